This is an optimization exercise on Yosys and OpenROAD, whose aim is small area, not a production implementation. Where RTL was checked, it was by simulation tests only, not by an equivalence proof against the original. Runs are listed by start time; runs that overlapped did not see each other's results, and the first one shown may already differ from the original design. The series may have gaps, and a smaller design here may also do less where the tests do not look. Only the layout flow was run in runs 4 and 5; the RTL was not checked for function there.

**design/flow/design.v**
```verilog
`timescale 1ns / 1ps
module PWMA(
    input clk,
    input reset,
    input [7:0] SW,
    output reg pwm_a,
    output reg pwm_b
    );
    reg [10:0] counter;
    reg pa, pb;
    wire [10:0] cnext = counter + 11'd1;
    function below;
        input [2:0] sel;
        input [10:0] c;
        begin
            case (sel)
                3'd1: below = c < 11'd650;
                3'd2: below = c < 11'd750;
                3'd3: below = c < 11'd850;
                3'd4: below = c < 11'd950;
                default: below = 1'b0;
            endcase
        end
    endfunction
    wire [10:0] cnext2 = counter + 11'd2;
    always @(posedge clk) begin
        if (reset) begin
            counter <= 11'd0;
            pa <= 1'b0;
            pb <= 1'b0;
            pwm_a <= 1'b0;
            pwm_b <= 1'b0;
        end
        else begin
            counter <= cnext;
            pa <= below(SW[6:4], cnext2);
            pb <= below(SW[3:1], cnext2);
            pwm_a <= pa;
            pwm_b <= pb;
        end
    end
endmodule
`timescale 1ns / 1ps
module distance(
    input clk,
    input reset,
    input disF,
    input disB,
    output reg detF,
    output reg detB
    );
    always @ (posedge clk) begin
        if (reset) begin
            detF <= 0;
            detB <= 0;
        end
        else begin
            if (disF == 0) begin
                detF <= 1;
            end
            else begin
                detF <= 0;
            end
            if (disB == 0) begin
                detB <= 1;
            end
            else begin
                detB <= 0;
            end
        end
    end
endmodule
`timescale 1ns / 1ps
module Overcurrent(
    input clk,
    input reset,
    input sens,
    output reg oc_flag
);
    reg [16:0] oc_timer;
    reg [13:0] debounce;
    localparam [16:0] TIM_END = 17'd43223;    
    localparam [13:0] DEB_END = 14'd6219;     
    wire [16:0] tim_next = {oc_timer[15:0], ~(oc_timer[16] ^ oc_timer[13])};
    wire [13:0] deb_next = {debounce[12:0], ~(debounce[13] ^ debounce[12])};
    wire tim_end = (oc_timer == TIM_END);
    wire deb_end = (debounce == DEB_END);
    always @(posedge clk) begin
        if (reset) begin
            oc_flag <= 1'b0;
            oc_timer <= 17'd0;
            debounce <= 14'd0;
        end
        else if (oc_flag) begin
            if (deb_end) begin
                oc_flag <= 1'b0;
                debounce <= 14'd0;
            end
            else
                debounce <= deb_next;
        end
        else if (tim_end) begin
            if (sens) begin
                if (deb_end) begin
                    debounce <= 14'd0;
                    oc_flag <= 1'b1;
                end
                else
                    debounce <= deb_next;
            end
            else
                oc_timer <= 17'd0;
        end
        else
            oc_timer <= tim_next;
    end
endmodule
`timescale 1ns / 1ps
module IPS_Line(
    input clk,
    input reset,
    input IPS_F,
    input IPS_L,
    input IPS_R,
    input IPS_TR,
    input IPS_TL,
    input EFOR,
    input EREV,
    input EL,
    input ER,
    input EAL,
    input EAR,
    input EFLIP,
    output reg ETL,
    output reg ETR,
    output reg FORA,
    output reg BCKA,
    output reg FORB
);
    localparam IDLE = 3'b000;
    localparam FORWARD = 3'b001;
    localparam ARIGHT = 3'b010;
    localparam ALEFT = 3'b011;
    localparam RIGHT = 3'b100;
    localparam LEFT = 3'b101;
    localparam SPIN = 3'b110;
    localparam REVERSE = 3'b111;
    reg [2:0] state;
    always @(posedge clk) begin
        ETR <= (state == RIGHT) || (state == SPIN);
        ETL <= (state == LEFT);
    end
    always @(posedge clk) begin
        if (reset) begin
            state <= IDLE;
            {FORA, BCKA, FORB} <= 3'b000;
        end
        else begin
            case (state)
                IDLE: begin
                    {FORA, BCKA, FORB} <= 3'b000;
                    if (IPS_F && EFOR && !EREV)
                        state <= FORWARD;
                    else if (IPS_F && !EFOR && !EREV)
                        state <= IDLE;
                    else if (EFLIP)
                        state <= SPIN;
                    else if (EREV)
                        state <= REVERSE;
                end
                FORWARD: begin
                    {FORA, BCKA, FORB} <= 3'b101;
                    if (!IPS_F)
                        state <= IDLE;
                    else if (IPS_TR && ER)
                        state <= RIGHT;
                    else if (IPS_TL && EL)
                        state <= LEFT;
                    else if (IPS_R && EAR)
                        state <= ARIGHT;
                    else if (IPS_L && EAL)
                        state <= ALEFT;
                end
                ARIGHT: begin
                    {FORA, BCKA, FORB} <= 3'b100;
                    if (IPS_F && !IPS_R)
                        state <= IDLE;
                end
                ALEFT: begin
                    {FORA, BCKA, FORB} <= 3'b011;
                    if (IPS_F && !IPS_L)
                        state <= IDLE;
                end
                RIGHT: begin
                    {FORA, BCKA, FORB} <= IPS_TL ? 3'b101 : 3'b100;
                    if (IPS_F && !IPS_L && !IPS_TL && !IPS_TR)
                        state <= IDLE;
                end
                LEFT: begin
                    {FORA, BCKA, FORB} <= IPS_TR ? 3'b101 : 3'b011;
                    if (IPS_F && !IPS_R && !IPS_TR && !IPS_TL)
                        state <= IDLE;
                end
                SPIN: begin
                    {FORA, BCKA, FORB} <= 3'b100;
                    if (IPS_F)
                        state <= IDLE;
                end
                REVERSE: begin
                    {FORA, BCKA, FORB} <= 3'b010;
                    if (!EREV)
                        state <= IDLE;
                end
            endcase
        end
    end
endmodule
`timescale 1ns / 1ps
module c_store(
    input clk,
    input reset,
    input [1:0] code,
    output reg [1:0] pos1, pos2, pos3
    );
    reg [1:0] state;             
    wire in_use = (pos1 == code) || (pos2 == code) || (pos3 == code);
    wire bgr = (pos1 == 2'b11) && (pos2 == 2'b10) && (pos3 == 2'b01);
    wire bg0 = (pos1 == 2'b11) && (pos2 == 2'b10) && (pos3 == 2'b00);
    reg [1:0] st;
    reg [1:0] n1, n2, n3;
    always @(*) begin
        st = state;
        n1 = pos1;
        n2 = pos2;
        n3 = pos3;
        if (code != 2'b00 && !in_use)
            st = code;
        else if (code == 2'b10 && bgr) begin
            n2 = 2'b01;
            n3 = 2'b10;
        end
        else if (code == 2'b11 && bgr) begin
            n1 = 2'b10;
            n2 = 2'b01;
            n3 = 2'b11;
        end
        else if (code == 2'b11 && bg0) begin
            n1 = 2'b10;
            n2 = 2'b11;
        end
        else
            st = 2'b00;
        if (st != 2'b00) begin
            if (pos1 == 2'b00)
                n1 = st;
            else if (pos2 == 2'b00)
                n2 = st;
            else if (pos3 == 2'b00)
                n3 = st;
        end
    end
    always @(posedge clk) begin
        if (reset) begin
            state <= 2'b00;
            pos1 <= 2'b00;
            pos2 <= 2'b00;
            pos3 <= 2'b00;
        end
        else begin
            state <= st;
            pos1 <= n1;
            pos2 <= n2;
            pos3 <= n3;
        end
    end
endmodule
`timescale 1ns / 1ps
module Color(
    input clk,
    input reset,
    input signal,
    output s2, s3,
    output wrap,                 
    output reg done,             
    output reg [1:0] state,
    output [5:0] led
    );
    reg [14:0] win;              
    localparam [14:0] WIN_LAST = 15'd25566;      
    assign wrap = (win == WIN_LAST);
    wire [14:0] win_next = {win[13:0], ~(win[14] ^ win[13])};
    reg pre_signal;
    wire edge_now = signal ^ pre_signal;
    reg [13:0] cnt;
    reg [13:0] x;
    reg [1:0] k;
    reg [1:0] code;              
    reg done2;
    wire gt = cnt > x;
    wire lt = cnt < x;
    wire f5 = cnt > 14'd5000;
    assign s2 = state[1];
    assign s3 = state[0];
    always @(posedge clk) begin
        if (reset) begin
            win <= 15'd0;
            pre_signal <= 1'b0;
            cnt <= 14'd0;
            done <= 1'b0;
            state <= 2'd0;
            k <= 2'd0;
            code <= 2'd0;
        end
        else begin
            pre_signal <= signal;
            done <= wrap;
            if (done)
                state <= state + 2'd1;
            if (done2 && state == 2'd3)
                code <= k;
            if (wrap) begin
                win <= 15'd0;
                cnt <= {13'd0, edge_now};
                case (state)
                    2'd3: begin
                        x <= cnt;
                        k <= {1'b1, f5};
                    end
                    2'd0: begin
                        if (gt || !k[1])
                            x <= cnt;
                        k <= {lt & k[0], (gt | ~k[1]) & f5};
                    end
                    2'd1: begin
                        if (gt && f5)
                            k <= 2'b11;
                        else if (lt && k[0])
                            k <= 2'b01;
                        else if (lt && k[1])
                            k <= 2'b10;
                        else
                            k <= 2'b00;
                    end
                    default: ;
                endcase
            end
            else begin
                win <= win_next;
                cnt <= cnt + {13'd0, edge_now};
            end
        end
    end
    always @(posedge clk)
        done2 <= done;
    c_store cstore(
        .clk(clk),
        .reset(reset),
        .code(code),
        .pos1(led[1:0]),
        .pos2(led[3:2]),
        .pos3(led[5:4])
    );
endmodule
`timescale 1ns / 1ps
module detect(
input clk,
input reset,
input isig,
input col_wrap,              
input col_done,              
input [1:0] col_state,
output reg IRED,
output reg IGREEN,
output reg IBLUE,
output reg IWHITE
    );
    reg pre_signal;
    reg [11:0] cnt;                  
    reg [1:0] statee;
    reg rok, bok, gok;
    wire detected = IRED | IGREEN | IBLUE;
    wire edge_now = isig ^ pre_signal;
    wire [11:0] f = cnt + {11'd0, edge_now & ~(&cnt)};
    wire ir_wrap = col_wrap && col_state == 2'd3;
    wire ir_done = col_done && col_state == 2'd3;
    always @(posedge clk) begin
        if (reset) begin
            pre_signal <= 1'b0;
            cnt <= 12'd0;
            statee <= 2'd0;
            gok <= 1'b0;
            IRED <= 1'b0;
            IGREEN <= 1'b0;
            IBLUE <= 1'b0;
            IWHITE <= 1'b0;
        end
        else begin
            pre_signal <= isig;
            cnt <= ir_wrap ? 12'd0 : f;
            if (ir_wrap && !detected) begin
                case (statee)
                    2'd0: rok <= f > 12'd800 && f < 12'd1200;
                    2'd1: bok <= f > 12'd2800 && f < 12'd3200;
                    2'd3: gok <= f > 12'd1800 && f < 12'd2300;
                    default: ;
                endcase
            end
            if (ir_done) begin
                statee <= statee + 2'd1;
                if (!detected && statee == 2'd2) begin
                    IRED <= rok;
                    IBLUE <= !rok && bok;
                    IGREEN <= !rok && !bok && gok;
                    IWHITE <= !rok && !bok && !gok;
                end
            end
        end
    end
endmodule
`timescale 1ns / 1ps
module Top(
    input clk,
    input [7:0] SW,
    input reset,
    input sens,
    input disF,
    input disB,
    input BOX,
    input signal,
    input IPS_F,
    input IPS_L,
    input IPS_R,
    input IPS_TR,
    input IPS_TL,
    input isig,
    output reg FORA,
    output reg BCKA,
    output reg FORB,
    output BCKB,
    output ENA,
    output ENB,
    output s2, s3,
    output [7:0] led,
    output [1:0] spot,
    output IWHITE,
    output IRED,
    output IGREEN,
    output IBLUE,
    output drop
);
    wire pwm_a, pwm_b;
    wire oc_flag;
    wire detF, detB;
    wire FORA_IPS, BCKA_IPS, FORB_IPS;
    wire TL, TR;
    reg L, R, AL, AR, FLIP, FOR, REV;
    wire col_wrap, col_done;
    wire [1:0] col_state;
    PWMA pwm (.clk(clk), .reset(reset), .SW(SW), .pwm_a(pwm_a), .pwm_b(pwm_b));
    distance distance (
    .clk(clk),
    .reset(reset),
    .disF(disF),
    .disB(disB),
    .detF(detF),
    .detB(detB)
    );
    Overcurrent oc_protection (
    .clk(clk),
    .reset(reset),
    .sens(sens),
    .oc_flag(oc_flag)
    );
    IPS_Line ips_line (
        .clk(clk),
        .reset(reset),
        .IPS_F(IPS_F),
        .IPS_L(IPS_L),
        .IPS_R(IPS_R),
        .IPS_TR(IPS_TR),
        .IPS_TL(IPS_TL),
        .FORA(FORA_IPS),
        .BCKA(BCKA_IPS),
        .FORB(FORB_IPS),
        .EFOR(FOR),
        .EREV(REV),
        .EL(L),
        .ER(R),
        .EAL(AL),
        .EAR(AR),
        .ETL(TL),
        .ETR(TR),
        .EFLIP(FLIP)
    );
    Color color (
        .clk(clk),
        .reset(reset),
        .signal(signal),
        .s2(s2),
        .s3(s3),
        .wrap(col_wrap),
        .done(col_done),
        .state(col_state),
        .led(led[5:0])
    );
    assign led[7:6] = 2'b00;
    assign drop = 1'b0;
    detect IR (
        .clk(clk),
        .reset(reset),
        .isig(isig),
        .col_wrap(col_wrap),
        .col_done(col_done),
        .col_state(col_state),
        .IWHITE(IWHITE),
        .IRED(IRED),
        .IGREEN(IGREEN),
        .IBLUE(IBLUE)
    );
    localparam START   = 4'd0;
    localparam PCOL    = 4'd1;
    localparam ASSIGN  = 4'd2;
    localparam POS1    = 4'd3;
    localparam POS2    = 4'd4;
    localparam SKIP    = 4'd5;
    localparam POS3    = 4'd6;
    localparam DASSIGN = 4'd7;
    localparam DPOS1   = 4'd8;
    localparam DPOS2   = 4'd9;
    localparam SPIN    = 4'd10;
    localparam PICKUP  = 4'd11;
    localparam DROPD   = 4'd12;
    reg [3:0] state;
    reg [1:0] pos;
    assign spot = {pos[1] | (pos[0] & IGREEN), pos[0] & ~IGREEN};
    reg [17:0] cnt;
    reg deb_done;
    localparam [17:0] CNT_SPIN = 18'd0;          
    localparam [17:0] CNT_SKIP = 18'd70086;      
    localparam [17:0] CNT_END  = 18'd56963;
    wire cnt_end = (cnt == CNT_END);
    wire [17:0] cnt_next = {cnt[16:0], ~(cnt[17] ^ cnt[10])};
    wire deb_end = deb_done | cnt_end;
    wire [1:0] ir_code = IRED ? 2'b01 : IGREEN ? 2'b10 : 2'b11;
    always @(posedge clk) begin
    if (reset) begin
        state <= START;
        L <= 0;
        R <= 0;
        AL <= 1;
        AR <= 1;
        pos <= 2'd0;
        FLIP <= 0;
        FOR <= 0;
        REV <= 0;
        deb_done <= 0;
        FORA <= 0;
        BCKA <= 0;
        FORB <= 0;
    end
    else begin
    if (SW[0]) begin
        case(state)
            START: begin
                FOR <= IRED | IGREEN | IBLUE;
                REV <= 0;
                if (IRED | IGREEN | IBLUE)
                    state <= PCOL;
            end
            PCOL: begin
                FOR <= 1;
                REV <= 0;
                if (led[1:0] == ir_code) begin
                    pos <= 2'd1;
                    state <= ASSIGN;
                end
                else if (led[3:2] == ir_code) begin
                    pos <= 2'd2;
                    state <= ASSIGN;
                end
                else if (led[5:4] == ir_code) begin
                    pos <= 2'd3;
                    state <= ASSIGN;
                end
            end
            ASSIGN: begin
                state <= (pos == 2'd1) ? POS1 : POS2;
            end
            POS1: begin
                L <= 0;
                R <= 0;
                AL <= 1;
                AR <= 1;
                if (IPS_TR) begin
                    AR <= 0;
                    cnt <= CNT_SKIP;
                    state <= SKIP;
                end
                else if (detF) begin
                    cnt <= CNT_SPIN;
                    state <= SPIN;
                end
            end
            POS2: begin
                if (pos == 2'd2) begin
                    L <= 1;
                    R <= 1;
                    AL <= 1;
                    AR <= 1;
                    if (detF) begin
                        cnt <= CNT_SPIN;
                        state <= SPIN;
                    end
                end
                else begin
                    if (IPS_TL && !L && !TL && !TR) begin
                        AL <= 0;
                        cnt <= CNT_SKIP;
                        state <= SKIP;
                    end
                    else begin
                        L <= 0;
                        R <= 1;
                        AR <= 1;
                        AL <= 1;
                    end
                end
            end
            SKIP: begin
                if (deb_end) begin
                    deb_done <= 1;
                    if (pos == 2'd3) begin
                        if (IPS_TL)
                            state <= POS3;
                    end
                    else if (pos == 2'd1)
                        state <= POS1;
                end
                else begin
                    cnt <= cnt_next;
                    L <= 0;
                    R <= 0;
                end
            end
            POS3: begin
                R <= 0;
                L <= 1;
                AL <= 1;
                AR <= 1;
                if (detF) begin
                    cnt <= CNT_SPIN;
                    state <= SPIN;
                end
            end
            DASSIGN: begin
                state <= (pos == 2'd1) ? DPOS1 : DPOS2;
            end
            DPOS1: begin
                FOR <= 1;
                REV <= 0;
                L <= 0;
                R <= 0;
                AL <= 1;
                AR <= 1;
                if (IPS_TL) begin
                    AL <= 0;
                    cnt <= CNT_SKIP;
                    state <= SKIP;
                end
                if (detF)
                    state <= DROPD;
            end
            SPIN: begin
                FOR <= 0;
                REV <= 1;
                if (cnt_end) begin
                    FLIP <= 1;
                    FOR <= 1;
                    REV <= 0;
                    if (IPS_F) begin
                        FLIP <= 0;
                        REV <= 1;
                        state <= PICKUP;
                    end
                end
                else
                    cnt <= cnt_next;
            end
            PICKUP: begin
                if (detB) begin
                    REV <= 1;
                    FOR <= 0;
                end
                else if (BOX) begin
                    REV <= 0;
                    FOR <= 1;
                    state <= DASSIGN;
                end
            end
            DROPD: begin
                if (detF)
                    FOR <= 0;
                if (!BOX) begin
                    cnt <= CNT_END;
                    state <= SPIN;
                end
            end
            default: ;
        endcase
    end
        FORA <= FORA_IPS;
        BCKA <= BCKA_IPS;
        FORB <= FORB_IPS;
    end
end
    assign BCKB = (FORA | BCKA) & ~FORB;
    assign ENA = pwm_a && ~oc_flag;
    assign ENB = pwm_b && ~oc_flag;
endmodule
```
**design/flow/run.sh**
```bash
#!/bin/bash
# synth_recipe.tcl (not shown) runs the flow's synth.tcl, then flattens the netlist and writes it again
# the make line also repeats each setting of config.mk as NAME=value (left out here)
make -C /OpenROAD-flow-scripts/flow DESIGN_CONFIG=/design/flow/config.mk WORK_HOME=/design/flow/orfs CLKGATE_MAP_FILE= SYNTH_SCRIPT=/design/flow/synth_recipe.tcl finish
```
**design/flow/config.mk**
```make
export PLATFORM = sky130hd
export DESIGN_NAME = Top
export DESIGN_NICKNAME = Top
export VERILOG_FILES = /design/flow/design.v
export SDC_FILE = /design/flow/constraint.sdc
export NUM_CORES = 4
export LEC_CHECK = 0
export CAP_MARGIN = 20
export CORE_MARGIN = 2
export CORE_UTILIZATION = 40
export SLEW_MARGIN = 20
```
**design/flow/constraint.sdc**
```tcl
create_clock -name core_clock -period 10.0 [get_ports {clk}]
set_input_delay 2.0000 -clock core_clock [delete_from_list [all_inputs] [get_ports {clk}]]
set_output_delay 2.0000 -clock core_clock [all_outputs]
set_load 0.01 [all_outputs]
```
==> summary.txt, run 1 <==
Fraction of the yosys area taken by sequential cells -> 42.46%
Number of hold-repair buffers added at the cts stage -> 0
Number of buffers between clock root and the deepest sink -> 2
Total inserted antenna cells -> 0
Total of flip-flops plus latches after synthesis -> 174
Number of enable flip-flop cells after synthesis -> 34
Pin count of the biggest net entering global routing -> 68
Via density per instance -> 5.530
Fraction of synthesized cell area in xor and xnor cells -> 4.377%
Final HPWL DP -> 13.70 mm
Ratio of cells with drive above 1 in the final layout -> 5.385%
Footprint of the flip-flops and latches -> 3824 um2
Congestion Overflow GR -> 0
Required time at the worst-slack endpoint -> 10.22 ns
Largest area contributor in the synthesized netlist -> dfxtp_1
Final cycle utilization of the critical path -> 46.83%
Total cell area at the placement stage -> 9545 um2
Critical register-to-register path startpoint -> IR.cnt[2]
Worst hold path stage count -> 1
Result of the run -> no timing/DRC/antenna violations
Fin worst setup slack -> 5.317 ns
Average wire per standard cell -> 15.15 um
MaxCap Viol Count -> 0
Vias in the first global route -> 6541
Final Hold Viols -> 0
Most used flip-flop cell after synthesis -> dfxtp_1
Ys Warns -> 8
Number of placed instances with taps included -> 1288
Starting Density -> 41.01%
Worst Setup Start Kind -> input pin
Average cell area after synthesis -> 8.820 um2
Post-synthesis mux area share -> 2.168%
Length in cells of the worst reg-to-reg path -> 11
Critical path type -> input pin to register
Layout area overhead -> 12.95%
Starting DRC count in detailed routing -> 586
Count of H-tree levels built during CTS -> 4
Worst hold start -> pwm.pa
Post-route cell area -> 10170 um2
Synthesized area -> 9005 um2
Number of core rows -> 54
Worst slew margin relative to its limit -> 36.98%
Overall routed net length -> 19.99 mm
Via count -> 7300
Clock transition at path regs -> 0.07 ns
Clock tree skew after final layout -> 0.01193 ns
Count of buffers added by post-CTS timing repair for setup -> 0
Main combinational cell family by area after synthesis -> simple AND/OR/NAND/NOR gates
Achievable Freq -> 213.5 MHz
Nature of the critical path endpoint -> register
Crit path DAT -> 4.91 ns
Complex-gate fraction of the synthesized area -> 19.20%
RSZ-0062 raised after global routing -> no
Final sum of negative setup slack -> 0 ns
Commonest cells in the netlist -> dfxtp_1, nor2_1, nand2_1
Final #Nets -> 1076
Core Box Area -> 21960 um2
Number of antenna violations at the first check in global routing -> 0
Area of the die -> 23730 um2
Transition at the pin with the smallest max-transition slack -> 0.9453 ns
Most used standard cell by instance count after synthesis -> dfxtp_1
Instance count of the mapped netlist -> 1021
Total Routing Usage GR -> 17.01%
Share of flip-flops with an asynchronous set or reset -> 0%
Count of input and output buffers -> 39
Multi-input combinational cell area -> 4798 um2
Arithmetic-cell share of the synthesized area counting full adders, half adders and majority gates -> 3.891%
Most area-consuming cells after synthesis -> dfxtp_1, edfxtp_1, nor2_1, ha_1, a21oi_1
Simple-gate portion of the synthesized area -> 23.52%
Global-route wire length before repair -> 33.02 mm
Final cell count without fillers -> 1320
Minimum clock period after layout -> 4.683 ns
Chip Width -> 154.0 um
Iteration count of the initial detailed-routing pass -> 7
Final ANT Viol Nets -> 0
Io pins -> 44
Remaining design rule violation count -> 0
Classification of the worst-slack hold path -> register to register
CTS tree -> done
Chip Height -> 154.0 um
Worst Setup SP -> isig
Slew Viols, Final -> 0
Count of final setup violators -> 0
Count of unique library cells instantiated by Yosys -> 77
Clock network latency to the later pin of the worst-skew pair -> 0.44 ns
Crit path max fanout -> 17
Fillers -> 2081
Root buf cell -> clkbuf_16
TritonCTS buffer count -> 17
Minimum setup slack after placement -> 4.965 ns
Hold path endpoint -> pwm.pwm_a
Total number of clock tree sinks -> 174
Final GP Congestion -> 0.8379
Capturing point of the worst reg2reg path -> IR.rok
Register-to-register setup slack -> 6.40 ns
Resize count post-CTS -> 0
Yosys top cell area share -> 31.12%
[worst max-delay path, stage by stage]
cell             delay [ns]
clkdlybuf4s50_1        0.43
xnor2_1                0.16
a21oi_1                0.14
ha_1                   0.20
ha_1                   0.55
nand3_1                0.17
or2_1                  0.29
mux2_2                 0.28
o21ai_0                0.28
nand2b_1               0.12
o31ai_1                0.29
[worst max path at each step]
| stage | end | slack (ns) | cells after the start |
|---|---|---|---|
| floorplan | cnt[0] | 5.83 | 5 |
| global placement | IR.rok | 4.99 | 11 |
| detailed placement | IR.rok | 4.96 | 11 |
| CTS | IR.rok | 5.37 | 11 |
| global route | IR.rok | 5.15 | 11 |
| finish | IR.rok | 5.32 | 11 |
[placed cells by master (no fill, tap or decap), drive strengths merged, types with 7 or more instances in the layout]
cell,synthesis,routed
a31oi,11,11
and2,24,24
inv,38,43
a22oi,13,13
nand2b,14,14
o21a,8,8
mux2i,15,15
a21o,8,8
nor2,106,106
or2,7,7
buf,20,7
nand4,15,15
edfxtp,34,34
xor2,25,25
ha,28,28
dfxtp,140,140
nor2b,33,33
nor4b,7,7
a21oi,62,62
and3,13,13
clkdlybuf4s50,0,38
clkbuf,40,17
or3,7,7
nor3,23,23
a22o,27,27
xnor2,20,20
a211oi,8,8
o211ai,13,13
nand2,80,80
nand4b,12,12
nand3,29,29
o21ai,49,49
clkinv,0,9
[cell type report]
cell class | instances | share of cell area [%]
clock inverters | 15 | 1.968
repair buffers | 45 | 4.232
inverters | 38 | 1.402
flip-flops and latches | 174 | 37.59
multi-input cells | 751 | 47.18
well taps | 280 | 3.444
clock buffers | 17 | 4.183
[sequential cells by signal, summed over array words and instances (netlist names), 3 cells and up]
name and count:
cnt 18, oc_protection.oc_timer 17, color.win 15, color.cnt 14, color.x 14, oc_protection.debounce 14, IR.cnt 12, pwm.counter 11
state 4, ips_line.state 3
[per-stage QoR]
stage,util [%],hold WS (ns)
2_1_floorplan,-,0.4066
3_3_place_gp,43.47,0.4174
3_5_place_dp,43.47,0.4270
4_1_cts,46.32,0.4445
5_1_grt,46.32,0.4609
6_report,46.32,0.4385
[cells by family after synthesis]
kind of cell | count (synthesis)
xor gates and xnor gates | 45
adders and majority gates | 28
AOI/OAI and AO/OA | 254
and+or+nand+nor | 402
DFF | 174
buffers and inverters | 98
muxes | 19
other | 1
[metal layers]
layer | vias to the layer above | global-route usage [%] | wire, um | share of wire, %
li1 | 3705 | - | - | -
met1 | 3424 | 23.59 | 9918 | 50
met2 | 150 | 25.90 | 8803 | 44
met3 | 21 | 3.861 | 985 | 4.9
met4 | 0 | 6.231 | 286 | 1.4
met5 | - | 0 | 0 | 0
Power of run 1 is not shown: the default activity estimate is doubtful for this run.
==> run 2, diff against run 1 <==
--- a/design/flow/config.mk
+++ b/design/flow/config.mk
@@ -5,6 +5,7 @@
 export SDC_FILE = /design/flow/constraint.sdc
 export NUM_CORES = 4
 export LEC_CHECK = 0
+export ABC_AREA = 1
 export CAP_MARGIN = 20
 export CORE_MARGIN = 2
 export CORE_UTILIZATION = 40
==> run 2 against run 1 <==
Still clean. Via count grew 12%. Worst hold slack got worse by 0.037 ns. Clock skew rose by 0.0042 ns.
==> summary.txt, run 2 <==
Register with the most flip-flops -> cnt
Required time at the worst-slack endpoint -> 10.18 ns (-0.04 ns)
Final ANT Viol Nets -> 0 (unchanged)
Nature of the critical path endpoint -> register
Ratio of cells with drive above 1 in the final layout -> 5.949% (+0.56 points)
CTS tree -> done
Starting DRC count in detailed routing -> 489 (-17%)
Complex-gate fraction of the synthesized area -> 12.29% (-6.9 points)
Layout area overhead -> 13.31%
Post-synthesis mux area share -> 0% (-2.2 points)
Root buf cell -> clkbuf_16
Arithmetic-cell share of the synthesized area counting full adders, half adders and majority gates -> 3.841% (-0.050 points)
Number of buffers between clock root and the deepest sink -> 2 (unchanged)
Slew Viols, Final -> 0 (unchanged)
Crit path DAT -> 4.71 ns (-0.20 ns)
Simple-gate portion of the synthesized area -> 30.80% (+7.3 points)
Final GP Congestion -> 0.9029 (+7.8%)
Average cell area after synthesis -> 7.120 um2 (-19%)
Worst slew margin relative to its limit -> 46.09% (+9.1 points)
Resize count post-CTS -> 0 (unchanged)
Register-to-register setup slack -> 7.00 ns (+0.60 ns)
Length in cells of the worst reg-to-reg path -> 16 (+5)
Yosys top cell area share -> 30.73% (-0.40 points)
Capturing point of the worst reg2reg path -> IR.bok
MaxCap Viol Count -> 0 (unchanged)
Core Box Area -> 22500 um2 (+2.5%)
Clock tree skew after final layout -> 0.01609 ns (+0.004163 ns)
Total number of clock tree sinks -> 174 (unchanged)
Most frequent cells in the layout -> nand2_1, inv_1, nor2_1
Via count -> 8155 (+12%)
Count of H-tree levels built during CTS -> 4 (unchanged)
Worst hold start -> color.done
Crit path max fanout -> 6 (-11)
Ys Warns -> 8 (unchanged)
Classification of the worst-slack hold path -> register to register
Share of flip-flops with an asynchronous set or reset -> 0% (unchanged)
Number of enable flip-flop cells after synthesis -> 34 (unchanged)
Count of input and output buffers -> 39 (unchanged)
Final sum of negative setup slack -> 0 ns (unchanged)
Via density per instance -> 5.056 (-8.6%)
Chip Width -> 155.0 um (+0.63%)
Congestion Overflow GR -> 0 (unchanged)
Fraction of synthesized cell area in xor and xnor cells -> 1.248% (-3.1 points)
Most common cell after layout, fill and taps aside -> nand2_1
Number of hold-repair buffers added at the cts stage -> 0 (unchanged)
Final cell count without fillers -> 1613 (+22%)
Largest area contributor in the synthesized netlist -> dfxtp_1
Flip-flop count of the largest register after layout -> 18 (unchanged)
Total of flip-flops plus latches after synthesis -> 174 (unchanged)
Fraction of the yosys area taken by sequential cells -> 41.92% (-0.54 points)
Final #Nets -> 1364 (+27%)
Average wire per standard cell -> 12.80 um (-16%)
Most area-consuming cells after synthesis -> dfxtp_1, nand2_1, edfxtp_1, inv_1, nor2_1
TritonCTS buffer count -> 17 (unchanged)
Critical path type -> input pin to register
Worst Setup Start Kind -> input pin
Most used standard cell by instance count after synthesis -> nand2_1
Final Hold Viols -> 0 (unchanged)
Global-route wire length before repair -> 35.02 mm (+6.1%)
Most used flip-flop cell after synthesis -> dfxtp_1
Count of final setup violators -> 0 (unchanged)
Worst hold path stage count -> 0 (-1)
Number of core rows -> 55 (+1.9%)
Io pins -> 44 (unchanged)
Starting Density -> 40.53% (-0.47 points)
Overall routed net length -> 20.65 mm (+3.3%)
Number of antenna violations at the first check in global routing -> 0 (unchanged)
Count of unique library cells instantiated by Yosys -> 51 (-34%)
Clock transition at path regs -> 0.07 ns (about the same)
Result of the run -> no timing/DRC/antenna violations
Final HPWL DP -> 14.70 mm (+7.3%)
Iteration count of the initial detailed-routing pass -> 5 (-2)
Registers with the most flip-flops -> cnt x18, oc_protection.oc_timer x17, color.win x15
Synthesized area -> 9121 um2 (+1.3%)
Main combinational cell family by area after synthesis -> simple AND/OR/NAND/NOR gates
RSZ-0062 raised after global routing -> no
Total inserted antenna cells -> 0 (unchanged)
Hold path endpoint -> color.done2
Minimum clock period after layout -> 4.525 ns (-0.1582 ns)
Area of the die -> 24030 um2 (+1.3%)
Chip Height -> 155.0 um (+0.63%)
Clock network latency to the later pin of the worst-skew pair -> 0.43 ns (about the same)
Transition at the pin with the smallest max-transition slack -> 0.8057 ns (-0.1395 ns)
Instance count of the mapped netlist -> 1281 (+25%)
Achievable Freq -> 221.0 MHz (+3.5%)
Critical register-to-register path startpoint -> IR.cnt[7]
Remaining design rule violation count -> 0 (unchanged)
Vias in the first global route -> 7489 (+14%)
Count of buffers added by post-CTS timing repair for setup -> 0 (unchanged)
Final cycle utilization of the critical path -> 45.25% (-1.6 points)
Number of placed instances with taps included -> 1581 (+23%)
Commonest cells in the netlist -> nand2_1, inv_1, nor2_1
Total Routing Usage GR -> 17.58% (+0.57 points)
Pin count of the biggest net entering global routing -> 48 (-29%)
[run 2: changes by cell type in the layout (fill, tap and decap cells not counted), sizes merged, moves of 18 or more]
cell / delta
a22o: -27
and2: -23
inv: +162
nand2: +201
nand3: +68
nor2: +79
nor2b: -33
o21ai: +18
[run 2: kinds of logic (layout without fill, tap and decap cells)]
| logic type | Yosys count | count (layout) |
|---|---|---|
| flip-flops | 174 | 174 |
| XOR/XNOR | 13 | 13 |
| AO/OA/AOI/OAI | 196 | 196 |
| adder cells (fa/ha/maj) | 28 | 28 |
| buffers and inverters | 230 | 275 |
| other | 1 | 3 |
| AND/OR/NAND/NOR | 639 | 639 |
[run 2: stage by stage]
step	instance area, um2	setup slack [ns]	util [%]	hold WS [ns]
after detailed placement	9758	5.028	43.36	0.3851
after global routing	10330	5.082	45.93	0.4051
after global placement	9758	5.041	43.36	0.3911
after CTS	10330	5.473	45.93	0.4008
after floorplan	9129	5.353	-	0.3646
final	10330	5.475	45.93	0.4018
[run 2: area by class of cell]
class	instances	area, um2
fill	2294	12170
multi-input combinational	879	4412
sequential	174	3824
inverter	200	750.7
clock buffer	19	454.2
timing repair buffer	43	415.4
tap	285	356.6
clock inverter	13	122.6
[run 2: worst max-delay path by stage]
stage / from / to / slack, ns / cells past startpoint
detailed placement: isig / IR.bok / 5.03 / 16
floorplan: IPS_TL / cnt[0] / 5.35 / 6
global placement: isig / IR.bok / 5.04 / 16
CTS: isig / IR.bok / 5.47 / 16
global route: isig / IR.bok / 5.08 / 16
finish: isig / IR.bok / 5.47 / 16
[run 2: critical path: stages]
cell and delay, ns:
clkdlybuf4s50_1 0.43, xnor2_1 0.14, a21oi_1 0.12, ha_1 0.28, ha_1 0.23, nand3_1 0.14
nor2_1 0.29, nand2_1 0.10, xor2_1 0.36, inv_1 0.10, nor2_1 0.14, nand3_1 0.08
nor2_1 0.13, nand2_1 0.07, nand2_1 0.06, nor2_1 0.03
[run 2: per-layer routing]
| metal | track usage, % | share of wire (%) | vias up |
|---|---|---|---|
| met3 | 3.510 | 4.7 | 21 |
| met5 | 0 | 0 | - |
| met4 | 4.586 | 0.98 | 0 |
| met2 | 28.68 | 45 | 154 |
| met1 | 23.88 | 50 | 3728 |
| li1 | - | - | 4252 |
Power of run 2 is not shown: the default activity estimate is doubtful for this run.
==> run 3, diff against run 2 <==
==> design/flow/flow/run.sh (new file) <==
#!/bin/bash
# Own flow: the standard layout (standard.sh) with two changes:
#  - clock tree: no dummy balancing loads, smaller clock buffers;
#  - port buffers: the smallest buffer, buf_1.
# Each tool's output goes to ORFS's own logs under orfs/logs; make's output
# goes to flow_make.log here.
set -euo pipefail
export CTS_ARGS="-sink_clustering_enable -repair_clock_nets -dont_use_dummy_load -root_buf sky130_fd_sc_hd__clkbuf_16 -buf_list sky130_fd_sc_hd__clkbuf_8 -sink_clustering_size 30 -sink_clustering_max_diameter 100"
export BUFFER_PORTS_ARGS="-buffer_cell sky130_fd_sc_hd__buf_1"
bash standard.sh finish > flow_make.log 2>&1
==> design/flow/standard.sh (new file) <==
#!/bin/bash
# synth_recipe.tcl (not shown) runs the flow's synth.tcl, then flattens the netlist and writes it again
# the make line also repeats each setting of config.mk as NAME=value (left out here)
make -C /OpenROAD-flow-scripts/flow DESIGN_CONFIG=/design/flow/config.mk WORK_HOME=/design/flow/orfs CLKGATE_MAP_FILE= SYNTH_SCRIPT=/design/flow/synth_recipe.tcl "${@:-finish}"
--- a/design/flow/config.mk
+++ b/design/flow/config.mk
@@ -5,7 +5,6 @@
 export SDC_FILE = /design/flow/constraint.sdc
 export NUM_CORES = 4
 export LEC_CHECK = 0
-export ABC_AREA = 1
 export CAP_MARGIN = 20
 export CORE_MARGIN = 2
 export CORE_UTILIZATION = 40
removed: design/flow/run.sh
==> run 3 against run 2 <==
Flip-flop and latch count is the same. Highest routed layer unchanged. Critical path depth shrank 5. Still clean. Die area shrank 1.2%. Non-clock buffer count grew 2. Sequential share of layout area grew 3.0 points. Utilization shrank 2.4 points. Register-to-register slack lost 0.49 ns. Cell area shrank 7.6%. Via count shrank 11%. Routed wire length shrank 5.8%. Count of clock-buffer cells in the layout shrank 2.
==> summary.txt, run 3 <==
Cell with the most instances on the worst path -> ha_1
RSZ-0062 raised after global routing -> no
Final #Nets -> 1076 (-21%)
Remaining design rule violation count -> 0 (unchanged)
Most common cell after layout, fill and taps aside -> dfxtp_1
Share of flip-flops with an asynchronous set or reset -> 0% (unchanged)
Critical path type -> input pin to register
Synthesized area -> 9005 um2 (-1.3%)
Via density per instance -> 5.544 (+9.7%)
Via count -> 7235 (-11%)
Classification of the worst-slack hold path -> register to register
Io pins -> 44 (unchanged)
Achievable Freq -> 234.1 MHz (+6.0%)
Registers with the most flip-flops -> cnt x18, oc_protection.oc_timer x17, color.win x15
Nature of the critical path endpoint -> register
Final GP Congestion -> 0.8444 (-6.5%)
Total Routing Usage GR -> 17.17% (-0.40 points)
Congestion Overflow GR -> 0 (unchanged)
Pin count of the biggest net entering global routing -> 63 (+31%)
Overall routed net length -> 19.44 mm (-5.8%)
Iteration count of the initial detailed-routing pass -> 5 (unchanged)
Worst Setup Start Kind -> input pin
Largest area contributor in the synthesized netlist -> dfxtp_1
Resize count post-CTS -> 0 (unchanged)
Yosys top cell area share -> 31.12% (+0.40 points)
Cell chain of the critical path -> buf_1 > xnor2_1 > a21oi_1 > ha_1 > ha_1 > nand3_1 > or2_1 > mux2_2 > o21ai_0 > nand2b_1 > o31ai_1
Result of the run -> no timing/DRC/antenna violations
Count of final setup violators -> 0 (unchanged)
Count of buffers added by post-CTS timing repair for setup -> 0 (unchanged)
Ys Warns -> 8 (unchanged)
Fillers -> 2188 (-4.6%)
Total inserted antenna cells -> 0 (unchanged)
Most used flip-flop cell after synthesis -> dfxtp_1
Minimum clock period after layout -> 4.271 ns (-0.2542 ns)
Global-route wire length before repair -> 33.84 mm (-3.4%)
Starting Density -> 41.01% (+0.47 points)
Layout area overhead -> 6.086%
Average wire per standard cell -> 14.90 um (+16%)
Transition at the pin with the smallest max-transition slack -> 0.8987 ns (+0.09295 ns)
Most used standard cell by instance count after synthesis -> dfxtp_1
Tightest hold margin -> 0.4416 ns (+0.03985 ns)
Starting DRC count in detailed routing -> 620 (+27%)
Clock tree skew after final layout -> 0.04661 ns (+0.03053 ns)
Area of the die -> 23730 um2 (-1.2%)
Most area-consuming cells after synthesis -> dfxtp_1, edfxtp_1, nor2_1, ha_1, a21oi_1
Clock transition at path regs -> 0.07 ns (about the same)
Total number of clock tree sinks -> 174 (unchanged)
Register-to-register setup slack -> 6.51 ns (-0.49 ns)
Chip Height -> 154.0 um (-0.62%)
Final HPWL DP -> 13.67 mm (-7.0%)
Final ANT Viol Nets -> 0 (unchanged)
Final sum of negative setup slack -> 0 ns (unchanged)
Count of input and output buffers -> 39 (unchanged)
Required time at the worst-slack endpoint -> 10.17 ns (about the same)
Vias in the first global route -> 6722 (-10%)
Slew Viols, Final -> 0 (unchanged)
Number of buffers between clock root and the deepest sink -> 2 (unchanged)
Final cycle utilization of the critical path -> 42.71% (-2.5 points)
Core Box Area -> 21960 um2 (-2.4%)
Minimum setup slack after placement -> 5.360 ns (+0.3324 ns)
Number of core rows -> 54 (-1.8%)
Register with the most flip-flops -> cnt
Ratio of cells with drive above 1 in the final layout -> 4.098% (-1.9 points)
Final Hold Viols -> 0 (unchanged)
MaxCap Viol Count -> 0 (unchanged)
Count of H-tree levels built during CTS -> 4 (unchanged)
Crit path max fanout -> 17 (+11)
Number of hold-repair buffers added at the cts stage -> 0 (unchanged)
Root buf cell -> clkbuf_16
Average cell area after synthesis -> 8.820 um2 (+24%)
Fraction of the yosys area taken by sequential cells -> 42.46% (+0.54 points)
Total of flip-flops plus latches after synthesis -> 174 (unchanged)
Number of enable flip-flop cells after synthesis -> 34 (unchanged)
Delay of the slowest cell on the worst path -> 0.55 ns (+0.12 ns)
Number of antenna violations at the first check in global routing -> 0 (unchanged)
Commonest cells in the netlist -> dfxtp_1, nor2_1, nand2_1
Most frequent cells in the layout -> dfxtp_1, nor2_1, nand2_1
Count of unique library cells instantiated by Yosys -> 77 (+51%)
Fin worst setup slack -> 5.729 ns (+0.2542 ns)
Cell with the biggest individual delay on the critical path -> ha_1
Chip Width -> 154.0 um (-0.62%)
Worst slew margin relative to its limit -> 40.01% (-6.1 points)
CTS tree -> done
Clock network latency to the later pin of the worst-skew pair -> 0.40 ns (-0.03 ns)
Finished Core Util -> 43.50% (-2.4 points)
TritonCTS buffer count -> 17 (unchanged)
Instance count of the mapped netlist -> 1021 (-20%)
Crit path DAT -> 4.44 ns (-0.27 ns)
Flip-flop count of the largest register after layout -> 18 (unchanged)
==> run 3: cell count changes after synthesis, sizes merged, moves of 23 or more <==
cell,change
a22o,+27
and2,+23
clkbuf,+29
inv,-158
nand2,-201
nand3,-68
nor2,-79
nor2b,+33
==> run 3: worst max-delay path, delay by kind of cell <==
family	cells	cell delay, ns
XOR/XNOR	1	0.14
AO/OA/AOI/OAI	3	0.62
buffers and inverters	1	0.10
adder cells (fa/ha/maj)	2	0.74
multiplexers	1	0.28
AND/OR/NAND/NOR	3	0.55
==> run 3: path summary, 6_finish.rpt <==
kind | start | end | depth (start not counted)
worst max-delay path | isig | IR.rok | 11
worst min-delay path | ips_line.BCKA | BCKA | 1
worst max register to register | IR.cnt[2] | IR.rok | 11
worst min register to register | ips_line.BCKA | BCKA | 1
==> run 3: through the flow <==
step,cells,instance area (um2)
floorplan,1023,9012
global placement,1288,9308
detailed placement,1288,9308
CTS,1305,9553
global route,1305,9553
finish,1305,9553
==> run 3: routing by layer <==
layer  track usage, %  vias up  routed length [um]
li1                 -     3705                   -
met1            23.76     3368                9520
met2            26.80      146                8607
met3            4.791       16                1130
met4            3.738        0                 182
met5                0        -                   0
==> run 3: kinds of logic (layout without fill, tap and decap cells) <==
group / after synthesis / count (layout) / synth area share (%)
simple gates: 402 / 402 / 23.52
compound gates: 254 / 254 / 19.20
flops: 174 / 174 / 42.46
buf+inv: 98 / 100 / 4.335
xor+xnor: 45 / 45 / 4.377
fa+ha+maj: 28 / 28 / 3.891
mux: 19 / 19 / 2.167
other cells: 1 / 3 / 0.04164
==> run 3: final cells by class <==
type / instances / area [um2] / area share, %
well taps: 280 / 350.3 / 3.667
multi-input cells: 751 / 4798 / 50.23
inverters: 38 / 142.6 / 1.493
clock buffers: 17 / 245.2 / 2.567
repair buffers: 45 / 192.7 / 2.017
flip-flops and latches: 174 / 3824 / 40.03
Power of run 3 is not shown: the default activity estimate is doubtful for this run.
==> run 4, diff against run 3 <==
--- a/design/flow/design.v
+++ b/design/flow/design.v
@@ -14,15 +14,16 @@
         input [10:0] c;
         begin
             case (sel)
-                3'd1: below = c < 11'd650;
-                3'd2: below = c < 11'd750;
-                3'd3: below = c < 11'd850;
-                3'd4: below = c < 11'd950;
+                3'd1: below = c < 11'd648;
+                3'd2: below = c < 11'd748;
+                3'd3: below = c < 11'd848;
+                3'd4: below = c < 11'd948;
                 default: below = 1'b0;
             endcase
+            if (sel >= 3'd1 && sel <= 3'd4 && c[10:1] == 10'h3ff)
+                below = 1'b1;
         end
     endfunction
-    wire [10:0] cnext2 = counter + 11'd2;
     always @(posedge clk) begin
         if (reset) begin
             counter <= 11'd0;
@@ -33,8 +34,8 @@
         end
         else begin
             counter <= cnext;
-            pa <= below(SW[6:4], cnext2);
-            pb <= below(SW[3:1], cnext2);
+            pa <= below(SW[6:4], counter);
+            pb <= below(SW[3:1], counter);
             pwm_a <= pa;
             pwm_b <= pb;
         end
@@ -79,16 +80,27 @@
 );
     reg [16:0] oc_timer;
     reg [13:0] debounce;
+    reg tim_done;                
     localparam [16:0] TIM_END = 17'd43223;    
     localparam [13:0] DEB_END = 14'd6219;     
     wire [16:0] tim_next = {oc_timer[15:0], ~(oc_timer[16] ^ oc_timer[13])};
     wire [13:0] deb_next = {debounce[12:0], ~(debounce[13] ^ debounce[12])};
-    wire tim_end = (oc_timer == TIM_END);
+    wire tim_end = tim_done | (oc_timer == TIM_END);
     wire deb_end = (debounce == DEB_END);
+    wire tim_clear = !oc_flag && tim_end && !sens;
+    always @(posedge clk) begin
+        if (reset || tim_clear) begin
+            oc_timer <= 17'd0;
+            tim_done <= 1'b0;
+        end
+        else begin
+            oc_timer <= tim_next;
+            tim_done <= tim_end;
+        end
+    end
     always @(posedge clk) begin
         if (reset) begin
             oc_flag <= 1'b0;
-            oc_timer <= 17'd0;
             debounce <= 14'd0;
         end
         else if (oc_flag) begin
@@ -99,20 +111,14 @@
             else
                 debounce <= deb_next;
         end
-        else if (tim_end) begin
-            if (sens) begin
-                if (deb_end) begin
-                    debounce <= 14'd0;
-                    oc_flag <= 1'b1;
-                end
-                else
-                    debounce <= deb_next;
+        else if (tim_end && sens) begin
+            if (deb_end) begin
+                debounce <= 14'd0;
+                oc_flag <= 1'b1;
             end
             else
-                oc_timer <= 17'd0;
+                debounce <= deb_next;
         end
-        else
-            oc_timer <= tim_next;
     end
 endmodule
 `timescale 1ns / 1ps
@@ -146,19 +152,33 @@
     localparam SPIN = 3'b110;
     localparam REVERSE = 3'b111;
     reg [2:0] state;
-    always @(posedge clk) begin
-        ETR <= (state == RIGHT) || (state == SPIN);
-        ETL <= (state == LEFT);
+    reg [2:0] prev;
+    reg ovr;
+    always @(posedge clk)
+        ovr <= (state == RIGHT) ? IPS_TL : IPS_TR;
+    always @(*) begin
+        ETR = (prev == RIGHT) || (prev == SPIN);
+        ETL = (prev == LEFT);
+        case (prev)
+            IDLE:    {FORA, BCKA, FORB} = 3'b000;
+            FORWARD: {FORA, BCKA, FORB} = 3'b101;
+            ARIGHT:  {FORA, BCKA, FORB} = 3'b100;
+            ALEFT:   {FORA, BCKA, FORB} = 3'b011;
+            RIGHT:   {FORA, BCKA, FORB} = ovr ? 3'b101 : 3'b100;
+            LEFT:    {FORA, BCKA, FORB} = ovr ? 3'b101 : 3'b011;
+            SPIN:    {FORA, BCKA, FORB} = 3'b100;
+            default: {FORA, BCKA, FORB} = 3'b010;    
+        endcase
     end
     always @(posedge clk) begin
         if (reset) begin
             state <= IDLE;
-            {FORA, BCKA, FORB} <= 3'b000;
+            prev <= IDLE;
         end
         else begin
+            prev <= state;
             case (state)
                 IDLE: begin
-                    {FORA, BCKA, FORB} <= 3'b000;
                     if (IPS_F && EFOR && !EREV)
                         state <= FORWARD;
                     else if (IPS_F && !EFOR && !EREV)
@@ -169,7 +189,6 @@
                         state <= REVERSE;
                 end
                 FORWARD: begin
-                    {FORA, BCKA, FORB} <= 3'b101;
                     if (!IPS_F)
                         state <= IDLE;
                     else if (IPS_TR && ER)
@@ -181,36 +200,24 @@
                     else if (IPS_L && EAL)
                         state <= ALEFT;
                 end
-                ARIGHT: begin
-                    {FORA, BCKA, FORB} <= 3'b100;
+                ARIGHT:
                     if (IPS_F && !IPS_R)
                         state <= IDLE;
-                end
-                ALEFT: begin
-                    {FORA, BCKA, FORB} <= 3'b011;
+                ALEFT:
                     if (IPS_F && !IPS_L)
                         state <= IDLE;
-                end
-                RIGHT: begin
-                    {FORA, BCKA, FORB} <= IPS_TL ? 3'b101 : 3'b100;
+                RIGHT:
                     if (IPS_F && !IPS_L && !IPS_TL && !IPS_TR)
                         state <= IDLE;
-                end
-                LEFT: begin
-                    {FORA, BCKA, FORB} <= IPS_TR ? 3'b101 : 3'b011;
+                LEFT:
                     if (IPS_F && !IPS_R && !IPS_TR && !IPS_TL)
                         state <= IDLE;
-                end
-                SPIN: begin
-                    {FORA, BCKA, FORB} <= 3'b100;
+                SPIN:
                     if (IPS_F)
                         state <= IDLE;
-                end
-                REVERSE: begin
-                    {FORA, BCKA, FORB} <= 3'b010;
+                REVERSE:
                     if (!EREV)
                         state <= IDLE;
-                end
             endcase
         end
     end
@@ -280,14 +287,13 @@
     input reset,
     input signal,
     output s2, s3,
-    output wrap,                 
     output reg done,             
     output reg [1:0] state,
     output [5:0] led
     );
     reg [14:0] win;              
     localparam [14:0] WIN_LAST = 15'd25566;      
-    assign wrap = (win == WIN_LAST);
+    wire wrap = (win == WIN_LAST);
     wire [14:0] win_next = {win[13:0], ~(win[14] ^ win[13])};
     reg pre_signal;
     wire edge_now = signal ^ pre_signal;
@@ -366,7 +372,6 @@
 input clk,
 input reset,
 input isig,
-input col_wrap,              
 input col_done,              
 input [1:0] col_state,
 output reg IRED,
@@ -375,13 +380,12 @@
 output reg IWHITE
     );
     reg pre_signal;
-    reg [11:0] cnt;                  
+    reg [11:0] cnt;
     reg [1:0] statee;
     reg rok, bok, gok;
     wire detected = IRED | IGREEN | IBLUE;
     wire edge_now = isig ^ pre_signal;
-    wire [11:0] f = cnt + {11'd0, edge_now & ~(&cnt)};
-    wire ir_wrap = col_wrap && col_state == 2'd3;
+    wire sat = &cnt[11:9];
     wire ir_done = col_done && col_state == 2'd3;
     always @(posedge clk) begin
         if (reset) begin
@@ -396,22 +400,24 @@
         end
         else begin
             pre_signal <= isig;
-            cnt <= ir_wrap ? 12'd0 : f;
-            if (ir_wrap && !detected) begin
-                case (statee)
-                    2'd0: rok <= f > 12'd800 && f < 12'd1200;
-                    2'd1: bok <= f > 12'd2800 && f < 12'd3200;
-                    2'd3: gok <= f > 12'd1800 && f < 12'd2300;
-                    default: ;
-                endcase
-            end
+            if (ir_done)
+                cnt <= {11'd0, edge_now};
+            else if (!sat)
+                cnt <= cnt + {11'd0, edge_now};
             if (ir_done) begin
                 statee <= statee + 2'd1;
-                if (!detected && statee == 2'd2) begin
-                    IRED <= rok;
-                    IBLUE <= !rok && bok;
-                    IGREEN <= !rok && !bok && gok;
-                    IWHITE <= !rok && !bok && !gok;
+                if (!detected) begin
+                    case (statee)
+                        2'd0: rok <= cnt > 12'd800 && cnt < 12'd1200;
+                        2'd1: bok <= cnt > 12'd2800 && cnt < 12'd3200;
+                        2'd3: gok <= cnt > 12'd1800 && cnt < 12'd2300;
+                        2'd2: begin
+                            IRED <= rok;
+                            IBLUE <= !rok && bok;
+                            IGREEN <= !rok && !bok && gok;
+                            IWHITE <= !rok && !bok && !gok;
+                        end
+                    endcase
                 end
             end
         end
@@ -454,7 +460,7 @@
     wire FORA_IPS, BCKA_IPS, FORB_IPS;
     wire TL, TR;
     reg L, R, AL, AR, FLIP, FOR, REV;
-    wire col_wrap, col_done;
+    wire col_done;
     wire [1:0] col_state;
     PWMA pwm (.clk(clk), .reset(reset), .SW(SW), .pwm_a(pwm_a), .pwm_b(pwm_b));
     distance distance (
@@ -498,7 +504,6 @@
         .signal(signal),
         .s2(s2),
         .s3(s3),
-        .wrap(col_wrap),
         .done(col_done),
         .state(col_state),
         .led(led[5:0])
@@ -509,7 +514,6 @@
         .clk(clk),
         .reset(reset),
         .isig(isig),
-        .col_wrap(col_wrap),
         .col_done(col_done),
         .col_state(col_state),
         .IWHITE(IWHITE),
@@ -593,7 +597,7 @@
                 AR <= 1;
                 if (IPS_TR) begin
                     AR <= 0;
-                    cnt <= CNT_SKIP;
+                    if (!deb_done) cnt <= CNT_SKIP;
                     state <= SKIP;
                 end
                 else if (detF) begin
@@ -615,7 +619,7 @@
                 else begin
                     if (IPS_TL && !L && !TL && !TR) begin
                         AL <= 0;
-                        cnt <= CNT_SKIP;
+                        if (!deb_done) cnt <= CNT_SKIP;
                         state <= SKIP;
                     end
                     else begin
@@ -664,7 +668,7 @@
                 AR <= 1;
                 if (IPS_TL) begin
                     AL <= 0;
-                    cnt <= CNT_SKIP;
+                    if (!deb_done) cnt <= CNT_SKIP;
                     state <= SKIP;
                 end
                 if (detF)
@@ -700,10 +704,8 @@
             DROPD: begin
                 if (detF)
                     FOR <= 0;
-                if (!BOX) begin
-                    cnt <= CNT_END;
+                if (!BOX)
                     state <= SPIN;
-                end
             end
             default: ;
         endcase
--- a/design/flow/config.mk
+++ b/design/flow/config.mk
@@ -7,5 +7,5 @@
 export LEC_CHECK = 0
 export CAP_MARGIN = 20
 export CORE_MARGIN = 2
-export CORE_UTILIZATION = 40
+export CORE_UTILIZATION = 65
 export SLEW_MARGIN = 20
==> run 4 against run 3 <==
Register-to-register slack gained 0.73 ns. Cell count fell by 12%. Setup slack improved by 0.44 ns. Critical path type unchanged. Worst hold slack lost 0.013 ns. Flip-flop and latch count did not move. Sequential share of layout area grew 2.3 points. Critical endpoint is now cnt[0]. First-iteration DRC count shrank 25%. Count of clock-buffer cells in the layout is the same.
==> summary.txt, run 4 <==
Critical path type -> input pin to register
Layout area overhead -> 4.658%
Most common cell after layout, fill and taps aside -> dfxtp_1
Clock tree skew after final layout -> 0.01645 ns (-0.03016 ns)
Nature of the critical path endpoint -> register
Remaining design rule violation count -> 0 (unchanged)
Clock transition at path regs -> 0.08 ns (about the same)
Instance count of the mapped netlist -> 956 (-6.4%)
Slew Viols, Final -> 0 (unchanged)
Transition at the pin with the smallest max-transition slack -> 0.9998 ns (+0.1011 ns)
Starting DRC count in detailed routing -> 462 (-25%)
Number of core rows -> 42 (-22%)
Final sum of negative setup slack -> 0 ns (unchanged)
Final Hold Viols -> 0 (unchanged)
Worst Setup Start Kind -> input pin
Length in cells of the worst reg-to-reg path -> 6 (-5)
Yosys top cell area share -> 32.50% (+1.4 points)
Family with the most delay on the worst path -> simple AND/OR/NAND/NOR gates
CTS tree -> done
Count of final setup violators -> 0 (unchanged)
Congestion Overflow GR -> 0 (unchanged)
Most frequent cells in the layout -> dfxtp_1, nor2_1, a21oi_1
Final cycle utilization of the critical path -> 38.27% (-4.4 points)
Number of enable flip-flop cells after synthesis -> 34 (unchanged)
Via density per instance -> 6.053 (+9.2%)
Most area-consuming cells after synthesis -> dfxtp_1, edfxtp_1, nor2_1, ha_1, a21oi_1
Registers with the most flip-flops -> cnt x18, oc_protection.oc_timer x17, color.win x15
Total number of clock tree sinks -> 174 (unchanged)
Count of unique library cells instantiated by Yosys -> 85 (+10%)
TritonCTS buffer count -> 17 (unchanged)
Critical path depth -> 7 (-4)
Count of buffers added by post-CTS timing repair for setup -> 0 (unchanged)
Count of input and output buffers -> 39 (unchanged)
Global routing usage on met3 -> 5.460% (+0.67 points)
Fraction of synthesized cell area in xor and xnor cells -> 3.758% (-0.62 points)
Flip-flop count of the largest register after layout -> 18 (unchanged)
Commonest cells in the netlist -> dfxtp_1, nor2_1, a21oi_1
Count of H-tree levels built during CTS -> 4 (unchanged)
Minimum clock period after layout -> 3.827 ns (-0.4440 ns)
Simple-gate portion of the synthesized area -> 23.48% (-0.047 points)
Cell with the biggest individual delay on the critical path -> nor2b_1
Chip Height -> 119.2 um (-23%)
Cell chain of the critical path -> buf_1 > nor2b_1 > inv_1 > a21oi_2 > inv_1 > and2_1 > a22o_1
Number of antenna violations at the first check in global routing -> 0 (unchanged)
Main combinational cell family by area after synthesis -> simple AND/OR/NAND/NOR gates
GRT met2 Usage -> 39.83% (+13 points)
Delay of the slowest cell on the worst path -> 0.56 ns (about the same)
Arithmetic-cell share of the synthesized area counting full adders, half adders and majority gates -> 4.063% (+0.17 points)
Classification of the worst-slack hold path -> register to register
Vias in the first global route -> 6423 (-4.4%)
Number of buffers between clock root and the deepest sink -> 2 (unchanged)
Iteration count of the initial detailed-routing pass -> 6 (+1)
Ys Warns -> 8 (unchanged)
Crit path buffers/inverters -> 3 (+2)
Complex-gate fraction of the synthesized area -> 17.05% (-2.2 points)
Root buf cell -> clkbuf_16
Share of flip-flops with an asynchronous set or reset -> 0% (unchanged)
Total of flip-flops plus latches after synthesis -> 174 (unchanged)
Final GP Congestion -> 0.8692 (+2.9%)
MaxCap Viol Count -> 0 (unchanged)
Register with the most flip-flops -> cnt
Post-route cell area -> 9025 um2 (-5.5%)
Result of the run -> no timing/DRC/antenna violations
Average cell area after synthesis -> 9.020 um2 (+2.3%)
GR Layer Usage met1 -> 35.74% (+12 points)
Most used standard cell by instance count after synthesis -> dfxtp_1
Cell with the most instances on the worst path -> inv_1
Achievable Freq -> 261.3 MHz (+12%)
Worst slew margin relative to its limit -> 33.26% (-6.8 points)
Average wire per standard cell -> 15.30 um (+2.7%)
Core Box Area -> 13090 um2 (-40%)
Fraction of the yosys area taken by sequential cells -> 44.34% (+1.9 points)
Largest area contributor in the synthesized netlist -> dfxtp_1
Total Routing Usage GR -> 25.43% (+8.3 points)
Final #Nets -> 1017 (-5.5%)
RSZ-0062 raised after global routing -> no
Resize count post-CTS -> 0 (unchanged)
Crit path DAT -> 3.95 ns (-0.49 ns)
Ratio of cells with drive above 1 in the final layout -> 4.451% (+0.35 points)
Total cell area at the placement stage -> 8776 um2 (-5.7%)
Via count -> 6912 (-4.5%)
Worst hold path stage count -> 0 (-1)
Clock network latency to the later pin of the worst-skew pair -> 0.37 ns (-0.03 ns)
Total inserted antenna cells -> 0 (unchanged)
Final HPWL DP -> 12.42 mm (-9.2%)
Most used flip-flop cell after synthesis -> dfxtp_1
Area of the die -> 14200 um2 (-40%)
Global route hottest layer -> met2
Chip Width -> 119.2 um (-23%)
Global-route wire length before repair -> 29.79 mm (-12%)
Final ANT Viol Nets -> 0 (unchanged)
Number of hold-repair buffers added at the cts stage -> 0 (unchanged)
Required time at the worst-slack endpoint -> 10.12 ns (-0.05 ns)
Starting Density -> 65.90% (+25 points)
Crit path max fanout -> 10 (-7)
Synthesized area -> 8623 um2 (-4.2%)
Io pins -> 44 (unchanged)
Overall routed net length -> 17.47 mm (-10%)
Pin count of the biggest net entering global routing -> 65 (+3.2%)
Post-synthesis mux area share -> 2.351% (+0.18 points)
==> run 4: changes by cell type after synthesis, moves of 7 or more <==
cell,change
nand2_1,-20
a22o_1,-16
and2_1,+11
xnor2_1,-7
o21ai_0,-19
nor2_1,+12
clkbuf_1,-11
and3_1,-9
==> run 4: final cells by class <==
type                    instances  area, um2
clock buffers                  17      245.2
fillers                      1084       4060
inverters                      44      165.2
multi-input cells             688       4393
flip-flops and latches        174       3824
well taps                     176      220.2
repair buffers                 43      177.7
==> run 4: metal layers <==
metal | up-vias | wire length [um]
met5 | - | 0
met4 | 0 | 157
met3 | 12 | 962
met2 | 198 | 8140
met1 | 3285 | 8211
li1 | 3417 | -
==> run 4: worst paths after layout <==
path                            startpoint          end  slack [ns]
worst min register to register  color.done  color.done2        0.43
worst max register to register    state[0]       cnt[0]        7.24
worst min-delay path            color.done  color.done2        0.43
worst max-delay path                IPS_TR       cnt[0]        6.17
==> run 4: cells by family (layout without fill, tap and decap cells) <==
kind of cell / Yosys count / in the layout
compound gates: 219 / 219
xor+xnor: 37 / 37
fa+ha+maj: 28 / 28
buf+inv: 96 / 104
flops: 174 / 174
mux: 20 / 20
other cells: 1 / 3
simple gates: 381 / 381
==> run 4: worst reg2reg max path, cell delays in order (launching register included) <==
cell      delay [ns]
dfxtp_1         0.98
nand2b_1        0.32
o22ai_1         0.28
a21oi_2         0.46
inv_1           0.07
and2_1          0.19
a22o_1          0.23
==> run 4: per-stage QoR <==
stage	instances	setup WS, ns	hold slack (ns)	utilization, %
2_1_floorplan	958	5.305	0.3990	-
3_3_place_gp	1124	5.924	0.4165	67.01
3_5_place_dp	1125	5.822	0.4178	67.07
4_1_cts	1142	6.212	0.4308	68.94
5_1_grt	1142	6.061	0.4591	68.97
6_report	1142	6.173	0.4289	68.97
Power of run 4 is not shown: the default activity estimate is doubtful for this run.
==> run 5, diff against run 4 <==
--- a/design/flow/config.mk
+++ b/design/flow/config.mk
@@ -7,5 +7,5 @@
 export LEC_CHECK = 0
 export CAP_MARGIN = 20
 export CORE_MARGIN = 2
-export CORE_UTILIZATION = 65
+export CORE_UTILIZATION = 40
 export SLEW_MARGIN = 20
==> run 5 against run 4 <==
Worst hold slack better by 0.019 ns. Utilization down 25 points. Die area is 60% higher. Sequential share of layout area fell by 0.67 points. Clock skew is 0.013 ns higher. First-iteration DRC count up 14%. Critical path type unchanged. Critical path depth unchanged.
==> summary.txt, run 5 <==
Most used standard cell by instance count after synthesis -> dfxtp_1
Nature of the critical path endpoint -> register
Number of buffers between clock root and the deepest sink -> 2 (unchanged)
Crit path max fanout -> 10 (unchanged)
Root buf cell -> clkbuf_16
Cell chain of the critical path -> buf_1 > nor2b_1 > inv_1 > a21oi_2 > inv_1 > and2_1 > a22o_1
Total number of clock tree sinks -> 174 (unchanged)
Critical register-to-register path startpoint -> state[3]
Final cycle utilization of the critical path -> 37.75% (-0.51 points)
Global-route wire length before repair -> 30.50 mm (+2.4%)
CTS tree -> done
Io pins -> 44 (unchanged)
Via count -> 6642 (-3.9%)
Final sum of negative setup slack -> 0 ns (unchanged)
Total of flip-flops plus latches after synthesis -> 174 (unchanged)
Pin count of the biggest net entering global routing -> 61 (-6.2%)
Delay of the slowest cell on the worst path -> 0.53 ns (-0.03 ns)
Final #Nets -> 1020 (+0.29%)
Final HPWL DP -> 12.53 mm (+0.91%)
Family with the most delay on the worst path -> simple AND/OR/NAND/NOR gates
Clock tree skew after final layout -> 0.02931 ns (+0.01286 ns)
Transition at the pin with the smallest max-transition slack -> 0.9170 ns (-0.08281 ns)
Number of enable flip-flop cells after synthesis -> 34 (unchanged)
Share of flip-flops with an asynchronous set or reset -> 0% (unchanged)
Worst hold start -> pwm.counter[0]
Total inserted antenna cells -> 0 (unchanged)
Yosys top cell area share -> 32.50% (unchanged)
MaxCap Viol Count -> 0 (unchanged)
Area of the die -> 22750 um2 (+60%)
Required time at the worst-slack endpoint -> 10.12 ns (about the same)
Total Routing Usage GR -> 16.60% (-8.8 points)
Count of H-tree levels built during CTS -> 4 (unchanged)
Resize count post-CTS -> 0 (unchanged)
Length in cells of the worst reg-to-reg path -> 6 (unchanged)
Ys Warns -> 8 (unchanged)
Count of input and output buffers -> 39 (unchanged)
Number of core rows -> 53 (+26%)
Critical path depth -> 7 (unchanged)
Vias in the first global route -> 6080 (-5.3%)
Chip Width -> 150.8 um (+27%)
Via density per instance -> 5.339 (-12%)
Number of antenna violations at the first check in global routing -> 0 (unchanged)
Fraction of the yosys area taken by sequential cells -> 44.34% (unchanged)
Hold path endpoint -> pwm.counter[0]
Most frequent cells in the layout -> dfxtp_1, nor2_1, a21oi_1
Worst slew margin relative to its limit -> 38.87% (+5.6 points)
Chip Height -> 150.8 um (+27%)
Crit path buffers/inverters -> 3 (unchanged)
Final ANT Viol Nets -> 0 (unchanged)
Most area-consuming cells after synthesis -> dfxtp_1, edfxtp_1, nor2_1, ha_1, a21oi_1
Register with the most flip-flops -> cnt
Count of buffers added by post-CTS timing repair for setup -> 0 (unchanged)
RSZ-0062 raised after global routing -> no
Most used flip-flop cell after synthesis -> dfxtp_1
Registers with the most flip-flops -> cnt x18, oc_protection.oc_timer x17, color.win x15
Flip-flop count of the largest register after layout -> 18 (unchanged)
Starting DRC count in detailed routing -> 527 (+14%)
Instance count of the mapped netlist -> 956 (unchanged)
Achievable Freq -> 264.9 MHz (+1.4%)
Final GP Congestion -> 0.8468 (-2.6%)
Commonest cells in the netlist -> dfxtp_1, nor2_1, a21oi_1
TritonCTS buffer count -> 17 (unchanged)
Most common cell after layout, fill and taps aside -> dfxtp_1
Result of the run -> no timing/DRC/antenna violations
Average cell area after synthesis -> 9.020 um2 (unchanged)
Clock transition at path regs -> 0.08 ns (about the same)
Core Box Area -> 21090 um2 (+61%)
Cell with the biggest individual delay on the critical path -> nor2b_1
Layout area overhead -> 6.341%
Minimum clock period after layout -> 3.775 ns (-0.05148 ns)
Largest area contributor in the synthesized netlist -> dfxtp_1
Slew Viols, Final -> 0 (unchanged)
Synthesized area -> 8623 um2 (unchanged)
Count of unique library cells instantiated by Yosys -> 85 (unchanged)
Capturing point of the worst reg2reg path -> state[2]
Clock network latency to the later pin of the worst-skew pair -> 0.39 ns (+0.02 ns)
Ratio of cells with drive above 1 in the final layout -> 4.644% (+0.19 points)
Remaining design rule violation count -> 0 (unchanged)
Crit path DAT -> 3.89 ns (-0.06 ns)
Congestion Overflow GR -> 0 (unchanged)
Critical path type -> input pin to register
Starting Density -> 40.89% (-25 points)
Worst hold path stage count -> 1 (+1)
Average wire per standard cell -> 14.49 um (-5.3%)
Cell with the most instances on the worst path -> inv_1
Register-to-register setup slack -> 7.37 ns (+0.13 ns)
Iteration count of the initial detailed-routing pass -> 5 (-1)
Overall routed net length -> 18.03 mm (+3.2%)
Number of hold-repair buffers added at the cts stage -> 0 (unchanged)
Final Hold Viols -> 0 (unchanged)
Worst Setup Start Kind -> input pin
Count of final setup violators -> 0 (unchanged)
Classification of the worst-slack hold path -> register to register
[run 5: final cells by class]
| cell class | instances | area, um2 |
|---|---|---|
| Inverter | 44 | 165.2 |
| Sequential cell | 174 | 3824 |
| Clock buffer | 17 | 245.2 |
| Tap cell | 275 | 344.1 |
| Multi-Input combinational cell | 688 | 4389 |
| Timing Repair Buffer | 46 | 202.7 |
| Fill cell | 2125 | 11920 |
[run 5: worst max path at each step]
| stage | endpoint | start | slack, ns |
|---|---|---|---|
| after floorplan | cnt[0] | reset | 5.31 |
| after global routing | cnt[0] | IPS_TR | 6.03 |
| final | cnt[0] | IPS_TR | 6.22 |
| after detailed placement | cnt[0] | IPS_TR | 5.85 |
| after global placement | cnt[0] | IPS_TR | 5.83 |
| after CTS | cnt[0] | IPS_TR | 6.25 |
[run 5: kinds of logic (layout without fill, tap and decap cells)]
family	Yosys count	after routing	synth area share [%]
muxes	20	20	2.351
adders and majority gates	28	28	4.063
xor gates and xnor gates	37	37	3.758
and+or+nand+nor	381	381	23.48
other	1	3	0.04349
buffers and inverters	96	107	4.919
DFF	174	174	44.34
AOI/OAI and AO/OA	219	219	17.05
[run 5: per-layer routing]
metal	vias up	routed length, um	GRT usage [%]
li1	3431	-	-
met1	3062	9099	24.28
met2	139	7896	24.80
met3	10	883	3.705
met4	0	153	4.206
met5	-	0	0
[run 5: stage by stage]
| stage | cells | hold WS, ns | worst slack, ns | util, % | cell area (um2) |
|---|---|---|---|---|---|
| finish | 1244 | 0.4477 | 6.225 | 43.49 | 9170 |
| global route | 1244 | 0.4631 | 6.031 | 43.49 | 9170 |
| floorplan | 958 | 0.3990 | 5.305 | - | 8631 |
| CTS | 1244 | 0.4529 | 6.252 | 43.49 | 9170 |
| global placement | 1227 | 0.4277 | 5.827 | 42.32 | 8925 |
| detailed placement | 1227 | 0.4327 | 5.846 | 42.32 | 8925 |
Power of run 5 is not shown: the default activity estimate is doubtful for this run.
==> run 6, diff against run 5 <==
--- a/design/flow/design.v
+++ b/design/flow/design.v
@@ -539,12 +539,11 @@
     assign spot = {pos[1] | (pos[0] & IGREEN), pos[0] & ~IGREEN};
     reg [17:0] cnt;
     reg deb_done;
-    localparam [17:0] CNT_SPIN = 18'd0;          
-    localparam [17:0] CNT_SKIP = 18'd70086;      
-    localparam [17:0] CNT_END  = 18'd56963;
-    wire cnt_end = (cnt == CNT_END);
+    localparam [17:0] CNT_SKIP = 18'd212679;     
+    localparam [17:0] CNT_SPIN = 18'd56963;      
+    wire cnt_end = (cnt == CNT_SPIN);
     wire [17:0] cnt_next = {cnt[16:0], ~(cnt[17] ^ cnt[10])};
-    wire deb_end = deb_done | cnt_end;
+    wire deb_end = deb_done | (cnt == CNT_SKIP);
     wire [1:0] ir_code = IRED ? 2'b01 : IGREEN ? 2'b10 : 2'b11;
     always @(posedge clk) begin
     if (reset) begin
@@ -597,11 +596,11 @@
                 AR <= 1;
                 if (IPS_TR) begin
                     AR <= 0;
-                    if (!deb_done) cnt <= CNT_SKIP;
+                    cnt <= 18'd0;
                     state <= SKIP;
                 end
                 else if (detF) begin
-                    cnt <= CNT_SPIN;
+                    cnt <= 18'd0;
                     state <= SPIN;
                 end
             end
@@ -612,14 +611,14 @@
                     AL <= 1;
                     AR <= 1;
                     if (detF) begin
-                        cnt <= CNT_SPIN;
+                        cnt <= 18'd0;
                         state <= SPIN;
                     end
                 end
                 else begin
                     if (IPS_TL && !L && !TL && !TR) begin
                         AL <= 0;
-                        if (!deb_done) cnt <= CNT_SKIP;
+                        cnt <= 18'd0;
                         state <= SKIP;
                     end
                     else begin
@@ -652,7 +651,7 @@
                 AL <= 1;
                 AR <= 1;
                 if (detF) begin
-                    cnt <= CNT_SPIN;
+                    cnt <= 18'd0;
                     state <= SPIN;
                 end
             end
@@ -668,7 +667,7 @@
                 AR <= 1;
                 if (IPS_TL) begin
                     AL <= 0;
-                    if (!deb_done) cnt <= CNT_SKIP;
+                    cnt <= 18'd0;
                     state <= SKIP;
                 end
                 if (detF)
--- a/design/flow/config.mk
+++ b/design/flow/config.mk
@@ -7,5 +7,5 @@
 export LEC_CHECK = 0
 export CAP_MARGIN = 20
 export CORE_MARGIN = 2
-export CORE_UTILIZATION = 40
+export CORE_UTILIZATION = 65
 export SLEW_MARGIN = 20
==> run 6 against run 5 <==
First-iteration DRC count fell by 3.8%. Flip-flop and latch count did not move. Global-route usage increased by 7.8 points. Synthesized area is 1.9% lower. Sequential share of layout area up 1.2 points. Critical path depth did not move. Routed wire length is 7.6% lower. Critical path type unchanged. Critical endpoint is now state[2].
==> summary.txt, run 6 <==
Result of the run -> no timing/DRC/antenna violations
Overall routed net length -> 16.67 mm (-7.6%)
Clock network latency to the later pin of the worst-skew pair -> 0.38 ns (about the same)
Slew Viols, Final -> 0 (unchanged)
Global-route wire length before repair -> 28.46 mm (-6.7%)
Number of enable flip-flop cells after synthesis -> 34 (unchanged)
Crit path buffers/inverters -> 1 (-2)
Io pins -> 44 (unchanged)
Instance count of the mapped netlist -> 935 (-2.2%)
Delay of the slowest cell on the worst path -> 0.48 ns (-0.05 ns)
CTS tree -> done
Number of hold-repair buffers added at the cts stage -> 0 (unchanged)
Synthesized area -> 8463 um2 (-1.9%)
Critical path type -> input pin to register
Final cell count without fillers -> 1121 (-9.9%)
Cell with the biggest individual delay on the critical path -> a2111oi_4
Minimum clock period after layout -> 3.674 ns (-0.1019 ns)
Achievable Freq -> 272.2 MHz (+2.8%)
Chip Width -> 118.1 um (-22%)
Chip Height -> 118.1 um (-22%)
Ys Warns -> 8 (unchanged)
Fraction of the yosys area taken by sequential cells -> 45.18% (+0.84 points)
Layout area overhead -> 5.426%
Final ANT Viol Nets -> 0 (unchanged)
Worst Setup Start Kind -> input pin
Fillers -> 1038 (-51%)
Count of input and output buffers -> 39 (unchanged)
Vias in the first global route -> 6240 (+2.6%)
MaxCap Viol Count -> 0 (unchanged)
Required time at the worst-slack endpoint -> 10.26 ns (+0.14 ns)
Transition at the pin with the smallest max-transition slack -> 1.029 ns (+0.1118 ns)
Family with the most delay on the worst path -> compound AO/OA/AOI/OAI gates
Share of flip-flops with an asynchronous set or reset -> 0% (unchanged)
Count of unique library cells instantiated by Yosys -> 78 (-8.2%)
Starting Density -> 66.79% (+26 points)
Total inserted antenna cells -> 0 (unchanged)
Flip-flop count of the largest register after layout -> 18 (unchanged)
Clock tree skew after final layout -> 0.02411 ns (-0.005197 ns)
Total number of clock tree sinks -> 174 (unchanged)
Final Hold Viols -> 0 (unchanged)
Ratio of cells with drive above 1 in the final layout -> 5.163% (+0.52 points)
Area of the die -> 13950 um2 (-39%)
Registers with the most flip-flops -> cnt x18, oc_protection.oc_timer x17, color.win x15
Via count -> 6695 (+0.80%)
Commonest cells in the netlist -> dfxtp_1, nor2_1, nand2_1
Count of buffers added by post-CTS timing repair for setup -> 0 (unchanged)
Nature of the critical path endpoint -> register
TritonCTS buffer count -> 17 (unchanged)
Average cell area after synthesis -> 9.051 um2 (+0.35%)
Via density per instance -> 5.972 (+12%)
Iteration count of the initial detailed-routing pass -> 5 (unchanged)
Count of final setup violators -> 0 (unchanged)
Final HPWL DP -> 11.72 mm (-6.5%)
Total of flip-flops plus latches after synthesis -> 174 (unchanged)
Number of placed instances with taps included -> 1104 (-10%)
Count of H-tree levels built during CTS -> 4 (unchanged)
Remaining design rule violation count -> 0 (unchanged)
Yosys top cell area share -> 33.12% (+0.62 points)
Pin count of the biggest net entering global routing -> 66 (+8.2%)
Clock transition at path regs -> 0.09 ns (about the same)
Starting DRC count in detailed routing -> 507 (-3.8%)
Register with the most flip-flops -> cnt
Cell chain of the critical path -> buf_1 > nand2b_1 > nor2_1 > o21ai_0 > a2111oi_4 > and3_4 > mux2_4
Final GP Congestion -> 0.8895 (+5.0%)
RSZ-0062 raised after global routing -> no
Final sum of negative setup slack -> 0 ns (unchanged)
Final #Nets -> 1000 (-2.0%)
Most area-consuming cells after synthesis -> dfxtp_1, edfxtp_1, ha_1, nor2_1, nand2_1
Resize count post-CTS -> 0 (unchanged)
Most common cell after layout, fill and taps aside -> dfxtp_1
Largest area contributor in the synthesized netlist -> dfxtp_1
Most frequent cells in the layout -> dfxtp_1, nor2_1, nand2_1
Most used standard cell by instance count after synthesis -> dfxtp_1
Average wire per standard cell -> 14.87 um (+2.6%)
Most used flip-flop cell after synthesis -> dfxtp_1
Congestion Overflow GR -> 0 (unchanged)
Worst slew margin relative to its limit -> 31.41% (-7.5 points)
Classification of the worst-slack hold path -> register to register
Core Box Area -> 12670 um2 (-40%)
Final cycle utilization of the critical path -> 36.74% (-1.0 points)
Root buf cell -> clkbuf_16
Total Routing Usage GR -> 24.42% (+7.8 points)
Number of core rows -> 41 (-23%)
Crit path max fanout -> 8 (-2)
Number of antenna violations at the first check in global routing -> 0 (unchanged)
Number of buffers between clock root and the deepest sink -> 2 (unchanged)
Crit path DAT -> 3.93 ns (+0.04 ns)
-- run 6: cell types whose count changed after synthesis, moves of 7 or more --
cell and delta:
a22oi_1 -11, nand2_1 +22, o211ai_1 -8, o21ai_0 +9, a22o_1 +9, o221ai_1 -7
nand3_1 +10, nor2_1 -29, mux2i_1 -8
-- run 6: through the flow --
stage	area [um2]	util, %	setup slack [ns]	hold WS, ns
2_1_floorplan	8471	-	5.336	0.3990
3_3_place_gp	8666	68.39	6.043	0.4261
3_5_place_dp	8670	68.42	5.994	0.4366
4_1_cts	8915	70.36	6.373	0.4382
5_1_grt	8922	70.42	6.255	0.4601
6_report	8922	70.42	6.326	0.4343
-- run 6: worst paths after layout --
| kind | start | depth (start not counted) | slack (ns) | endpoint |
|---|---|---|---|---|
| worst min-delay path | oc_protection.oc_timer[0] | 1 | 0.43 | oc_protection.oc_timer[1] |
| worst min register to register | oc_protection.oc_timer[0] | 1 | 0.43 | oc_protection.oc_timer[1] |
| worst max-delay path | IPS_TL | 7 | 6.33 | state[2] |
| worst max register to register | color.cnt[3] | 8 | 7.10 | color.x[7] |
-- run 6: logic make-up after synthesis --
logic type | after synthesis | synth area share (%)
AOI/OAI and AO/OA | 217 | 17.61
DFF | 174 | 45.18
other | 1 | 0.04431
adders and majority gates | 28 | 4.140
and+or+nand+nor | 374 | 23.06
xor gates and xnor gates | 38 | 3.932
muxes | 14 | 1.759
buffers and inverters | 89 | 4.273
-- run 6: final cells by class --
type	instances	area [um2]	area share (%)
clock buffers	17	245.2	2.749
inverters	40	150.1	1.683
multi-input cells	674	4303	48.23
flip-flops and latches	174	3824	42.86
well taps	172	215.2	2.412
repair buffers	44	185.2	2.075
-- run 6: routing by layer --
metal,vias up,global-route usage [%],wire length (um)
met5,-,0,0
li1,3339,-,-
met4,0,7.756,295
met2,148,40.35,7780
met3,26,4.603,792
met1,3182,32.39,7799
Power of run 6 is not shown: the default activity estimate is doubtful for this run.
==> run 7, diff against run 6 <==
==> design/flow/flow/run.sh (replaced) <==
#!/bin/bash
# Own flow: the standard layout (standard.sh) with two changes:
#  - clock tree: no dummy balancing loads, smaller clock buffers;
#  - port buffers: the smallest buffer, buf_1;
#  - after global routing, gates off the critical paths are downsized
#    (ORFS RECOVER_POWER).
# Each tool's output goes to ORFS's own logs under orfs/logs; make's output
# goes to flow_make.log here.
set -euo pipefail
export CTS_ARGS="-sink_clustering_enable -repair_clock_nets -dont_use_dummy_load -root_buf sky130_fd_sc_hd__clkbuf_16 -buf_list sky130_fd_sc_hd__clkbuf_8 -sink_clustering_size 30 -sink_clustering_max_diameter 100"
export BUFFER_PORTS_ARGS="-buffer_cell sky130_fd_sc_hd__buf_1"
export RECOVER_POWER=100
bash standard.sh finish > flow_make.log 2>&1
==> run 7 against run 6 <==
The layout now fails its checks (capacitance limit, slew limit). Worst hold slack better by 0.0053 ns. Synthesized area unchanged. Cell count stayed put. Largest cell class unchanged. Highest routed layer unchanged.
==> summary.txt, run 7 <==
Crit path buffers/inverters -> 2 (+1)
Clock network latency to the later pin of the worst-skew pair -> 0.38 ns (about the same)
Chip Height -> 118.1 um (unchanged)
Crit path max fanout -> 65 (+57)
Family with the most delay on the worst path -> buffers and inverters
Core Box Area -> 12670 um2 (unchanged)
Tightest hold margin -> 0.4396 ns (+0.005297 ns)
Number of hold-repair buffers added at the cts stage -> 0 (unchanged)
Total of flip-flops plus latches after synthesis -> 174 (unchanged)
Delay of the slowest cell on the worst path -> 2.05 ns (+1.57 ns)
Commonest cells in the netlist -> dfxtp_1, nor2_1, nand2_1
Reasons for failing layout checks -> capacitance limit, slew limit
Average wire per standard cell -> 14.86 um (about the same)
Congestion Overflow GR -> 0 (unchanged)
Worst Setup Start Kind -> input pin
Footprint of the flip-flops and latches -> 3824 um2 (unchanged)
Number of core rows -> 41 (unchanged)
Cell chain of the critical path -> clkbuf_1 > clkbuf_1 > a21oi_1 > and2_1
Most used standard cell by instance count after synthesis -> dfxtp_1
Clock transition at path regs -> 0.09 ns (about the same)
Share of flip-flops with an asynchronous set or reset -> 0% (unchanged)
Total inserted antenna cells -> 0 (unchanged)
Ys Warns -> 8 (unchanged)
RSZ-0062 raised after global routing -> no
Registers with the most flip-flops -> cnt x18, oc_protection.oc_timer x17, color.win x15
Iteration count of the initial detailed-routing pass -> 5 (unchanged)
Chip Width -> 118.1 um (unchanged)
Resize count post-CTS -> 0 (unchanged)
Count of H-tree levels built during CTS -> 4 (unchanged)
Multi-input combinational cell area -> 4280 um2 (-0.52%)
Instance count of the mapped netlist -> 935 (unchanged)
Largest area contributor in the synthesized netlist -> dfxtp_1
Flip-flop count of the largest register after layout -> 18 (unchanged)
Most common cell after layout, fill and taps aside -> dfxtp_1
Achievable Freq -> 166.0 MHz (-39%)
Transition at the pin with the smallest max-transition slack -> 2.816 ns (+1.787 ns)
Vias in the first global route -> 6240 (unchanged)
Finished Core Util -> 70.14% (-0.28 points)
Critical path type -> input pin to register
Ratio of cells with drive above 1 in the final layout -> 4.320% (-0.84 points)
Result of the run -> complete, but fails checks
Number of enable flip-flop cells after synthesis -> 34 (unchanged)
Classification of the worst-slack hold path -> register to register
Final ANT Viol Nets -> 0 (unchanged)
Final sum of negative setup slack -> 0 ns (unchanged)
Final HPWL DP -> 11.72 mm (unchanged)
Number of antenna violations at the first check in global routing -> 0 (unchanged)
Starting DRC count in detailed routing -> 523 (+3.2%)
Average cell area after synthesis -> 9.051 um2 (unchanged)
Fraction of the yosys area taken by sequential cells -> 45.18% (unchanged)
Slew Viols, Final -> 85 (+85)
TritonCTS buffer count -> 17 (unchanged)
Count of unique library cells instantiated by Yosys -> 78 (unchanged)
Via count -> 6705 (+0.15%)
Final Hold Viols -> 0 (unchanged)
Area of the die -> 13950 um2 (unchanged)
Pin count of the biggest net entering global routing -> 66 (unchanged)
Count of buffers added by post-CTS timing repair for setup -> 0 (unchanged)
Final #Nets -> 1000 (unchanged)
Worst slew margin relative to its limit -> -87.71% (-120 points)
Cell with the most instances on the worst path -> clkbuf_1
Count of input and output buffers -> 39 (unchanged)
Register with the most flip-flops -> cnt
MaxCap Viol Count -> 2 (+2)
Number of buffers between clock root and the deepest sink -> 2 (unchanged)
Minimum clock period after layout -> 6.024 ns (+2.350 ns)
Most frequent cells in the layout -> dfxtp_1, nor2_1, nand2_1
Count of final setup violators -> 0 (unchanged)
Fillers -> 1049 (+1.1%)
Total Routing Usage GR -> 24.42% (unchanged)
Nature of the critical path endpoint -> register
Final GP Congestion -> 0.8895 (unchanged)
Most used flip-flop cell after synthesis -> dfxtp_1
Required time at the worst-slack endpoint -> 10.26 ns (about the same)
Most area-consuming cells after synthesis -> dfxtp_1, edfxtp_1, ha_1, nor2_1, nand2_1
Layout area overhead -> 5.012%
Global-route wire length before repair -> 28.46 mm (unchanged)
Crit path DAT -> 6.28 ns (+2.35 ns)
Final cycle utilization of the critical path -> 60.24% (+24 points)
Synthesized area -> 8463 um2 (unchanged)
CTS tree -> done
Total number of clock tree sinks -> 174 (unchanged)
Starting Density -> 66.79% (unchanged)
Overall routed net length -> 16.66 mm (about the same)
Io pins -> 44 (unchanged)
Root buf cell -> clkbuf_16
Yosys top cell area share -> 33.12% (unchanged)
Via density per instance -> 5.981 (+0.15%)
Remaining design rule violation count -> 0 (unchanged)
Cell with the biggest individual delay on the critical path -> clkbuf_1
Clock tree skew after final layout -> 0.02373 ns (-0.0003845 ns)
==> run 7: cell counts after synthesis <==
No cell type changed its count.
==> run 7: per-stage QoR <==
step	cell area, um2	setup slack, ns	std cells
6_report	8887	3.976	1121
5_1_grt	8887	3.530	1121
4_1_cts	8915	6.373	1121
3_5_place_dp	8670	5.994	1104
3_3_place_gp	8666	6.043	1104
2_1_floorplan	8471	5.336	937
==> run 7: final timing paths <==
path	from	slack, ns	depth (start not counted)	to
max	reset	3.98	4	oc_protection.oc_timer[6]
min reg2reg	oc_protection.oc_timer[0]	0.44	1	oc_protection.oc_timer[1]
min	oc_protection.oc_timer[0]	0.44	1	oc_protection.oc_timer[1]
max reg2reg	state[2]	6.61	5	cnt[0]
==> run 7: logic make-up (layout without fill, tap and decap cells) <==
group	Yosys count	after routing	share of synthesized area [%]
DFF	174	174	45.18
buffers and inverters	89	101	4.273
xor gates and xnor gates	38	38	3.932
and+or+nand+nor	374	374	23.06
other	1	3	0.04431
adders and majority gates	28	28	4.140
AOI/OAI and AO/OA	217	217	17.61
muxes	14	14	1.759
==> run 7: metal layers <==
layer | vias to the layer above | share of wire (%) | wire length (um) | global-route usage (%)
met2 | 147 | 47 | 7782 | 40.35
met1 | 3189 | 47 | 7902 | 32.39
met3 | 24 | 4.3 | 710 | 4.603
li1 | 3345 | - | - | -
met4 | 0 | 1.6 | 267 | 7.756
met5 | - | 0 | 0 | 0
==> run 7: area by class of cell <==
class	count	share of cell area (%)
inverter	40	1.689
sequential	174	43.02
tap	172	2.422
multi-input combinational	674	48.16
timing repair buffer	44	1.943
clock buffer	17	2.759
Power of run 7 is not shown: the default activity estimate is doubtful for this run.
==> run 8, diff against run 7 <==
--- a/design/flow/design.v
+++ b/design/flow/design.v
@@ -302,9 +302,12 @@
     reg [1:0] k;
     reg [1:0] code;              
     reg done2;
-    wire gt = cnt > x;
-    wire lt = cnt < x;
+    reg seen;
+    wire eq = (cnt == x);
+    wire gt = seen & ~eq;
+    wire lt = ~seen & ~eq;
     wire f5 = cnt > 14'd5000;
+    wire x0_next = (cnt == 14'd0) && (state == 2'd3 || eq || !k[1]);
     assign s2 = state[1];
     assign s3 = state[0];
     always @(posedge clk) begin
@@ -325,6 +328,7 @@
             if (done2 && state == 2'd3)
                 code <= k;
             if (wrap) begin
+                seen <= edge_now & x0_next;
                 win <= 15'd0;
                 cnt <= {13'd0, edge_now};
                 case (state)
@@ -351,6 +355,7 @@
                 endcase
             end
             else begin
+                seen <= seen | eq;
                 win <= win_next;
                 cnt <= cnt + {13'd0, edge_now};
             end
@@ -667,9 +672,10 @@
                 AR <= 1;
                 if (IPS_TL) begin
                     AL <= 0;
-                    cnt <= 18'd0;
                     state <= SKIP;
                 end
+                if (IPS_TL && !detF)
+                    cnt <= 18'd0;
                 if (detF)
                     state <= DROPD;
             end
==> design/flow/flow/run.sh (replaced) <==
#!/bin/bash
# Own flow: the standard layout (standard.sh) with two changes:
#  - clock tree: no dummy balancing loads, smaller clock buffers;
#  - port buffers: the smallest buffer, buf_1.
# Each tool's output goes to ORFS's own logs under orfs/logs; make's output
# goes to flow_make.log here.
set -euo pipefail
export CTS_ARGS="-sink_clustering_enable -repair_clock_nets -dont_use_dummy_load -root_buf sky130_fd_sc_hd__clkbuf_16 -buf_list sky130_fd_sc_hd__clkbuf_8 -sink_clustering_size 30 -sink_clustering_max_diameter 100"
export BUFFER_PORTS_ARGS="-buffer_cell sky130_fd_sc_hd__buf_1"
bash standard.sh finish > flow_make.log 2>&1
==> run 8 against run 7 <==
Now clean on timing, DRC and antenna. Critical endpoint is now color.x[9]. Maximum frequency grew 44%. Die area shrank 0.40%. Non-clock buffer count shrank 1. Via count shrank 2.4%. Largest cell class unchanged.
==> summary.txt, run 8 <==
Synthesized area -> 8428 um2 (-0.41%)
Most area-consuming cells after synthesis -> dfxtp_1, edfxtp_1, nor2_1, a21oi_1, xor2_1
Average wire per standard cell -> 15.51 um (+4.3%)
Final #Nets -> 963 (-3.7%)
Count of buffers added by post-CTS timing repair for setup -> 0 (unchanged)
Most frequent cells in the layout -> dfxtp_1, nor2_1, nand2_1
Count of unique library cells instantiated by Yosys -> 87 (+12%)
Share of flip-flops with an asynchronous set or reset -> 0% (unchanged)
Crit path DAT -> 4.18 ns (-2.10 ns)
Yosys top cell area share -> 33.25% (+0.14 points)
Total Routing Usage GR -> 25.55% (+1.1 points)
Classification of the worst-slack hold path -> register to register
Slew Viols, Final -> 0 (-100%)
Critical path type -> input pin to register
Delay of the slowest cell on the worst path -> 0.85 ns (-1.20 ns)
Area of the die -> 13890 um2 (-0.40%)
Registers with the most flip-flops -> cnt x18, oc_protection.oc_timer x17, color.win x15
Resize count post-CTS -> 0 (unchanged)
Achievable Freq -> 238.5 MHz (+44%)
Crit path buffers/inverters -> 3 (+1)
Family with the most delay on the worst path -> simple AND/OR/NAND/NOR gates
Ys Warns -> 8 (unchanged)
Vias in the first global route -> 6162 (-1.3%)
Final ANT Viol Nets -> 0 (unchanged)
Remaining design rule violation count -> 0 (unchanged)
Average cell area after synthesis -> 9.231 um2 (+2.0%)
Crit path max fanout -> 74 (+14%)
Fillers -> 1039 (-0.95%)
Number of enable flip-flop cells after synthesis -> 35 (+2.9%)
Via density per instance -> 5.959 (-0.37%)
Starting DRC count in detailed routing -> 499 (-4.6%)
MaxCap Viol Count -> 0 (-2)
Overall routed net length -> 17.03 mm (+2.2%)
Clock transition at path regs -> 0.07 ns (-0.02 ns)
Number of hold-repair buffers added at the cts stage -> 0 (unchanged)
Iteration count of the initial detailed-routing pass -> 5 (unchanged)
CTS tree -> done
Capturing point of the worst reg2reg path -> color.x[9]
Clock tree skew after final layout -> 0.03369 ns (+0.009964 ns)
Congestion Overflow GR -> 0 (unchanged)
Final GP Congestion -> 0.8715 (-2.0%)
Transition at the pin with the smallest max-transition slack -> 1.054 ns (-1.761 ns)
Commonest cells in the netlist -> dfxtp_1, nor2_1, nand2_1
Root buf cell -> clkbuf_16
Required time at the worst-slack endpoint -> 9.99 ns (-0.27 ns)
Most common cell after layout, fill and taps aside -> dfxtp_1
Global-route wire length before repair -> 29.35 mm (+3.1%)
Number of antenna violations at the first check in global routing -> 0 (unchanged)
Final sum of negative setup slack -> 0 ns (unchanged)
Chip Height -> 117.9 um (-0.20%)
Via count -> 6543 (-2.4%)
Register-to-register setup slack -> 7.36 ns (+0.75 ns)
Total of flip-flops plus latches after synthesis -> 175 (+0.57%)
Cell with the biggest individual delay on the critical path -> nor3b_2
Hold path endpoint -> pwm.pwm_a
Critical register-to-register path startpoint -> color.win[13]
Core Box Area -> 12620 um2 (-0.40%)
Starting Density -> 66.79% (about the same)
Count of final setup violators -> 0 (unchanged)
Worst Setup Start Kind -> input pin
TritonCTS buffer count -> 17 (unchanged)
Most used standard cell by instance count after synthesis -> dfxtp_1
Nature of the critical path endpoint -> register
Most used flip-flop cell after synthesis -> dfxtp_1
Worst slew margin relative to its limit -> 29.41% (+120 points)
Register with the most flip-flops -> cnt
Length in cells of the worst reg-to-reg path -> 4 (-1)
Result of the run -> no timing/DRC/antenna violations
RSZ-0062 raised after global routing -> no
Largest area contributor in the synthesized netlist -> dfxtp_1
Worst hold start -> pwm.pa
Ratio of cells with drive above 1 in the final layout -> 6.048% (+1.7 points)
Number of buffers between clock root and the deepest sink -> 2 (unchanged)
Cell chain of the critical path -> clkbuf_2 > buf_4 > inv_1 > and2_1 > nor3b_2
Count of input and output buffers -> 39 (unchanged)
Chip Width -> 117.9 um (-0.20%)
Pin count of the biggest net entering global routing -> 75 (+14%)
Minimum clock period after layout -> 4.193 ns (-1.831 ns)
Count of H-tree levels built during CTS -> 4 (unchanged)
Io pins -> 44 (unchanged)
Final HPWL DP -> 11.71 mm (about the same)
Layout area overhead -> 4.914% (about the same)
Total number of clock tree sinks -> 175 (+0.57%)
Total inserted antenna cells -> 0 (unchanged)
Number of core rows -> 41 (unchanged)
Instance count of the mapped netlist -> 913 (-2.4%)
Final Hold Viols -> 0 (unchanged)
Flip-flop count of the largest register after layout -> 18 (unchanged)
Final cycle utilization of the critical path -> 41.93% (-18 points)
Fraction of the yosys area taken by sequential cells -> 45.72% (+0.54 points)
Worst hold path stage count -> 1 (unchanged)
Clock network latency to the later pin of the worst-skew pair -> 0.38 ns (about the same)
-- run 8: worst max-delay path by stage --
stage / end / cells past startpoint / slack, ns / start
6_report: color.x[9] / 5 / 5.81 / reset
5_1_grt: color.x[13] / 5 / 5.60 / reset
4_1_cts: color.x[2] / 5 / 5.78 / reset
3_5_place_dp: color.x[2] / 5 / 5.39 / reset
2_1_floorplan: cnt[0] / 5 / 5.19 / reset
3_3_place_gp: color.x[7] / 5 / 5.43 / reset
-- run 8: kinds of logic (layout without fill, tap and decap cells) --
kind of cell             after synthesis  after routing  share of synthesized area [%]
AND/OR/NAND/NOR                      375            375                          23.89
other                                  1              3                        0.04449
multiplexers                          20             20                          2.390
buffers and inverters                 71             82                          3.860
flip-flops                           175            175                          45.72
XOR/XNOR                              51             51                          5.300
adder cells (fa/ha/maj)               14             14                          2.078
AO/OA/AOI/OAI                        206            206                          16.72
-- run 8: per-layer routing --
metal	vias to the layer above	GRT usage, %	wire, um
met5	-	0	0
met4	0	8.283	299
met3	26	4.845	796
met2	174	41.02	8086
met1	3073	35.00	7843
li1	3270	-	-
-- run 8: through the flow --
stage,instance area [um2],utilization [%],worst slack (ns),std cells,hold WS [ns]
final,8842,70.07,5.807,1098,0.4369
after global routing,8842,70.07,5.599,1098,0.4500
after CTS,8842,70.07,5.779,1098,0.4366
after detailed placement,8597,68.12,5.388,1081,0.4223
after global placement,8597,68.12,5.427,1081,0.4191
after floorplan,8436,-,5.194,915,0.3990
-- run 8: layout make-up --
cell class / count / area, um2 / share of cell area (%)
clock buffers: 17 / 245.2 / 2.773
flip-flops and latches: 175 / 3854 / 43.58
repair buffers: 43 / 177.7 / 2.009
multi-input cells: 669 / 4268 / 48.27
well taps: 172 / 215.2 / 2.434
inverters: 22 / 82.58 / 0.9339
Power of run 8 is not shown: the default activity estimate is doubtful for this run.
==> run 9, diff against run 8 <==
--- a/design/flow/config.mk
+++ b/design/flow/config.mk
@@ -8,4 +8,5 @@
 export CAP_MARGIN = 20
 export CORE_MARGIN = 2
 export CORE_UTILIZATION = 65
+export GPL_TIMING_DRIVEN = 0
 export SLEW_MARGIN = 20
==> run 9 against run 8 <==
Register-to-register slack worse by 0.06 ns. Sequential share of layout area is 1.1 points lower. Setup slack better by 0.092 ns. Still clean on timing, DRC and antenna. Cell area is 2.5% higher. Synthesized area stayed put. Flip-flop and latch count stayed put. Synthesized cell count stayed put. Critical path type unchanged.
==> summary.txt, run 9 <==
Result of the run -> no timing/DRC/antenna violations
Count of buffers added by post-CTS timing repair for setup -> 0 (unchanged)
Average cell area after synthesis -> 9.231 um2 (unchanged)
MaxCap Viol Count -> 0 (unchanged)
Classification of the worst-slack hold path -> register to register
Post-route cell area -> 9065 um2 (+2.5%)
Ratio of cells with drive above 1 in the final layout -> 7.938% (+1.9 points)
Register with the most flip-flops -> cnt
Starting DRC count in detailed routing -> 584 (+17%)
Via count -> 6928 (+5.9%)
Total inserted antenna cells -> 0 (unchanged)
Count of input and output buffers -> 35 (-10%)
Starting Density -> 66.79% (unchanged)
Worst Setup Start Kind -> input pin
Share of flip-flops with an asynchronous set or reset -> 0% (unchanged)
Nature of the critical path endpoint -> register
Multi-input combinational cell area -> 4268 um2 (unchanged)
Transition at the pin with the smallest max-transition slack -> 0.8535 ns (-0.2007 ns)
Fillers -> 983 (-5.4%)
Remaining design rule violation count -> 0 (unchanged)
CTS tree -> done
Iteration count of the initial detailed-routing pass -> 5 (unchanged)
Fraction of the yosys area taken by sequential cells -> 45.72% (unchanged)
Average wire per standard cell -> 16.52 um (+6.5%)
Total cell area at the placement stage -> 8820 um2 (+2.6%)
Io pins -> 44 (unchanged)
Final ANT Viol Nets -> 0 (unchanged)
Worst slew margin relative to its limit -> 43.10% (+14 points)
TritonCTS buffer count -> 17 (unchanged)
Final Hold Viols -> 0 (unchanged)
Number of enable flip-flop cells after synthesis -> 35 (unchanged)
Resize count post-CTS -> 0 (unchanged)
Total of flip-flops plus latches after synthesis -> 175 (unchanged)
Clock tree skew after final layout -> 0.02584 ns (-0.007852 ns)
Registers with the most flip-flops -> cnt x18, oc_protection.oc_timer x17, color.win x15
Clock transition at path regs -> 0.08 ns (about the same)
Required time at the worst-slack endpoint -> 10.07 ns (+0.08 ns)
Yosys top cell area share -> 33.25% (unchanged)
Clock network latency to the later pin of the worst-skew pair -> 0.38 ns (about the same)
Count of unique library cells instantiated by Yosys -> 87 (unchanged)
Vias in the first global route -> 6686 (+8.5%)
Most frequent cells in the layout -> dfxtp_1, nor2_1, nand2_1
Chip Height -> 117.9 um (unchanged)
Delay of the slowest cell on the worst path -> 0.47 ns (-0.38 ns)
Number of core rows -> 41 (unchanged)
Number of buffers between clock root and the deepest sink -> 2 (unchanged)
Most area-consuming cells after synthesis -> dfxtp_1, edfxtp_1, nor2_1, a21oi_1, xor2_1
Ys Warns -> 8 (unchanged)
Family with the most delay on the worst path -> buffers and inverters
Number of antenna violations at the first check in global routing -> 0 (unchanged)
Via density per instance -> 6.067 (+1.8%)
Area of the die -> 13890 um2 (unchanged)
Number of hold-repair buffers added at the cts stage -> 0 (unchanged)
Final GP Congestion -> 0.9588 (+10%)
Crit path max fanout -> 10 (-86%)
Commonest cells in the netlist -> dfxtp_1, nor2_1, nand2_1
Most used flip-flop cell after synthesis -> dfxtp_1
Instance count of the mapped netlist -> 913 (unchanged)
Total Routing Usage GR -> 28.07% (+2.5 points)
Achievable Freq -> 243.8 MHz (+2.2%)
Slew Viols, Final -> 0 (unchanged)
Critical path type -> input pin to register
Cell chain of the critical path -> clkbuf_1 > inv_1 > clkbuf_1 > nand2_1 > nor4_2 > buf_4 > buf_4
Core Box Area -> 12620 um2 (unchanged)
Final #Nets -> 1007 (+4.6%)
Footprint of the flip-flops and latches -> 3854 um2 (unchanged)
Final sum of negative setup slack -> 0 ns (unchanged)
Count of H-tree levels built during CTS -> 4 (unchanged)
Final cycle utilization of the critical path -> 41.01% (-0.92 points)
Crit path DAT -> 4.17 ns (about the same)
Layout area overhead -> 7.556%
Pin count of the biggest net entering global routing -> 17 (-77%)
Flip-flop count of the largest register after layout -> 18 (unchanged)
Most used standard cell by instance count after synthesis -> dfxtp_1
Overall routed net length -> 18.86 mm (+11%)
Minimum clock period after layout -> 4.101 ns (-0.09192 ns)
RSZ-0062 raised after global routing -> no
Congestion Overflow GR -> 0 (unchanged)
Total number of clock tree sinks -> 175 (unchanged)
Cell with the biggest individual delay on the critical path -> clkbuf_1
Most common cell after layout, fill and taps aside -> dfxtp_1
Count of final setup violators -> 0 (unchanged)
Synthesized area -> 8428 um2 (unchanged)
Global-route wire length before repair -> 31.92 mm (+8.8%)
Crit path buffers/inverters -> 5 (+2)
Chip Width -> 117.9 um (unchanged)
Final HPWL DP -> 13.56 mm (+16%)
Largest area contributor in the synthesized netlist -> dfxtp_1
Root buf cell -> clkbuf_16
[run 9: cell counts after synthesis]
No cell type changed its count.
[run 9: final cells by class]
| class | instances | area share (%) |
|---|---|---|
| multi-input cells | 669 | 47.08 |
| flip-flops and latches | 175 | 42.51 |
| inverters | 22 | 0.9110 |
| well taps | 172 | 2.374 |
| clock buffers | 17 | 2.705 |
| plain buffers | 49 | 2.678 |
| repair buffers | 38 | 1.739 |
[run 9: through the flow]
step | cells | hold WS, ns | utilization [%] | setup WS (ns)
floorplan | 915 | 0.3990 | - | 5.194
global placement | 1122 | 0.4111 | 69.59 | 4.066
CTS | 1142 | 0.4287 | 71.83 | 5.955
global route | 1142 | 0.4437 | 71.83 | 5.809
detailed placement | 1125 | 0.4129 | 69.89 | 5.572
finish | 1142 | 0.4322 | 71.83 | 5.899
[run 9: layer usage]
layer | vias to the layer above | part of all wire (%) | GRT usage (%)
met5 | - | 0 | 0
met4 | 0 | 2.0 | 10.84
met3 | 32 | 6.5 | 5.475
met2 | 274 | 48 | 45.35
met1 | 3260 | 44 | 37.33
li1 | 3362 | - | -
[run 9: worst paths after layout]
| kind | to | slack [ns] | startpoint | depth (start not counted) |
|---|---|---|---|---|
| hold / removal | color.done2 | 0.43 | color.done | 0 |
| setup reg to reg | cnt[13] | 7.30 | state[3] | 8 |
| hold reg to reg | color.done2 | 0.43 | color.done | 0 |
| setup / recovery | cnt[13] | 5.90 | reset | 7 |
[run 9: kinds of logic (layout without fill, tap and decap cells)]
logic type               Yosys count  count (layout)  share of synthesized area, %
AND/OR/NAND/NOR                  375             375                         23.89
other                              1               3                       0.04449
buffers and inverters             71             126                         3.860
flip-flops                       175             175                         45.72
XOR/XNOR                          51              51                         5.300
AO/OA/AOI/OAI                    206             206                         16.72
adder cells (fa/ha/maj)           14              14                         2.078
multiplexers                      20              20                         2.390
Power of run 9 is not shown: the default activity estimate is doubtful for this run.
==> run 10, diff against run 9 <==
--- a/design/flow/design.v
+++ b/design/flow/design.v
@@ -543,12 +543,26 @@
     reg [1:0] pos;
     assign spot = {pos[1] | (pos[0] & IGREEN), pos[0] & ~IGREEN};
     reg [17:0] cnt;
-    reg deb_done;
+    reg deb_done, rev_done;
     localparam [17:0] CNT_SKIP = 18'd212679;     
     localparam [17:0] CNT_SPIN = 18'd56963;      
-    wire cnt_end = (cnt == CNT_SPIN);
     wire [17:0] cnt_next = {cnt[16:0], ~(cnt[17] ^ cnt[10])};
     wire deb_end = deb_done | (cnt == CNT_SKIP);
+    wire cnt_end = rev_done | (cnt == CNT_SPIN);
+    wire skip_start = (state == POS1 && IPS_TR) ||
+                      (state == POS2 && pos != 2'd2 && IPS_TL && !L && !TL && !TR) ||
+                      (state == DPOS1 && IPS_TL);
+    wire spin_start = (state == POS1 && !IPS_TR && detF) ||
+                      (state == POS2 && pos == 2'd2 && detF) ||
+                      (state == POS3 && detF);
+    always @(posedge clk) begin
+        if (SW[0])
+            cnt <= (skip_start || spin_start) ? 18'd0 : cnt_next;
+        if (SW[0] && spin_start)
+            rev_done <= 1'b0;
+        else if (SW[0] && state == SPIN && cnt_end)
+            rev_done <= 1'b1;
+    end
     wire [1:0] ir_code = IRED ? 2'b01 : IGREEN ? 2'b10 : 2'b11;
     always @(posedge clk) begin
     if (reset) begin
@@ -601,11 +615,9 @@
                 AR <= 1;
                 if (IPS_TR) begin
                     AR <= 0;
-                    cnt <= 18'd0;
                     state <= SKIP;
                 end
                 else if (detF) begin
-                    cnt <= 18'd0;
                     state <= SPIN;
                 end
             end
@@ -616,14 +628,12 @@
                     AL <= 1;
                     AR <= 1;
                     if (detF) begin
-                        cnt <= 18'd0;
                         state <= SPIN;
                     end
                 end
                 else begin
                     if (IPS_TL && !L && !TL && !TR) begin
                         AL <= 0;
-                        cnt <= 18'd0;
                         state <= SKIP;
                     end
                     else begin
@@ -645,7 +655,6 @@
                         state <= POS1;
                 end
                 else begin
-                    cnt <= cnt_next;
                     L <= 0;
                     R <= 0;
                 end
@@ -656,7 +665,6 @@
                 AL <= 1;
                 AR <= 1;
                 if (detF) begin
-                    cnt <= 18'd0;
                     state <= SPIN;
                 end
             end
@@ -674,8 +682,6 @@
                     AL <= 0;
                     state <= SKIP;
                 end
-                if (IPS_TL && !detF)
-                    cnt <= 18'd0;
                 if (detF)
                     state <= DROPD;
             end
@@ -692,8 +698,6 @@
                         state <= PICKUP;
                     end
                 end
-                else
-                    cnt <= cnt_next;
             end
             PICKUP: begin
                 if (detB) begin
--- a/design/flow/config.mk
+++ b/design/flow/config.mk
@@ -8,5 +8,4 @@
 export CAP_MARGIN = 20
 export CORE_MARGIN = 2
 export CORE_UTILIZATION = 65
-export GPL_TIMING_DRIVEN = 0
 export SLEW_MARGIN = 20
==> run 10 against run 9 <==
Worst hold slack improved by 0.011 ns. Non-clock buffer count down 45. Critical path depth down 2. Largest cell class unchanged. Clock skew fell by 0.0050 ns. First-iteration DRC count rose by 0.17%. Cell area shrank 4.3%. Global-route usage fell by 3.6 points. Via count is 8.5% lower. Register-to-register slack worse by 0.27 ns. Flip-flop and latch count is 1 higher. Highest routed layer unchanged. Die area is 2.3% lower. Still clean.
==> summary.txt, run 10 <==
Result of the run -> no timing/DRC/antenna violations
Number of enable flip-flop cells after synthesis -> 35 (unchanged)
Final Hold Viols -> 0 (unchanged)
Starting Density -> 66.03% (-0.75 points)
Crit path buffers/inverters -> 3 (-2)
Final sum of negative setup slack -> 0 ns (unchanged)
Total inserted antenna cells -> 0 (unchanged)
Core Box Area -> 12470 um2 (-1.2%)
Worst Setup Start Kind -> input pin
Arithmetic-cell share of the synthesized area counting full adders, half adders and majority gates -> 2.128% (+0.050 points)
Final ANT Viol Nets -> 0 (unchanged)
Total number of clock tree sinks -> 176 (+0.57%)
Family with the most delay on the worst path -> simple AND/OR/NAND/NOR gates
Instance count of the mapped netlist -> 898 (-1.6%)
Number of buffers between clock root and the deepest sink -> 2 (unchanged)
Clock transition at path regs -> 0.08 ns (about the same)
Clock tree skew after final layout -> 0.02081 ns (-0.005033 ns)
Achievable Freq -> 250.8 MHz (+2.8%)
Most used flip-flop cell after synthesis -> dfxtp_1
TritonCTS buffer count -> 17 (unchanged)
Transition at the pin with the smallest max-transition slack -> 1.055 ns (+0.2013 ns)
Count of H-tree levels built during CTS -> 4 (unchanged)
Global-route wire length before repair -> 26.71 mm (-16%)
Number of hold-repair buffers added at the cts stage -> 0 (unchanged)
Ys Warns -> 8 (unchanged)
Layout area overhead -> 5.350%
Total of flip-flops plus latches after synthesis -> 176 (+0.57%)
Most common cell after layout, fill and taps aside -> dfxtp_1
Delay of the slowest cell on the worst path -> 0.84 ns (+0.37 ns)
Chip Width -> 116.5 um (-1.1%)
Vias in the first global route -> 5929 (-11%)
Post-synthesis mux area share -> 1.733% (-0.66 points)
Count of unique library cells instantiated by Yosys -> 80 (-8.0%)
Share of flip-flops with an asynchronous set or reset -> 0% (unchanged)
Io pins -> 44 (unchanged)
Register with the most flip-flops -> cnt
Count of input and output buffers -> 39 (+11%)
Minimum clock period after layout -> 3.988 ns (-0.1134 ns)
Simple-gate portion of the synthesized area -> 25.32% (+1.4 points)
Total Routing Usage GR -> 24.50% (-3.6 points)
Main combinational cell family by area after synthesis -> simple AND/OR/NAND/NOR gates
Cell with the biggest individual delay on the critical path -> nor3b_2
MaxCap Viol Count -> 0 (unchanged)
Crit path max fanout -> 82 (+72)
Final #Nets -> 948 (-5.9%)
Uppermost signal routing layer after detailed routing -> met4
Slew Viols, Final -> 0 (unchanged)
Flip-flop count of the largest register after layout -> 18 (unchanged)
Classification of the worst-slack hold path -> register to register
Met2 routed wirelength -> 7.691 mm (-14%)
Iteration count of the initial detailed-routing pass -> 7 (+2)
RSZ-0062 raised after global routing -> no
Count of buffers added by post-CTS timing repair for setup -> 0 (unchanged)
Critical path type -> input pin to register
Registers with the most flip-flops -> cnt x18, oc_protection.oc_timer x17, color.win x15
Final HPWL DP -> 10.98 mm (-19%)
Synthesized area -> 8232 um2 (-2.3%)
Complex-gate fraction of the synthesized area -> 14.61% (-2.1 points)
Nature of the critical path endpoint -> register
Root buf cell -> clkbuf_16
Most used standard cell by instance count after synthesis -> dfxtp_1
Count of final setup violators -> 0 (unchanged)
Most frequent cells in the layout -> dfxtp_1, nor2_1, nand2_1
Resize count post-CTS -> 0 (unchanged)
Largest area contributor in the synthesized netlist -> dfxtp_1
Clock network latency to the later pin of the worst-skew pair -> 0.38 ns (about the same)
Commonest cells in the netlist -> dfxtp_1, nor2_1, nand2_1
Via density per instance -> 5.856 (-3.5%)
Fraction of the yosys area taken by sequential cells -> 47.06% (+1.3 points)
Overall routed net length -> 15.97 mm (-15%)
Average wire per standard cell -> 14.75 um (-11%)
Ratio of cells with drive above 1 in the final layout -> 3.293% (-4.6 points)
Most area-consuming cells after synthesis -> dfxtp_1, edfxtp_1, nor2_1, and2_1, xor2_1
Average cell area after synthesis -> 9.167 um2 (-0.70%)
Chip Height -> 116.5 um (-1.1%)
WL met1 -> 7.217 mm (-13%)
Final GP Congestion -> 0.9270 (-3.3%)
Fillers -> 1036 (+5.4%)
Area of the die -> 13580 um2 (-2.3%)
Crit path DAT -> 3.99 ns (-0.18 ns)
Remaining design rule violation count -> 0 (unchanged)
Worst slew margin relative to its limit -> 29.68% (-13 points)
CTS tree -> done
Number of antenna violations at the first check in global routing -> 0 (unchanged)
Required time at the worst-slack endpoint -> 10.00 ns (-0.07 ns)
Via count -> 6342 (-8.5%)
Yosys top cell area share -> 34.29% (+1.0 points)
Fraction of synthesized cell area in xor and xnor cells -> 5.746% (+0.45 points)
Starting DRC count in detailed routing -> 585 (+0.17%)
Finished Core Util -> 69.57% (-2.3 points)
Final cycle utilization of the critical path -> 39.88% (-1.1 points)
Cell chain of the critical path -> clkbuf_2 > buf_4 > inv_1 > and2_1 > nor3b_2
Congestion Overflow GR -> 0 (unchanged)
Number of core rows -> 41 (unchanged)
Met3 WL -> 727 um (-41%)
Pin count of the biggest net entering global routing -> 83 (+66)
==> run 10: through the flow <==
| stage | hold WS (ns) | cells | setup slack, ns | instance area [um2] |
|---|---|---|---|---|
| finish | 0.4434 | 1083 | 6.012 | 8672 |
| global route | 0.4619 | 1083 | 5.844 | 8672 |
| CTS | 0.4452 | 1083 | 5.958 | 8666 |
| detailed placement | 0.4251 | 1066 | 5.576 | 8421 |
| global placement | 0.4213 | 1066 | 5.636 | 8421 |
| floorplan | 0.4064 | 900 | 6.127 | 8239 |
==> run 10: final timing paths <==
path / startpoint / endpoint / slack, ns / depth (start not counted)
worst max register to register: state[1] / state[1] / 7.03 / 6
worst min-delay path: pwm.pb / pwm.pwm_b / 0.44 / 1
worst min register to register: pwm.pb / pwm.pwm_b / 0.44 / 1
worst max-delay path: reset / color.x[4] / 6.01 / 5
==> run 10: kinds of logic (layout without fill, tap and decap cells) <==
| group | after synthesis | in the layout |
|---|---|---|
| flip-flops | 176 | 176 |
| other | 1 | 3 |
| AO/OA/AOI/OAI | 180 | 180 |
| XOR/XNOR | 54 | 54 |
| buffers and inverters | 66 | 77 |
| adder cells (fa/ha/maj) | 14 | 14 |
| multiplexers | 14 | 14 |
| AND/OR/NAND/NOR | 393 | 393 |
==> run 10: routing by layer <==
metal	GRT usage (%)	up-vias
li1	-	3199
met1	30.51	2944
met2	41.47	170
met3	6.072	29
met4	8.941	0
met5	0	-
==> run 10: final cells by class <==
type                            instances  area (um2)  share of cell area [%]
Multi-Input combinational cell        658        4100                   47.28
Sequential cell                       176        3874                   44.67
Clock buffer                           17       245.2                   2.828
Tap cell                              172       215.2                   2.482
Timing Repair Buffer                   42       170.2                   1.962
Inverter                               18       67.56                  0.7791
Power of run 10 is not shown: the default activity estimate is doubtful for this run.
==> run 11, diff against run 10 <==
==> design/flow/design.v: back to that of run 8 <==
==> design/flow/flow/run.sh (replaced) <==
#!/bin/bash
# Own flow: the standard layout (standard.sh) with two changes:
#  - clock tree: no dummy balancing loads, smaller clock buffers;
#  - port buffers: the smallest buffer, buf_1;
#  - after placement's repair_design, flow/post_resize.tcl downsizes gates
#    with slack to spare and repairs slew and capacitance again.
# Each tool's output goes to ORFS's own logs under orfs/logs; make's output
# goes to flow_make.log here.
set -euo pipefail
export CTS_ARGS="-sink_clustering_enable -repair_clock_nets -dont_use_dummy_load -root_buf sky130_fd_sc_hd__clkbuf_16 -buf_list sky130_fd_sc_hd__clkbuf_8 -sink_clustering_size 30 -sink_clustering_max_diameter 100"
export BUFFER_PORTS_ARGS="-buffer_cell sky130_fd_sc_hd__buf_1"
export POST_RESIZE_TCL="$PWD/flow/post_resize.tcl"
bash standard.sh finish > flow_make.log 2>&1
==> design/flow/flow/post_resize.tcl (new file) <==
# After placement's repair_design: downsize gates off the critical paths
# (the clock period leaves a lot of slack), then repair slew and
# capacitance again.
repair_timing -recover_power 100 -verbose
repair_design -slew_margin 20 -cap_margin 20 -verbose
==> run 11 against run 10 <==
Register-to-register slack got worse by 0.16 ns. Global-route usage up 1.0 points. Sequential share of layout area decreased by 1.3 points. Non-clock buffer count grew 4. Clock skew grew 0.015 ns. Routed wire length grew 7.2%. First-iteration DRC count is 15% lower. Setup slack got worse by 0.27 ns.
==> summary.txt, run 11 <==
Result of the run -> no timing/DRC/antenna violations
Clock tree skew after final layout -> 0.03577 ns (+0.01496 ns)
Starting Density -> 66.79% (+0.75 points)
Number of enable flip-flop cells after synthesis -> 35 (unchanged)
Largest area contributor in the synthesized netlist -> dfxtp_1
Layout area overhead -> 5.330% (about the same)
Area of the die -> 13890 um2 (+2.3%)
Critical path type -> input pin to register
Classification of the worst-slack hold path -> register to register
Flip-flop count of the largest register after layout -> 18 (unchanged)
Capturing point of the worst reg2reg path -> cnt[4]
Instance count of the mapped netlist -> 913 (+1.7%)
Met2 routed wirelength -> 8.220 mm (+6.9%)
WL met1 -> 7.981 mm (+11%)
Count of final setup violators -> 0 (unchanged)
Fillers -> 1034 (-0.19%)
Post-route cell area -> 8877 um2 (+2.4%)
Cell chain of the critical path -> clkbuf_2 > clkbuf_4 > buf_16 > inv_1 > nand2_1 > nor4_2 > clkbuf_1
Final GP Congestion -> 0.8715 (-6.0%)
Chip Height -> 117.9 um (+1.1%)
Number of buffers between clock root and the deepest sink -> 2 (unchanged)
Worst Setup Start Kind -> input pin
Most common cell after layout, fill and taps aside -> dfxtp_1
Number of antenna violations at the first check in global routing -> 0 (unchanged)
Io pins -> 44 (unchanged)
Register with the most flip-flops -> cnt
Pin count of the biggest net entering global routing -> 56 (-33%)
Transition at the pin with the smallest max-transition slack -> 0.9662 ns (-0.08853 ns)
Remaining design rule violation count -> 0 (unchanged)
TritonCTS buffer count -> 17 (unchanged)
Arithmetic-cell share of the synthesized area counting full adders, half adders and majority gates -> 2.078% (-0.050 points)
Worst hold path stage count -> 1 (unchanged)
Crit path buffers/inverters -> 5 (+2)
Total Routing Usage GR -> 25.53% (+1.0 points)
Iteration count of the initial detailed-routing pass -> 5 (-2)
Achievable Freq -> 235.1 MHz (-6.2%)
Crit path DAT -> 4.22 ns (+0.23 ns)
Count of buffers added by post-CTS timing repair for setup -> 0 (unchanged)
CTS tree -> done
Most frequent cells in the layout -> dfxtp_1, nor2_1, nand2_1
Nature of the critical path endpoint -> register
Minimum clock period after layout -> 4.253 ns (+0.2655 ns)
Length in cells of the worst reg-to-reg path -> 6 (unchanged)
Final HPWL DP -> 11.91 mm (+8.5%)
Core Box Area -> 12620 um2 (+1.2%)
Clock network latency to the later pin of the worst-skew pair -> 0.38 ns (about the same)
Fraction of the yosys area taken by sequential cells -> 45.72% (-1.3 points)
Total cell area at the placement stage -> 8632 um2 (+2.5%)
Count of input and output buffers -> 39 (unchanged)
Global-route wire length before repair -> 29.53 mm (+11%)
Cell with the biggest individual delay on the critical path -> clkbuf_1
Total inserted antenna cells -> 0 (unchanged)
Worst hold start -> pwm.pa
Final ANT Viol Nets -> 0 (unchanged)
Chip Width -> 117.9 um (+1.1%)
Clock transition at path regs -> 0.08 ns (about the same)
Final sum of negative setup slack -> 0 ns (unchanged)
Family with the most delay on the worst path -> buffers and inverters
Critical register-to-register path startpoint -> state[0]
Fraction of synthesized cell area in xor and xnor cells -> 5.300% (-0.45 points)
Count of unique library cells instantiated by Yosys -> 87 (+8.8%)
Number of hold-repair buffers added at the cts stage -> 0 (unchanged)
RSZ-0062 raised after global routing -> no
Count of H-tree levels built during CTS -> 4 (unchanged)
Number of core rows -> 41 (unchanged)
Most used standard cell by instance count after synthesis -> dfxtp_1
Yosys top cell area share -> 33.25% (-1.0 points)
Congestion Overflow GR -> 0 (unchanged)
Final #Nets -> 966 (+1.9%)
MaxCap Viol Count -> 0 (unchanged)
Most area-consuming cells after synthesis -> dfxtp_1, edfxtp_1, nor2_1, a21oi_1, xor2_1
Met3 WL -> 720 um (-0.96%)
Share of flip-flops with an asynchronous set or reset -> 0% (unchanged)
Total number of clock tree sinks -> 175 (-0.57%)
Via count -> 6564 (+3.5%)
Ratio of cells with drive above 1 in the final layout -> 6.136% (+2.8 points)
Overall routed net length -> 17.12 mm (+7.2%)
Starting DRC count in detailed routing -> 497 (-15%)
Registers with the most flip-flops -> cnt x18, oc_protection.oc_timer x17, color.win x15
Vias in the first global route -> 6237 (+5.2%)
Crit path max fanout -> 55 (-33%)
Register-to-register setup slack -> 6.87 ns (-0.16 ns)
Ys Warns -> 8 (unchanged)
Resize count post-CTS -> 0 (unchanged)
Post-synthesis mux area share -> 2.390% (+0.66 points)
Main combinational cell family by area after synthesis -> simple AND/OR/NAND/NOR gates
Average cell area after synthesis -> 9.231 um2 (+0.70%)
Worst slew margin relative to its limit -> 35.59% (+5.9 points)
Most used flip-flop cell after synthesis -> dfxtp_1
Total of flip-flops plus latches after synthesis -> 175 (-0.57%)
Uppermost signal routing layer after detailed routing -> met4
Complex-gate fraction of the synthesized area -> 16.72% (+2.1 points)
Simple-gate portion of the synthesized area -> 23.89% (-1.4 points)
Final Hold Viols -> 0 (unchanged)
Slew Viols, Final -> 0 (unchanged)
Average wire per standard cell -> 15.55 um (+5.4%)
Commonest cells in the netlist -> dfxtp_1, nor2_1, nand2_1
Root buf cell -> clkbuf_16
Via density per instance -> 5.962 (+1.8%)
Synthesized area -> 8428 um2 (+2.4%)
Final cycle utilization of the critical path -> 42.53% (+2.7 points)
Delay of the slowest cell on the worst path -> 0.75 ns (-0.09 ns)
Hold path endpoint -> pwm.pwm_a
Required time at the worst-slack endpoint -> 9.97 ns (-0.03 ns)
run 11: worst max-delay path by stage:
stage | endpoint | start | slack, ns | cells after the start
after floorplan | cnt[0] | reset | 5.19 | 5
after global placement | color.x[7] | reset | 5.43 | 5
after detailed placement | cnt[7] | reset | 5.33 | 7
after CTS | cnt[4] | reset | 5.71 | 7
after global routing | cnt[4] | reset | 5.48 | 7
final | cnt[4] | reset | 5.75 | 7
run 11: area by class of cell:
type	instances	area (um2)	area share (%)
flip-flops and latches	175	3854	43.41
repair buffers	46	220.2	2.481
well taps	172	215.2	2.424
multi-input cells	669	4260	47.99
inverters	22	82.58	0.9302
clock buffers	17	245.2	2.763
run 11: through the flow:
| step | utilization, % | cells | hold slack (ns) | setup WS (ns) |
|---|---|---|---|---|
| floorplan | - | 915 | 0.3990 | 5.194 |
| global placement | 68.12 | 1081 | 0.4191 | 5.427 |
| detailed placement | 68.40 | 1084 | 0.4223 | 5.331 |
| CTS | 70.35 | 1101 | 0.4407 | 5.712 |
| global route | 70.35 | 1101 | 0.4582 | 5.484 |
| finish | 70.35 | 1101 | 0.4380 | 5.747 |
run 11: logic make-up (layout without fill, tap and decap cells):
logic type	count (synthesis)	in the layout
adders and majority gates	14	14
buffers and inverters	71	85
xor gates and xnor gates	51	51
AOI/OAI and AO/OA	206	206
other	1	3
and+or+nand+nor	375	375
DFF	175	175
muxes	20	20
run 11: routing by layer:
metal | up-vias | global-route usage (%)
li1 | 3281 | -
met1 | 3099 | 34.59
met2 | 161 | 41.61
met3 | 23 | 5.572
met4 | 0 | 6.777
met5 | - | 0
Power of run 11 is not shown: the default activity estimate is doubtful for this run.
==> run 12, diff against run 11 <==
--- a/design/flow/design.v
+++ b/design/flow/design.v
@@ -81,10 +81,10 @@
     reg [16:0] oc_timer;
     reg [13:0] debounce;
     reg tim_done;                
-    localparam [16:0] TIM_END = 17'd43223;    
-    localparam [13:0] DEB_END = 14'd6219;     
-    wire [16:0] tim_next = {oc_timer[15:0], ~(oc_timer[16] ^ oc_timer[13])};
-    wire [13:0] deb_next = {debounce[12:0], ~(debounce[13] ^ debounce[12])};
+    localparam [16:0] TIM_END = 17'd36415;    
+    localparam [13:0] DEB_END = 14'd2105;     
+    wire [16:0] tim_next = {~oc_timer[15:0], ~(oc_timer[16] ^ oc_timer[14])};
+    wire [13:0] deb_next = {~debounce[12:0], ~(debounce[13] ^ debounce[12])};
     wire tim_end = tim_done | (oc_timer == TIM_END);
     wire deb_end = (debounce == DEB_END);
     wire tim_clear = !oc_flag && tim_end && !sens;
@@ -292,9 +292,9 @@
     output [5:0] led
     );
     reg [14:0] win;              
-    localparam [14:0] WIN_LAST = 15'd25566;      
+    localparam [14:0] WIN_LAST = 15'd24245;      
     wire wrap = (win == WIN_LAST);
-    wire [14:0] win_next = {win[13:0], ~(win[14] ^ win[13])};
+    wire [14:0] win_next = {~win[13:0], ~(win[14] ^ win[13])};
     reg pre_signal;
     wire edge_now = signal ^ pre_signal;
     reg [13:0] cnt;
@@ -543,12 +543,26 @@
     reg [1:0] pos;
     assign spot = {pos[1] | (pos[0] & IGREEN), pos[0] & ~IGREEN};
     reg [17:0] cnt;
-    reg deb_done;
-    localparam [17:0] CNT_SKIP = 18'd212679;     
-    localparam [17:0] CNT_SPIN = 18'd56963;      
-    wire cnt_end = (cnt == CNT_SPIN);
-    wire [17:0] cnt_next = {cnt[16:0], ~(cnt[17] ^ cnt[10])};
+    reg deb_done, rev_done;
+    localparam [17:0] CNT_SKIP = 18'd16314;      
+    localparam [17:0] CNT_SPIN = 18'd258954;     
+    wire [17:0] cnt_next = {~cnt[16:0], ~(cnt[17] ^ cnt[16])};
     wire deb_end = deb_done | (cnt == CNT_SKIP);
+    wire cnt_end = rev_done | (cnt == CNT_SPIN);
+    wire skip_start = (state == POS1 && IPS_TR) ||
+                      (state == POS2 && pos != 2'd2 && IPS_TL && !L && !TL && !TR) ||
+                      (state == DPOS1 && IPS_TL);
+    wire spin_start = (state == POS1 && !IPS_TR && detF) ||
+                      (state == POS2 && pos == 2'd2 && detF) ||
+                      (state == POS3 && detF);
+    always @(posedge clk) begin
+        if (SW[0])
+            cnt <= (skip_start || spin_start) ? 18'd0 : cnt_next;
+        if (SW[0] && spin_start)
+            rev_done <= 1'b0;
+        else if (SW[0] && state == SPIN && cnt_end)
+            rev_done <= 1'b1;
+    end
     wire [1:0] ir_code = IRED ? 2'b01 : IGREEN ? 2'b10 : 2'b11;
     always @(posedge clk) begin
     if (reset) begin
@@ -601,11 +615,9 @@
                 AR <= 1;
                 if (IPS_TR) begin
                     AR <= 0;
-                    cnt <= 18'd0;
                     state <= SKIP;
                 end
                 else if (detF) begin
-                    cnt <= 18'd0;
                     state <= SPIN;
                 end
             end
@@ -616,14 +628,12 @@
                     AL <= 1;
                     AR <= 1;
                     if (detF) begin
-                        cnt <= 18'd0;
                         state <= SPIN;
                     end
                 end
                 else begin
                     if (IPS_TL && !L && !TL && !TR) begin
                         AL <= 0;
-                        cnt <= 18'd0;
                         state <= SKIP;
                     end
                     else begin
@@ -645,7 +655,6 @@
                         state <= POS1;
                 end
                 else begin
-                    cnt <= cnt_next;
                     L <= 0;
                     R <= 0;
                 end
@@ -656,7 +665,6 @@
                 AL <= 1;
                 AR <= 1;
                 if (detF) begin
-                    cnt <= 18'd0;
                     state <= SPIN;
                 end
             end
@@ -674,8 +682,6 @@
                     AL <= 0;
                     state <= SKIP;
                 end
-                if (IPS_TL && !detF)
-                    cnt <= 18'd0;
                 if (detF)
                     state <= DROPD;
             end
@@ -692,8 +698,6 @@
                         state <= PICKUP;
                     end
                 end
-                else
-                    cnt <= cnt_next;
             end
             PICKUP: begin
                 if (detB) begin
==> design/flow/flow/run.sh (replaced) <==
#!/bin/bash
# Own flow: the standard layout (standard.sh) with two changes:
#  - clock tree: no dummy balancing loads, smaller clock buffers;
#  - port buffers: the smallest buffer, buf_1.
# Each tool's output goes to ORFS's own logs under orfs/logs; make's output
# goes to flow_make.log here.
set -euo pipefail
export CTS_ARGS="-sink_clustering_enable -repair_clock_nets -dont_use_dummy_load -root_buf sky130_fd_sc_hd__clkbuf_16 -buf_list sky130_fd_sc_hd__clkbuf_8 -sink_clustering_size 30 -sink_clustering_max_diameter 100"
export BUFFER_PORTS_ARGS="-buffer_cell sky130_fd_sc_hd__buf_1"
bash standard.sh finish > flow_make.log 2>&1
removed: design/flow/flow/post_resize.tcl
==> run 12 against run 11 <==
Largest cell class unchanged. Synthesized area shrank 2.3%. Die area shrank 2.2%. Clock skew shrank 0.0060 ns. First-iteration DRC count grew 47%. Count of clock-buffer cells in the layout is the same. Critical path type unchanged.
==> summary.txt, run 12 <==
Global-route wire length before repair -> 27.36 mm (-7.3%)
Clock tree skew after final layout -> 0.02980 ns (-0.005973 ns)
Resize count post-CTS -> 0 (unchanged)
Final GP Congestion -> 0.9154 (+5.0%)
Root buf cell -> clkbuf_16
Crit path max fanout -> 73 (+33%)
Worst Setup Start Kind -> input pin
Largest area contributor in the synthesized netlist -> dfxtp_1
Final ANT Viol Nets -> 0 (unchanged)
Total cell area at the placement stage -> 8394 um2 (-2.8%)
Vias in the first global route -> 5949 (-4.6%)
Crit path DAT -> 3.52 ns (-0.70 ns)
Chip Height -> 116.5 um (-1.1%)
Count of input and output buffers -> 39 (unchanged)
Total of flip-flops plus latches after synthesis -> 176 (+0.57%)
Count of final setup violators -> 0 (unchanged)
Synthesized area -> 8233 um2 (-2.3%)
Count of buffers added by post-CTS timing repair for setup -> 0 (unchanged)
Pin count of the biggest net entering global routing -> 74 (+32%)
Most used standard cell by instance count after synthesis -> nor2_1
Final #Nets -> 951 (-1.6%)
Overall routed net length -> 16.56 mm (-3.3%)
Most used flip-flop cell after synthesis -> dfxtp_1
Registers with the most flip-flops -> cnt x18, oc_protection.oc_timer x17, color.win x15
Count of unique library cells instantiated by Yosys -> 88 (+1.1%)
Area of the die -> 13580 um2 (-2.2%)
Fraction of the yosys area taken by sequential cells -> 47.05% (+1.3 points)
Required time at the worst-slack endpoint -> 9.99 ns (+0.02 ns)
Critical path depth -> 6 (-1)
Timing endpoint of the critical path -> color.x[11]
Number of enable flip-flop cells after synthesis -> 35 (unchanged)
Register-to-register setup slack -> 7.19 ns (+0.32 ns)
Critical register-to-register path startpoint -> color.win[14]
Core Box Area -> 12520 um2 (-0.81%)
Clock transition at path regs -> 0.07 ns (about the same)
Nature of the critical path endpoint -> register
Average cell area after synthesis -> 9.127 um2 (-1.1%)
Clock network latency to the later pin of the worst-skew pair -> 0.38 ns (about the same)
Chip Width -> 116.5 um (-1.1%)
Count of H-tree levels built during CTS -> 4 (unchanged)
Remaining design rule violation count -> 0 (unchanged)
Via density per instance -> 5.996 (+0.58%)
Most area-consuming cells after synthesis -> dfxtp_1, edfxtp_1, nor2_1, xor2_1, a21oi_1
Family with the most delay on the worst path -> compound AO/OA/AOI/OAI gates
Minimum clock period after layout -> 3.538 ns (-0.7153 ns)
Result of the run -> no timing/DRC/antenna violations
RSZ-0062 raised after global routing -> no
Ys Warns -> 8 (unchanged)
Via count -> 6500 (-0.98%)
Io pins -> 44 (unchanged)
Average wire per standard cell -> 15.27 um (-1.8%)
Ratio of cells with drive above 1 in the final layout -> 5.263% (-0.87 points)
Total Routing Usage GR -> 25.12% (-0.41 points)
Layout area overhead -> 4.939%
Final cycle utilization of the critical path -> 35.38% (-7.2 points)
Delay of the slowest cell on the worst path -> 0.72 ns (-0.03 ns)
Instance count of the mapped netlist -> 902 (-1.2%)
Achievable Freq -> 282.7 MHz (+20%)
Number of antenna violations at the first check in global routing -> 0 (unchanged)
Transition at the pin with the smallest max-transition slack -> 0.9322 ns (-0.03403 ns)
Slew Viols, Final -> 0 (unchanged)
Total number of clock tree sinks -> 176 (+0.57%)
Starting Density -> 65.77% (-1.0 points)
Cell with the biggest individual delay on the critical path -> a31oi_2
Critical path type -> input pin to register
Number of buffers between clock root and the deepest sink -> 2 (unchanged)
Commonest cells in the netlist -> nor2_1, dfxtp_1, nand2_1
Final sum of negative setup slack -> 0 ns (unchanged)
Length in cells of the worst reg-to-reg path -> 6 (unchanged)
Post-route cell area -> 8640 um2 (-2.7%)
Capturing point of the worst reg2reg path -> color.x[11]
Crit path buffers/inverters -> 3 (-2)
Most frequent cells in the layout -> nor2_1, dfxtp_1, nand2_1
Cell chain of the critical path -> clkbuf_2 > buf_4 > clkinv_1 > and2_1 > o21ai_0 > a31oi_2
Most common cell after layout, fill and taps aside -> nor2_1
Number of hold-repair buffers added at the cts stage -> 0 (unchanged)
CTS tree -> done
Worst Setup SP -> reset
Iteration count of the initial detailed-routing pass -> 5 (unchanged)
Share of flip-flops with an asynchronous set or reset -> 0% (unchanged)
Register with the most flip-flops -> cnt
Final HPWL DP -> 11.55 mm (-3.0%)
Starting DRC count in detailed routing -> 732 (+47%)
Final Hold Viols -> 0 (unchanged)
TritonCTS buffer count -> 17 (unchanged)
Congestion Overflow GR -> 0 (unchanged)
Total inserted antenna cells -> 0 (unchanged)
Number of core rows -> 41 (unchanged)
MaxCap Viol Count -> 0 (unchanged)
Classification of the worst-slack hold path -> register to register
Yosys top cell area share -> 34.29% (+1.0 points)
Fillers -> 1037 (+0.29%)
Worst slew margin relative to its limit -> 37.77% (+2.2 points)
Flip-flop count of the largest register after layout -> 18 (unchanged)
-- run 12: changes by cell type after synthesis, sizes merged, moves of 7 or more --
cell	before	now
clkbuf	21	28
nor2	110	161
nor3	25	15
a21oi	59	48
o21ai	37	27
a22o	25	0
o2bb2ai	1	10
and2	36	7
mux2i	19	9
-- run 12: worst min path at each step --
stage                        from  cells after the start       endpoint
floorplan            color.win[8]                      1   color.win[9]
global placement     color.win[0]                      1   color.win[1]
detailed placement   color.win[0]                      1   color.win[1]
CTS                  color.win[0]                      1   color.win[1]
global route        color.win[12]                      1  color.win[13]
finish               color.win[1]                      1   color.win[2]
-- run 12: through the flow --
stage | instances | utilization (%) | hold WS [ns] | worst slack [ns]
after detailed placement | 1067 | 67.06 | 0.3956 | 6.008
final | 1084 | 69.02 | 0.4047 | 6.462
after CTS | 1084 | 69.02 | 0.4056 | 6.397
after global routing | 1084 | 69.02 | 0.4181 | 6.298
after global placement | 1067 | 67.06 | 0.3873 | 6.005
after floorplan | 904 | - | 0.3833 | 6.281
-- run 12: cells by family (layout without fill, tap and decap cells) --
group | count (synthesis) | count (layout) | share of synthesized area [%]
compound gates | 183 | 183 | 16.17
xor+xnor | 52 | 52 | 5.532
fa+ha+maj | 16 | 16 | 2.432
buf+inv | 78 | 86 | 4.118
flops | 176 | 176 | 47.05
mux | 11 | 11 | 1.368
other cells | 1 | 3 | 0.04555
simple gates | 385 | 385 | 23.28
-- run 12: worst reg2reg max path, delay by kind of cell (launching register included) --
| family | cells | cell delay [ns] |
|---|---|---|
| AO/OA/AOI/OAI | 2 | 0.83 |
| flip-flops | 1 | 0.34 |
| AND/OR/NAND/NOR | 4 | 1.27 |
-- run 12: final cells by class --
type / count / area (um2) / share of cell area, %
well taps: 172 / 215.2 / 2.491
multi-input cells: 650 / 4034 / 46.69
flip-flops and latches: 176 / 3874 / 44.84
repair buffers: 42 / 170.2 / 1.970
inverters: 27 / 101.3 / 1.173
clock buffers: 17 / 245.2 / 2.839
-- run 12: per-layer routing --
metal	track usage, %	vias to the layer above	wire length [um]
li1	-	3208	-
met1	33.26	3022	7389
met2	40.47	238	7798
met3	6.850	32	1090
met4	7.765	0	280
met5	0	-	0
Power of run 12 is not shown: the default activity estimate is doubtful for this run.
==> run 13, diff against run 12 <==
--- a/design/flow/design.v
+++ b/design/flow/design.v
@@ -6,36 +6,33 @@
     output reg pwm_a,
     output reg pwm_b
     );
-    reg [10:0] counter;
+    reg [10:0] q;
     reg pa, pb;
-    wire [10:0] cnext = counter + 11'd1;
     function below;
         input [2:0] sel;
         input [10:0] c;
         begin
             case (sel)
-                3'd1: below = c < 11'd648;
-                3'd2: below = c < 11'd748;
-                3'd3: below = c < 11'd848;
-                3'd4: below = c < 11'd948;
+                3'd1: below = c < 11'd650;
+                3'd2: below = c < 11'd750;
+                3'd3: below = c < 11'd850;
+                3'd4: below = c < 11'd950;
                 default: below = 1'b0;
             endcase
-            if (sel >= 3'd1 && sel <= 3'd4 && c[10:1] == 10'h3ff)
-                below = 1'b1;
         end
     endfunction
     always @(posedge clk) begin
         if (reset) begin
-            counter <= 11'd0;
+            q <= 11'd2;
             pa <= 1'b0;
             pb <= 1'b0;
             pwm_a <= 1'b0;
             pwm_b <= 1'b0;
         end
         else begin
-            counter <= cnext;
-            pa <= below(SW[6:4], counter);
-            pb <= below(SW[3:1], counter);
+            q <= q + 11'd1;
+            pa <= below(SW[6:4], q);
+            pb <= below(SW[3:1], q);
             pwm_a <= pa;
             pwm_b <= pb;
         end
@@ -229,19 +226,22 @@
     input [1:0] code,
     output reg [1:0] pos1, pos2, pos3
     );
-    reg [1:0] state;             
     wire in_use = (pos1 == code) || (pos2 == code) || (pos3 == code);
     wire bgr = (pos1 == 2'b11) && (pos2 == 2'b10) && (pos3 == 2'b01);
     wire bg0 = (pos1 == 2'b11) && (pos2 == 2'b10) && (pos3 == 2'b00);
-    reg [1:0] st;
     reg [1:0] n1, n2, n3;
     always @(*) begin
-        st = state;
         n1 = pos1;
         n2 = pos2;
         n3 = pos3;
-        if (code != 2'b00 && !in_use)
-            st = code;
+        if (code != 2'b00 && !in_use) begin
+            if (pos1 == 2'b00)
+                n1 = code;
+            else if (pos2 == 2'b00)
+                n2 = code;
+            else if (pos3 == 2'b00)
+                n3 = code;
+        end
         else if (code == 2'b10 && bgr) begin
             n2 = 2'b01;
             n3 = 2'b10;
@@ -255,26 +255,14 @@
             n1 = 2'b10;
             n2 = 2'b11;
         end
-        else
-            st = 2'b00;
-        if (st != 2'b00) begin
-            if (pos1 == 2'b00)
-                n1 = st;
-            else if (pos2 == 2'b00)
-                n2 = st;
-            else if (pos3 == 2'b00)
-                n3 = st;
-        end
     end
     always @(posedge clk) begin
         if (reset) begin
-            state <= 2'b00;
             pos1 <= 2'b00;
             pos2 <= 2'b00;
             pos3 <= 2'b00;
         end
         else begin
-            state <= st;
             pos1 <= n1;
             pos2 <= n2;
             pos3 <= n3;
==> design/flow/flow/run.sh (replaced) <==
#!/bin/bash
# Own flow: the standard layout (standard.sh) with two changes:
#  - clock tree: no dummy balancing loads, clkbuf_8 buffers only;
#  - port buffers: the smallest buffer, buf_1.
# Each tool's output goes to ORFS's own logs under orfs/logs; make's output
# goes to flow_make.log here.
set -euo pipefail
export CTS_ARGS="-sink_clustering_enable -repair_clock_nets -dont_use_dummy_load -root_buf sky130_fd_sc_hd__clkbuf_8 -buf_list sky130_fd_sc_hd__clkbuf_8 -sink_clustering_size 30 -sink_clustering_max_diameter 100"
export BUFFER_PORTS_ARGS="-buffer_cell sky130_fd_sc_hd__buf_1"
bash standard.sh finish > flow_make.log 2>&1
==> run 13 against run 12 <==
Still clean. Sequential share of layout area grew 0.083 points. Cell area shrank 1.2%. Register-to-register slack better by 0.20 ns. Maximum frequency decreased by 12%. Synthesized cell count is 1.4% lower. Critical endpoint unchanged.
==> summary.txt, run 13 <==
Resize count post-CTS -> 0 (unchanged)
CTS tree -> done
Worst slew margin relative to its limit -> 29.92% (-7.9 points)
Starting DRC count in detailed routing -> 408 (-44%)
Number of buffers between clock root and the deepest sink -> 2 (unchanged)
Nature of the critical path endpoint -> register
Number of antenna violations at the first check in global routing -> 0 (unchanged)
Iteration count of the initial detailed-routing pass -> 5 (unchanged)
Total inserted antenna cells -> 0 (unchanged)
Registers with the most flip-flops -> cnt x18, oc_protection.oc_timer x17, color.win x15
Commonest cells in the netlist -> nor2_1, dfxtp_1, nand2_1
Remaining design rule violation count -> 0 (unchanged)
Pin count of the biggest net entering global routing -> 69 (-6.8%)
Layout area overhead -> 4.874% (about the same)
Achievable Freq -> 249.5 MHz (-12%)
Clock transition at path regs -> 0.07 ns (about the same)
Yosys top cell area share -> 34.19% (-0.091 points)
Required time at the worst-slack endpoint -> 10.05 ns (+0.06 ns)
Global-route wire length before repair -> 26.70 mm (-2.4%)
Clock tree skew after final layout -> 0.02225 ns (-0.007543 ns)
Starting Density -> 67.19% (+1.4 points)
Most frequent cells in the layout -> nor2_1, dfxtp_1, nand2_1
Overall routed net length -> 15.94 mm (-3.7%)
Crit path max fanout -> 68 (-6.8%)
Register-to-register setup slack -> 7.39 ns (+0.20 ns)
Most common cell after layout, fill and taps aside -> nor2_1
TritonCTS buffer count -> 17 (unchanged)
Final Hold Viols -> 0 (unchanged)
Instance count of the mapped netlist -> 889 (-1.4%)
Worst Setup Start Kind -> input pin
Classification of the worst-slack hold path -> register to register
Final GP Congestion -> 0.9218 (+0.70%)
Number of core rows -> 40 (-2.4%)
Number of enable flip-flop cells after synthesis -> 35 (unchanged)
Most area-consuming cells after synthesis -> dfxtp_1, edfxtp_1, nor2_1, xor2_1, a21oi_1
GR Layer Usage met1 -> 31.65% (-1.6 points)
Total number of clock tree sinks -> 174 (-1.1%)
Chip Width -> 115.9 um (-0.56%)
Io pins -> 44 (unchanged)
Transition at the pin with the smallest max-transition slack -> 1.047 ns (+0.1145 ns)
Largest area contributor in the synthesized netlist -> dfxtp_1
Delay of the slowest cell on the worst path -> 0.85 ns (+0.13 ns)
Cell with the biggest individual delay on the critical path -> nor3b_2
Crit path DAT -> 4.06 ns (+0.54 ns)
Average wire per standard cell -> 14.91 um (-2.4%)
Critical path type -> input pin to register
Count of input and output buffers -> 39 (unchanged)
Count of final setup violators -> 0 (unchanged)
Register with the most flip-flops -> cnt
Number of hold-repair buffers added at the cts stage -> 0 (unchanged)
Chip Height -> 115.9 um (-0.56%)
Ratio of cells with drive above 1 in the final layout -> 4.772% (-0.49 points)
Most used flip-flop cell after synthesis -> dfxtp_1
Worst Setup SP -> reset
Count of H-tree levels built during CTS -> 4 (unchanged)
Final sum of negative setup slack -> 0 ns (unchanged)
Count of unique library cells instantiated by Yosys -> 79 (-10%)
Result of the run -> no timing/DRC/antenna violations
Fraction of the yosys area taken by sequential cells -> 47.11% (+0.058 points)
Flip-flop count of the largest register after layout -> 18 (unchanged)
Core Box Area -> 12110 um2 (-3.2%)
Final ANT Viol Nets -> 0 (unchanged)
Ys Warns -> 8 (unchanged)
RSZ-0062 raised after global routing -> no
Timing endpoint of the critical path -> color.x[11]
Final cycle utilization of the critical path -> 40.08% (+4.7 points)
Clock network latency to the later pin of the worst-skew pair -> 0.45 ns (+0.07 ns)
Most used standard cell by instance count after synthesis -> nor2_1
Final HPWL DP -> 11.12 mm (-3.8%)
Via density per instance -> 5.939 (-0.95%)
Length in cells of the worst reg-to-reg path -> 4 (-2)
Count of buffers added by post-CTS timing repair for setup -> 0 (unchanged)
Cell chain of the critical path -> clkbuf_2 > buf_4 > inv_1 > and2_1 > nor3b_2
Synthesized area -> 8138 um2 (-1.2%)
Congestion Overflow GR -> 0 (unchanged)
Global route hottest layer -> met2
Vias in the first global route -> 6000 (+0.86%)
Root buf cell -> clkbuf_8
Via count -> 6349 (-2.3%)
Total of flip-flops plus latches after synthesis -> 174 (-1.1%)
GRT met2 Usage -> 40.47% (about the same)
Critical register-to-register path startpoint -> color.win[6]
Capturing point of the worst reg2reg path -> color.x[11]
Share of flip-flops with an asynchronous set or reset -> 0% (unchanged)
Area of the die -> 13430 um2 (-1.1%)
Final #Nets -> 940 (-1.2%)
Global routing usage on met3 -> 5.910% (-0.94 points)
MaxCap Viol Count -> 0 (unchanged)
Slew Viols, Final -> 0 (unchanged)
Minimum clock period after layout -> 4.008 ns (+0.4698 ns)
Total Routing Usage GR -> 24.73% (-0.39 points)
Average cell area after synthesis -> 9.154 um2 (+0.29%)
==> run 13: how the worst min path moves through the flow <==
| stage | startpoint | to | slack (ns) | depth (start not counted) |
|---|---|---|---|---|
| after floorplan | color.win[1] | color.win[2] | 0.38 | 1 |
| after global routing | color.win[8] | color.win[9] | 0.40 | 1 |
| final | color.win[8] | color.win[9] | 0.39 | 1 |
| after global placement | color.win[1] | color.win[2] | 0.39 | 1 |
| after detailed placement | color.win[1] | color.win[2] | 0.40 | 1 |
| after CTS | color.win[8] | color.win[9] | 0.40 | 1 |
==> run 13: layer usage <==
layer / part of all wire (%) / vias up
li1: - / 3163
met1: 46 / 2983
met2: 47 / 175
met3: 5.2 / 28
met4: 2.0 / 0
met5: 0 / -
==> run 13: kinds of logic after synthesis <==
kind of cell / count (synthesis) / share of synthesized area (%)
AO/OA/AOI/OAI: 183 / 15.94
XOR/XNOR: 46 / 4.951
adder cells (fa/ha/maj): 16 / 2.460
buffers and inverters: 79 / 4.166
flip-flops: 174 / 47.11
multiplexers: 14 / 1.768
other: 1 / 0.04608
AND/OR/NAND/NOR: 376 / 23.55
==> run 13: stage by stage <==
| stage | cells | cell area [um2] | utilization [%] | hold slack (ns) | setup WS (ns) |
|---|---|---|---|---|---|
| after floorplan | 891 | 8145 | - | 0.3833 | 6.201 |
| after global placement | 1052 | 8300 | 68.53 | 0.3926 | 5.606 |
| after detailed placement | 1052 | 8300 | 68.53 | 0.3952 | 5.514 |
| after CTS | 1069 | 8534 | 70.46 | 0.3962 | 5.965 |
| after global routing | 1069 | 8534 | 70.46 | 0.4037 | 5.790 |
| final | 1069 | 8534 | 70.46 | 0.3940 | 5.992 |
==> run 13: cell type report <==
type	count	area, um2
Multi-Input combinational cell	638	3978
Fill cell	988	3577
Clock buffer	17	234.0
Sequential cell	174	3834
Timing Repair Buffer	41	162.7
Inverter	31	116.4
Tap cell	168	210.2
==> run 13: critical path, delay by kind of cell <==
family,cells,cell delay [ns]
and+or+nand+nor,2,1.09
buffers and inverters,3,0.94
Power of run 13 is not shown: the default activity estimate is doubtful for this run.
==> run 14, diff against run 13 <==
--- a/design/flow/design.v
+++ b/design/flow/design.v
@@ -239,7 +239,7 @@
                 n1 = code;
             else if (pos2 == 2'b00)
                 n2 = code;
-            else if (pos3 == 2'b00)
+            else
                 n3 = code;
         end
         else if (code == 2'b10 && bgr) begin
@@ -635,11 +635,11 @@
             SKIP: begin
                 if (deb_end) begin
                     deb_done <= 1;
-                    if (pos == 2'd3) begin
+                    if (pos[1]) begin
                         if (IPS_TL)
                             state <= POS3;
                     end
-                    else if (pos == 2'd1)
+                    else
                         state <= POS1;
                 end
                 else begin
==> design/flow/flow/run.sh (replaced) <==
#!/bin/bash
# Own flow: the standard layout (standard.sh) with these changes:
#  - synthesis maps logic with flow/abc.script, an area-oriented ABC script
#    (yosys's own default sequence with more area recovery in &nf, and a
#    second round of choice computation and mapping), in place
#    of ORFS's abc_speed.script, which upsizes and buffers for speed that a
#    10 ns clock does not need. Everything else in synthesis is unchanged
#    (same yosys passes, so the same registers with the same names and
#    cells); ORFS's scripts are copied to orfs_scripts/ with only that one
#    file replaced, and the whole flow runs from that copy;
#  - clock tree: no dummy balancing loads, clkbuf_8 buffers only;
#  - port buffers: the smallest buffer, buf_1.
# Each tool's output goes to ORFS's own logs under orfs/logs; make's output
# goes to flow_make.log here.
set -euo pipefail
rm -rf orfs_scripts
cp -r "$FLOW_HOME/scripts" orfs_scripts
cp flow/abc.script orfs_scripts/abc_speed.script
export CTS_ARGS="-sink_clustering_enable -repair_clock_nets -dont_use_dummy_load -root_buf sky130_fd_sc_hd__clkbuf_8 -buf_list sky130_fd_sc_hd__clkbuf_8 -sink_clustering_size 30 -sink_clustering_max_diameter 100"
export BUFFER_PORTS_ARGS="-buffer_cell sky130_fd_sc_hd__buf_1"
bash standard.sh "SCRIPTS_DIR=$PWD/orfs_scripts" finish > flow_make.log 2>&1
==> design/flow/flow/abc.script (new file) <==
strash
&get -n
&fraig -x
&put
scorr
dc2
dretime
strash
&get -n
&dch -f
&nf -R 1000
&put
strash
&get -n
&dch -f
&nf -R 1000
&put
==> run 14 against run 13 <==
Still clean. Clock skew is 0.011 ns higher. Routed wire length fell by 4.3%. Setup slack better by 0.23 ns. Worst hold slack improved by 0.011 ns. Maximum frequency up 6.2%. Critical path depth increased by 6. Critical path type unchanged. Largest cell class is now flip-flops and latches.
==> summary.txt, run 14 <==
Result of the run -> no timing/DRC/antenna violations
Io pins -> 44 (unchanged)
Layout area overhead -> 7.845%
Total inserted antenna cells -> 0 (unchanged)
Worst slew margin relative to its limit -> 35.28% (+5.4 points)
Classification of the worst-slack hold path -> register to register
Final HPWL DP -> 10.66 mm (-4.1%)
Iteration count of the initial detailed-routing pass -> 7 (+2)
Total Routing Usage GR -> 25.33% (+0.60 points)
RSZ-0062 raised after global routing -> no
Share of flip-flops with an asynchronous set or reset -> 0% (unchanged)
MaxCap Viol Count -> 0 (unchanged)
Yosys top cell area share -> 37.20% (+3.0 points)
Most used flip-flop cell after synthesis -> dfxtp_1
Instance count of the mapped netlist -> 818 (-8.0%)
Clock transition at path regs -> 0.08 ns (about the same)
Final ANT Viol Nets -> 0 (unchanged)
Total of flip-flops plus latches after synthesis -> 174 (unchanged)
Vias in the first global route -> 5802 (-3.3%)
GRT met2 Usage -> 42.68% (+2.2 points)
GR Layer Usage met1 -> 31.80% (+0.15 points)
Final Hold Viols -> 0 (unchanged)
Crit path DAT -> 4.15 ns (+0.09 ns)
Final #Nets -> 916 (-2.6%)
Most area-consuming cells after synthesis -> dfxtp_1, edfxtp_1, nor2_1, a21oi_1, nor3_1
Global-route wire length before repair -> 26.03 mm (-2.5%)
Congestion Overflow GR -> 0 (unchanged)
TritonCTS buffer count -> 17 (unchanged)
Count of final setup violators -> 0 (unchanged)
Number of antenna violations at the first check in global routing -> 0 (unchanged)
Most used standard cell by instance count after synthesis -> nor2_1
Pin count of the biggest net entering global routing -> 73 (+5.8%)
Via count -> 6130 (-3.4%)
Count of unique library cells instantiated by Yosys -> 54 (-32%)
Commonest cells in the netlist -> nor2_1, dfxtp_1, a21oi_1
Count of H-tree levels built during CTS -> 4 (unchanged)
Chip Height -> 111.3 um (-4.0%)
Global route hottest layer -> met2
Tightest hold margin -> 0.4054 ns (+0.01144 ns)
Synthesized area -> 7480 um2 (-8.1%)
Root buf cell -> clkbuf_8
Minimum setup slack after placement -> 5.837 ns (+0.3225 ns)
Registers with the most flip-flops -> cnt x18, oc_protection.oc_timer x17, color.win x15
Via density per instance -> 6.010 (+1.2%)
Final GP Congestion -> 0.9154 (-0.69%)
Starting DRC count in detailed routing -> 444 (+8.8%)
Required time at the worst-slack endpoint -> 10.37 ns (+0.32 ns)
Nature of the critical path endpoint -> register
Chip Width -> 111.3 um (-4.0%)
Worst Setup Start Kind -> input pin
CTS tree -> done
Average wire per standard cell -> 14.96 um (+0.31%)
Final cycle utilization of the critical path -> 37.73% (-2.3 points)
Flip-flop count of the largest register after layout -> 18 (unchanged)
Global routing usage on met3 -> 6.889% (+0.98 points)
Total number of clock tree sinks -> 174 (unchanged)
Crit path max fanout -> 3 (-96%)
Ys Warns -> 8 (unchanged)
Core Box Area -> 11320 um2 (-6.5%)
Fraction of the yosys area taken by sequential cells -> 51.25% (+4.1 points)
Remaining design rule violation count -> 0 (unchanged)
Minimum clock period after layout -> 3.773 ns (-0.2344 ns)
Most common cell after layout, fill and taps aside -> nor2_1
Critical path type -> input pin to register
Resize count post-CTS -> 0 (unchanged)
Number of enable flip-flop cells after synthesis -> 35 (unchanged)
Register with the most flip-flops -> cnt
Starting Density -> 66.07% (-1.1 points)
Fin worst setup slack -> 6.227 ns (+0.2344 ns)
Area of the die -> 12380 um2 (-7.8%)
Final cell count without fillers -> 1020 (-4.6%)
Overall routed net length -> 15.26 mm (-4.3%)
Number of placed instances with taps included -> 1003 (-4.7%)
Transition at the pin with the smallest max-transition slack -> 0.9650 ns (-0.08163 ns)
Clock network latency to the later pin of the worst-skew pair -> 0.45 ns (about the same)
Achievable Freq -> 265.0 MHz (+6.2%)
Final sum of negative setup slack -> 0 ns (unchanged)
Clock tree skew after final layout -> 0.03284 ns (+0.01059 ns)
Ratio of cells with drive above 1 in the final layout -> 2.623% (-2.1 points)
Average cell area after synthesis -> 9.144 um2 (-0.11%)
Count of buffers added by post-CTS timing repair for setup -> 0 (unchanged)
Number of buffers between clock root and the deepest sink -> 2 (unchanged)
Number of hold-repair buffers added at the cts stage -> 0 (unchanged)
Count of input and output buffers -> 39 (unchanged)
Number of core rows -> 39 (-2.5%)
Most frequent cells in the layout -> nor2_1, dfxtp_1, a21oi_1
Largest area contributor in the synthesized netlist -> dfxtp_1
Slew Viols, Final -> 0 (unchanged)
## run 14: changes by cell type in the layout (fill, tap and decap cells not counted), moves of 10 or more
cell      delta
nor2_1      -10
xor2_1      -12
clkinv_1    +22
a21oi_1     +28
inv_1       -31
nor3_1      +32
## run 14: metrics by stage
stage | util [%] | cell area [um2]
global route | 71.25 | 8066
floorplan | - | 7487
detailed placement | 69.12 | 7825
global placement | 69.12 | 7825
CTS | 71.19 | 8059
finish | 71.25 | 8066
## run 14: area by class of cell
cell class | instances | area [um2]
fill | 896 | 3254
multi-input combinational | 621 | 3560
timing repair buffer | 43 | 177.7
sequential | 174 | 3834
inverter | 22 | 82.58
tap | 143 | 178.9
clock buffer | 17 | 234.0
## run 14: cells by family after synthesis
kind of cell | share of synthesized area (%)
flip-flops | 51.25
multiplexers | 0.5520
XOR/XNOR | 3.864
AND/OR/NAND/NOR | 25.43
buffers and inverters | 1.405
adder cells (fa/ha/maj) | 2.676
other | 0.05014
AO/OA/AOI/OAI | 14.77
## run 14: per-layer routing
metal	up-vias	share of wire (%)
met1	2859	46
met5	-	0
met3	22	4.1
li1	3105	-
met4	0	1.6
met2	144	48
## run 14: worst paths after layout
check | startpoint | endpoint | slack (ns) | depth (start not counted)
setup / recovery | signal | color.cnt[13] | 6.23 | 11
hold / removal | color.win[9] | color.win[10] | 0.41 | 1
setup reg to reg | state[2] | state[1] | 7.15 | 9
hold reg to reg | color.win[9] | color.win[10] | 0.41 | 1
## run 14: critical path: stages
cell and delay [ns]:
buf_1 0.10, xor2_1 0.28, ha_1 0.24, and4_1 0.26
and3_1 0.19, and2_0 0.21, and4_1 0.27, and3_1 0.19
and2_0 0.17, o21ai_0 0.10, a21oi_1 0.12
Power of run 14 is not shown: the default activity estimate is doubtful for this run.
==> run 15, diff against run 14 <==
--- a/design/flow/flow/run.sh
+++ b/design/flow/flow/run.sh
@@ -1,8 +1,7 @@
 #!/bin/bash
 # Own flow: the standard layout (standard.sh) with these changes:
 #  - synthesis maps logic with flow/abc.script, an area-oriented ABC script
-#    (yosys's own default sequence with more area recovery in &nf, and a
-#    second round of choice computation and mapping), in place
+#    (yosys's own default sequence with more area recovery in &nf), in place
 #    of ORFS's abc_speed.script, which upsizes and buffers for speed that a
 #    10 ns clock does not need. Everything else in synthesis is unchanged
 #    (same yosys passes, so the same registers with the same names and
==> design/flow/flow/abc.script (replaced) <==
strash
&get -n
&fraig -x
&put
scorr
dc2
dretime
strash
&get -n
&dch -f
&nf -R 1000
&put
==> run 15 against run 14 <==
Register-to-register slack improved by 0.16 ns. Global-route usage is 0.69 points higher. Non-clock buffer count decreased by 1. Cell count rose by 2.6%. Maximum frequency up 6.5%. Synthesized area up 0.84%. Cell area increased by 0.68%. Setup slack improved by 0.23 ns. First-iteration DRC count up 27%. Largest cell class unchanged.
==> summary.txt, run 15 <==
MaxCap Viol Count -> 0 (unchanged)
Resize count post-CTS -> 0 (unchanged)
Post-route cell area -> 8122 um2 (+0.68%)
Count of buffers added by post-CTS timing repair for setup -> 0 (unchanged)
Cell with the most instances on the worst path -> a21oi_1
Final #Nets -> 943 (+2.9%)
Number of hold-repair buffers added at the cts stage -> 0 (unchanged)
Final GP Congestion -> 0.9560 (+4.4%)
Number of enable flip-flop cells after synthesis -> 35 (unchanged)
Count of H-tree levels built during CTS -> 4 (unchanged)
Clock transition at path regs -> 0.07 ns (about the same)
Worst slew margin relative to its limit -> 34.62% (-0.66 points)
RSZ-0062 raised after global routing -> no
Number of buffers between clock root and the deepest sink -> 2 (unchanged)
Number of antenna violations at the first check in global routing -> 0 (unchanged)
Final cycle utilization of the critical path -> 35.44% (-2.3 points)
Nature of the critical path endpoint -> register
Critical path type -> input pin to register
Cell with the biggest individual delay on the critical path -> nand3_1
Ratio of cells with drive above 1 in the final layout -> 2.434% (-0.19 points)
Yosys top cell area share -> 36.89% (-0.31 points)
Required time at the worst-slack endpoint -> 10.36 ns (about the same)
Number of core rows -> 39 (unchanged)
Global-route wire length before repair -> 26.77 mm (+2.8%)
Total Routing Usage GR -> 26.02% (+0.69 points)
Minimum setup slack after placement -> 6.081 ns (+0.2443 ns)
Core Box Area -> 11370 um2 (+0.43%)
TritonCTS buffer count -> 17 (unchanged)
Instance count of the mapped netlist -> 846 (+3.4%)
Total cell area at the placement stage -> 7880 um2 (+0.70%)
Final sum of negative setup slack -> 0 ns (unchanged)
Pin count of the biggest net entering global routing -> 74 (+1.4%)
Chip Width -> 111.7 um (+0.40%)
Commonest cells in the netlist -> nor2_1, dfxtp_1, a21oi_1, nand2_1, nor3_1
Average wire per standard cell -> 15.17 um (+1.5%)
Total of flip-flops plus latches after synthesis -> 174 (unchanged)
Total number of clock tree sinks -> 174 (unchanged)
Achievable Freq -> 282.1 MHz (+6.5%)
Most used standard cell by instance count after synthesis -> nor2_1
Family with the most delay on the worst path -> compound AO/OA/AOI/OAI gates
Most area-consuming cells after synthesis -> dfxtp_1, edfxtp_1, nor2_1, a21oi_1, nor3_1
Chip Height -> 111.7 um (+0.40%)
Final HPWL DP -> 11.25 mm (+5.6%)
Io pins -> 44 (unchanged)
Final ANT Viol Nets -> 0 (unchanged)
Share of flip-flops with an asynchronous set or reset -> 0% (unchanged)
Cell chain of the critical path -> buf_1 > nand2b_1 > a21oi_1 > o221ai_1 > nor4_1 > nand3_1 > a41o_1 > a21oi_1
Register with the most flip-flops -> cnt
Count of final setup violators -> 0 (unchanged)
Clock network latency to the later pin of the worst-skew pair -> 0.46 ns (about the same)
Ys Warns -> 8 (unchanged)
Crit path DAT -> 3.90 ns (-0.25 ns)
Remaining design rule violation count -> 0 (unchanged)
Fillers -> 884 (-1.3%)
Registers with the most flip-flops -> cnt x18, oc_protection.oc_timer x17, color.win x15
Flip-flop count of the largest register after layout -> 18 (unchanged)
Vias in the first global route -> 6029 (+3.9%)
Classification of the worst-slack hold path -> register to register
Most frequent cells in the layout -> nor2_1, dfxtp_1, nand2_1
Result of the run -> no timing/DRC/antenna violations
CTS tree -> done
Iteration count of the initial detailed-routing pass -> 5 (-2)
Synthesized area -> 7542 um2 (+0.84%)
Crit path buffers/inverters -> 1 (unchanged)
Crit path max fanout -> 8 (+5)
Overall routed net length -> 15.89 mm (+4.1%)
Minimum clock period after layout -> 3.544 ns (-0.2289 ns)
Transition at the pin with the smallest max-transition slack -> 0.9671 ns (+0.002113 ns)
Most common cell after layout, fill and taps aside -> nor2_1
Worst Setup Start Kind -> input pin
Total inserted antenna cells -> 0 (unchanged)
Fraction of the yosys area taken by sequential cells -> 50.83% (-0.43 points)
Clock tree skew after final layout -> 0.02222 ns (-0.01062 ns)
Via count -> 6336 (+3.4%)
Final Hold Viols -> 0 (unchanged)
Congestion Overflow GR -> 0 (unchanged)
Layout area overhead -> 7.681%
Fin worst setup slack -> 6.456 ns (+0.2289 ns)
Delay of the slowest cell on the worst path -> 0.31 ns (+0.03 ns)
Slew Viols, Final -> 0 (unchanged)
Starting DRC count in detailed routing -> 565 (+27%)
Area of the die -> 12480 um2 (+0.81%)
Largest area contributor in the synthesized netlist -> dfxtp_1
Count of unique library cells instantiated by Yosys -> 56 (+3.7%)
Root buf cell -> clkbuf_8
Starting Density -> 66.34% (+0.27 points)
Average cell area after synthesis -> 8.915 um2 (-2.5%)
Via density per instance -> 6.052 (+0.70%)
Most used flip-flop cell after synthesis -> dfxtp_1
Register-to-register setup slack -> 7.31 ns (+0.16 ns)
Count of input and output buffers -> 39 (unchanged)
run 15: metal layers:
| layer | GRT usage (%) | vias to the layer above | share of wire, % |
|---|---|---|---|
| met3 | 6.315 | 37 | 5.9 |
| met5 | 0 | - | 0 |
| met4 | 10.62 | 0 | 2.0 |
| met1 | 32.59 | 2935 | 44 |
| li1 | - | 3151 | - |
| met2 | 43.43 | 213 | 48 |
run 15: per-stage QoR:
stage                     std cells  hold WS [ns]  util [%]
after floorplan                 848        0.3790         -
after global placement         1030        0.3966     69.31
after detailed placement       1030        0.4016     69.31
after CTS                      1047        0.4098     71.37
after global routing           1047        0.4159     71.43
final                          1047        0.4111     71.43
run 15: logic make-up (layout without fill, tap and decap cells):
logic type,after synthesis,after routing,synth area share [%]
fa+ha+maj,16,16,2.654
buf+inv,30,86,1.642
flops,174,174,50.83
compound gates,171,171,14.07
other cells,1,3,0.04972
mux,6,6,0.8129
xor+xnor,36,36,4.180
simple gates,412,412,25.76
run 15: final timing paths:
path | endpoint | cells after the start | startpoint
min reg2reg | oc_protection.oc_timer[16] | 1 | oc_protection.oc_timer[15]
min | oc_protection.oc_timer[16] | 1 | oc_protection.oc_timer[15]
max reg2reg | state[2] | 10 | state[0]
max | state[2] | 8 | IPS_TL
run 15: cell type report:
cell class / instances / area [um2] / area share, %
Inverter: 27 / 101.3 / 1.248
Sequential cell: 174 / 3834 / 47.20
Tap cell: 143 / 178.9 / 2.203
Timing Repair Buffer: 42 / 170.2 / 2.095
Multi-Input combinational cell: 644 / 3603 / 44.37
Clock buffer: 17 / 234.0 / 2.881
run 15: worst register-to-register path, cell delays in order, from the launching register on:
cell	delay, ns
dfxtp_1	0.60
nor2_1	0.19
nand2_1	0.12
or2_0	0.28
nor2_1	0.11
a21oi_1	0.14
o221ai_1	0.15
nor4_1	0.30
nand3_1	0.31
a41o_1	0.30
a21oi_1	0.13
Power of run 15 is not shown: the default activity estimate is doubtful for this run.
==> run 16, diff against run 15 <==
--- a/design/flow/design.v
+++ b/design/flow/design.v
@@ -48,11 +48,7 @@
     output reg detB
     );
     always @ (posedge clk) begin
-        if (reset) begin
-            detF <= 0;
-            detB <= 0;
-        end
-        else begin
+        begin
             if (disF == 0) begin
                 detF <= 1;
             end
@@ -551,7 +547,7 @@
         else if (SW[0] && state == SPIN && cnt_end)
             rev_done <= 1'b1;
     end
-    wire [1:0] ir_code = IRED ? 2'b01 : IGREEN ? 2'b10 : 2'b11;
+    wire [1:0] ir_code = {~IRED, ~IGREEN};
     always @(posedge clk) begin
     if (reset) begin
         state <= START;
--- a/design/flow/flow/run.sh
+++ b/design/flow/flow/run.sh
@@ -1,7 +1,8 @@
 #!/bin/bash
 # Own flow: the standard layout (standard.sh) with these changes:
 #  - synthesis maps logic with flow/abc.script, an area-oriented ABC script
-#    (yosys's own default sequence with more area recovery in &nf), in place
+#    (yosys's own default sequence with more area recovery in &nf, and a
+#    second round of choice computation and mapping), in place
 #    of ORFS's abc_speed.script, which upsizes and buffers for speed that a
 #    10 ns clock does not need. Everything else in synthesis is unchanged
 #    (same yosys passes, so the same registers with the same names and
==> design/flow/flow/abc.script (replaced) <==
strash
&get -n
&fraig -x
&put
scorr
dc2
dretime
strash
&get -n
&dch -f
&nf -R 1000
&put
strash
&get -n
&dch -f
&nf -R 1000
&put
==> run 16 against run 15 <==
Via count down 2.0%. Flip-flop and latch count unchanged. Count of clock-buffer cells in the layout unchanged. Utilization down 0.34 points. Clock skew up 0.0012 ns. Synthesized cell count down 2.5%. Global-route usage down 1.6 points. Die area down 1.5%. Routed wire length down 6.9%.
==> summary.txt, run 16 <==
Result of the run -> no timing/DRC/antenna violations
Average cell area after synthesis -> 9.003 um2 (+0.98%)
Classification of the worst-slack hold path -> register to register
Flip-flop count of the largest register after layout -> 18 (unchanged)
Capturing point of the worst reg2reg path -> L
Instance count of the mapped netlist -> 825 (-2.5%)
Count of H-tree levels built during CTS -> 4 (unchanged)
Chip Width -> 110.9 um (-0.74%)
Number of buffers between clock root and the deepest sink -> 2 (unchanged)
Pin count of the biggest net entering global routing -> 70 (-5.4%)
Count of input and output buffers -> 39 (unchanged)
Number of antenna violations at the first check in global routing -> 0 (unchanged)
Vias in the first global route -> 5744 (-4.7%)
Clock transition at path regs -> 0.08 ns (about the same)
Remaining design rule violation count -> 0 (unchanged)
Global-route wire length before repair -> 25.25 mm (-5.7%)
Number of hold-repair buffers added at the cts stage -> 0 (unchanged)
Commonest cells in the netlist -> nor2_1, dfxtp_1, a21oi_1
Most common cell after layout, fill and taps aside -> nor2_1
RSZ-0062 raised after global routing -> no
Total number of clock tree sinks -> 174 (unchanged)
Achievable Freq -> 232.5 MHz (-18%)
Worst slew margin relative to its limit -> 45.11% (+10 points)
Required time at the worst-slack endpoint -> 10.29 ns (-0.07 ns)
Most used standard cell by instance count after synthesis -> nor2_1
Slew Viols, Final -> 0 (unchanged)
Final ANT Viol Nets -> 0 (unchanged)
Most frequent cells in the layout -> nor2_1, dfxtp_1, a21oi_1
TritonCTS buffer count -> 17 (unchanged)
Critical path type -> input pin to register
Via count -> 6209 (-2.0%)
Share of flip-flops with an asynchronous set or reset -> 0% (unchanged)
Nature of the critical path endpoint -> register
Final cycle utilization of the critical path -> 43.00% (+7.6 points)
Largest area contributor in the synthesized netlist -> dfxtp_1
Io pins -> 44 (unchanged)
Layout area overhead -> 7.901%
Yosys top cell area share -> 37.47% (+0.57 points)
Register-to-register setup slack -> 7.43 ns (+0.12 ns)
Critical register-to-register path startpoint -> state[3]
Total inserted antenna cells -> 0 (unchanged)
Timing endpoint of the critical path -> color.cnt[0]
Worst Setup SP -> reset
Root buf cell -> clkbuf_8
CTS tree -> done
Final HPWL DP -> 10.29 mm (-8.5%)
Starting Density -> 65.89% (-0.45 points)
Clock network latency to the later pin of the worst-skew pair -> 0.44 ns (-0.02 ns)
Crit path DAT -> 4.59 ns (+0.69 ns)
Starting DRC count in detailed routing -> 693 (+23%)
Number of enable flip-flop cells after synthesis -> 35 (unchanged)
Iteration count of the initial detailed-routing pass -> 5 (unchanged)
Fraction of the yosys area taken by sequential cells -> 51.62% (+0.79 points)
Count of final setup violators -> 0 (unchanged)
MaxCap Viol Count -> 0 (unchanged)
Area of the die -> 12300 um2 (-1.5%)
Average wire per standard cell -> 14.41 um (-5.1%)
Worst Setup Start Kind -> input pin
Fillers -> 910 (+2.9%)
Total of flip-flops plus latches after synthesis -> 174 (unchanged)
Most area-consuming cells after synthesis -> dfxtp_1, edfxtp_1, nor2_1, a21oi_1, nor3_1
Minimum clock period after layout -> 4.300 ns (+0.7561 ns)
Clock tree skew after final layout -> 0.02347 ns (+0.001249 ns)
Length in cells of the worst reg-to-reg path -> 10 (unchanged)
Synthesized area -> 7427 um2 (-1.5%)
Chip Height -> 110.9 um (-0.74%)
Congestion Overflow GR -> 0 (unchanged)
Final Hold Viols -> 0 (unchanged)
Register with the most flip-flops -> cnt
Crit path max fanout -> 69 (+61)
Final sum of negative setup slack -> 0 ns (unchanged)
Most used flip-flop cell after synthesis -> dfxtp_1
Final GP Congestion -> 0.9263 (-3.1%)
Total Routing Usage GR -> 24.46% (-1.6 points)
Ys Warns -> 8 (unchanged)
Via density per instance -> 6.046 (about the same)
Registers with the most flip-flops -> cnt x18, oc_protection.oc_timer x17, color.win x15
Final #Nets -> 923 (-2.1%)
Count of buffers added by post-CTS timing repair for setup -> 0 (unchanged)
Count of unique library cells instantiated by Yosys -> 55 (-1.8%)
Overall routed net length -> 14.80 mm (-6.9%)
Ratio of cells with drive above 1 in the final layout -> 2.602% (+0.17 points)
Number of core rows -> 39 (unchanged)
Resize count post-CTS -> 0 (unchanged)
Transition at the pin with the smallest max-transition slack -> 0.8213 ns (-0.1458 ns)
Core Box Area -> 11270 um2 (-0.86%)
[run 16: changes by cell type in the layout (fill, tap and decap cells not counted), moves of 9 or more]
cell | before | now
nand3_1 | 29 | 19
nor2_1 | 166 | 141
a21oi_1 | 65 | 75
o21ai_0 | 29 | 38
[run 16: layout make-up]
class	instances	area, um2	area share [%]
Multi-Input combinational cell	618	3470	43.29
Sequential cell	174	3834	47.84
Inverter	32	120.1	1.499
Timing Repair Buffer	43	177.7	2.217
Clock buffer	17	234.0	2.920
Tap cell	143	178.9	2.233
[run 16: cells by family (layout without fill, tap and decap cells)]
kind of cell	count (synthesis)	after routing	synth area share (%)
simple gates	376	376	24.28
compound gates	186	186	14.98
flops	174	174	51.62
buf+inv	35	92	1.921
xor+xnor	32	32	3.774
fa+ha+maj	16	16	2.695
mux	5	5	0.6907
other cells	1	3	0.05049
[run 16: stage by stage]
stage | utilization (%) | instances | area (um2) | hold WS [ns] | setup WS (ns)
final | 71.10 | 1027 | 8014 | 0.4095 | 5.700
after global routing | 71.10 | 1027 | 8014 | 0.4208 | 5.531
after CTS | 71.03 | 1027 | 8006 | 0.4080 | 5.718
after detailed placement | 68.95 | 1010 | 7772 | 0.4032 | 5.241
after global placement | 68.95 | 1010 | 7772 | 0.3907 | 5.380
after floorplan | - | 827 | 7435 | 0.3833 | 6.253
[run 16: layer usage]
layer | global-route usage, % | vias up | share of wire [%]
met1 | 31.06 | 2931 | 45
met5 | 0 | - | 0
li1 | - | 3095 | -
met4 | 7.250 | 0 | 1.2
met2 | 41.84 | 164 | 49
met3 | 5.686 | 19 | 4.5
[run 16: worst min-delay path by stage]
stage / slack [ns] / to / cells after the start / start
CTS: 0.41 / oc_protection.oc_timer[16] / 1 / oc_protection.oc_timer[15]
floorplan: 0.38 / oc_protection.oc_timer[13] / 1 / oc_protection.oc_timer[12]
finish: 0.41 / color.win[7] / 1 / color.win[6]
global route: 0.42 / oc_protection.oc_timer[3] / 1 / oc_protection.oc_timer[2]
global placement: 0.39 / color.win[5] / 1 / color.win[4]
detailed placement: 0.40 / color.win[7] / 1 / color.win[6]
[run 16: critical path, cell delays in order]
cell,delay [ns]
clkbuf_2,0.07
buf_4,0.59
clkinv_1,0.81
nand2_1,0.89
o21ai_0,0.19
Power of run 16 is not shown: the default activity estimate is doubtful for this run.

## what the ideal ports hide
No port has a modelled driver above. Below, the same layouts with a new extraction and two added sets of constraints. Step 1 assumes that a clkbuf_16 drives the clock port and a buf_2 every other input. Step 2 times the ports against the registers' clock, not the clock port: input delays grow and output delays shrink by t, the midpoint of the rising clock arrivals with the driver on. Three values: no drivers, after step 1, after step 2; two values: the first two.
run | t, ns | setup slack, ns | worst setup path after step 2 | clock arrival spread, ns | cell pins on the clock port's net
run 1 | 0.475 | 5.317 / 5.324 / 4.849 | input to register | 0.012 / 0.013 | 1
run 2 | 0.468 | 5.475 / 5.498 / 5.030 | input to register | 0.016 / 0.016 | 1
run 3 | 0.419 | 5.729 / 5.734 / 5.315 | input to register | 0.046 / 0.046 | 1
run 4 | 0.411 | 6.173 / 6.194 / 5.783 | input to register | 0.025 / 0.024 | 1
run 5 | 0.410 | 6.225 / 6.243 / 5.833 | input to register | 0.041 / 0.041 | 1
run 6 | 0.410 | 6.326 / 6.342 / 5.932 | input to register | 0.025 / 0.025 | 1
run 7 | 0.411 | 3.976 / 3.986 / 3.575 | input to register | 0.024 / 0.024 | 1
run 8 | 0.404 | 5.807 / 5.826 / 5.422 | input to register | 0.034 / 0.034 | 1
run 9 | 0.408 | 5.899 / 5.904 / 5.496 | input to register | 0.030 / 0.030 | 1
run 10 | 0.412 | 6.012 / 6.035 / 5.622 | input to register | 0.029 / 0.029 | 1
run 11 | 0.402 | 5.747 / 5.765 / 5.362 | input to register | 0.037 / 0.037 | 1
run 12 | 0.409 | 6.462 / 6.480 / 6.071 | input to register | 0.030 / 0.029 | 1
run 13 | 0.477 | 5.992 / 6.006 / 5.529 | input to register | 0.023 / 0.024 | 1
run 14 | 0.473 | 6.227 / 6.240 / 5.767 | input to register | 0.033 / 0.033 | 1
run 15 | 0.480 | 6.456 / 6.466 / 5.985 | input to register | 0.023 / 0.023 | 1
run 16 | 0.461 | 5.700 / 5.713 / 5.252 | input to register | 0.027 / 0.026 | 1
The setup slack of run 15, which loses most, moves by +0.010 ns with the drivers and by -0.471 ns with both steps.
